This is an optimization exercise on Yosys and OpenROAD, whose aim is a short achievable clock period and few clock cycles, not a production implementation. At most, simulation tests tie the RTL to the original design; equivalence was not proved. Runs are listed by start time; runs that overlapped did not see each other's results, and the first one shown may already differ from the original design. Some runs may be left out. An edit can pass the tests and still lose a function that they never use. For run 4, only the layout was checked, not whether the RTL still works.

--- config.mk ---
export PLATFORM = sky130hd
export DESIGN_NAME = core
export DESIGN_NICKNAME = core
export VERILOG_FILES = /design/flow/design.v
export SDC_FILE = /design/flow/constraint.sdc
export NUM_CORES = 4
export LEC_CHECK = 0
export CAP_MARGIN = 20
export CORE_MARGIN = 2
export CORE_UTILIZATION = 40
export SLEW_MARGIN = 20
--- constraint.sdc ---
create_clock -name core_clock -period 7.0 [get_ports {I_clk}]
set_input_delay 1.4000 -clock core_clock [delete_from_list [all_inputs] [get_ports {I_clk}]]
set_output_delay 1.4000 -clock core_clock [all_outputs]
set_load 0.01 [all_outputs]
--- design.v ---
    localparam ADD     = 4'b0000;
    localparam SUB     = 4'b0001;
    localparam OR      = 4'b0010;
    localparam AND     = 4'b0011;
    localparam XOR     = 4'b0100;
    localparam NOT     = 4'b0101;
    localparam READ    = 4'b0110;
    localparam WRITE   = 4'b0111;
    localparam LOAD    = 4'b1000;
    localparam CMP     = 4'b1001;
    localparam SHIFT   = 4'b1010;
    localparam JMP     = 4'b1011;
    localparam JMPC    = 4'b1100;
    localparam SPECIAL = 4'b1101;
    localparam STACK   = 4'b1110;
    localparam MEM_NOP   = 2'b00;
    localparam MEM_READ  = 2'b01;
    localparam MEM_WRITE = 2'b10;
    localparam CMP_EQ_BIT       = 0;
    localparam CMP_RA_GT_RB_BIT = 1;
    localparam CMP_RB_GT_RA_BIT = 2;
    localparam CMP_RA_ZERO_BIT  = 3;
    localparam CMP_RB_ZERO_BIT  = 4;
    localparam CMP_CODE_EQ       = 3'b000;
    localparam CMP_CODE_RA_GT_RB = 3'b001;
    localparam CMP_CODE_RB_GT_RA = 3'b010;
    localparam CMP_CODE_RA_ZERO  = 3'b011;
    localparam CMP_CODE_RB_ZERO  = 3'b100;
    localparam FETCH         = 10'b0000000001;
    localparam DECODE        = 10'b0000000010;
    localparam REG_READ      = 10'b0000000100;
    localparam EXEC          = 10'b0000001000;
    localparam STORE         = 10'b0000010000;
    localparam REG_WRITE     = 10'b0000100000;
    localparam FETCH_IRQ_NUM = 10'b0001000000;
    localparam SAVE_PC       = 10'b0010000000;
    localparam ENTER_ISR     = 10'b0100000000;
    localparam DECREMENT_SP  = 10'b1000000000;
    localparam RAM_SIZE  = 16'h8000;
    localparam APP       = 16'h0064;
    localparam TIMER1_COUNT         = RAM_SIZE - 10;
    localparam TIMER_ENABLE         = RAM_SIZE - 9;
    localparam UART_1_RW            = RAM_SIZE - 2;
    localparam UART_1_RX_DATA_READY = RAM_SIZE - 1;
    localparam UART_1_TX_READY      = RAM_SIZE;
module alu(input wire I_clk,
    input wire I_reset,
    input wire I_enable,
    input wire[3:0] I_opcode,
    input wire I_opcode_mode,
    input wire[7:0] I_immediate,
    input wire[15:0] I_pc,
    input wire[15:0] I_rA,
    input wire[15:0] I_rB,
    input wire[2:0] I_compare_code,
    input wire I_irq_active,
    output reg[15:0] O_out,
    output reg O_write_rD,
    output reg O_write_pc,
    output reg O_irq_enable,
    output reg[1:0] O_memory_size,
    output reg[1:0] O_memory_mode);
     localparam ADD     = 4'b0000;
    localparam SUB     = 4'b0001;
    localparam OR      = 4'b0010;
    localparam AND     = 4'b0011;
    localparam XOR     = 4'b0100;
    localparam NOT     = 4'b0101;
    localparam READ    = 4'b0110;
    localparam WRITE   = 4'b0111;
    localparam LOAD    = 4'b1000;
    localparam CMP     = 4'b1001;
    localparam SHIFT   = 4'b1010;
    localparam JMP     = 4'b1011;
    localparam JMPC    = 4'b1100;
    localparam SPECIAL = 4'b1101;
    localparam STACK   = 4'b1110;
     localparam MEM_NOP   = 2'b00;
    localparam MEM_READ  = 2'b01;
    localparam MEM_WRITE = 2'b10;
     localparam CMP_EQ_BIT       = 0;
    localparam CMP_RA_GT_RB_BIT = 1;
    localparam CMP_RB_GT_RA_BIT = 2;
    localparam CMP_RA_ZERO_BIT  = 3;
    localparam CMP_RB_ZERO_BIT  = 4;
    localparam CMP_CODE_EQ       = 3'b000;
    localparam CMP_CODE_RA_GT_RB = 3'b001;
    localparam CMP_CODE_RB_GT_RA = 3'b010;
    localparam CMP_CODE_RA_ZERO  = 3'b011;
    localparam CMP_CODE_RB_ZERO  = 3'b100;
localparam OPCODE_MODE_SIGNED = 1'b0;
localparam OPCODE_MODE_UNSIGNED = 1'b1;
localparam OPCODE_MODE_HI = 1'b1;
localparam OPCODE_MODE_LO = 1'b0;
localparam OPCODE_MODE_IMMEDIATE = 1'b1;
reg irq_recover;
always @(posedge I_clk)
begin: ALU
    if (I_reset) begin
        O_irq_enable <= 0;
        irq_recover <= 0;
    end
    else begin
    if (I_enable == 1) begin
        if (I_opcode == ADD)
        begin
            if (I_opcode_mode == OPCODE_MODE_SIGNED)
            begin
                if (I_immediate[0] == 1) begin
                    O_out <= $signed(I_rA) + $signed({{12{I_immediate[4]}}, I_immediate[4:1]});
                end
                else begin
                    O_out <= $signed(I_rA) + $signed(I_rB);
                end
            end
            else begin
                if (I_immediate[0] == 1) begin
                    O_out <= $unsigned(I_rA) + $unsigned({12'b0, I_immediate[4:1]});
                end
                else begin
                    O_out <= $unsigned(I_rA) + $unsigned(I_rB);
                end
            end
            O_write_pc <= 0;
            O_write_rD <= 1;
            O_memory_mode <= MEM_NOP;
            O_memory_size <= 1;
        end
        else if (I_opcode == SUB)
        begin
            if (I_opcode_mode == OPCODE_MODE_SIGNED)
            begin
                if (I_immediate[0] == 1) begin
                    O_out <= $signed(I_rA) - $signed({{12{I_immediate[4]}}, I_immediate[4:1]});
                end
                else begin
                    O_out <= $signed(I_rA) - $signed(I_rB);
                end
            end
            else begin
                if (I_immediate[0] == 1) begin
                    O_out <= $unsigned(I_rA) - $signed({12'b0, I_immediate[4:1]});
                end
                else begin
                    O_out <= $unsigned(I_rA) - $unsigned(I_rB);
                end
            end
            O_write_pc <= 0;
            O_write_rD <= 1;
            O_memory_mode <= MEM_NOP;
            O_memory_size <= 1;
        end
        else if (I_opcode == OR)
        begin
            if (I_opcode_mode == OPCODE_MODE_IMMEDIATE) begin
                O_out <= I_rA | {11'b0, I_immediate[4:0]};
            end 
            else begin 
                O_out <= I_rA | I_rB;
            end
            O_write_pc <= 0;
            O_write_rD <= 1;
            O_memory_mode <= MEM_NOP;
            O_memory_size <= 1;
        end
        else if (I_opcode == AND)
        begin
            if (I_opcode_mode == OPCODE_MODE_IMMEDIATE) begin
                O_out <= I_rA & {11'b0, I_immediate[4:0]};
            end 
            else begin 
                O_out <= I_rA & I_rB;
            end
            O_write_pc <= 0;
            O_write_rD <= 1;
            O_memory_mode <= MEM_NOP;
            O_memory_size <= 1;
        end
        else if (I_opcode == XOR)
        begin
            if (I_opcode_mode == OPCODE_MODE_IMMEDIATE) begin
                O_out <= I_rA ^ {11'b0, I_immediate[4:0]};
            end 
            else begin 
                O_out <= I_rA ^ I_rB;
            end
            O_write_pc <= 0;
            O_write_rD <= 1;
            O_memory_mode <= MEM_NOP;
            O_memory_size <= 1;
        end
        else if (I_opcode == NOT)
        begin
            O_out <= ~I_rA;
            O_write_pc <= 0;
            O_write_rD <= 1;
            O_memory_mode <= MEM_NOP;
            O_memory_size <= 1;
        end
        else if (I_opcode == READ)
        begin
            O_out <= $signed(I_rA) + $signed({{11{I_immediate[4]}}, I_immediate[4:0]});
            O_write_pc <= 0;
            O_write_rD <= 1;
            O_memory_mode <= MEM_READ;
            O_memory_size <= I_opcode_mode == 1 ? 2 : 1;
        end
        else if (I_opcode == WRITE)
        begin
            O_out <= $signed(I_rA) + $signed({{11{I_immediate[4]}}, I_immediate[4:0]});
            O_write_pc <= 0;
            O_write_rD <= 0;
            O_memory_mode <= MEM_WRITE;
            O_memory_size <= I_opcode_mode == 1 ? 2 : 1;
        end
        else if (I_opcode == LOAD)
        begin
            if (I_opcode_mode == OPCODE_MODE_HI)
            begin
                O_out[15:8] <= I_immediate;
                O_out[7:0] <= 0;
            end
            else begin
                O_out[15:8] <= 0;
                O_out[7:0] <= I_immediate;
            end
            O_write_pc <= 0;
            O_write_rD <= 1;
            O_memory_mode <= MEM_NOP;
            O_memory_size <= 1;
        end
        else if (I_opcode == CMP)
        begin
            if (I_opcode_mode == OPCODE_MODE_SIGNED)
            begin
                O_out[CMP_RB_GT_RA_BIT] <= $signed(I_rA) < $signed(I_rB) ? 1 : 0;
                O_out[CMP_RA_GT_RB_BIT] <= $signed(I_rA) > $signed(I_rB) ? 1 : 0;
                O_out[CMP_EQ_BIT]       <= $signed(I_rA) == $signed(I_rB) ? 1 : 0;
                O_out[CMP_RA_ZERO_BIT]  <= $signed(I_rA) == 0 ? 1 : 0;
                O_out[CMP_RB_ZERO_BIT]  <= $signed(I_rB) == 0 ? 1 : 0;
            end
            else
            begin
                O_out[CMP_RB_GT_RA_BIT] <= $unsigned(I_rA) < $unsigned(I_rB) ? 1 : 0;
                O_out[CMP_RA_GT_RB_BIT] <= $unsigned(I_rA) > $unsigned(I_rB) ? 1 : 0;
                O_out[CMP_EQ_BIT]       <= $unsigned(I_rA) == $unsigned(I_rB) ? 1 : 0;
                O_out[CMP_RA_ZERO_BIT]  <= $unsigned(I_rA) == 0 ? 1 : 0;
                O_out[CMP_RB_ZERO_BIT]  <= $unsigned(I_rB) == 0 ? 1 : 0;
            end
            O_out[15:5] <= 0;
            O_write_pc <= 0;
            O_write_rD <= 1;
            O_memory_mode <= MEM_NOP;
            O_memory_size <= 1;
        end
        else if (I_opcode == SHIFT)
        begin
            if (I_opcode_mode == 1) begin
                O_out <= I_rA >> $unsigned(I_immediate);
            end
            else begin
                O_out <= I_rA << $unsigned(I_immediate);
            end
            O_write_pc <= 0;
            O_write_rD <= 1;
            O_memory_mode <= MEM_NOP;
            O_memory_size <= 1;
        end
        else if (I_opcode == JMP)
        begin
            if (I_opcode_mode == 0) begin
                O_out <= $signed(I_pc) + $signed({{8{I_immediate[7]}}, I_immediate});
            end
            else begin
                O_out <= I_rA;
            end
            O_write_pc <= 1;
            O_write_rD <= 0;
            O_memory_mode <= MEM_NOP;
            O_memory_size <= 1;
        end
        else if (I_opcode == JMPC)
        begin
            if (I_opcode_mode == 1) begin
                O_out <= $signed(I_pc) + $signed({{8{I_immediate[4]}}, I_immediate});
            end
            else begin
                O_out <= I_rB;
            end
            O_memory_mode <= MEM_NOP;
            O_memory_size <= 1;
            O_write_rD <= 0;
            if (I_compare_code == CMP_CODE_EQ)
            begin
                O_write_pc <= I_rA[CMP_EQ_BIT] == 1 ? 1 : 0;
            end
            else if(I_compare_code == CMP_CODE_RA_GT_RB)
            begin
                O_write_pc <= I_rA[CMP_RA_GT_RB_BIT] == 1 ? 1 : 0;
            end
            else if(I_compare_code == CMP_CODE_RB_GT_RA)
            begin
                O_write_pc <= I_rA[CMP_RB_GT_RA_BIT] == 1 ? 1 : 0;
            end
            else if(I_compare_code == CMP_CODE_RA_ZERO)
            begin
                O_write_pc <= I_rA[CMP_RA_ZERO_BIT] == 1 ? 1 : 0;
            end
            else if(I_compare_code == CMP_CODE_RB_ZERO)
            begin
                O_write_pc <= I_rA[CMP_RB_ZERO_BIT] == 1 ? 1 : 0;
            end
        end
        else if(I_opcode == SPECIAL)
        begin
            if (I_immediate[2:0] == 3'b000) begin 
                O_out <= I_pc;
                O_memory_mode <= MEM_NOP;
                O_write_rD <= 1;
                O_write_pc <= 0;
                O_memory_size <= 1;
            end
            else if (I_immediate[2:0] == 3'b001) begin 
                O_out <= I_pc;
                O_memory_mode <= MEM_NOP;
                O_write_rD <= 0;
                O_write_pc <= 0;
                O_memory_size <= 1;
                O_irq_enable <= 1;
                irq_recover <= 1;
            end
            else if (I_immediate[2:0] == 3'b010) begin 
                O_out <= I_pc;
                O_memory_mode <= MEM_NOP;
                O_write_rD <= 0;
                O_write_pc <= 0;
                O_memory_size <= 1;
                O_irq_enable <= 0;
                irq_recover <= 0;
            end
            else if (I_immediate[2:0] == 3'b100) begin 
                O_out <= $signed(I_rA) + 2;
                O_memory_mode <= MEM_READ;
                O_write_rD <= 0;
                O_write_pc <= 1;
                O_memory_size <= 2;
                O_irq_enable <= irq_recover;
            end
        end
        else if(I_opcode == STACK)
        begin
            if (I_opcode_mode == 0) begin
                O_out <= $signed(I_rA) - 2;
                O_memory_mode <= MEM_WRITE;
                O_write_rD <= 1;
                O_write_pc <= 0;
                O_memory_size <= 2;
            end 
            else if (I_opcode_mode == 1) begin
                O_out <= $signed(I_rA) + 2;
                O_memory_mode <= MEM_READ;
                O_write_rD <= 1;
                O_write_pc <= 0;
                O_memory_size <= 2;
            end
        end
    end
    if (I_irq_active) begin
        O_irq_enable <= 0;
    end
    end
end
endmodule
module ctrl_unit(input wire I_clk, 
    input wire I_reset,
    /*verilator lint_off UNUSED*/
    input wire[15:0] I_instruction,
    input wire I_mem_ready,
    input wire I_data_ready,
    input wire I_irq_enabled,
    input wire I_irq_active,
    output reg O_irq_ack,
    output reg[9:0] O_state,
    output reg O_execute,
    output reg O_push_pc);
     localparam ADD     = 4'b0000;
    localparam SUB     = 4'b0001;
    localparam OR      = 4'b0010;
    localparam AND     = 4'b0011;
    localparam XOR     = 4'b0100;
    localparam NOT     = 4'b0101;
    localparam READ    = 4'b0110;
    localparam WRITE   = 4'b0111;
    localparam LOAD    = 4'b1000;
    localparam CMP     = 4'b1001;
    localparam SHIFT   = 4'b1010;
    localparam JMP     = 4'b1011;
    localparam JMPC    = 4'b1100;
    localparam SPECIAL = 4'b1101;
    localparam STACK   = 4'b1110;
     localparam FETCH         = 10'b0000000001;
    localparam DECODE        = 10'b0000000010;
    localparam REG_READ      = 10'b0000000100;
    localparam EXEC          = 10'b0000001000;
    localparam STORE         = 10'b0000010000;
    localparam REG_WRITE     = 10'b0000100000;
    localparam FETCH_IRQ_NUM = 10'b0001000000;
    localparam SAVE_PC       = 10'b0010000000;
    localparam ENTER_ISR     = 10'b0100000000;
    localparam DECREMENT_SP  = 10'b1000000000;
reg mem_wait, wait_irq_number, irq_save_pc;
reg[15:0] instr;
always @(posedge I_clk)
begin: CTRL_UNIT
    if (I_reset == 1) 
    begin
        mem_wait <= 0;
        O_state <= 1;
        O_execute <= 0;
        O_irq_ack <= 0;
        O_push_pc <= 0;
        wait_irq_number <= 0;
        irq_save_pc <= 0;
    end
    else if (O_state == FETCH)
    begin
        if (I_mem_ready == 1 && mem_wait == 0)
        begin
            O_execute <= 1;
            mem_wait <= 1;
        end
        else if (mem_wait == 1)
        begin
            O_execute <= 0;
            if (I_data_ready == 1)
            begin
                mem_wait <= 0;
                O_state <= DECODE;
            end
        end
    end
    else if (O_state == DECODE)
    begin
        O_state <= REG_READ;
        instr <= I_instruction;
    end
    else if (O_state == REG_READ)
    begin
        O_state <= EXEC;
    end
    else if (O_state == EXEC)
    begin
        if (instr[15:12] == WRITE || instr[15:12] == READ || (instr[15:12] == SPECIAL && instr[2:0] == 3'b100) || instr[15:12] == STACK)
        begin
            if (I_mem_ready == 1 && mem_wait == 0)
            begin
                O_execute <= 1;
                mem_wait <= 1;
            end
            O_state <= STORE; 
        end
        else 
        begin
            O_state <= REG_WRITE;
        end
    end
    else if (O_state == STORE)
    begin
        if (I_mem_ready == 1 && mem_wait == 0)
        begin
            O_execute <= 1;
            mem_wait <= 1;
        end
        else if (mem_wait == 1)
        begin
            O_execute <= 0;
            if (((instr[15:12] == WRITE || (instr[15:12] == STACK && instr[8] == 0)) && I_mem_ready == 1) 
                || ((instr[15:12] == READ || (instr[15:12] == SPECIAL && instr[2:0] == 3'b100) || (instr[15:12] == STACK && instr[8])) && I_data_ready == 1))
            begin
                mem_wait <= 0;
                O_state <= REG_WRITE;
            end
        end
    end
    else if (O_state == REG_WRITE)
    begin
        if ((instr[15:12] == STACK && instr[8]) || (instr[15:12] == SPECIAL && instr[2:0] == 3'b100)) begin
            O_state <= DECREMENT_SP;
        end
        else begin
if (I_irq_enabled && I_irq_active && irq_save_pc == 0) begin
                O_irq_ack <= 1;
                O_state <= FETCH_IRQ_NUM;
            end
            else if (irq_save_pc == 1) begin
                irq_save_pc <= 0;
                O_push_pc <= 0;
                O_state <= ENTER_ISR;
            end
            else begin
                O_state <= FETCH;
            end
        end
    end
    else if (O_state == FETCH_IRQ_NUM) begin
        O_irq_ack <= 0;
        if (wait_irq_number == 1) begin
            O_state <= SAVE_PC;
            wait_irq_number <= 0;
        end
        else begin
            wait_irq_number <= 1;
        end
    end
    else if (O_state == SAVE_PC) begin
        irq_save_pc <= 1;
        O_push_pc <= 1;
        O_irq_ack <= 0;
        O_state <= DECODE;
    end
    else if (O_state == ENTER_ISR) begin
        O_state <= FETCH;
    end
    else if (O_state == DECREMENT_SP) begin
        if (I_irq_enabled && I_irq_active && irq_save_pc == 0) begin
            O_irq_ack <= 1;
            O_state <= FETCH_IRQ_NUM;
        end
        else if (irq_save_pc == 1) begin
            irq_save_pc <= 0;
            O_push_pc <= 0;
            O_state <= ENTER_ISR;
        end
        else begin
            O_state <= FETCH;
        end
    end
end
endmodule
module decoder(input wire I_clk,
    input wire I_reset, 
    input wire I_enable,
    input wire[15:0] I_instruction,
    output reg [3:0] O_opcode,
    output reg[2:0] O_rD_select,
    output reg[1:0] O_rD_write_pos,
    output reg[2:0] O_rA_select,
    output reg[2:0] O_rB_select,
    output reg[7:0] O_immediate,
    output reg O_mode);
     localparam ADD     = 4'b0000;
    localparam SUB     = 4'b0001;
    localparam OR      = 4'b0010;
    localparam AND     = 4'b0011;
    localparam XOR     = 4'b0100;
    localparam NOT     = 4'b0101;
    localparam READ    = 4'b0110;
    localparam WRITE   = 4'b0111;
    localparam LOAD    = 4'b1000;
    localparam CMP     = 4'b1001;
    localparam SHIFT   = 4'b1010;
    localparam JMP     = 4'b1011;
    localparam JMPC    = 4'b1100;
    localparam SPECIAL = 4'b1101;
    localparam STACK   = 4'b1110;
always @(posedge I_clk)
begin: decoder
    if (I_enable == 1 && I_reset == 0)
    begin
        O_opcode    <= I_instruction[15:12];
        O_rD_select <= I_instruction[11:9];
        O_rA_select <= I_instruction[7:5];
        O_rB_select <= I_instruction[4:2];
        O_mode      <= I_instruction[8];
        if (I_instruction[15:12] == WRITE)
        begin
            O_immediate <= {{3{I_instruction[11]}}, I_instruction[11:9], I_instruction[1:0]}; 
            O_rD_write_pos <= 0;
        end
        else if(I_instruction[15:12] == LOAD || I_instruction[15:12] == JMP)
        begin
            O_immediate <= I_instruction[7:0];
            if (I_instruction[8] == 0) begin
                O_rD_write_pos <= 1;
            end
            else begin
                O_rD_write_pos <= 2;
            end
        end
        else begin
            O_immediate <= {{3{I_instruction[4]}}, I_instruction[4:0]};
            O_rD_write_pos <= 0;
        end
    end
end
endmodule
module mem_ctrl(input wire I_clk,
    input wire I_reset, 
    input wire I_exec,
    input wire I_write,
    input wire[1:0] I_size,
    input wire[15:0] I_addr, 
    input wire[15:0] I_data,
    input wire MEM_ready,
    input wire[15:0] MEM_data_in,
    input wire MEM_data_ready,
    output reg[15:0] O_data, 
    output reg O_data_ready,
    output reg O_ready,
    output reg MEM_exec,
    output reg MEM_write,
    output reg[15:0] MEM_addr,
    output reg[1:0] MEM_size,
    output reg[15:0] MEM_data_out);
reg[1:0] state;
always @(*)
begin
    MEM_addr = I_addr;
    MEM_write = I_write;
    MEM_size = I_size;
    MEM_data_out = I_data;
    O_data = MEM_data_in;
    if (state == 0)
    begin
        O_ready = MEM_ready && !I_exec;
    end
    else
    begin
        O_ready = 0;
    end
end
always @(posedge I_clk)
begin: MEM_CTRL
    if (I_reset == 1) begin
        state <= 0;
        MEM_exec <= 0;
        O_data_ready <= 0;
    end
    else begin
        if (state == 0 && I_exec == 1 && MEM_ready == 1) 
        begin
            O_data_ready <= 0;
            MEM_exec <= 1;
            if (I_write == 1) 
            begin
                state <= 2;
            end
            else
            begin
                state <= 1;
            end
        end
        else if (state == 1)
        begin
            MEM_exec <= 0;
            if (MEM_data_ready == 1)
            begin
                O_data_ready <= 1;
                state <= 2;  
            end
        end
        else if (state == 2)
        begin
            MEM_exec <= 0;
            O_data_ready <= 0;
            if (MEM_ready == 1)
            begin
                state <= 0;
            end
        end
    end
end
endmodule
module pc(input wire I_clk,
    input wire I_reset,
    input wire I_enable,
    input wire[15:0] I_in,
    input wire I_write,
    output reg[15:0] O_out);
always @(posedge I_clk)
begin: PC
    if (I_reset == 1) begin
        O_out <= 0;
    end
    else if (I_enable == 1)
    begin
        if (I_write == 1)
        begin
            O_out <= I_in;
        end
        else begin
            O_out <= O_out + 2;
        end
    end
end
endmodule
module register(input wire I_clk,
    input wire I_reset, 
    input wire I_enable,
    input wire[2:0] I_rD_select,
    input wire[2:0] I_rA_select,
    input wire[2:0] I_rB_select,
    input wire[15:0] I_rD_in,
    input wire I_rD_write,
    input wire[1:0] I_rD_write_pos,
    output reg[15:0] O_rA_out,
    output reg[15:0] O_rB_out);
reg[15:0] registers[0:7];
integer i;
always @(posedge I_clk)
begin: register
    if (I_reset) begin
        for (i=0; i < 8; i=i+1) begin
            registers[i] <= 0;
        end
    end
    else if (I_enable == 1)
    begin
        O_rA_out <= registers[I_rA_select];
        O_rB_out <= registers[I_rB_select];
        if (I_rD_write == 1)
        begin
            if (I_rD_write_pos == 0) begin
                registers[I_rD_select] <= I_rD_in;
            end
            else if (I_rD_write_pos == 1) begin
                registers[I_rD_select][7:0] <= I_rD_in[7:0];
            end
            else if(I_rD_write_pos == 2) begin
                registers[I_rD_select][15:8] <= I_rD_in[15:8];
            end
        end
    end
end
endmodule
module core(input wire I_clk, 
    input wire I_reset,
    input wire I_irq_active,
    input wire MEM_ready,
    input wire[15:0] MEM_data_in, 
    input wire MEM_data_ready,
    output reg O_irq_ack,
    output reg MEM_exec, 
    output reg MEM_write,
    output reg[1:0] MEM_size, 
    output reg[15:0] MEM_addr, 
    output reg[15:0] MEM_data_out);
     localparam ADD     = 4'b0000;
    localparam SUB     = 4'b0001;
    localparam OR      = 4'b0010;
    localparam AND     = 4'b0011;
    localparam XOR     = 4'b0100;
    localparam NOT     = 4'b0101;
    localparam READ    = 4'b0110;
    localparam WRITE   = 4'b0111;
    localparam LOAD    = 4'b1000;
    localparam CMP     = 4'b1001;
    localparam SHIFT   = 4'b1010;
    localparam JMP     = 4'b1011;
    localparam JMPC    = 4'b1100;
    localparam SPECIAL = 4'b1101;
    localparam STACK   = 4'b1110;
     localparam FETCH         = 10'b0000000001;
    localparam DECODE        = 10'b0000000010;
    localparam REG_READ      = 10'b0000000100;
    localparam EXEC          = 10'b0000001000;
    localparam STORE         = 10'b0000010000;
    localparam REG_WRITE     = 10'b0000100000;
    localparam FETCH_IRQ_NUM = 10'b0001000000;
    localparam SAVE_PC       = 10'b0010000000;
    localparam ENTER_ISR     = 10'b0100000000;
    localparam DECREMENT_SP  = 10'b1000000000;
     localparam MEM_NOP   = 2'b00;
    localparam MEM_READ  = 2'b01;
    localparam MEM_WRITE = 2'b10;
    localparam RAM_SIZE  = 16'h8000;
    localparam APP       = 16'h0064;
    localparam TIMER1_COUNT         = RAM_SIZE - 10;
    localparam TIMER_ENABLE         = RAM_SIZE - 9;
    localparam UART_1_RW            = RAM_SIZE - 2;
    localparam UART_1_RX_DATA_READY = RAM_SIZE - 1;
    localparam UART_1_TX_READY      = RAM_SIZE;
localparam PUSH_PC_INSTRUCTION = {STACK, 4'b1110, {3{1'b1}}, 5'b00001};
reg alu_enable, decoder_enable, register_enable, pc_enable, mem_enable;
wire push_pc;
reg write_rD, pc_write, mem_write;
wire alu_pc_write, mem_ready, mem_execute, mem_data_ready, alu_write_rD, mode, irq_ack, alu_irq_enable;
wire[1:0] rD_write_pos;
reg[1:0] memory_mode, memory_size, alu_memory_size;
reg[2:0] reg_rD_select, rD_select, rA_select, rB_select;
reg[3:0] opcode;
reg[7:0] immediate;
reg[15:0] irq_number, pc_out, pc_in, rA_out, rB_out, alu_out, register_in, instruction, mem_addr, mem_data_in, mem_data_out;
/*verilator lint_off UNUSED*/
reg[9:0] state;
reg read_irq_number;
reg[15:0] instruction_q;
alu alu(.I_clk(I_clk),
    .I_reset(I_reset), 
    .I_enable(alu_enable),
    .I_opcode(opcode),
    .I_opcode_mode(mode),
    .I_immediate(immediate),
    .I_pc(pc_out),
    .I_rA(rA_out),
    .I_rB(rB_out),
    .I_compare_code(rD_select),
    .I_irq_active(irq_ack),
    .O_memory_mode(memory_mode),
    .O_memory_size(alu_memory_size),
    .O_out(alu_out),
    .O_write_rD(alu_write_rD),
    .O_write_pc(alu_pc_write),
    .O_irq_enable(alu_irq_enable));
ctrl_unit ctrl_unit(.I_clk(I_clk),
    .I_reset(I_reset),
    .I_irq_active(I_irq_active),
    .I_irq_enabled(alu_irq_enable), 
    .I_instruction(instruction),
    .I_mem_ready(mem_ready),
    .I_data_ready(mem_data_ready),
    .O_irq_ack(irq_ack),
    .O_state(state),
    .O_execute(mem_execute),
    .O_push_pc(push_pc));
decoder decoder(.I_clk(I_clk), 
    .I_reset(I_reset), 
    .I_enable(decoder_enable),
    .I_instruction(instruction),
    .O_opcode(opcode),
    .O_rD_select(rD_select),
    .O_rD_write_pos(rD_write_pos),
    .O_rA_select(rA_select),
    .O_rB_select(rB_select),
    .O_immediate(immediate),
    .O_mode(mode));
mem_ctrl mem_ctrl(.I_clk(I_clk), 
    .I_reset(I_reset), 
    .I_exec(mem_execute),
    .I_write(mem_write),
    .I_size(memory_size),
    .I_addr(mem_addr),
    .I_data(mem_data_in),
    .O_data(mem_data_out),
    .O_data_ready(mem_data_ready),
    .O_ready(mem_ready),
    .MEM_ready(MEM_ready),
    .MEM_exec(MEM_exec),
    .MEM_write(MEM_write),
    .MEM_size(MEM_size),
    .MEM_addr(MEM_addr),
    .MEM_data_out(MEM_data_out),
    .MEM_data_in(MEM_data_in),
    .MEM_data_ready(MEM_data_ready));
register register(.I_clk(I_clk), 
    .I_reset(I_reset), 
    .I_enable(register_enable),
    .I_rD_write(write_rD),
    .I_rD_select(reg_rD_select),
    .I_rD_write_pos(rD_write_pos),
    .I_rA_select(rA_select),
    .I_rB_select(rB_select),
    .O_rA_out(rA_out),
    .O_rB_out(rB_out),
    .I_rD_in(register_in));
pc pc(.I_clk(I_clk),
    .I_reset(I_reset), 
    .I_in(pc_in),
    .I_enable(pc_enable),
    .I_write(pc_write),
    .O_out(pc_out));
always @(posedge I_clk)
begin: INSTRUCTION_HOLD
    if (state == DECODE) begin
        instruction_q <= instruction;
    end
end
always @(posedge I_clk)
begin: IRQ_READ_NUMBER
    if (I_reset == 1) begin
        read_irq_number <= 0;
    end
    else if (irq_ack == 1) begin
        read_irq_number <= 1;
    end
    if (read_irq_number == 1) begin
        irq_number <= MEM_data_in;
        read_irq_number <= 0;
    end
end
always @(*)
begin
    begin
        if (state == DECODE) begin
            instruction = push_pc ? PUSH_PC_INSTRUCTION : MEM_data_in; 
        end
        else begin
            instruction = instruction_q;
        end
        decoder_enable = state == DECODE;
        register_enable = (state == REG_READ) || (state == REG_WRITE) || (state == DECREMENT_SP);
        alu_enable = state == EXEC;
        mem_enable = (state == STORE) || (state == SAVE_PC);
        pc_enable = (state == REG_WRITE) || (state == ENTER_ISR);
        mem_data_in = (opcode == STACK && instruction[0] == 1) ? pc_out : rB_out;
        write_rD = ((state == REG_WRITE) && alu_write_rD) || (state == DECREMENT_SP);
        memory_size = (state == FETCH) ? 2 : alu_memory_size;
        O_irq_ack = irq_ack;
        if (state != FETCH && ((opcode == SPECIAL && instruction[2:0] == 3'b100) || (opcode == STACK && instruction[8] == 1))) begin
            mem_addr = rA_out;
        end
        else begin
            mem_addr = mem_enable ? alu_out : pc_out;
        end
        if (state == DECREMENT_SP) begin
            reg_rD_select = rA_select;
        end
        else begin
            reg_rD_select = rD_select;
        end
        if (state == ENTER_ISR) begin
            pc_in = APP + irq_number * 2;
            pc_write = 1;
        end
        else if (instruction[15:12] == SPECIAL && instruction[2:0] == 3'b100) begin
            pc_in = mem_data_out;
            pc_write = 1;
        end
        else begin
            pc_in = alu_out;
            pc_write = alu_pc_write;
        end
        if (memory_mode == MEM_READ && state != DECREMENT_SP) begin
            register_in = mem_data_out;
        end
        else begin
            register_in = alu_out;
        end
        if (mem_enable && memory_mode == MEM_WRITE)
        begin
            mem_write = 1;
        end
        else begin
            mem_write = 0;
        end
    end
end
endmodule
--- run.sh ---
#!/bin/bash
# synth_recipe.tcl (not shown) runs the flow's synth.tcl, then flattens the netlist and writes it again
# the make line also repeats each setting of config.mk as NAME=value (left out here)
make -C /OpenROAD-flow-scripts/flow DESIGN_CONFIG=/design/flow/config.mk WORK_HOME=/design/flow/orfs CLKGATE_MAP_FILE= SYNTH_SCRIPT=/design/flow/synth_recipe.tcl finish
==> impl_results.md, run 1 <==
* Initial Util at 0.403
* Hold Crit Class: reg -> reg
* Die area at 63900 µm²
* Die height at 253 µm
* Endpoints failing hold at 0
* Layout cells sized above 1 at 0.106
* Avg Cell Area, Syn at 9.00 µm²
* Met3 wire length at 11.8 mm
* Fin crit period at 5.94 ns
* Post-Synthesis Cells at 2753
* Final Skew at 0.0426 ns
* Commonest non-fill, non-tap cells in the layout: 349 x nor2_1, 245 x edfxtp_1, 233 x nand2_1
* # resized after CTS at 0
* Status: complete, no violations
* Final GP Congestion at 1.08
* Setup crit start kind: flip-flop
* Crit path DAT at 4.54 ns
* Met2 Routed Length at 47.4 mm
* RSZ-0062 raised after global routing: no
* Core area at 61500 µm²
* Most common cell after layout, fill and taps aside: nor2_1
* Number of synthesized flops with an enable pin at 245
* Clk pin slew, worst setup/hold paths at 0.07 ns
* GR Util All Layers at 0.338
* Setup ws final at 1.06 ns
* Worst skew pair latency at 0.61 ns
* Setup violations, final at 0
* Max_slew headroom at 0.144
* Post-Route Setup TNS at 0 ns
* Synthesized area at 24800 µm²
* Die Span X at 253 µm
* Hold Buf Count CTS at 0
* Post-CTS setup buffer count at 0
* Post-route ant nets at 0
* DP HPWL at 80.7 mm
* WL/cell at 31.1 µm
* I/O pin count at 58
* Detailed Route WL at 110 mm
* Largest net degree at the start of global routing at 120
* Clk Tree Root Cell: clkbuf_16
* WS Path Type: reg -> out
* Top layer in use: met5
* CTS tree: built
* Met1 Wirelength at 42.7 mm
* Total grt overflow at 0
* Clock sink total at 284
* H-Tree Depth at 1
* Sequential area share after synthesis at 0.328
* First-pass GRT wire length at 158 mm
* CTS buffer count at 31
* Pre-CTS WS at 1.65 ns
* Vias at 23880
* DRC violations left at 0
* Clock buffer depth at 3
* CP endpoint kind: primary output
* Worst-Margin Slew at 1.28 ns
* P&R area growth vs syn at 9.63%
* IO buf count at 57
* DRT Pass-1 Iters at 8
* Synth unique cells at 91
* Initial DRC count at 3046
* Syn nets at 2896
* Initial antenna violation count at 7
* Post-synth ARST share at 0
* Dominant synthesized flop cell: edfxtp_1
* Core Rows at 91
* Crit path required time at 5.60 ns
* Ys Warns at 7
* Slew Limit Fails at 0
* Vias per cell at 6.75
* # nets final at 2861
* Vias in the first global route at 22591
* Max-cap viol count at 0
* F_max at 0.168 GHz
* #FFs+latches synth at 284
* Worst-path maximum fanout at 32
* Tcrit/Tclk final at 0.849
-- layout make-up --
type / instances / area (µm²)
inverters: 96 / 360
repair buffers: 126 / 1100
fillers: 5931 / 34300
clock buffers: 34 / 787
flip-flops and latches: 284 / 8140
multi-input cells: 2179 / 15600
diodes: 7 / 17.5
clock inverters: 24 / 179
well taps: 790 / 988
-- cells by family (layout without fill, tap and decap cells) --
kind of cell	Yosys count	count (layout)	synth area share
AO/OA/AOI/OAI	711	711	0.186
XOR/XNOR	106	106	0.0375
adder cells (fa/ha/maj)	122	122	0.0634
buffers and inverters	290	280	0.0451
flip-flops	284	284	0.328
multiplexers	243	243	0.147
other	0	7	0
AND/OR/NAND/NOR	997	997	0.192
-- worst max-delay path, cell delays in order (launching register included) --
cell and delay [ns]:
dfxtp_1 0.35, or4_1 0.59, nor2_1 0.29, nand3_1 0.48, inv_2 0.27, nor2_1 0.07
a21oi_1 0.40, nor3b_2 0.25, buf_4 0.42, nand2_1 0.11, o21ai_1 0.11, clkdlybuf4s50_1 0.56
-- sequential cells by signal, indices dropped and copies added, names as in the netlist, 2 cells and up --
name	flops
alu.O_memory_mode	2
pc.O_out	16
alu.O_memory_size	2
irq_number	15
decoder.O_rD_write_pos	2
decoder.O_rB_select	3
decoder.O_immediate	8
mem_ctrl.state	2
decoder.O_opcode	4
decoder.O_rA_select	3
decoder.O_rD_select	3
ctrl_unit.instr	8
instruction_q	16
register.registers	128
register.O_rB_out	16
alu.O_out	16
register.O_rA_out	16
ctrl_unit.O_state	10
-- through the flow --
stage | instance area (µm²) | util | hold slack [ns] | cells
floorplan | 24800 | - | 0.447 | 2753
finish | 27200 | 0.442 | 0.474 | 3540
CTS | 27100 | 0.441 | 0.479 | 3533
global route | 27100 | 0.441 | 0.497 | 3534
global placement | 26200 | 0.425 | 0.460 | 3475
detailed placement | 26200 | 0.426 | 0.467 | 3475
-- routing by layer --
layer / global-route usage / vias to the layer above
met5: 0 / -
met1: 0.437 / 11637
met3: 0.0818 / 349
li1: - / 10339
met2: 0.504 / 1549
met4: 0.219 / 6
-- final timing paths --
path	startpoint	to	slack, ns	depth (start not counted)
setup reg to reg	ctrl_unit.O_state[5]$_SDFFE_PP0P_	pc.O_out[0]$_SDFFE_PP0P_	2.25	12
hold / removal	mem_ctrl.MEM_exec$_SDFFE_PP0P_	mem_ctrl.MEM_exec$_SDFFE_PP0P_	0.47	2
setup / recovery	ctrl_unit.O_state[5]$_SDFFE_PP0P_	MEM_data_out[10]	1.06	11
hold reg to reg	mem_ctrl.MEM_exec$_SDFFE_PP0P_	mem_ctrl.MEM_exec$_SDFFE_PP0P_	0.47	2
-- synth_stat cells, drive strengths merged (39+ instances only) --
master / number / share of area
buf: 51 / 0.0088
mux2: 42 / 0.019
clkbuf: 143 / 0.022
edfxtp: 245 / 0.30
dfxtp: 39 / 0.032
mux2i: 108 / 0.044
xnor2: 73 / 0.026
nor4: 44 / 0.011
ha: 116 / 0.059
a211oi: 42 / 0.013
nor3: 83 / 0.017
nand2: 233 / 0.035
inv: 91 / 0.014
nor2: 351 / 0.053
mux4: 93 / 0.085
o21ai: 162 / 0.033
a21oi: 193 / 0.039
nand3: 63 / 0.013
Testbench counts, summed over its fixed seeds: cycles 399,212.
Power of run 1 is not shown: the default activity estimate is doubtful for this run.
==> run 2, diff against run 1 <==
==> design.v (replaced) <==
    localparam ADD     = 4'b0000;
    localparam SUB     = 4'b0001;
    localparam OR      = 4'b0010;
    localparam AND     = 4'b0011;
    localparam XOR     = 4'b0100;
    localparam NOT     = 4'b0101;
    localparam READ    = 4'b0110;
    localparam WRITE   = 4'b0111;
    localparam LOAD    = 4'b1000;
    localparam CMP     = 4'b1001;
    localparam SHIFT   = 4'b1010;
    localparam JMP     = 4'b1011;
    localparam JMPC    = 4'b1100;
    localparam SPECIAL = 4'b1101;
    localparam STACK   = 4'b1110;
    localparam MEM_NOP   = 2'b00;
    localparam MEM_READ  = 2'b01;
    localparam MEM_WRITE = 2'b10;
    localparam CMP_EQ_BIT       = 0;
    localparam CMP_RA_GT_RB_BIT = 1;
    localparam CMP_RB_GT_RA_BIT = 2;
    localparam CMP_RA_ZERO_BIT  = 3;
    localparam CMP_RB_ZERO_BIT  = 4;
    localparam CMP_CODE_EQ       = 3'b000;
    localparam CMP_CODE_RA_GT_RB = 3'b001;
    localparam CMP_CODE_RB_GT_RA = 3'b010;
    localparam CMP_CODE_RA_ZERO  = 3'b011;
    localparam CMP_CODE_RB_ZERO  = 3'b100;
    localparam FETCH         = 10'b0000000001;
    localparam DECODE        = 10'b0000000010;
    localparam REG_READ      = 10'b0000000100;
    localparam EXEC          = 10'b0000001000;
    localparam STORE         = 10'b0000010000;
    localparam REG_WRITE     = 10'b0000100000;
    localparam FETCH_IRQ_NUM = 10'b0001000000;
    localparam SAVE_PC       = 10'b0010000000;
    localparam ENTER_ISR     = 10'b0100000000;
    localparam DECREMENT_SP  = 10'b1000000000;
    localparam RAM_SIZE  = 16'h8000;
    localparam APP       = 16'h0064;
    localparam TIMER1_COUNT         = RAM_SIZE - 10;
    localparam TIMER_ENABLE         = RAM_SIZE - 9;
    localparam UART_1_RW            = RAM_SIZE - 2;
    localparam UART_1_RX_DATA_READY = RAM_SIZE - 1;
    localparam UART_1_TX_READY      = RAM_SIZE;
module core(input wire I_clk,
    input wire I_reset,
    input wire I_irq_active,
    input wire MEM_ready,
    input wire[15:0] MEM_data_in,
    input wire MEM_data_ready,
    output reg O_irq_ack,
    output reg MEM_exec,
    output reg MEM_write,
    output reg[1:0] MEM_size,
    output reg[15:0] MEM_addr,
    output reg[15:0] MEM_data_out);
     localparam ADD     = 4'b0000;
    localparam SUB     = 4'b0001;
    localparam OR      = 4'b0010;
    localparam AND     = 4'b0011;
    localparam XOR     = 4'b0100;
    localparam NOT     = 4'b0101;
    localparam READ    = 4'b0110;
    localparam WRITE   = 4'b0111;
    localparam LOAD    = 4'b1000;
    localparam CMP     = 4'b1001;
    localparam SHIFT   = 4'b1010;
    localparam JMP     = 4'b1011;
    localparam JMPC    = 4'b1100;
    localparam SPECIAL = 4'b1101;
    localparam STACK   = 4'b1110;
localparam OK_FETCH = 2'd0, OK_KILL = 2'd1, OK_READ = 2'd2, OK_WRITE = 2'd3;
localparam M_RUN = 3'd0, M_DRAIN = 3'd1, M_ACK = 3'd2, M_NUM = 3'd3, M_PUSH = 3'd4;
localparam APP = 16'h0064;
reg        r_fetch;              
reg        o_v;                  
reg [1:0]  o_kind;
reg [15:0] fpc;                  
reg [15:0] npc;                  
reg [1:0]  ib_cnt;               
reg [15:0] ib0, ib1;
reg        ir_v;
reg [15:0] ir, ipc;
reg [1:0]  st;
reg [15:0] regs [0:7];
reg        ie, rec, irq_q;
reg [2:0]  mode;
reg [15:0] irqn;
reg [15:0] A, B, bop, lop, moff, tgt_rel;
reg        cin;
reg [15:0] sum_q, log_q, shf_q, sp_q;
reg [4:0]  cmp_q;
wire [3:0] op = ir[15:12];
wire m = ir[8];
wire [2:0] rd = ir[11:9], ra = ir[7:5], rb = ir[4:2];
wire is_add   = op == ADD;
wire is_sub   = op == SUB;
wire is_or    = op == OR;
wire is_and   = op == AND;
wire is_xor   = op == XOR;
wire is_not   = op == NOT;
wire is_read  = op == READ;
wire is_write = op == WRITE;
wire is_load  = op == LOAD;
wire is_cmp   = op == CMP;
wire is_shift = op == SHIFT;
wire is_jmp   = op == JMP;
wire is_jmpc  = op == JMPC;
wire is_spec  = op == SPECIAL;
wire is_spc   = is_spec && ir[2:0] == 3'b000;
wire is_ei    = is_spec && ir[2:0] == 3'b001;
wire is_di    = is_spec && ir[2:0] == 3'b010;
wire is_reti  = is_spec && ir[2:0] == 3'b100;
wire is_push  = op == STACK && !m;
wire is_pop   = op == STACK && m;
wire is_rdop  = is_read || is_pop || is_reti;
wire is_wrop  = is_write || is_push;
wire is_memop = is_rdop || is_wrop;
wire is_logic = is_or || is_and || is_xor || is_not || is_load || is_spc;
wire wb_en    = is_add || is_sub || is_logic || is_cmp || is_shift || is_push || is_pop || is_reti;
wire acc = MEM_exec && MEM_ready;
wire s0 = ir_v && st == 2'd0;
wire s1 = ir_v && st == 2'd1;
wire s2 = ir_v && st == 2'd2;
wire s3 = ir_v && st == 2'd3;
wire flag = (rd == 3'd0) ? A[0] : (rd == 3'd1) ? A[1] : (rd == 3'd2) ? A[2] :
            (rd == 3'd3) ? A[3] : (rd == 3'd4) ? A[4] : 1'b0;
wire br_taken = is_jmp || (is_jmpc && flag);
wire [15:0] br_tgt = (is_jmp && !m) || (is_jmpc && m) ? tgt_rel : is_jmp ? A : B;
wire rd_done = s3 && is_rdop && MEM_data_ready && o_v && o_kind == OK_READ;
wire redirect_br = s1 && br_taken;
wire redirect_reti = rd_done && is_reti;
wire irq_vec_go = mode == M_PUSH && acc;
wire redirect = redirect_br || redirect_reti || irq_vec_go;
wire [15:0] vec = APP + {irqn[14:0], 1'b0};
wire [15:0] rtgt = redirect_reti ? MEM_data_in : irq_vec_go ? vec : br_tgt;
wire ir_done = (s2 && !is_memop) || ((s2 || s3) && is_wrop && acc) || rd_done;
wire ir_free = !ir_v || ir_done;
wire irq_take = mode == M_RUN && ir_free && ie && irq_q && !redirect_reti;
wire kill = redirect || irq_take;
wire fc = MEM_data_ready && o_v && o_kind == OK_FETCH;
wire ir_load = mode == M_RUN && ir_free && !irq_take && !redirect && (ib_cnt != 2'd0 || fc);
wire [15:0] ir_src = (ib_cnt != 2'd0) ? ib0 : MEM_data_in;
wire fetch_ok = ({1'b0, ib_cnt} + {2'b0, o_v && o_kind == OK_FETCH}) <= 3'd1;
wire [15:0] maddr = A + moff;
wire [15:0] wdata = (is_push && ir[0]) ? ipc : B;
wire [1:0]  msize = (is_read || is_write) ? (m ? 2'd2 : 2'd1) : 2'd2;
wire dreq = s1 && is_memop;
wire [15:0] rA_v = regs[ra];
wire [15:0] rB_v = regs[rb];
wire [15:0] imm4 = m ? {12'b0, ir[4:1]} : {{12{ir[4]}}, ir[4:1]};
wire [15:0] bsrc = ir[0] ? imm4 : rB_v;
wire eq = A == B;
wire lt = m ? (A < B) : ($signed(A) < $signed(B));
wire gt = !lt && !eq;
wire [15:0] res = (is_add || is_sub) ? sum_q :
                  is_logic ? log_q :
                  is_shift ? shf_q :
                  is_cmp ? {11'b0, cmp_q} : sp_q;
wire [2:0] wb_addr = (is_pop || is_reti) ? ra : rd;
wire [1:0] wb_mask = is_load ? (m ? 2'b10 : 2'b01) : 2'b11;
integer i;
always @(posedge I_clk) begin
    if (I_reset) begin
        MEM_exec <= 1'b0;
        r_fetch <= 1'b0;
        o_v <= 1'b0;
        o_kind <= OK_FETCH;
        fpc <= 16'h0000;
        npc <= 16'h0000;
        ib_cnt <= 2'd0;
        ir_v <= 1'b0;
        st <= 2'd0;
        ie <= 1'b0;
        rec <= 1'b0;
        irq_q <= 1'b0;
        mode <= M_RUN;
        O_irq_ack <= 1'b0;
        for (i = 0; i < 8; i = i + 1)
            regs[i] <= 16'h0000;
    end
    else begin
        irq_q <= I_irq_active;
        if (mode == M_NUM) begin
            MEM_exec <= 1'b1;
            r_fetch <= 1'b0;
            MEM_write <= 1'b1;
            MEM_size <= 2'd2;
            MEM_addr <= regs[7] - 16'd2;
            MEM_data_out <= npc;
        end
        else if (dreq) begin
            MEM_exec <= 1'b1;
            r_fetch <= 1'b0;
            MEM_write <= is_wrop;
            MEM_size <= msize;
            MEM_addr <= maddr;
            MEM_data_out <= wdata;
        end
        else if (redirect) begin
            MEM_exec <= 1'b1;
            r_fetch <= 1'b1;
            MEM_write <= 1'b0;
            MEM_size <= 2'd2;
            MEM_addr <= rtgt;
        end
        else if (irq_take || acc) begin
            MEM_exec <= 1'b0;
        end
        else if (!MEM_exec && mode == M_RUN && fetch_ok) begin
            MEM_exec <= 1'b1;
            r_fetch <= 1'b1;
            MEM_write <= 1'b0;
            MEM_size <= 2'd2;
            MEM_addr <= fpc;
        end
        if (redirect)
            fpc <= rtgt;
        else if (acc && r_fetch)
            fpc <= fpc + 16'd2;
        if (acc) begin
            o_v <= 1'b1;
            o_kind <= r_fetch ? (kill ? OK_KILL : OK_FETCH) : (MEM_write ? OK_WRITE : OK_READ);
        end
        else begin
            if (MEM_data_ready)
                o_v <= 1'b0;
            if (kill && o_kind == OK_FETCH)
                o_kind <= OK_KILL;
        end
        if (kill) begin
            ib_cnt <= 2'd0;
        end
        else begin
            if (ir_load && ib_cnt != 2'd0) begin
                if (fc) begin
                    if (ib_cnt == 2'd1) begin
                        ib0 <= MEM_data_in;
                    end
                    else begin
                        ib0 <= ib1;
                        ib1 <= MEM_data_in;
                    end
                end
                else begin
                    ib0 <= ib1;
                    ib_cnt <= ib_cnt - 2'd1;
                end
            end
            else if (fc && !ir_load) begin
                if (ib_cnt == 2'd0)
                    ib0 <= MEM_data_in;
                else
                    ib1 <= MEM_data_in;
                ib_cnt <= ib_cnt + 2'd1;
            end
        end
        if (redirect)
            npc <= rtgt;
        else if (ir_load)
            npc <= npc + 16'd2;
        if (ir_load) begin
            ir <= ir_src;
            ipc <= npc;
            ir_v <= 1'b1;
            st <= 2'd0;
        end
        else if (ir_done || irq_take) begin
            ir_v <= 1'b0;
        end
        else if (ir_v) begin
            if (st != 2'd3)
                st <= st + 2'd1;
        end
        if (s0) begin
            A <= rA_v;
            B <= rB_v;
            bop <= is_sub ? ~bsrc : bsrc;
            cin <= is_sub;
            lop <= m ? {11'b0, ir[4:0]} : rB_v;
            moff <= is_read ? {{11{ir[4]}}, ir[4:0]} :
                    is_write ? {{11{ir[11]}}, ir[11:9], ir[1:0]} :
                    is_push ? 16'hFFFE : 16'h0000;
            tgt_rel <= ipc + (is_jmp ? {{8{ir[7]}}, ir[7:0]} : {{11{ir[4]}}, ir[4:0]});
        end
        if (s1) begin
            sum_q <= A + bop + {15'b0, cin};
            log_q <= is_or ? (A | lop) : is_and ? (A & lop) : is_xor ? (A ^ lop) :
                     is_not ? ~A : is_load ? {ir[7:0], ir[7:0]} : ipc;
            shf_q <= ir[4] ? 16'h0000 : (m ? (A >> ir[3:0]) : (A << ir[3:0]));
            cmp_q <= {B == 16'h0000, A == 16'h0000, lt, gt, eq};
            sp_q <= is_push ? A - 16'd2 : A + 16'd2;
            if (is_ei) begin
                ie <= 1'b1;
                rec <= 1'b1;
            end
            if (is_di) begin
                ie <= 1'b0;
                rec <= 1'b0;
            end
        end
        if (s2 && wb_en) begin
            if (wb_mask[0]) regs[wb_addr][7:0] <= res[7:0];
            if (wb_mask[1]) regs[wb_addr][15:8] <= res[15:8];
        end
        if (rd_done) begin
            if (is_reti)
                ie <= rec;
            else
                regs[rd] <= MEM_data_in;
        end
        case (mode)
            M_RUN: begin
                if (irq_take)
                    mode <= M_DRAIN;
            end
            M_DRAIN: begin
                if (!o_v && !MEM_exec) begin
                    O_irq_ack <= 1'b1;
                    ie <= 1'b0;
                    mode <= M_ACK;
                end
            end
            M_ACK: begin
                O_irq_ack <= 1'b0;
                mode <= M_NUM;
            end
            M_NUM: begin
                irqn <= MEM_data_in;
                regs[7] <= regs[7] - 16'd2;
                mode <= M_PUSH;
            end
            default: begin
                if (acc)
                    mode <= M_RUN;
            end
        endcase
    end
end
endmodule
==> run 2 against run 1 <==
Fmax up 23%; core utilization up 1.2 points; sequential share of layout area increased by 13 points; sequential cell count rose by 164; via count down 11%; critical path depth rose by 1; register-to-register slack worse by 0.10 ns; global-route usage fell by 8.0 points; clock skew shrank 0.0064 ns; area after synthesis is 7.7% higher.
==> impl_results.md, run 2 <==
* Ys Warns at 1
* Dominant synthesized flop cell: edfxtp_1
* Post-synth top area share at 0.447
* Hold Buf Count CTS at 0
* Post-Synthesis Cells at 2514
* Area contributors post-synth: edfxtp_1 45%, mux4_2 5.7%, ha_1 5.4%
* Post-Route Setup TNS at 0 ns
* Worst skew pair latency at 0.63 ns
* # resized after CTS at 0
* DRC violations left at 0
* Layout cells sized above 1 at 0.108
* #FFs+latches synth at 448
* Number of synthesized flops with an enable pin at 397
* DP HPWL at 65.2 mm
* Post-synth ARST share at 0
* Vias in the first global route at 20169
* Post-synthesis simple-gate area fraction at 0.145
* Clk pin slew, worst setup/hold paths at 0.06 ns
* Initial antenna violation count at 2
* WS Path Type: reg -> reg
* I/O pin count at 58
* Sequential area share after synthesis at 0.485
* Vias per cell at 6.17
* Clk Tree Root Cell: clkbuf_16
* CTS buffer count at 52
* Fill cells at 6171
* Detailed Route WL at 91.2 mm
* Synth top cells by count: 397 x edfxtp_1, 286 x nor2_1, 231 x nand2_1
* Synth unique cells at 83
* Vias at 21180
* Clock buffer depth at 3
* Initial DRC count at 2538
* CP endpoint kind: flip-flop
* WL/cell at 26.6 µm
* Fin crit period at 4.85 ns
* Avg Cell Area, Syn at 10.6 µm²
* GR Util All Layers at 0.258
* P&R area growth vs syn at 11.9%
* Crit path DAT at 5.20 ns
* Clock sink total at 448
* Max-cap viol count at 0
* Multi-input logic area at 12900 µm²
* Core area at 65900 µm²
* DRT Pass-1 Iters at 5
* Largest family of logic cells by synthesized area: simple AND/OR/NAND/NOR gates
* Share of synthesized area spent on multiplexers at 0.0988
* Hold Crit Class: reg -> reg
* Die area at 68800 µm²
* Final GP Congestion at 0.961
* Final Skew at 0.0362 ns
* Total grt overflow at 0
* Initial Util at 0.405
* Post-CTS setup buffer count at 0
* Commonest non-fill, non-tap cells in the layout: 397 x edfxtp_1, 283 x nor2_1, 231 x nand2_1
* Adder-cell share of the synthesized area at 0.0577
* H-Tree Depth at 2
* Largest net degree at the start of global routing at 70
* Xor and xnor area share after synthesis at 0.0354
* Die height at 262 µm
* Slew Limit Fails at 0
* CTS tree: built
* F_max at 0.206 GHz
* Post-route ant nets at 0
* Synthesized area at 26700 µm²
* Post-synthesis compound-gate area fraction at 0.143
* Worst-path maximum fanout at 22
* Most common cell after layout, fill and taps aside: edfxtp_1
* RSZ-0062 raised after global routing: no
* Die Span X at 262 µm
* Worst-Margin Slew at 1.12 ns
* Tcrit/Tclk final at 0.693
* IO buf count at 57
* Most common cell in the synthesized netlist: edfxtp_1
* Max FFs per register at 128
* FF/Latch Area at 12900 µm²
* Setup crit start kind: flip-flop
* Crit path required time at 7.35 ns
* First-pass GRT wire length at 133 mm
* Max_slew headroom at 0.254
* Cell taking the most area after synthesis: edfxtp_1
* Setup violations, final at 0
* Endpoints failing hold at 0
* Core Rows at 94
* Status: complete, no violations
* Syn nets at 2655
* # nets final at 2667
## run 2: cell count changes after synthesis, sizes merged, moves of 15 or more
cell / previous run / this run
nor4: 44 / 18
o211ai: 27 / 46
o21a: 12 / 27
nand3: 63 / 48
buf: 51 / 26
mux2i: 108 / 57
mux4: 93 / 67
a21oi: 193 / 156
nor2: 351 / 287
edfxtp: 245 / 397
clkbuf: 143 / 116
## run 2: cell families after synthesis
| family | count (synthesis) |
|---|---|
| flops | 448 |
| mux | 168 |
| fa+ha+maj | 120 |
| simple gates | 826 |
| buf+inv | 243 |
| xor+xnor | 108 |
| compound gates | 601 |
## run 2: area by class of cell
cell class,instances,area share
sequential,448,0.433
multi-input combinational,1823,0.431
clock buffer,65,0.0459
tap,864,0.0362
timing repair buffer,100,0.0297
inverter,101,0.0127
clock inverter,30,0.0114
antenna,2,0.000167
## run 2: final timing paths
kind / startpoint / slack [ns] / end / depth (start not counted)
max reg2reg: ir[13]$_DFFE_PP_ / 2.15 / sp_q[15]$_DFFE_PP_ / 12
max: ir[13]$_DFFE_PP_ / 2.15 / sp_q[15]$_DFFE_PP_ / 12
min reg2reg: O_irq_ack$_SDFFE_PP0P_ / 0.49 / O_irq_ack$_SDFFE_PP0P_ / 2
min: O_irq_ack$_SDFFE_PP0P_ / 0.49 / O_irq_ack$_SDFFE_PP0P_ / 2
## run 2: critical path, stage by stage, from the launching register on
cell      delay, ns
edfxtp_1       0.81
nand2b_1       0.21
or3_1          0.67
inv_1          0.55
ha_1           0.38
nor2b_1        0.14
o21ai_0        0.29
a21boi_0       0.22
o41ai_1        0.54
o211ai_1       0.24
a31o_2         0.27
a21oi_1        0.17
xnor2_1        0.08
## run 2: layer usage
layer / up-vias / share of wire / global-route usage
met1: 10424 / 0.41 / 0.357
met4: 0 / 0.045 / 0.103
met2: 1126 / 0.45 / 0.399
met5: - / 0 / 0
li1: 9413 / - / -
met3: 217 / 0.099 / 0.0490
## run 2: metrics by stage
| stage | std cells | hold slack (ns) | utilization | setup WS [ns] | cell area, µm² |
|---|---|---|---|---|---|
| floorplan | 2514 | 0.430 | - | 2.59 | 26700 |
| global placement | 3336 | 0.483 | 0.427 | 2.19 | 28200 |
| detailed placement | 3336 | 0.485 | 0.427 | 2.11 | 28200 |
| CTS | 3431 | 0.497 | 0.453 | 2.36 | 29900 |
| global route | 3431 | 0.531 | 0.454 | 1.93 | 29900 |
| finish | 3433 | 0.491 | 0.454 | 2.15 | 29900 |
Testbench counts for the RTL of run 2, summed over its fixed seeds: cycles 128,395.
Power of run 2 is not shown: the default activity estimate is doubtful for this run.
==> run 3, diff against run 2 <==
--- a/config.mk
+++ b/config.mk
@@ -5,7 +5,10 @@
 export SDC_FILE = /design/flow/constraint.sdc
 export NUM_CORES = 4
 export LEC_CHECK = 0
+export ABC_CLOCK_PERIOD_IN_PS = 2400
 export CAP_MARGIN = 20
 export CORE_MARGIN = 2
 export CORE_UTILIZATION = 40
+export SETUP_SLACK_MARGIN = 4.6
 export SLEW_MARGIN = 20
+export TNS_END_PERCENT = 100
==> run 3 against run 2 <==
Setup slack improved by 1.6 ns; still clean on timing, DRC and antenna; sequential cell count unchanged; first-iteration DRC count increased by 43%; routed wire length grew 22%; synthesized cell count unchanged; fmax increased by 49%; area after synthesis is the same.
==> impl_results.md, run 3 <==
* Status: complete, no violations
* Initial Util at 0.405
* I/O pin count at 58
* Multi-input logic area at 15900 µm²
* GR peak layer: met2
* Fill cells at 5285
* Worst Path Buf+Inv at 6
* CTS buffer count at 51
* Post-route ant nets at 0
* Core area at 65900 µm²
* Syn nets at 2655
* Sequential area share after synthesis at 0.485
* Clock sink total at 448
* Dominant synthesized flop cell: edfxtp_1
* IO buf count at 57
* Die Span X at 262 µm
* Setup ws final at 3.73 ns
* Post-Route Setup TNS at 0 ns
* Synthesized area at 26700 µm²
* Endpoints failing hold at 0
* RSZ-0062 raised after global routing: yes
* Hold Crit Class: reg -> reg
* Synth top cells by count: 397 x edfxtp_1, 286 x nor2_1, 231 x nand2_1
* Final Skew at 0.0249 ns
* Detailed Route WL at 111 mm
* Clock buffer depth at 3
* M1 GR Usage at 0.410
* Core Rows at 94
* Cell taking the most area after synthesis: edfxtp_1
* Worst skew pair latency at 0.64 ns
* WS Path Type: reg -> reg
* H-Tree Depth at 2
* CP startpoint: ir[12]$_DFFE_PP_
* Die area at 68800 µm²
* DP HPWL at 67.0 mm
* Hold_sp: O_irq_ack$_SDFFE_PP0P_
* CTS tree: built
* # nets final at 3023
* Met2 Use GR at 0.440
* Fin crit period at 3.27 ns
* Final hold slack at 0.505 ns
* Slowest CP cell: edfxtp_1
* Clk pin slew, worst setup/hold paths at 0.07 ns
* Ant diodes at 0
* RR Startpoint: ir[12]$_DFFE_PP_
* Post-Synthesis Cells at 2514
* Worst-Margin Slew at 0.981 ns
* Final GP Congestion at 0.946
* Max stage delay on crit path at 0.47 ns
* Layout cells sized above 1 at 0.379
* Vias per cell at 6.40
* Avg Cell Area, Syn at 10.6 µm²
* Initial antenna violation count at 5
* Final instance area at 37200 µm²
* Worst-path maximum fanout at 4
* GR Util All Layers at 0.298
* Crit path required time at 7.36 ns
* Commonest non-fill, non-tap cells in the layout: 397 x edfxtp_1, 198 x nand2_1, 197 x nor2_1
* Initial DRC count at 3640
* Die height at 262 µm
* P&R area growth vs syn at 39.5%
* WL/cell at 29.3 µm
* Most common cell in the synthesized netlist: edfxtp_1
* Synth unique cells at 83
* Setup violations, final at 0
* Post-synth top area share at 0.447
* Post-synth ARST share at 0
* Vias in the first global route at 22413
* Hold Buf Count CTS at 0
* F_max at 0.306 GHz
* Total grt overflow at 0
* Most common cell after layout, fill and taps aside: edfxtp_1
* #FFs+latches synth at 448
* DRC violations left at 0
* Setup crit start kind: flip-flop
* CP endpoint kind: flip-flop
* Max-cap viol count at 0
* Tcrit/Tclk final at 0.467
* Crit-path leading delay family: compound AO/OA/AOI/OAI gates
* Crit path cell chain: buf_6 > buf_6 > nor2b_1 > o211ai_1 > o31a_1 > a31oi_4 > buf_6 > a21o_1 > a2111o_1 > buf_6 > a31oi_4 > buf_6 > buf_12
* Largest net degree at the start of global routing at 45
* Number of synthesized flops with an enable pin at 397
* Clk Tree Root Cell: clkbuf_16
* Ys Warns at 1
* Area contributors post-synth: edfxtp_1 45%, mux4_2 5.7%, ha_1 5.4%
* Vias at 24226
* M3 GR Usage at 0.0691
* Max_slew headroom at 0.344
* Slew Limit Fails at 0
* DRT Pass-1 Iters at 7
* Most used cell, CP: buf_6
* Max FFs per register at 128
* DP Area at 28900 µm²
* Pre-CTS WS at 2.00 ns
* Crit path DAT at 3.63 ns
* FF/Latch Area at 12900 µm²
* First-pass GRT wire length at 152 mm
-- run 3: changes by cell type in the layout (fill, tap and decap cells not counted), moves of 39 or more --
cell,delta
a21oi_1,-66
nor2_2,+54
clkdlybuf4s50_1,-39
buf_12,+58
nor2_1,-86
buf_6,+113
buf_4,+146
o21ai_0,-60
a21oi_2,+56
-- run 3: worst paths after layout --
check	slack, ns	depth (start not counted)	endpoint
hold reg to reg	0.50	2	O_irq_ack$_SDFFE_PP0P_
hold / removal	0.50	2	O_irq_ack$_SDFFE_PP0P_
setup / recovery	3.73	13	MEM_addr[11]$_DFFE_PP_
setup reg to reg	3.73	13	MEM_addr[11]$_DFFE_PP_
-- run 3: worst register-to-register path: stages, from the launching register on --
cell,delay (ns)
edfxtp_1,0.47
buf_6,0.17
buf_6,0.12
nor2b_1,0.14
o211ai_1,0.42
o31a_1,0.28
a31oi_4,0.13
buf_6,0.15
a21o_1,0.17
a2111o_1,0.36
buf_6,0.16
a31oi_4,0.17
buf_6,0.16
buf_12,0.11
-- run 3: per-layer routing --
layer / wire length (µm) / vias to the layer above
li1: - / 10195
met1: 41600 / 11899
met2: 48000 / 1715
met3: 14500 / 405
met4: 6790 / 12
met5: 256 / -
-- run 3: kinds of logic after synthesis --
logic type,count (synthesis),share of synthesized area
fa+ha+maj,120,0.0577
simple gates,826,0.145
compound gates,601,0.143
flops,448,0.485
buf+inv,243,0.0352
mux,168,0.0988
xor+xnor,108,0.0354
-- run 3: cell type report --
class	instances	area share
Clock buffer	59	0.0351
Clock inverter	36	0.0151
Inverter	101	0.0117
Multi-Input combinational cell	1839	0.428
Sequential cell	448	0.348
Tap cell	864	0.0290
Timing Repair Buffer	441	0.134
-- run 3: timing repair --
item | in CTS | in global routing
gates resized for setup | 528 | 354
gates cloned | 29 | 14
pin swaps | 129 | 138
setup endpoints to repair | 738 | 637
setup buffers | 210 | 105
-- run 3: stage by stage --
| step | util | instances |
|---|---|---|
| after floorplan | - | 2514 |
| after global placement | 0.439 | 3335 |
| after detailed placement | 0.439 | 3335 |
| after CTS | 0.527 | 3669 |
| after global routing | 0.566 | 3788 |
| final | 0.566 | 3788 |
Power of run 3 is not shown: the default activity estimate is doubtful for this run.
==> run 4, diff against run 3 <==
==> design.v (replaced) <==
    localparam ADD     = 4'b0000;
    localparam SUB     = 4'b0001;
    localparam OR      = 4'b0010;
    localparam AND     = 4'b0011;
    localparam XOR     = 4'b0100;
    localparam NOT     = 4'b0101;
    localparam READ    = 4'b0110;
    localparam WRITE   = 4'b0111;
    localparam LOAD    = 4'b1000;
    localparam CMP     = 4'b1001;
    localparam SHIFT   = 4'b1010;
    localparam JMP     = 4'b1011;
    localparam JMPC    = 4'b1100;
    localparam SPECIAL = 4'b1101;
    localparam STACK   = 4'b1110;
    localparam MEM_NOP   = 2'b00;
    localparam MEM_READ  = 2'b01;
    localparam MEM_WRITE = 2'b10;
    localparam CMP_EQ_BIT       = 0;
    localparam CMP_RA_GT_RB_BIT = 1;
    localparam CMP_RB_GT_RA_BIT = 2;
    localparam CMP_RA_ZERO_BIT  = 3;
    localparam CMP_RB_ZERO_BIT  = 4;
    localparam CMP_CODE_EQ       = 3'b000;
    localparam CMP_CODE_RA_GT_RB = 3'b001;
    localparam CMP_CODE_RB_GT_RA = 3'b010;
    localparam CMP_CODE_RA_ZERO  = 3'b011;
    localparam CMP_CODE_RB_ZERO  = 3'b100;
    localparam FETCH         = 10'b0000000001;
    localparam DECODE        = 10'b0000000010;
    localparam REG_READ      = 10'b0000000100;
    localparam EXEC          = 10'b0000001000;
    localparam STORE         = 10'b0000010000;
    localparam REG_WRITE     = 10'b0000100000;
    localparam FETCH_IRQ_NUM = 10'b0001000000;
    localparam SAVE_PC       = 10'b0010000000;
    localparam ENTER_ISR     = 10'b0100000000;
    localparam DECREMENT_SP  = 10'b1000000000;
    localparam RAM_SIZE  = 16'h8000;
    localparam APP       = 16'h0064;
    localparam TIMER1_COUNT         = RAM_SIZE - 10;
    localparam TIMER_ENABLE         = RAM_SIZE - 9;
    localparam UART_1_RW            = RAM_SIZE - 2;
    localparam UART_1_RX_DATA_READY = RAM_SIZE - 1;
    localparam UART_1_TX_READY      = RAM_SIZE;
module core(input wire I_clk,
    input wire I_reset,
    input wire I_irq_active,
    input wire MEM_ready,
    input wire[15:0] MEM_data_in,
    input wire MEM_data_ready,
    output reg O_irq_ack,
    output reg MEM_exec,
    output reg MEM_write,
    output reg[1:0] MEM_size,
    output reg[15:0] MEM_addr,
    output reg[15:0] MEM_data_out);
     localparam ADD     = 4'b0000;
    localparam SUB     = 4'b0001;
    localparam OR      = 4'b0010;
    localparam AND     = 4'b0011;
    localparam XOR     = 4'b0100;
    localparam NOT     = 4'b0101;
    localparam READ    = 4'b0110;
    localparam WRITE   = 4'b0111;
    localparam LOAD    = 4'b1000;
    localparam CMP     = 4'b1001;
    localparam SHIFT   = 4'b1010;
    localparam JMP     = 4'b1011;
    localparam JMPC    = 4'b1100;
    localparam SPECIAL = 4'b1101;
    localparam STACK   = 4'b1110;
localparam OK_FETCH = 2'd0, OK_KILL = 2'd1, OK_READ = 2'd2, OK_WRITE = 2'd3;
localparam M_RUN = 3'd0, M_DRAIN = 3'd1, M_ACK = 3'd2, M_NUM = 3'd3, M_PUSH = 3'd4;
localparam W_SUM = 3'd0, W_LOG = 3'd1, W_SHF = 3'd2, W_CMP = 3'd3, W_SP = 3'd4, W_LD = 3'd5;
localparam APP = 16'h0064;
localparam CI = 4;               
reg        r_fetch;              
reg        o_v;                  
reg [1:0]  o_kind;
reg [15:0] o_addr;
reg [15:0] fpc;                  
reg [15:0] npc;                  
reg [1:0]  ib_cnt;               
reg [15:0] ib0, ib1;
reg        ie, rec, irq_q;
reg [2:0]  mode;
reg [15:0] irqn;
reg [127:0] rf;                  
localparam CN = 1 << CI, TW = 15 - CI;
reg [CN-1:0]       cv;
reg [CN*TW-1:0]    ctag;
reg [CN*16-1:0]    cdat;
reg        d_v;
reg [15:0] d_ir, d_pc;
reg        x_v, x_st;
reg [15:0] x_ir, x_pc;
reg [15:0] A, B, bop, lop, moff, tgt_rel;
reg        cin;
reg [15:0] sum_q, log_q, shf_q, sp_q, ld_q;
reg [4:0]  cmp_q;
reg        w_v, w_en1, w_en2;
reg [2:0]  w_a1, w_a2, w_sel;
reg [1:0]  w_mask;
wire [3:0] op = x_ir[15:12];
wire m = x_ir[8];
wire [2:0] rd = x_ir[11:9], ra = x_ir[7:5];
wire is_add   = op == ADD;
wire is_sub   = op == SUB;
wire is_or    = op == OR;
wire is_and   = op == AND;
wire is_xor   = op == XOR;
wire is_not   = op == NOT;
wire is_read  = op == READ;
wire is_write = op == WRITE;
wire is_load  = op == LOAD;
wire is_cmp   = op == CMP;
wire is_shift = op == SHIFT;
wire is_jmp   = op == JMP;
wire is_jmpc  = op == JMPC;
wire is_spec  = op == SPECIAL;
wire is_spc   = is_spec && x_ir[2:0] == 3'b000;
wire is_ei    = is_spec && x_ir[2:0] == 3'b001;
wire is_di    = is_spec && x_ir[2:0] == 3'b010;
wire is_reti  = is_spec && x_ir[2:0] == 3'b100;
wire is_push  = op == STACK && !m;
wire is_pop   = op == STACK && m;
wire is_rdop  = is_read || is_pop || is_reti;
wire is_wrop  = is_write || is_push;
wire is_memop = is_rdop || is_wrop;
wire is_logic = is_or || is_and || is_xor || is_not || is_load || is_spc;
wire x_wen1   = is_add || is_sub || is_logic || is_cmp || is_shift || is_read || is_push || is_pop || is_reti;
wire [2:0] x_a1 = is_reti ? ra : rd;
wire x_wen2   = is_pop;
wire [2:0] x_sel = (is_add || is_sub) ? W_SUM : is_logic ? W_LOG : is_shift ? W_SHF :
                   is_cmp ? W_CMP : (is_read || is_pop) ? W_LD : W_SP;
wire [3:0] dop = d_ir[15:12];
wire dm = d_ir[8];
wire [2:0] d_ra = d_ir[7:5], d_rb = d_ir[4:2];
wire d_spec = dop == SPECIAL;
wire d_uses_a = !(dop == LOAD || (dop == JMP && !dm) || (d_spec && d_ir[2:0] != 3'b100) || dop == 4'hF);
wire d_uses_b = ((dop == ADD || dop == SUB) && !d_ir[0]) ||
                ((dop == OR || dop == AND || dop == XOR) && !dm) ||
                dop == WRITE || dop == CMP || (dop == JMPC && !dm) ||
                (dop == STACK && !dm && !d_ir[0]);
wire hazard = x_v && ((d_uses_a && ((x_wen1 && x_a1 == d_ra) || (x_wen2 && ra == d_ra))) ||
                      (d_uses_b && ((x_wen1 && x_a1 == d_rb) || (x_wen2 && ra == d_rb))));
wire [15:0] res = (w_sel == W_SUM) ? sum_q : (w_sel == W_LOG) ? log_q : (w_sel == W_SHF) ? shf_q :
                  (w_sel == W_CMP) ? {11'b0, cmp_q} : (w_sel == W_LD) ? ld_q : sp_q;
reg [15:0] rA_v, rB_v;
always @(*) begin
    rA_v = rf[16*d_ra +: 16];
    if (w_v && w_en2 && w_a2 == d_ra)
        rA_v = sp_q;
    if (w_v && w_en1 && w_a1 == d_ra) begin
        if (w_mask[0]) rA_v[7:0] = res[7:0];
        if (w_mask[1]) rA_v[15:8] = res[15:8];
    end
    rB_v = rf[16*d_rb +: 16];
    if (w_v && w_en2 && w_a2 == d_rb)
        rB_v = sp_q;
    if (w_v && w_en1 && w_a1 == d_rb) begin
        if (w_mask[0]) rB_v[7:0] = res[7:0];
        if (w_mask[1]) rB_v[15:8] = res[15:8];
    end
end
wire [15:0] imm4 = dm ? {12'b0, d_ir[4:1]} : {{12{d_ir[4]}}, d_ir[4:1]};
wire [15:0] bsrc = d_ir[0] ? imm4 : rB_v;
wire hit     = cv[fpc[CI:1]]     && ctag[TW*fpc[CI:1] +: TW]     == fpc[15:CI+1];
wire hit_rel = cv[tgt_rel[CI:1]] && ctag[TW*tgt_rel[CI:1] +: TW] == tgt_rel[15:CI+1];
wire hit_A   = cv[A[CI:1]]       && ctag[TW*A[CI:1] +: TW]       == A[15:CI+1];
wire hit_B   = cv[B[CI:1]]       && ctag[TW*B[CI:1] +: TW]       == B[15:CI+1];
wire [15:0] cdata = cdat[16*fpc[CI:1] +: 16];
wire acc = MEM_exec && MEM_ready;
wire x_first = x_v && !x_st;
wire x_wait = x_v && x_st;
wire flag = (rd == 3'd0) ? A[0] : (rd == 3'd1) ? A[1] : (rd == 3'd2) ? A[2] :
            (rd == 3'd3) ? A[3] : (rd == 3'd4) ? A[4] : 1'b0;
wire br_taken = is_jmp || (is_jmpc && flag);
wire [15:0] br_tgt = (is_jmp && !m) || (is_jmpc && m) ? tgt_rel : is_jmp ? A : B;
wire wr_done = x_wait && is_wrop && acc && !r_fetch;
wire rd_done = x_wait && is_rdop && MEM_data_ready && o_v && o_kind == OK_READ;
wire x_done = (x_first && !is_memop) || wr_done || rd_done;
wire x_free = !x_v || x_done;
wire redirect_br = x_first && br_taken;
wire redirect_reti = rd_done && is_reti;
wire irq_vec_go = mode == M_PUSH && acc;
wire redirect = redirect_br || redirect_reti || irq_vec_go;
wire [15:0] vec = APP + {irqn[14:0], 1'b0};
wire rt_hit = redirect_br && (((is_jmp && !m) || (is_jmpc && m)) ? hit_rel : is_jmp ? hit_A : hit_B);
wire [15:0] rtgt = redirect_reti ? MEM_data_in : irq_vec_go ? vec : br_tgt;
wire irq_take = mode == M_RUN && ie && irq_q && x_free && !redirect;
wire kill = redirect || irq_take;
wire o_live = o_v && o_kind == OK_FETCH;
wire fc = MEM_data_ready && o_live;
wire ch = mode == M_RUN && hit && !o_live && ib_cnt != 2'd2;
wire d_adv = d_v && x_free && !hazard && !kill;
wire d_load = (!d_v || d_adv) && !kill && mode == M_RUN && (ib_cnt != 2'd0 || fc || ch);
wire [15:0] new_instr = fc ? MEM_data_in : cdata;
wire [15:0] d_src = (ib_cnt != 2'd0) ? ib0 : new_instr;
wire fetch_ok = ({1'b0, ib_cnt} + {2'b0, o_live}) <= 3'd1;
wire [15:0] maddr = A + moff;
wire [15:0] wdata = (is_push && x_ir[0]) ? x_pc : B;
wire [1:0]  msize = (is_read || is_write) ? (m ? 2'd2 : 2'd1) : 2'd2;
wire dreq = x_first && is_memop;
wire eq = A == B;
wire lt = m ? (A < B) : ($signed(A) < $signed(B));
wire gt = !lt && !eq;
integer i;
always @(posedge I_clk) begin
    if (I_reset) begin
        MEM_exec <= 1'b0;
        r_fetch <= 1'b0;
        o_v <= 1'b0;
        o_kind <= OK_FETCH;
        fpc <= 16'h0000;
        npc <= 16'h0000;
        ib_cnt <= 2'd0;
        d_v <= 1'b0;
        x_v <= 1'b0;
        x_st <= 1'b0;
        w_v <= 1'b0;
        ie <= 1'b0;
        rec <= 1'b0;
        irq_q <= 1'b0;
        mode <= M_RUN;
        O_irq_ack <= 1'b0;
        for (i = 0; i < 8; i = i + 1)
            rf[16*i +: 16] <= 16'h0000;
        cv <= {CN{1'b0}};
    end
    else begin
        irq_q <= I_irq_active;
        if (mode == M_NUM) begin
            MEM_exec <= 1'b1;
            r_fetch <= 1'b0;
            MEM_write <= 1'b1;
            MEM_size <= 2'd2;
            MEM_addr <= rf[127:112] - 16'd2;
            MEM_data_out <= npc;
        end
        else if (dreq) begin
            MEM_exec <= 1'b1;
            r_fetch <= 1'b0;
            MEM_write <= is_wrop;
            MEM_size <= msize;
            MEM_addr <= maddr;
            MEM_data_out <= wdata;
        end
        else if (redirect) begin
            MEM_exec <= !rt_hit;
            r_fetch <= 1'b1;
            MEM_write <= 1'b0;
            MEM_size <= 2'd2;
            MEM_addr <= rtgt;
        end
        else if (irq_take || acc || (ch && r_fetch)) begin
            MEM_exec <= 1'b0;
        end
        else if (!MEM_exec && mode == M_RUN && fetch_ok && !hit) begin
            MEM_exec <= 1'b1;
            r_fetch <= 1'b1;
            MEM_write <= 1'b0;
            MEM_size <= 2'd2;
            MEM_addr <= fpc;
        end
        if (redirect)
            fpc <= rtgt;
        else if ((acc && r_fetch) || ch)
            fpc <= fpc + 16'd2;
        if (acc) begin
            o_v <= 1'b1;
            o_addr <= MEM_addr;
            o_kind <= r_fetch ? ((kill || ch) ? OK_KILL : OK_FETCH) : (MEM_write ? OK_WRITE : OK_READ);
        end
        else begin
            if (MEM_data_ready)
                o_v <= 1'b0;
            if (kill && o_kind == OK_FETCH)
                o_kind <= OK_KILL;
        end
        if (MEM_data_ready && o_v && (o_kind == OK_FETCH || o_kind == OK_KILL)) begin
            cv[o_addr[CI:1]] <= 1'b1;
            ctag[TW*o_addr[CI:1] +: TW] <= o_addr[15:CI+1];
            cdat[16*o_addr[CI:1] +: 16] <= MEM_data_in;
        end
        if (kill) begin
            ib_cnt <= 2'd0;
        end
        else begin
            if (d_load && ib_cnt != 2'd0) begin
                if (fc || ch) begin
                    if (ib_cnt == 2'd1) begin
                        ib0 <= new_instr;
                    end
                    else begin
                        ib0 <= ib1;
                        ib1 <= new_instr;
                    end
                end
                else begin
                    ib0 <= ib1;
                    ib_cnt <= ib_cnt - 2'd1;
                end
            end
            else if ((fc || ch) && !d_load) begin
                if (ib_cnt == 2'd0)
                    ib0 <= new_instr;
                else
                    ib1 <= new_instr;
                ib_cnt <= ib_cnt + 2'd1;
            end
        end
        if (redirect)
            npc <= rtgt;
        else if (irq_take)
            npc <= d_v ? d_pc : npc;
        else if (d_load)
            npc <= npc + 16'd2;
        if (d_load) begin
            d_ir <= d_src;
            d_pc <= npc;
            d_v <= 1'b1;
        end
        else if (d_adv || kill) begin
            d_v <= 1'b0;
        end
        if (d_adv) begin
            x_v <= 1'b1;
            x_st <= 1'b0;
            x_ir <= d_ir;
            x_pc <= d_pc;
            A <= rA_v;
            B <= rB_v;
            bop <= (dop == SUB) ? ~bsrc : bsrc;
            cin <= dop == SUB;
            lop <= dm ? {11'b0, d_ir[4:0]} : rB_v;
            moff <= (dop == READ) ? {{11{d_ir[4]}}, d_ir[4:0]} :
                    (dop == WRITE) ? {{11{d_ir[11]}}, d_ir[11:9], d_ir[1:0]} :
                    (dop == STACK && !dm) ? 16'hFFFE : 16'h0000;
            tgt_rel <= d_pc + ((dop == JMP) ? {{8{d_ir[7]}}, d_ir[7:0]} : {{11{d_ir[4]}}, d_ir[4:0]});
        end
        else if (x_done) begin
            x_v <= 1'b0;
        end
        else if (x_v) begin
            x_st <= 1'b1;
        end
        if (x_first) begin
            sum_q <= A + bop + {15'b0, cin};
            log_q <= is_or ? (A | lop) : is_and ? (A & lop) : is_xor ? (A ^ lop) :
                     is_not ? ~A : is_load ? {x_ir[7:0], x_ir[7:0]} : x_pc;
            shf_q <= x_ir[4] ? 16'h0000 : (m ? (A >> x_ir[3:0]) : (A << x_ir[3:0]));
            cmp_q <= {B == 16'h0000, A == 16'h0000, lt, gt, eq};
            sp_q <= is_push ? A - 16'd2 : A + 16'd2;
            if (is_ei) begin
                ie <= 1'b1;
                rec <= 1'b1;
            end
            if (is_di) begin
                ie <= 1'b0;
                rec <= 1'b0;
            end
        end
        if (rd_done) begin
            ld_q <= MEM_data_in;
            if (is_reti)
                ie <= rec;
        end
        w_v <= x_done;
        if (x_done) begin
            w_en1 <= x_wen1;
            w_a1 <= x_a1;
            w_en2 <= x_wen2;
            w_a2 <= ra;
            w_sel <= x_sel;
            w_mask <= is_load ? (m ? 2'b10 : 2'b01) : 2'b11;
        end
        if (w_v && w_en2)
            rf[16*w_a2 +: 16] <= sp_q;
        if (w_v && w_en1) begin
            if (w_mask[0]) rf[16*w_a1 +: 8] <= res[7:0];
            if (w_mask[1]) rf[16*w_a1+8 +: 8] <= res[15:8];
        end
        case (mode)
            M_RUN: begin
                if (irq_take)
                    mode <= M_DRAIN;
            end
            M_DRAIN: begin
                if (!o_v && !MEM_exec && !w_v) begin
                    O_irq_ack <= 1'b1;
                    ie <= 1'b0;
                    mode <= M_ACK;
                end
            end
            M_ACK: begin
                O_irq_ack <= 1'b0;
                mode <= M_NUM;
            end
            M_NUM: begin
                irqn <= MEM_data_in;
                rf[127:112] <= rf[127:112] - 16'd2;
                mode <= M_PUSH;
            end
            default: begin
                if (acc)
                    mode <= M_RUN;
            end
        endcase
    end
end
endmodule
==> run 4 against run 3 <==
Highest routed layer unchanged; count of clock-buffer cells in the layout rose by 77; first-iteration DRC count rose by 140%; global-route usage increased by 2.4 points; critical endpoint is now ib0[1]$_DFFE_PP_; cell area grew 120%.
==> impl_results.md, run 4 <==
* RSZ-0062 raised after global routing: yes
* Worst Path Buf+Inv at 3
* Clock buffer depth at 3
* Post-Synthesis Cells at 5347
* Hold Crit Class: reg -> reg
* Largest net degree at the start of global routing at 102
* Sequential area share after synthesis at 0.457
* Clk Tree Root Cell: clkbuf_16
* Clock sink total at 971
* Crit path cell chain: buf_4 > nand2_1 > o22ai_1 > a221oi_1 > xnor2_1 > and4_2 > o2111ai_4 > buf_12 > nand2_4 > a21oi_4 > clkbuf_16 > mux2_2
* Die area at 152000 µm²
* Max-cap viol count at 0
* Vias at 54797
* Initial antenna violation count at 14
* CTS tree: built
* Die height at 390 µm
* Clk pin slew, worst setup/hold paths at 0.06 ns
* Area contributors post-synth: edfxtp_1 39%, mux4_2 12%, mux2_2 6.6%
* Final Skew at 0.0788 ns
* Slowest CP cell: nand2_1
* Avg Cell Area, Syn at 11.1 µm²
* IO buf count at 57
* DRC violations left at 0
* Synth top cells by count: 777 x edfxtp_1, 680 x nand2_1, 451 x o21ai_0
* Slew Limit Fails at 0
* Crit-path leading delay family: compound AO/OA/AOI/OAI gates
* Crit path required time at 7.49 ns
* Hold Buf Count CTS at 0
* DP HPWL at 146 mm
* Setup ws final at 3.32 ns
* Worst-Margin Slew at 1.15 ns
* Core area at 148000 µm²
* Synthesized area at 59500 µm²
* F_max at 0.272 GHz
* Max stage delay on crit path at 0.47 ns
* Worst-path maximum fanout at 9
* P&R area growth vs syn at 38.9%
* CTS buffer count at 113
* Number of synthesized flops with an enable pin at 777
* I/O pin count at 58
* Initial Util at 0.403
* Worst skew pair latency at 0.81 ns
* # nets final at 6202
* Most common cell in the synthesized netlist: edfxtp_1
* #FFs+latches synth at 971
* Vias per cell at 6.79
* Initial DRC count at 8880
* Post-route ant nets at 0
* Tcrit/Tclk final at 0.526
* GR Util All Layers at 0.321
* Synth unique cells at 94
* Most common cell after layout, fill and taps aside: edfxtp_1
* Setup crit start kind: flip-flop
* WL/cell at 33.2 µm
* Vias in the first global route at 49675
* DRT Pass-1 Iters at 7
* Layout cells sized above 1 at 0.447
* Max_slew headroom at 0.227
* Total grt overflow at 0
* Setup violations, final at 0
* Pre-CTS WS at 1.57 ns
* Core Rows at 141
* WS Path Type: reg -> reg
* Syn nets at 5503
* Status: complete, no violations
* H-Tree Depth at 3
* Max FFs per register at 256
* Dominant synthesized flop cell: edfxtp_1
* Post-synth ARST share at 0
* CP endpoint kind: flip-flop
* Crit path DAT at 4.17 ns
* Cell taking the most area after synthesis: edfxtp_1
* Ys Warns at 1
* Final GP Congestion at 0.988
* Commonest non-fill, non-tap cells in the layout: 777 x edfxtp_1, 479 x nand2_1, 396 x buf_4
* Fin crit period at 3.68 ns
* Post-synth top area share at 0.392
* Detailed Route WL at 268 mm
* First-pass GRT wire length at 357 mm
* Endpoints failing hold at 0
* Die Span X at 390 µm
run 4: cell count changes in the layout (fill, tap and decap cells not counted), moves of 92 or more:
cell and delta:
o21ai_1 +95, nand2_1 +281, mux2i_1 +92, mux2_4 +117
buf_4 +207, nand2_2 +105, o21ai_2 +124, a22oi_1 +111
buf_6 +116, mux2_2 +187, edfxtp_1 +380, dfxtp_1 +138
mux4_2 +246, nor2_1 +127
run 4: path summary, 6_finish.rpt:
check                       from  cells after the start                  to  slack (ns)
max          fpc[2]$_SDFFE_PP0P_                     12    ib0[1]$_DFFE_PP_        3.32
min reg2reg   d_ir[11]$_DFFE_PP_                      0  x_ir[11]$_DFFE_PP_        0.45
max reg2reg  fpc[2]$_SDFFE_PP0P_                     12    ib0[1]$_DFFE_PP_        3.32
min           d_ir[11]$_DFFE_PP_                      0  x_ir[11]$_DFFE_PP_        0.45
run 4: layer usage:
| metal | vias to the layer above | global-route usage | wire length [µm] |
|---|---|---|---|
| li1 | 21963 | - | - |
| met1 | 26791 | 0.420 | 93600 |
| met2 | 4732 | 0.477 | 114000 |
| met3 | 1297 | 0.0951 | 39200 |
| met4 | 14 | 0.180 | 21500 |
| met5 | - | 0 | 225 |
run 4: layout make-up:
cell class,instances,area (µm²)
diodes,5,12.5
clock buffers,136,2960
clock inverters,74,935
fillers,11495,65100
inverters,130,581
multi-input cells,3903,37200
flip-flops and latches,971,27200
well taps,1930,2410
repair buffers,925,11400
repair inverters,2,12.5
run 4: repair_timing:
| item | 4_1_cts | 5_1_grt |
|---|---|---|
| setup endpoints to repair | 1564 | 1368 |
| setup buffers | 476 | 186 |
| pin swaps | 242 | 324 |
| gates resized for setup | 1421 | 989 |
| cloned | 83 | 30 |
run 4: stage by stage:
stage	setup TNS, ns	hold WS, ns	cell area [µm²]	instances	utilization
2_1_floorplan	-814.54	0.424	59900	5347	-
3_3_place_gp	0	0.486	62500	7086	0.422
4_1_cts	0	0.467	77100	7855	0.522
6_report	0	0.446	82700	8076	0.559
5_1_grt	0	0.470	82700	8072	0.559
3_5_place_dp	0	0.477	62500	7086	0.423
run 4: cell families (layout without fill, tap and decap cells):
| group | count (synthesis) | count (layout) | synth area share |
|---|---|---|---|
| multiplexers | 818 | 818 | 0.211 |
| XOR/XNOR | 167 | 167 | 0.0248 |
| adder cells (fa/ha/maj) | 135 | 135 | 0.0290 |
| flip-flops | 971 | 971 | 0.457 |
| AND/OR/NAND/NOR | 1526 | 1560 | 0.113 |
| buffers and inverters | 510 | 1267 | 0.0334 |
| AO/OA/AOI/OAI | 1220 | 1223 | 0.131 |
| other | 0 | 5 | 0 |
run 4: worst reg2reg max path: stages (launching register included):
cell and delay (ns):
dfxtp_4 0.36, buf_4 0.19, nand2_1 0.47, o22ai_1 0.19, a221oi_1 0.43, xnor2_1 0.13
and4_2 0.30, o2111ai_4 0.30, buf_12 0.17, nand2_4 0.06, a21oi_4 0.24, clkbuf_16 0.20
mux2_2 0.33
Power of run 4 is not shown: the default activity estimate is doubtful for this run.
==> run 5, diff against run 4 <==
--- a/design.v
+++ b/design.v
@@ -74,7 +74,8 @@
 localparam M_RUN = 3'd0, M_DRAIN = 3'd1, M_ACK = 3'd2, M_NUM = 3'd3, M_PUSH = 3'd4;
 localparam W_SUM = 3'd0, W_LOG = 3'd1, W_SHF = 3'd2, W_CMP = 3'd3, W_SP = 3'd4, W_LD = 3'd5;
 localparam APP = 16'h0064;
-localparam CI = 4;               
+localparam CI = 4;
+localparam DW = 30;               
 reg        r_fetch;              
 reg        o_v;                  
 reg [1:0]  o_kind;
@@ -83,6 +84,7 @@
 reg [15:0] npc;                  
 reg [1:0]  ib_cnt;               
 reg [15:0] ib0, ib1;
+reg        ib_wp, ib_rp;
 reg        ie, rec, irq_q;
 reg [2:0]  mode;
 reg [15:0] irqn;
@@ -105,35 +107,33 @@
 wire [3:0] op = x_ir[15:12];
 wire m = x_ir[8];
 wire [2:0] rd = x_ir[11:9], ra = x_ir[7:5];
-wire is_add   = op == ADD;
-wire is_sub   = op == SUB;
-wire is_or    = op == OR;
-wire is_and   = op == AND;
-wire is_xor   = op == XOR;
-wire is_not   = op == NOT;
-wire is_read  = op == READ;
-wire is_write = op == WRITE;
-wire is_load  = op == LOAD;
-wire is_cmp   = op == CMP;
-wire is_shift = op == SHIFT;
-wire is_jmp   = op == JMP;
-wire is_jmpc  = op == JMPC;
-wire is_spec  = op == SPECIAL;
-wire is_spc   = is_spec && x_ir[2:0] == 3'b000;
-wire is_ei    = is_spec && x_ir[2:0] == 3'b001;
-wire is_di    = is_spec && x_ir[2:0] == 3'b010;
-wire is_reti  = is_spec && x_ir[2:0] == 3'b100;
-wire is_push  = op == STACK && !m;
-wire is_pop   = op == STACK && m;
-wire is_rdop  = is_read || is_pop || is_reti;
-wire is_wrop  = is_write || is_push;
-wire is_memop = is_rdop || is_wrop;
-wire is_logic = is_or || is_and || is_xor || is_not || is_load || is_spc;
-wire x_wen1   = is_add || is_sub || is_logic || is_cmp || is_shift || is_read || is_push || is_pop || is_reti;
-wire [2:0] x_a1 = is_reti ? ra : rd;
-wire x_wen2   = is_pop;
-wire [2:0] x_sel = (is_add || is_sub) ? W_SUM : is_logic ? W_LOG : is_shift ? W_SHF :
-                   is_cmp ? W_CMP : (is_read || is_pop) ? W_LD : W_SP;
+wire [DW-1:0] d_dec;
+reg  [DW-1:0] x_dec;
+idec dec_d(.i(d_ir), .o(d_dec));
+wire is_sub   = x_dec[0];
+wire is_or    = x_dec[1];
+wire is_and   = x_dec[2];
+wire is_xor   = x_dec[3];
+wire is_not   = x_dec[4];
+wire is_read  = x_dec[5];
+wire is_write = x_dec[6];
+wire is_load  = x_dec[7];
+wire is_jmp   = x_dec[8];
+wire is_jmpc  = x_dec[9];
+wire is_ei    = x_dec[10];
+wire is_di    = x_dec[11];
+wire is_reti  = x_dec[12];
+wire is_push  = x_dec[13];
+wire is_rdop  = x_dec[14];
+wire is_wrop  = x_dec[15];
+wire is_memop = x_dec[16];
+wire x_wen1   = x_dec[17];
+wire x_wen2   = x_dec[18];
+wire br_rel   = x_dec[19];
+wire [2:0] x_a1  = x_dec[22:20];
+wire [2:0] x_sel = x_dec[25:23];
+wire [1:0] x_mask = x_dec[27:26];
+wire [1:0] msize  = x_dec[29:28];
 wire [3:0] dop = d_ir[15:12];
 wire dm = d_ir[8];
 wire [2:0] d_ra = d_ir[7:5], d_rb = d_ir[4:2];
@@ -166,18 +166,30 @@
 end
 wire [15:0] imm4 = dm ? {12'b0, d_ir[4:1]} : {{12{d_ir[4]}}, d_ir[4:1]};
 wire [15:0] bsrc = d_ir[0] ? imm4 : rB_v;
-wire hit     = cv[fpc[CI:1]]     && ctag[TW*fpc[CI:1] +: TW]     == fpc[15:CI+1];
-wire hit_rel = cv[tgt_rel[CI:1]] && ctag[TW*tgt_rel[CI:1] +: TW] == tgt_rel[15:CI+1];
-wire hit_A   = cv[A[CI:1]]       && ctag[TW*A[CI:1] +: TW]       == A[15:CI+1];
-wire hit_B   = cv[B[CI:1]]       && ctag[TW*B[CI:1] +: TW]       == B[15:CI+1];
-wire [15:0] cdata = cdat[16*fpc[CI:1] +: 16];
+wire fill = MEM_data_ready && o_v && (o_kind == OK_FETCH || o_kind == OK_KILL);
+wire [CI-1:0] fidx = o_addr[CI:1];
+wire [15:0] fpc2 = fpc + 16'd2;
+wire hc_f   = cv[fpc[CI:1]]     && ctag[TW*fpc[CI:1] +: TW]     == fpc[15:CI+1]     && !(fill && fidx == fpc[CI:1]);
+wire hc_f2  = cv[fpc2[CI:1]]    && ctag[TW*fpc2[CI:1] +: TW]    == fpc2[15:CI+1]    && !(fill && fidx == fpc2[CI:1]);
+wire hc_rel = cv[tgt_rel[CI:1]] && ctag[TW*tgt_rel[CI:1] +: TW] == tgt_rel[15:CI+1] && !(fill && fidx == tgt_rel[CI:1]);
+wire hc_A   = cv[A[CI:1]]       && ctag[TW*A[CI:1] +: TW]       == A[15:CI+1]       && !(fill && fidx == A[CI:1]);
+wire hc_B   = cv[B[CI:1]]       && ctag[TW*B[CI:1] +: TW]       == B[15:CI+1]       && !(fill && fidx == B[CI:1]);
+wire [15:0] cd_f   = cdat[16*fpc[CI:1] +: 16];
+wire [15:0] cd_f2  = cdat[16*fpc2[CI:1] +: 16];
+wire [15:0] cd_rel = cdat[16*tgt_rel[CI:1] +: 16];
+wire [15:0] cd_A   = cdat[16*A[CI:1] +: 16];
+wire [15:0] cd_B   = cdat[16*B[CI:1] +: 16];
+reg hit;                         
+reg [15:0] cdata;                
 wire acc = MEM_exec && MEM_ready;
 wire x_first = x_v && !x_st;
 wire x_wait = x_v && x_st;
-wire flag = (rd == 3'd0) ? A[0] : (rd == 3'd1) ? A[1] : (rd == 3'd2) ? A[2] :
-            (rd == 3'd3) ? A[3] : (rd == 3'd4) ? A[4] : 1'b0;
-wire br_taken = is_jmp || (is_jmpc && flag);
-wire [15:0] br_tgt = (is_jmp && !m) || (is_jmpc && m) ? tgt_rel : is_jmp ? A : B;
+reg  br_taken;                   
+wire [2:0] d_c = d_ir[11:9];
+wire d_flag = (d_c == 3'd0) ? rA_v[0] : (d_c == 3'd1) ? rA_v[1] : (d_c == 3'd2) ? rA_v[2] :
+              (d_c == 3'd3) ? rA_v[3] : (d_c == 3'd4) ? rA_v[4] : 1'b0;
+wire d_taken = dop == JMP || (dop == JMPC && d_flag);
+wire [15:0] br_tgt = br_rel ? tgt_rel : is_jmp ? A : B;
 wire wr_done = x_wait && is_wrop && acc && !r_fetch;
 wire rd_done = x_wait && is_rdop && MEM_data_ready && o_v && o_kind == OK_READ;
 wire x_done = (x_first && !is_memop) || wr_done || rd_done;
@@ -187,7 +199,8 @@
 wire irq_vec_go = mode == M_PUSH && acc;
 wire redirect = redirect_br || redirect_reti || irq_vec_go;
 wire [15:0] vec = APP + {irqn[14:0], 1'b0};
-wire rt_hit = redirect_br && (((is_jmp && !m) || (is_jmpc && m)) ? hit_rel : is_jmp ? hit_A : hit_B);
+wire rt_hit = redirect_br && (br_rel ? hc_rel : is_jmp ? hc_A : hc_B);
+wire [15:0] rt_cd = br_rel ? cd_rel : is_jmp ? cd_A : cd_B;
 wire [15:0] rtgt = redirect_reti ? MEM_data_in : irq_vec_go ? vec : br_tgt;
 wire irq_take = mode == M_RUN && ie && irq_q && x_free && !redirect;
 wire kill = redirect || irq_take;
@@ -197,11 +210,12 @@
 wire d_adv = d_v && x_free && !hazard && !kill;
 wire d_load = (!d_v || d_adv) && !kill && mode == M_RUN && (ib_cnt != 2'd0 || fc || ch);
 wire [15:0] new_instr = fc ? MEM_data_in : cdata;
-wire [15:0] d_src = (ib_cnt != 2'd0) ? ib0 : new_instr;
+wire [15:0] d_src = (ib_cnt != 2'd0) ? (ib_rp ? ib1 : ib0) : new_instr;
+wire ib_pop = d_load && ib_cnt != 2'd0;
+wire ib_keep = (fc || ch) && !(d_load && ib_cnt == 2'd0);
 wire fetch_ok = ({1'b0, ib_cnt} + {2'b0, o_live}) <= 3'd1;
 wire [15:0] maddr = A + moff;
 wire [15:0] wdata = (is_push && x_ir[0]) ? x_pc : B;
-wire [1:0]  msize = (is_read || is_write) ? (m ? 2'd2 : 2'd1) : 2'd2;
 wire dreq = x_first && is_memop;
 wire eq = A == B;
 wire lt = m ? (A < B) : ($signed(A) < $signed(B));
@@ -216,6 +230,8 @@
         fpc <= 16'h0000;
         npc <= 16'h0000;
         ib_cnt <= 2'd0;
+        ib_wp <= 1'b0;
+        ib_rp <= 1'b0;
         d_v <= 1'b0;
         x_v <= 1'b0;
         x_st <= 1'b0;
@@ -228,6 +244,7 @@
         for (i = 0; i < 8; i = i + 1)
             rf[16*i +: 16] <= 16'h0000;
         cv <= {CN{1'b0}};
+        hit <= 1'b0;
     end
     else begin
         irq_q <= I_irq_active;
@@ -264,10 +281,20 @@
             MEM_size <= 2'd2;
             MEM_addr <= fpc;
         end
-        if (redirect)
+        if (redirect) begin
             fpc <= rtgt;
-        else if ((acc && r_fetch) || ch)
-            fpc <= fpc + 16'd2;
+            hit <= rt_hit;
+            cdata <= rt_cd;
+        end
+        else if ((acc && r_fetch) || ch) begin
+            fpc <= fpc2;
+            hit <= hc_f2;
+            cdata <= cd_f2;
+        end
+        else begin
+            hit <= hc_f;
+            cdata <= cd_f;
+        end
         if (acc) begin
             o_v <= 1'b1;
             o_addr <= MEM_addr;
@@ -279,37 +306,24 @@
             if (kill && o_kind == OK_FETCH)
                 o_kind <= OK_KILL;
         end
-        if (MEM_data_ready && o_v && (o_kind == OK_FETCH || o_kind == OK_KILL)) begin
+        if (fill) begin
             cv[o_addr[CI:1]] <= 1'b1;
             ctag[TW*o_addr[CI:1] +: TW] <= o_addr[15:CI+1];
             cdat[16*o_addr[CI:1] +: 16] <= MEM_data_in;
         end
+        if (fc || ch) begin
+            if (ib_wp) ib1 <= new_instr;
+            else       ib0 <= new_instr;
+        end
         if (kill) begin
             ib_cnt <= 2'd0;
+            ib_wp <= 1'b0;
+            ib_rp <= 1'b0;
         end
         else begin
-            if (d_load && ib_cnt != 2'd0) begin
-                if (fc || ch) begin
-                    if (ib_cnt == 2'd1) begin
-                        ib0 <= new_instr;
-                    end
-                    else begin
-                        ib0 <= ib1;
-                        ib1 <= new_instr;
-                    end
-                end
-                else begin
-                    ib0 <= ib1;
-                    ib_cnt <= ib_cnt - 2'd1;
-                end
-            end
-            else if ((fc || ch) && !d_load) begin
-                if (ib_cnt == 2'd0)
-                    ib0 <= new_instr;
-                else
-                    ib1 <= new_instr;
-                ib_cnt <= ib_cnt + 2'd1;
-            end
+            ib_cnt <= ib_cnt + {1'b0, ib_keep} - {1'b0, ib_pop};
+            if (ib_keep) ib_wp <= !ib_wp;
+            if (ib_pop) ib_rp <= !ib_rp;
         end
         if (redirect)
             npc <= rtgt;
@@ -329,6 +343,8 @@
             x_v <= 1'b1;
             x_st <= 1'b0;
             x_ir <= d_ir;
+            x_dec <= d_dec;
+            br_taken <= d_taken;
             x_pc <= d_pc;
             A <= rA_v;
             B <= rB_v;
@@ -374,7 +390,7 @@
             w_en2 <= x_wen2;
             w_a2 <= ra;
             w_sel <= x_sel;
-            w_mask <= is_load ? (m ? 2'b10 : 2'b01) : 2'b11;
+            w_mask <= x_mask;
         end
         if (w_v && w_en2)
             rf[16*w_a2 +: 16] <= sp_q;
@@ -411,3 +427,57 @@
     end
 end
 endmodule
+module idec(input wire [15:0] i, output wire [29:0] o);
+     localparam ADD     = 4'b0000;
+    localparam SUB     = 4'b0001;
+    localparam OR      = 4'b0010;
+    localparam AND     = 4'b0011;
+    localparam XOR     = 4'b0100;
+    localparam NOT     = 4'b0101;
+    localparam READ    = 4'b0110;
+    localparam WRITE   = 4'b0111;
+    localparam LOAD    = 4'b1000;
+    localparam CMP     = 4'b1001;
+    localparam SHIFT   = 4'b1010;
+    localparam JMP     = 4'b1011;
+    localparam JMPC    = 4'b1100;
+    localparam SPECIAL = 4'b1101;
+    localparam STACK   = 4'b1110;
+localparam W_SUM = 3'd0, W_LOG = 3'd1, W_SHF = 3'd2, W_CMP = 3'd3, W_SP = 3'd4, W_LD = 3'd5;
+wire [3:0] op = i[15:12];
+wire m = i[8];
+wire is_add   = op == ADD;
+wire is_sub   = op == SUB;
+wire is_or    = op == OR;
+wire is_and   = op == AND;
+wire is_xor   = op == XOR;
+wire is_not   = op == NOT;
+wire is_read  = op == READ;
+wire is_write = op == WRITE;
+wire is_load  = op == LOAD;
+wire is_cmp   = op == CMP;
+wire is_shift = op == SHIFT;
+wire is_jmp   = op == JMP;
+wire is_jmpc  = op == JMPC;
+wire is_spec  = op == SPECIAL;
+wire is_spc   = is_spec && i[2:0] == 3'b000;
+wire is_ei    = is_spec && i[2:0] == 3'b001;
+wire is_di    = is_spec && i[2:0] == 3'b010;
+wire is_reti  = is_spec && i[2:0] == 3'b100;
+wire is_push  = op == STACK && !m;
+wire is_pop   = op == STACK && m;
+wire is_rdop  = is_read || is_pop || is_reti;
+wire is_wrop  = is_write || is_push;
+wire is_memop = is_rdop || is_wrop;
+wire is_logic = is_or || is_and || is_xor || is_not || is_load || is_spc;
+wire wen1     = is_add || is_sub || is_logic || is_cmp || is_shift || is_read || is_push || is_pop || is_reti;
+wire [2:0] a1 = is_reti ? i[7:5] : i[11:9];
+wire wen2     = is_pop;
+wire br_rel   = (is_jmp && !m) || (is_jmpc && m);
+wire [2:0] sel = (is_add || is_sub) ? W_SUM : is_logic ? W_LOG : is_shift ? W_SHF :
+                 is_cmp ? W_CMP : (is_read || is_pop) ? W_LD : W_SP;
+wire [1:0] mask = is_load ? (m ? 2'b10 : 2'b01) : 2'b11;
+wire [1:0] msize = (is_read || is_write) ? (m ? 2'd2 : 2'd1) : 2'd2;
+assign o = {msize, mask, sel, a1, br_rel, wen2, wen1, is_memop, is_wrop, is_rdop, is_push, is_reti,
+            is_di, is_ei, is_jmpc, is_jmp, is_load, is_write, is_read, is_not, is_xor, is_and, is_or, is_sub};
+endmodule
==> run 5 against run 4 <==
Register-to-register slack better by 0.40 ns; highest routed layer unchanged; non-clock buffer count down 84; largest cell class unchanged; core utilization down 2.6 points; count of clock-buffer cells in the layout up 3; clock skew down 0.0076 ns; routed wire length up 6.2%; area after synthesis up 5.9%; fmax up 12%.
==> impl_results.md, run 5 <==
* Status: complete, no violations
* I/O pin count at 58
* Dominant synthesized flop cell: edfxtp_1
* Max FFs per register at 256
* Vias at 58474
* CTS buffer count at 114
* Worst r2r path cells at 10
* Layout cells sized above 1 at 0.364
* Initial DRC count at 9926
* DRC violations left at 0
* Slew Limit Fails at 0
* Pre-CTS WS at 1.32 ns
* Avg Cell Area, Syn at 10.7 µm²
* Crit path DAT at 3.97 ns
* Final Skew at 0.0712 ns
* Ys Warns at 1
* Post-synth ARST share at 0
* Post-route ant nets at 0
* Post-synth top area share at 0.387
* Max-cap viol count at 0
* Final GP Congestion at 0.977
* # nets final at 6549
* Tcrit/Tclk final at 0.468
* Most common cell after layout, fill and taps aside: edfxtp_1
* Setup violations, final at 0
* Dpl cells at 7669
* Worst Path Buf+Inv at 2
* DP HPWL at 159 mm
* Die area at 161000 µm²
* #FFs+latches synth at 1010
* Fin crit period at 3.28 ns
* Crit path cell chain: buf_4 > inv_4 > nand3_2 > o22ai_1 > nor3_4 > xnor2_1 > nor4_1 > and3_1 > a311o_2 > a211oi_2
* Fill cells at 12882
* Core Rows at 145
* P&R area growth vs syn at 32.3%
* CP endpoint kind: flip-flop
* GR Util All Layers at 0.320
* Multi-input logic area at 37800 µm²
* Die height at 401 µm
* Largest net degree at the start of global routing at 97
* Die Span X at 401 µm
* Initial Util at 0.403
* Cell taking the most area after synthesis: edfxtp_1
* Worst-path maximum fanout at 13
* Most common cell in the synthesized netlist: nand2_1
* Hold Buf Count CTS at 0
* Cell depth of the worst setup path at 10
* Worst-Margin Slew at 1.15 ns
* R2R Setup Slk at 3.72 ns
* Clock buffer depth at 3
* Clock sink total at 1010
* Vias per cell at 6.83
* Clk Tree Root Cell: clkbuf_16
* Number of synthesized flops with an enable pin at 813
* Sequential area share after synthesis at 0.450
* Total grt overflow at 0
* Post-Route Setup TNS at 0 ns
* FF/Latch Area at 28400 µm²
* Synthesized area at 63100 µm²
* Max stage delay on crit path at 0.47 ns
* Crit path required time at 7.69 ns
* Crit-path leading delay family: compound AO/OA/AOI/OAI gates
* Post-Synthesis Cells at 5872
* Syn nets at 6025
* Core area at 156000 µm²
* IO buf count at 57
* Area contributors post-synth: edfxtp_1 39%, mux4_2 11%, dfxtp_1 6.3%
* Setup ws final at 3.72 ns
* WL/cell at 33.3 µm
* F_max at 0.305 GHz
* WS Path Type: reg -> reg
* Setup crit start kind: flip-flop
* Endpoints failing hold at 0
* RSZ-0062 raised after global routing: yes
* Synth top cells by count: 858 x nand2_1, 813 x edfxtp_1, 443 x nor2_1
* DRT Pass-1 Iters at 7
* Worst skew pair latency at 0.79 ns
* Vias in the first global route at 52103
* Slowest CP cell: nand3_2
* H-Tree Depth at 3
* Max_slew headroom at 0.229
* Final non-filler cell total at 8562
* Hold Crit Class: reg -> reg
* Initial antenna violation count at 14
* Commonest non-fill, non-tap cells in the layout: 813 x edfxtp_1, 721 x nand2_1, 396 x buf_4
* Synth unique cells at 88
* Clk pin slew, worst setup/hold paths at 0.07 ns
* Detailed Route WL at 285 mm
* CTS tree: built
* First-pass GRT wire length at 378 mm
* Worst Hold Path Cells at 0
## run 5: cell count changes after synthesis, sizes merged, moves of 38 or more
cell    delta
nand2    +178
mux2     -103
a211oi   +128
and2      +57
o21ai    -112
buf       +63
xnor2     +43
a31oi     +38
nor2      +39
a21oi     +67
mux2i     +65
## run 5: worst reg2reg max path: cells and delay by family (launching register included)
| family | cells | cell delay (ns) |
|---|---|---|
| AND/OR/NAND/NOR | 4 | 0.94 |
| XOR/XNOR | 1 | 0.23 |
| buffers and inverters | 2 | 0.61 |
| AO/OA/AOI/OAI | 3 | 1.04 |
| flip-flops | 1 | 0.37 |
## run 5: final cells by class
type | instances | share of cell area
timing repair inverter | 2 | 0.000180
inverter | 129 | 0.00687
antenna | 6 | 0.000180
clock inverter | 79 | 0.0102
timing repair buffer | 841 | 0.123
sequential | 1010 | 0.340
tap | 2058 | 0.0309
clock buffer | 139 | 0.0357
multi-input combinational | 4298 | 0.453
## run 5: per-stage QoR
stage	util	hold WS, ns	area, µm²
2_1_floorplan	-	0.400	63800
3_3_place_gp	0.422	0.404	66000
3_5_place_dp	0.422	0.408	66000
4_1_cts	0.501	0.401	78400
5_1_grt	0.533	0.435	83400
6_report	0.533	0.409	83400
## run 5: final timing paths
check	from	end
setup / recovery	A[4]$_DFFE_PP_	MEM_exec$_SDFFE_PP0P_
hold reg to reg	x_dec[26]$_SDFFCE_PN1P_	w_mask[0]$_DFFE_PP_
setup reg to reg	A[4]$_DFFE_PP_	MEM_exec$_SDFFE_PP0P_
hold / removal	x_dec[26]$_SDFFCE_PN1P_	w_mask[0]$_DFFE_PP_
## run 5: per-layer routing
layer  share of wire  routed length (µm)  up-vias  track usage
met5         0.00064                 181        -            0
met4           0.081               23000       14        0.173
met3            0.16               44900     1361        0.101
met2            0.41              118000     5334        0.465
met1            0.35               99000    28386        0.424
li1                -                   -    23379            -
## run 5: cell families after synthesis
family	count (synthesis)	share of synthesized area
buffers and inverters	589	0.0389
AOI/OAI and AO/OA	1350	0.140
adders and majority gates	132	0.0268
xor gates and xnor gates	215	0.0299
and+or+nand+nor	1802	0.126
DFF	1010	0.450
muxes	774	0.190
## run 5: repair_timing
item / in CTS / in global routing
pin swaps: 240 / 315
resized for setup: 1090 / 650
gates cloned: 59 / 53
endpoints found under the setup margin: 1571 / 1223
buffers inserted: 390 / 166
Testbench counts for the RTL of run 5, summed over its fixed seeds: cycles 96,845.
Power of run 5 is not shown: the default activity estimate is doubtful for this run.
==> run 6, diff against run 5 <==
--- a/design.v
+++ b/design.v
@@ -71,7 +71,7 @@
     localparam SPECIAL = 4'b1101;
     localparam STACK   = 4'b1110;
 localparam OK_FETCH = 2'd0, OK_KILL = 2'd1, OK_READ = 2'd2, OK_WRITE = 2'd3;
-localparam M_RUN = 3'd0, M_DRAIN = 3'd1, M_ACK = 3'd2, M_NUM = 3'd3, M_PUSH = 3'd4;
+localparam M_RUN = 3'd0, M_DRAIN = 3'd1, M_ACK = 3'd2, M_NUM = 3'd3, M_PUSH = 3'd4, M_VEC = 3'd5;
 localparam W_SUM = 3'd0, W_LOG = 3'd1, W_SHF = 3'd2, W_CMP = 3'd3, W_SP = 3'd4, W_LD = 3'd5;
 localparam APP = 16'h0064;
 localparam CI = 4;
@@ -95,7 +95,8 @@
 reg [CN*16-1:0]    cdat;
 reg        d_v;
 reg [15:0] d_ir, d_pc;
-reg        x_v, x_st;
+reg        x_v;
+reg [1:0]  x_st;
 reg [15:0] x_ir, x_pc;
 reg [15:0] A, B, bop, lop, moff, tgt_rel;
 reg        cin;
@@ -168,22 +169,20 @@
 wire [15:0] bsrc = d_ir[0] ? imm4 : rB_v;
 wire fill = MEM_data_ready && o_v && (o_kind == OK_FETCH || o_kind == OK_KILL);
 wire [CI-1:0] fidx = o_addr[CI:1];
-wire [15:0] fpc2 = fpc + 16'd2;
+wire [15:0] fpc2;
+add16 add_fpc2(.a(fpc), .b(16'd2), .ci(1'b0), .s(fpc2));
 wire hc_f   = cv[fpc[CI:1]]     && ctag[TW*fpc[CI:1] +: TW]     == fpc[15:CI+1]     && !(fill && fidx == fpc[CI:1]);
 wire hc_f2  = cv[fpc2[CI:1]]    && ctag[TW*fpc2[CI:1] +: TW]    == fpc2[15:CI+1]    && !(fill && fidx == fpc2[CI:1]);
 wire hc_rel = cv[tgt_rel[CI:1]] && ctag[TW*tgt_rel[CI:1] +: TW] == tgt_rel[15:CI+1] && !(fill && fidx == tgt_rel[CI:1]);
-wire hc_A   = cv[A[CI:1]]       && ctag[TW*A[CI:1] +: TW]       == A[15:CI+1]       && !(fill && fidx == A[CI:1]);
-wire hc_B   = cv[B[CI:1]]       && ctag[TW*B[CI:1] +: TW]       == B[15:CI+1]       && !(fill && fidx == B[CI:1]);
 wire [15:0] cd_f   = cdat[16*fpc[CI:1] +: 16];
 wire [15:0] cd_f2  = cdat[16*fpc2[CI:1] +: 16];
 wire [15:0] cd_rel = cdat[16*tgt_rel[CI:1] +: 16];
-wire [15:0] cd_A   = cdat[16*A[CI:1] +: 16];
-wire [15:0] cd_B   = cdat[16*B[CI:1] +: 16];
 reg hit;                         
 reg [15:0] cdata;                
 wire acc = MEM_exec && MEM_ready;
-wire x_first = x_v && !x_st;
-wire x_wait = x_v && x_st;
+wire x_first = x_v && x_st == 2'd0;
+wire x_wait = x_v && x_st == 2'd1;
+wire reti_fin = x_v && x_st == 2'd2;    
 reg  br_taken;                   
 wire [2:0] d_c = d_ir[11:9];
 wire d_flag = (d_c == 3'd0) ? rA_v[0] : (d_c == 3'd1) ? rA_v[1] : (d_c == 3'd2) ? rA_v[2] :
@@ -192,16 +191,16 @@
 wire [15:0] br_tgt = br_rel ? tgt_rel : is_jmp ? A : B;
 wire wr_done = x_wait && is_wrop && acc && !r_fetch;
 wire rd_done = x_wait && is_rdop && MEM_data_ready && o_v && o_kind == OK_READ;
-wire x_done = (x_first && !is_memop) || wr_done || rd_done;
+wire x_done = (x_first && !is_memop) || wr_done || (rd_done && !is_reti) || reti_fin;
 wire x_free = !x_v || x_done;
 wire redirect_br = x_first && br_taken;
-wire redirect_reti = rd_done && is_reti;
-wire irq_vec_go = mode == M_PUSH && acc;
+wire redirect_reti = reti_fin;
+wire irq_vec_go = mode == M_VEC;
 wire redirect = redirect_br || redirect_reti || irq_vec_go;
 wire [15:0] vec = APP + {irqn[14:0], 1'b0};
-wire rt_hit = redirect_br && (br_rel ? hc_rel : is_jmp ? hc_A : hc_B);
-wire [15:0] rt_cd = br_rel ? cd_rel : is_jmp ? cd_A : cd_B;
-wire [15:0] rtgt = redirect_reti ? MEM_data_in : irq_vec_go ? vec : br_tgt;
+wire rt_hit = redirect_br && br_rel && hc_rel;
+wire [15:0] rt_cd = cd_rel;
+wire [15:0] rtgt = redirect_reti ? ld_q : irq_vec_go ? vec : br_tgt;
 wire irq_take = mode == M_RUN && ie && irq_q && x_free && !redirect;
 wire kill = redirect || irq_take;
 wire o_live = o_v && o_kind == OK_FETCH;
@@ -214,12 +213,45 @@
 wire ib_pop = d_load && ib_cnt != 2'd0;
 wire ib_keep = (fc || ch) && !(d_load && ib_cnt == 2'd0);
 wire fetch_ok = ({1'b0, ib_cnt} + {2'b0, o_live}) <= 3'd1;
-wire [15:0] maddr = A + moff;
+wire [15:0] maddr, sum_d, sp_d, tgt_d;
+add16 add_maddr(.a(A), .b(moff), .ci(1'b0), .s(maddr));
+add16 add_sum(.a(A), .b(bop), .ci(cin), .s(sum_d));
+add16 add_sp(.a(A), .b(is_push ? 16'hFFFE : 16'h0002), .ci(1'b0), .s(sp_d));
+add16 add_tgt(.a(d_pc), .b((dop == JMP) ? {{8{d_ir[7]}}, d_ir[7:0]} : {{11{d_ir[4]}}, d_ir[4:0]}), .ci(1'b0), .s(tgt_d));
 wire [15:0] wdata = (is_push && x_ir[0]) ? x_pc : B;
 wire dreq = x_first && is_memop;
 wire eq = A == B;
 wire lt = m ? (A < B) : ($signed(A) < $signed(B));
 wire gt = !lt && !eq;
+reg        q_ld, q_ld_d, q_write, q_write_i;
+reg [1:0]  q_size, q_size_i;
+reg [15:0] q_addr, q_addr_i, q_dout, q_dout_i;
+always @(*) begin
+    q_ld = 1'b1;
+    q_ld_d = 1'b0;
+    q_write = 1'b0;
+    q_size = 2'd2;
+    q_addr = fpc;
+    q_dout = npc;
+    if (mode == M_NUM) begin
+        q_ld_d = 1'b1;
+        q_write = 1'b1;
+        q_addr = rf[127:112] - 16'd2;
+    end
+    else if (dreq) begin
+        q_ld_d = 1'b1;
+        q_write = is_wrop;
+        q_size = msize;
+        q_addr = maddr;
+        q_dout = wdata;
+    end
+    else if (redirect) begin
+        q_addr = rtgt;
+    end
+    else if (MEM_exec) begin
+        q_ld = 1'b0;
+    end
+end
 integer i;
 always @(posedge I_clk) begin
     if (I_reset) begin
@@ -234,7 +266,7 @@
         ib_rp <= 1'b0;
         d_v <= 1'b0;
         x_v <= 1'b0;
-        x_st <= 1'b0;
+        x_st <= 2'd0;
         w_v <= 1'b0;
         ie <= 1'b0;
         rec <= 1'b0;
@@ -248,28 +280,13 @@
     end
     else begin
         irq_q <= I_irq_active;
-        if (mode == M_NUM) begin
+        if (mode == M_NUM || dreq) begin
             MEM_exec <= 1'b1;
             r_fetch <= 1'b0;
-            MEM_write <= 1'b1;
-            MEM_size <= 2'd2;
-            MEM_addr <= rf[127:112] - 16'd2;
-            MEM_data_out <= npc;
-        end
-        else if (dreq) begin
-            MEM_exec <= 1'b1;
-            r_fetch <= 1'b0;
-            MEM_write <= is_wrop;
-            MEM_size <= msize;
-            MEM_addr <= maddr;
-            MEM_data_out <= wdata;
         end
         else if (redirect) begin
             MEM_exec <= !rt_hit;
             r_fetch <= 1'b1;
-            MEM_write <= 1'b0;
-            MEM_size <= 2'd2;
-            MEM_addr <= rtgt;
         end
         else if (irq_take || acc || (ch && r_fetch)) begin
             MEM_exec <= 1'b0;
@@ -277,10 +294,15 @@
         else if (!MEM_exec && mode == M_RUN && fetch_ok && !hit) begin
             MEM_exec <= 1'b1;
             r_fetch <= 1'b1;
-            MEM_write <= 1'b0;
-            MEM_size <= 2'd2;
-            MEM_addr <= fpc;
         end
+        MEM_write <= q_ld ? q_write : q_write_i;
+        q_write_i <= q_ld ? q_write : MEM_write;
+        MEM_size <= q_ld ? q_size : q_size_i;
+        q_size_i <= q_ld ? q_size : MEM_size;
+        MEM_addr <= q_ld ? q_addr : q_addr_i;
+        q_addr_i <= q_ld ? q_addr : MEM_addr;
+        MEM_data_out <= q_ld_d ? q_dout : q_dout_i;
+        q_dout_i <= q_ld_d ? q_dout : MEM_data_out;
         if (redirect) begin
             fpc <= rtgt;
             hit <= rt_hit;
@@ -297,8 +319,8 @@
         end
         if (acc) begin
             o_v <= 1'b1;
-            o_addr <= MEM_addr;
-            o_kind <= r_fetch ? ((kill || ch) ? OK_KILL : OK_FETCH) : (MEM_write ? OK_WRITE : OK_READ);
+            o_addr <= q_addr_i;
+            o_kind <= r_fetch ? ((kill || ch) ? OK_KILL : OK_FETCH) : (q_write_i ? OK_WRITE : OK_READ);
         end
         else begin
             if (MEM_data_ready)
@@ -321,7 +343,11 @@
             ib_rp <= 1'b0;
         end
         else begin
-            ib_cnt <= ib_cnt + {1'b0, ib_keep} - {1'b0, ib_pop};
+            case ({ib_keep, ib_pop})
+                2'b10: ib_cnt <= ib_cnt + 2'd1;
+                2'b01: ib_cnt <= ib_cnt - 2'd1;
+                default: ;
+            endcase
             if (ib_keep) ib_wp <= !ib_wp;
             if (ib_pop) ib_rp <= !ib_rp;
         end
@@ -341,7 +367,7 @@
         end
         if (d_adv) begin
             x_v <= 1'b1;
-            x_st <= 1'b0;
+            x_st <= 2'd0;
             x_ir <= d_ir;
             x_dec <= d_dec;
             br_taken <= d_taken;
@@ -354,21 +380,24 @@
             moff <= (dop == READ) ? {{11{d_ir[4]}}, d_ir[4:0]} :
                     (dop == WRITE) ? {{11{d_ir[11]}}, d_ir[11:9], d_ir[1:0]} :
                     (dop == STACK && !dm) ? 16'hFFFE : 16'h0000;
-            tgt_rel <= d_pc + ((dop == JMP) ? {{8{d_ir[7]}}, d_ir[7:0]} : {{11{d_ir[4]}}, d_ir[4:0]});
+            tgt_rel <= tgt_d;
         end
         else if (x_done) begin
             x_v <= 1'b0;
         end
-        else if (x_v) begin
-            x_st <= 1'b1;
+        else if (x_first) begin
+            x_st <= 2'd1;
+        end
+        else if (rd_done) begin
+            x_st <= 2'd2;
         end
         if (x_first) begin
-            sum_q <= A + bop + {15'b0, cin};
+            sum_q <= sum_d;
             log_q <= is_or ? (A | lop) : is_and ? (A & lop) : is_xor ? (A ^ lop) :
                      is_not ? ~A : is_load ? {x_ir[7:0], x_ir[7:0]} : x_pc;
             shf_q <= x_ir[4] ? 16'h0000 : (m ? (A >> x_ir[3:0]) : (A << x_ir[3:0]));
             cmp_q <= {B == 16'h0000, A == 16'h0000, lt, gt, eq};
-            sp_q <= is_push ? A - 16'd2 : A + 16'd2;
+            sp_q <= sp_d;
             if (is_ei) begin
                 ie <= 1'b1;
                 rec <= 1'b1;
@@ -419,9 +448,12 @@
                 rf[127:112] <= rf[127:112] - 16'd2;
                 mode <= M_PUSH;
             end
-            default: begin
+            M_PUSH: begin
                 if (acc)
-                    mode <= M_RUN;
+                    mode <= M_VEC;
+            end
+            default: begin
+                mode <= M_RUN;
             end
         endcase
     end
@@ -481,3 +513,46 @@
 assign o = {msize, mask, sel, a1, br_rel, wen2, wen1, is_memop, is_wrop, is_rdop, is_push, is_reti,
             is_di, is_ei, is_jmpc, is_jmp, is_load, is_write, is_read, is_not, is_xor, is_and, is_or, is_sub};
 endmodule
+module add16(input wire [15:0] a, input wire [15:0] b, input wire ci, output wire [15:0] s);
+wire [15:0] p = a ^ b;
+wire [15:0] g0 = (a & b) | {15'b0, p[0] & ci};
+wire [15:0] g1, p1, g2, p2, g3, p3, g4;
+genvar i;
+generate
+    for (i = 0; i < 16; i = i + 1) begin : l1
+        if (i < 1) begin : lo
+            assign g1[i] = g0[i];
+            assign p1[i] = p[i];
+        end else begin : hi
+            assign g1[i] = g0[i] | (p[i] & g0[i-1]);
+            assign p1[i] = p[i] & p[i-1];
+        end
+    end
+    for (i = 0; i < 16; i = i + 1) begin : l2
+        if (i < 2) begin : lo
+            assign g2[i] = g1[i];
+            assign p2[i] = p1[i];
+        end else begin : hi
+            assign g2[i] = g1[i] | (p1[i] & g1[i-2]);
+            assign p2[i] = p1[i] & p1[i-2];
+        end
+    end
+    for (i = 0; i < 16; i = i + 1) begin : l3
+        if (i < 4) begin : lo
+            assign g3[i] = g2[i];
+            assign p3[i] = p2[i];
+        end else begin : hi
+            assign g3[i] = g2[i] | (p2[i] & g2[i-4]);
+            assign p3[i] = p2[i] & p2[i-4];
+        end
+    end
+    for (i = 0; i < 16; i = i + 1) begin : l4
+        if (i < 8) begin : lo
+            assign g4[i] = g3[i];
+        end else begin : hi
+            assign g4[i] = g3[i] | (p3[i] & g3[i-8]);
+        end
+    end
+endgenerate
+assign s = p ^ {g4[14:0], ci};
+endmodule
==> run 6 against run 5 <==
Via count decreased by 10%; critical path depth increased by 1; area after synthesis decreased by 1.9%; global-route usage decreased by 3.5 points; fmax increased by 4.3%; register-to-register slack improved by 0.13 ns; hold slack improved by 0.0046 ns; highest routed layer unchanged; critical path type unchanged; cell area decreased by 2.1%; still clean on timing, DRC and antenna.
==> impl_results.md, run 6 <==
* Pre-CTS WS at 1.97 ns
* Crit path DAT at 3.64 ns
* Clk Tree Root Cell: clkbuf_16
* Worst-path maximum fanout at 5
* Post-route ant nets at 0
* Core Rows at 144
* # nets final at 6116
* Status: complete, no violations
* RSZ-0062 raised after global routing: yes
* Endpoints failing hold at 0
* Area contributors post-synth: edfxtp_1 41%, mux4_2 7.3%, mux2i_1 6.9%
* Slew Limit Fails at 0
* Dominant synthesized flop cell: edfxtp_1
* IO buf count at 57
* Most common cell after layout, fill and taps aside: edfxtp_1
* Final Skew at 0.0346 ns
* Number of synthesized flops with an enable pin at 848
* Post-Route Setup TNS at 0 ns
* Die area at 158000 µm²
* Hold EP: w_sel[1]$_DFFE_PP_
* Worst r2r path cells at 11
* Worst-Margin Slew at 1.14 ns
* Syn nets at 5568
* Max_slew headroom at 0.239
* Fin crit period at 3.14 ns
* Cell taking the most area after synthesis: edfxtp_1
* DRT Pass-1 Iters at 9
* CP endpoint kind: flip-flop
* Detailed Route WL at 247 mm
* Layout cells sized above 1 at 0.371
* Tcrit/Tclk final at 0.449
* Vias in the first global route at 48054
* Synth unique cells at 98
* P&R area growth vs syn at 31.9%
* I/O pin count at 58
* Crit path required time at 7.50 ns
* H-Tree Depth at 3
* Clock sink total at 1046
* Synthesized area at 61900 µm²
* RR Startpoint: d_ir[7]$_DFFE_PP_
* Final hold slack at 0.413 ns
* Max FFs per register at 256
* WS Path Type: reg -> reg
* Hold Crit Class: reg -> reg
* Die Span X at 397 µm
* CTS tree: built
* R2R Setup Slk at 3.86 ns
* Vias at 52551
* Ys Warns at 1
* Core area at 154000 µm²
* Initial antenna violation count at 9
* Post-synth ARST share at 0
* First-pass GRT wire length at 335 mm
* WL/cell at 30.5 µm
* Commonest non-fill, non-tap cells in the layout: 848 x edfxtp_1, 451 x nand2_1, 395 x mux2i_1
* DRC violations left at 0
* Worst skew pair latency at 0.77 ns
* F_max at 0.318 GHz
* Max-cap viol count at 0
* Setup violations, final at 0
* Setup crit start kind: flip-flop
* #FFs+latches synth at 1046
* Final GP Congestion at 0.942
* Largest net degree at the start of global routing at 80
* Synth top cells by count: 848 x edfxtp_1, 540 x nand2_1, 427 x mux2i_1
* Avg Cell Area, Syn at 11.4 µm²
* Initial DRC count at 7047
* Vias per cell at 6.48
* Most common cell in the synthesized netlist: edfxtp_1
* DP Area at 64400 µm²
* Clk pin slew, worst setup/hold paths at 0.06 ns
* CTS buffer count at 113
* Hold Buf Count CTS at 0
* Die height at 397 µm
* R2R Path End: br_taken$_DFFE_PP_
* Initial Util at 0.402
* Final instance area at 81600 µm²
* GR Util All Layers at 0.285
* Post-synth top area share at 0.411
* Total grt overflow at 0
* Worst Hold Path Cells at 0
* Setup ws final at 3.86 ns
* Hold_sp: x_dec[24]$_SDFFCE_PP0P_
* DP HPWL at 135 mm
* Clock buffer depth at 3
* Sequential area share after synthesis at 0.476
* Post-Synthesis Cells at 5411
[run 6: cell count changes in the layout (fill, tap and decap cells not counted), moves of 53 or more]
cell / before / now
a22oi_1: 100 / 47
mux2_2: 197 / 116
mux2_4: 48 / 221
mux2i_1: 188 / 395
mux4_2: 298 / 200
nand2_1: 721 / 451
[run 6: area by class of cell]
class | count | area, µm²
Timing Repair Buffer | 822 | 9910
Timing Repair inverter | 3 | 23.8
Multi-Input combinational cell | 3860 | 35300
Inverter | 113 | 519
Antenna cell | 4 | 10.0
Clock buffer | 139 | 3050
Tap cell | 2044 | 2560
Sequential cell | 1046 | 29500
Fill cell | 12551 | 72200
Clock inverter | 74 | 802
[run 6: per-layer routing]
metal | up-vias | routed length, µm | GRT usage
met5 | - | 103 | 0
met4 | 10 | 17700 | 0.137
met3 | 1029 | 29700 | 0.0722
met2 | 3805 | 108000 | 0.439
met1 | 25969 | 91600 | 0.376
li1 | 21738 | - | -
[run 6: cells by family after synthesis]
logic type | synth area share
muxes | 0.208
xor gates and xnor gates | 0.0266
AOI/OAI and AO/OA | 0.121
and+or+nand+nor | 0.102
adders and majority gates | 0.0281
buffers and inverters | 0.0395
DFF | 0.476
[run 6: worst max path at each step]
stage | start | depth (start not counted) | slack, ns | endpoint
4_1_cts | A[0]$_DFFE_PP_ | 14 | 4.00 | sum_q[14]$_DFFE_PP_
5_1_grt | A[0]$_DFFE_PP_ | 15 | 3.75 | MEM_addr[14]$_DFFE_PN_
6_report | d_ir[7]$_DFFE_PP_ | 11 | 3.86 | br_taken$_DFFE_PP_
2_1_floorplan | I_reset | 4 | 1.57 | cdat[0]$_DFFE_PP_
3_3_place_gp | MEM_ready | 10 | 2.03 | tgt_rel[13]$_DFFE_PP_
3_5_place_dp | MEM_ready | 10 | 1.97 | tgt_rel[11]$_DFFE_PP_
[run 6: what timing repair did]
action / in CTS / in global routing
gates resized for setup: 1063 / 747
setup buffers: 351 / 204
pin swaps: 207 / 329
setup endpoints to repair: 1694 / 1228
gates cloned: 76 / 29
[run 6: critical path, cell delays in order (launching register included)]
cell	delay (ns)
edfxtp_1	0.52
buf_12	0.20
xor2_1	0.14
nor4_2	0.41
buf_6	0.19
mux2_2	0.33
mux2_2	0.31
a22oi_2	0.17
o21ai_2	0.09
a22oi_2	0.25
o22ai_1	0.12
and2_1	0.16
[run 6: metrics by stage]
stage	utilization	std cells
after floorplan	-	5411
after global placement	0.418	7228
after detailed placement	0.418	7228
after CTS	0.496	7868
after global routing	0.530	8101
final	0.531	8105
Testbench counts for the RTL of run 6, summed over its fixed seeds: cycles 96,845.
Power of run 6 is not shown: the default activity estimate is doubtful for this run.
==> run 7, diff against run 6 <==
--- a/design.v
+++ b/design.v
@@ -171,11 +171,22 @@
 wire [CI-1:0] fidx = o_addr[CI:1];
 wire [15:0] fpc2;
 add16 add_fpc2(.a(fpc), .b(16'd2), .ci(1'b0), .s(fpc2));
-wire hc_f   = cv[fpc[CI:1]]     && ctag[TW*fpc[CI:1] +: TW]     == fpc[15:CI+1]     && !(fill && fidx == fpc[CI:1]);
-wire hc_f2  = cv[fpc2[CI:1]]    && ctag[TW*fpc2[CI:1] +: TW]    == fpc2[15:CI+1]    && !(fill && fidx == fpc2[CI:1]);
-wire hc_rel = cv[tgt_rel[CI:1]] && ctag[TW*tgt_rel[CI:1] +: TW] == tgt_rel[15:CI+1] && !(fill && fidx == tgt_rel[CI:1]);
+wire [CN-1:0] m_f, m_r;
+wire [TW-1:0] ftag = fpc[15:CI+1], ftag1 = fpc[15:CI+1] + 1'b1, rtag = tgt_rel[15:CI+1];
+genvar gi;
+generate
+    for (gi = 0; gi < CN; gi = gi + 1) begin : cmpg
+        assign m_f[gi] = cv[gi] && ctag[TW*gi +: TW] == ftag;
+        assign m_r[gi] = cv[gi] && ctag[TW*gi +: TW] == rtag;
+    end
+endgenerate
+wire [CI-1:0] fi = fpc[CI:1], fi2 = fpc[CI:1] + 1'b1, ri = tgt_rel[CI:1];
+wire m_f2 = (fi != {CI{1'b1}}) ? m_f[fi2] : (cv[0] && ctag[TW-1:0] == ftag1);
+wire hc_f   = m_f[fi] && !(fill && fidx == fi);
+wire hc_f2  = m_f2 && !(fill && fidx == fi2);
+wire hc_rel = m_r[ri] && !(fill && fidx == ri);
 wire [15:0] cd_f   = cdat[16*fpc[CI:1] +: 16];
-wire [15:0] cd_f2  = cdat[16*fpc2[CI:1] +: 16];
+wire [15:0] cd_f2  = cdat[16*fi2 +: 16];
 wire [15:0] cd_rel = cdat[16*tgt_rel[CI:1] +: 16];
 reg hit;                         
 reg [15:0] cdata;                
@@ -185,8 +196,18 @@
 wire reti_fin = x_v && x_st == 2'd2;    
 reg  br_taken;                   
 wire [2:0] d_c = d_ir[11:9];
-wire d_flag = (d_c == 3'd0) ? rA_v[0] : (d_c == 3'd1) ? rA_v[1] : (d_c == 3'd2) ? rA_v[2] :
-              (d_c == 3'd3) ? rA_v[3] : (d_c == 3'd4) ? rA_v[4] : 1'b0;
+reg [7:0] fl;
+integer k;
+always @(*)
+    for (k = 0; k < 8; k = k + 1)
+        fl[k] = (d_c == 3'd0) ? rf[16*k] : (d_c == 3'd1) ? rf[16*k+1] : (d_c == 3'd2) ? rf[16*k+2] :
+                (d_c == 3'd3) ? rf[16*k+3] : (d_c == 3'd4) ? rf[16*k+4] : 1'b0;
+wire res_fl = (d_c == 3'd0) ? res[0] : (d_c == 3'd1) ? res[1] : (d_c == 3'd2) ? res[2] :
+              (d_c == 3'd3) ? res[3] : (d_c == 3'd4) ? res[4] : 1'b0;
+wire sp_fl = (d_c == 3'd0) ? sp_q[0] : (d_c == 3'd1) ? sp_q[1] : (d_c == 3'd2) ? sp_q[2] :
+             (d_c == 3'd3) ? sp_q[3] : (d_c == 3'd4) ? sp_q[4] : 1'b0;
+wire d_flag = (w_v && w_en1 && w_mask[0] && w_a1 == d_ra) ? res_fl :
+              (w_v && w_en2 && w_a2 == d_ra) ? sp_fl : fl[d_ra];
 wire d_taken = dop == JMP || (dop == JMPC && d_flag);
 wire [15:0] br_tgt = br_rel ? tgt_rel : is_jmp ? A : B;
 wire wr_done = x_wait && is_wrop && acc && !r_fetch;
@@ -223,9 +244,9 @@
 wire eq = A == B;
 wire lt = m ? (A < B) : ($signed(A) < $signed(B));
 wire gt = !lt && !eq;
-reg        q_ld, q_ld_d, q_write, q_write_i;
-reg [1:0]  q_size, q_size_i;
-reg [15:0] q_addr, q_addr_i, q_dout, q_dout_i;
+reg        q_ld, q_ld_d, q_write;
+reg [1:0]  q_size;
+reg [15:0] q_addr, q_dout;
 always @(*) begin
     q_ld = 1'b1;
     q_ld_d = 1'b0;
@@ -256,6 +277,10 @@
 always @(posedge I_clk) begin
     if (I_reset) begin
         MEM_exec <= 1'b0;
+        MEM_write <= 1'b0;
+        MEM_size <= 2'd0;
+        MEM_addr <= 16'h0000;
+        MEM_data_out <= 16'h0000;
         r_fetch <= 1'b0;
         o_v <= 1'b0;
         o_kind <= OK_FETCH;
@@ -295,14 +320,13 @@
             MEM_exec <= 1'b1;
             r_fetch <= 1'b1;
         end
-        MEM_write <= q_ld ? q_write : q_write_i;
-        q_write_i <= q_ld ? q_write : MEM_write;
-        MEM_size <= q_ld ? q_size : q_size_i;
-        q_size_i <= q_ld ? q_size : MEM_size;
-        MEM_addr <= q_ld ? q_addr : q_addr_i;
-        q_addr_i <= q_ld ? q_addr : MEM_addr;
-        MEM_data_out <= q_ld_d ? q_dout : q_dout_i;
-        q_dout_i <= q_ld_d ? q_dout : MEM_data_out;
+        if (q_ld) begin
+            MEM_write <= q_write;
+            MEM_size <= q_size;
+            MEM_addr <= q_addr;
+        end
+        if (q_ld_d)
+            MEM_data_out <= q_dout;
         if (redirect) begin
             fpc <= rtgt;
             hit <= rt_hit;
@@ -319,8 +343,8 @@
         end
         if (acc) begin
             o_v <= 1'b1;
-            o_addr <= q_addr_i;
-            o_kind <= r_fetch ? ((kill || ch) ? OK_KILL : OK_FETCH) : (q_write_i ? OK_WRITE : OK_READ);
+            o_addr <= MEM_addr;
+            o_kind <= r_fetch ? ((kill || ch) ? OK_KILL : OK_FETCH) : (MEM_write ? OK_WRITE : OK_READ);
         end
         else begin
             if (MEM_data_ready)
==> run 7 against run 6 <==
Core utilization down 1.2 points; still clean; synthesized cell count up 6.0%; sequential cell count down 35; clock skew up 0.012 ns; sequential share of layout area up 1.1 points; cell area down 7.2%; global-route usage up 0.64 points; count of clock-buffer cells in the layout up 6; hold slack better by 0.0098 ns.
==> impl_results.md, run 7 <==
* Commonest non-fill, non-tap cells in the layout: 778 x edfxtp_1, 631 x nand2_1, 355 x buf_4
* Synth unique cells at 94
* Initial antenna violation count at 5
* GR Util All Layers at 0.292
* Final core area utilization at 0.518
* Post-synthesis simple-gate area fraction at 0.131
* I/O pin count at 58
* Core Rows at 140
* Clk Tree Root Cell: clkbuf_16
* Max FFs per register at 256
* End of the critical path: hit$_SDFF_PP0_
* Avg Cell Area, Syn at 10.3 µm²
* Area contributors post-synth: edfxtp_1 40%, dfxtp_1 7.9%, xnor2_1 5.2%
* Die area at 151000 µm²
* Post-route ant nets at 0
* Hold Crit Class: reg -> reg
* H-Tree Depth at 3
* CP startpoint: tgt_rel[10]$_DFFE_PP_
* First-pass GRT wire length at 330 mm
* R2R Path End: hit$_SDFF_PP0_
* Post-Synthesis Cells at 5736
* Crit path required time at 7.65 ns
* Ant diodes at 0
* Die Span X at 388 µm
* Worst-path maximum fanout at 17
* Dominant synthesized flop cell: edfxtp_1
* Post-synthesis compound-gate area fraction at 0.163
* Max_slew headroom at 0.273
* F_max at 0.338 GHz
* Slew Limit Fails at 0
* Vias per cell at 6.44
* R2R Setup Slk at 4.04 ns
* Die height at 388 µm
* Status: complete, no violations
* Sequential area share after synthesis at 0.475
* CP endpoint kind: flip-flop
* Final hold slack at 0.423 ns
* Most common cell in the synthesized netlist: edfxtp_1
* WL/cell at 29.1 µm
* Xor and xnor area share after synthesis at 0.0748
* Endpoints failing hold at 0
* Max-cap viol count at 0
* IO buf count at 57
* Cell taking the most area after synthesis: edfxtp_1
* Core area at 146000 µm²
* WS Path Type: reg -> reg
* Final instance area at 75700 µm²
* Setup crit start kind: flip-flop
* Synthesized area at 59000 µm²
* Total grt overflow at 0
* P&R area growth vs syn at 28.4%
* Syn nets at 5891
* Final Skew at 0.0469 ns
* Worst skew pair latency at 0.76 ns
* Layout cells sized above 1 at 0.288
* Adder-cell share of the synthesized area at 0.0291
* CTS buffer count at 111
* DP Area at 61600 µm²
* CTS tree: built
* # nets final at 6284
* Share of synthesized area spent on multiplexers at 0.0905
* Synth top cells by count: 778 x edfxtp_1, 730 x nand2_1, 377 x nor2_1
* Fin crit period at 2.96 ns
* Clock buffer depth at 3
* Initial Util at 0.404
* Worst-Margin Slew at 1.09 ns
* Worst r2r path cells at 10
* DRT Pass-1 Iters at 6
* Tcrit/Tclk final at 0.423
* Crit path DAT at 3.61 ns
* Detailed Route WL at 237 mm
* Vias in the first global route at 48160
* Post-synth ARST share at 0
* Largest family of logic cells by synthesized area: compound AO/OA/AOI/OAI gates
* DRC violations left at 0
* RSZ-0062 raised after global routing: yes
* Clock sink total at 1011
* Largest net degree at the start of global routing at 95
* Fill cells at 12441
* #FFs+latches synth at 1011
* DP HPWL at 137 mm
* Ys Warns at 1
* Initial DRC count at 7973
* Setup violations, final at 0
* Vias at 52411
* Most common cell after layout, fill and taps aside: edfxtp_1
* Post-synth top area share at 0.396
* Number of synthesized flops with an enable pin at 778
* Final GP Congestion at 0.939
* RR Startpoint: tgt_rel[10]$_DFFE_PP_
* Clk pin slew, worst setup/hold paths at 0.07 ns
run 7: cell types whose count changed after synthesis, sizes merged, moves of 138 or more:
| cell | delta |
|---|---|
| mux4 | -145 |
| a22o | +142 |
| xnor2 | +225 |
| nand2 | +190 |
| mux2 | -138 |
| mux2i | -267 |
run 7: how the worst min path moves through the flow:
| stage | start | to | slack [ns] | cells after the start |
|---|---|---|---|---|
| 2_1_floorplan | x_dec[26]$_SDFFCE_PN1P_ | w_mask[0]$_DFFE_PP_ | 0.40 | 0 |
| 3_3_place_gp | x_dec[26]$_SDFFCE_PN1P_ | w_mask[0]$_DFFE_PP_ | 0.41 | 0 |
| 3_5_place_dp | x_dec[24]$_SDFFCE_PP0P_ | w_sel[1]$_DFFE_PP_ | 0.41 | 0 |
| 4_1_cts | x_dec[24]$_SDFFCE_PP0P_ | w_sel[1]$_DFFE_PP_ | 0.42 | 0 |
| 5_1_grt | x_dec[24]$_SDFFCE_PP0P_ | w_sel[1]$_DFFE_PP_ | 0.43 | 0 |
| 6_report | x_dec[24]$_SDFFCE_PP0P_ | w_sel[1]$_DFFE_PP_ | 0.42 | 0 |
run 7: repair_timing:
item                                    4_1_cts  5_1_grt
buffers inserted                            284      141
pin swaps                                   174      218
gates resized for setup                    1039      520
hold buffers                                  0        0
endpoints found under the setup margin     1616     1070
cloned                                       50       19
run 7: per-stage QoR:
step / std cells / setup WS (ns) / setup TNS [ns]
final: 8143 / 4.04 / 0
after global routing: 8143 / 4.03 / 0
after CTS: 7982 / 4.21 / 0
after detailed placement: 7438 / 1.90 / 0
after global placement: 7437 / 1.98 / 0
after floorplan: 5736 / -5.47 / -2364.49
run 7: cell type report:
class,count,area (µm²),share of cell area
clock buffers,145,3110,0.0411
clock inverters,65,646,0.00852
inverters,115,458,0.00605
multi-input cells,4210,33200,0.438
flip-flops and latches,1011,28200,0.372
well taps,1917,2400,0.0317
repair buffers,677,7770,0.103
repair inverters,3,20.0,0.000264
run 7: cell families (layout without fill, tap and decap cells):
| family | after synthesis | count (layout) |
|---|---|---|
| mux | 427 | 427 |
| xor+xnor | 504 | 504 |
| simple gates | 1697 | 1719 |
| flops | 1011 | 1011 |
| fa+ha+maj | 134 | 134 |
| buf+inv | 539 | 1005 |
| compound gates | 1424 | 1426 |
run 7: worst max-delay path, cell delays in order, from the launching register on:
cell,delay [ns]
edfxtp_1,0.45
buf_12,0.21
xor2_1,0.19
nor4_1,0.40
a31oi_2,0.34
o21ai_2,0.24
a32oi_1,0.15
mux2i_2,0.31
nand4_1,0.22
o41a_1,0.18
o2bb2ai_1,0.12
run 7: metal layers:
layer | wire length (µm) | vias up | global-route usage
met2 | 104000 | 3637 | 0.444
met4 | 15100 | 6 | 0.140
met1 | 89200 | 25695 | 0.389
li1 | - | 22201 | -
met5 | 42 | - | 0
met3 | 28800 | 872 | 0.0708
Testbench counts for the RTL of run 7, summed over its fixed seeds: cycles 96,845.
Power of run 7 is not shown: the default activity estimate is doubtful for this run.
==> run 8, diff against run 7 <==
--- a/design.v
+++ b/design.v
@@ -74,8 +74,8 @@
 localparam M_RUN = 3'd0, M_DRAIN = 3'd1, M_ACK = 3'd2, M_NUM = 3'd3, M_PUSH = 3'd4, M_VEC = 3'd5;
 localparam W_SUM = 3'd0, W_LOG = 3'd1, W_SHF = 3'd2, W_CMP = 3'd3, W_SP = 3'd4, W_LD = 3'd5;
 localparam APP = 16'h0064;
-localparam CI = 4;
-localparam DW = 30;               
+localparam CI = 4;               
+localparam DW = 31;
 reg        r_fetch;              
 reg        o_v;                  
 reg [1:0]  o_kind;
@@ -94,11 +94,11 @@
 reg [CN*TW-1:0]    ctag;
 reg [CN*16-1:0]    cdat;
 reg        d_v;
-reg [15:0] d_ir, d_pc;
+reg [15:0] d_ir, d_pc, d_pc2;     
 reg        x_v;
 reg [1:0]  x_st;
 reg [15:0] x_ir, x_pc;
-reg [15:0] A, B, bop, lop, moff, tgt_rel;
+reg [15:0] A, B, bop, lop, moff, tgt_rel, tgt_rel2;
 reg        cin;
 reg [15:0] sum_q, log_q, shf_q, sp_q, ld_q;
 reg [4:0]  cmp_q;
@@ -135,6 +135,7 @@
 wire [2:0] x_sel = x_dec[25:23];
 wire [1:0] x_mask = x_dec[27:26];
 wire [1:0] msize  = x_dec[29:28];
+wire is_cmp       = x_dec[30];
 wire [3:0] dop = d_ir[15:12];
 wire dm = d_ir[8];
 wire [2:0] d_ra = d_ir[7:5], d_rb = d_ir[4:2];
@@ -144,7 +145,8 @@
                 ((dop == OR || dop == AND || dop == XOR) && !dm) ||
                 dop == WRITE || dop == CMP || (dop == JMPC && !dm) ||
                 (dop == STACK && !dm && !d_ir[0]);
-wire hazard = x_v && ((d_uses_a && ((x_wen1 && x_a1 == d_ra) || (x_wen2 && ra == d_ra))) ||
+wire fwd_cmp = x_v && is_cmp && x_a1 == d_ra && dop == JMPC;
+wire hazard = x_v && ((d_uses_a && !fwd_cmp && ((x_wen1 && x_a1 == d_ra) || (x_wen2 && ra == d_ra))) ||
                       (d_uses_b && ((x_wen1 && x_a1 == d_rb) || (x_wen2 && ra == d_rb))));
 wire [15:0] res = (w_sel == W_SUM) ? sum_q : (w_sel == W_LOG) ? log_q : (w_sel == W_SHF) ? shf_q :
                   (w_sel == W_CMP) ? {11'b0, cmp_q} : (w_sel == W_LD) ? ld_q : sp_q;
@@ -185,6 +187,16 @@
 wire hc_f   = m_f[fi] && !(fill && fidx == fi);
 wire hc_f2  = m_f2 && !(fill && fidx == fi2);
 wire hc_rel = m_r[ri] && !(fill && fidx == ri);
+wire [CN-1:0] m_r2;
+wire [TW-1:0] rtag2 = tgt_rel2[15:CI+1];
+generate
+    for (gi = 0; gi < CN; gi = gi + 1) begin : cmpg2
+        assign m_r2[gi] = cv[gi] && ctag[TW*gi +: TW] == rtag2;
+    end
+endgenerate
+wire [CI-1:0] ri2 = tgt_rel2[CI:1];
+wire hc_rel2 = m_r2[ri2] && !(fill && fidx == ri2);
+wire [15:0] cd_rel2 = cdat[16*ri2 +: 16];
 wire [15:0] cd_f   = cdat[16*fpc[CI:1] +: 16];
 wire [15:0] cd_f2  = cdat[16*fi2 +: 16];
 wire [15:0] cd_rel = cdat[16*tgt_rel[CI:1] +: 16];
@@ -206,7 +218,11 @@
               (d_c == 3'd3) ? res[3] : (d_c == 3'd4) ? res[4] : 1'b0;
 wire sp_fl = (d_c == 3'd0) ? sp_q[0] : (d_c == 3'd1) ? sp_q[1] : (d_c == 3'd2) ? sp_q[2] :
              (d_c == 3'd3) ? sp_q[3] : (d_c == 3'd4) ? sp_q[4] : 1'b0;
-wire d_flag = (w_v && w_en1 && w_mask[0] && w_a1 == d_ra) ? res_fl :
+wire [4:0] x_flags = {B == 16'h0000, A == 16'h0000, lt, gt, eq};
+wire x_fl = (d_c == 3'd0) ? x_flags[0] : (d_c == 3'd1) ? x_flags[1] : (d_c == 3'd2) ? x_flags[2] :
+            (d_c == 3'd3) ? x_flags[3] : (d_c == 3'd4) ? x_flags[4] : 1'b0;
+wire d_flag = fwd_cmp ? x_fl :
+              (w_v && w_en1 && w_mask[0] && w_a1 == d_ra) ? res_fl :
               (w_v && w_en2 && w_a2 == d_ra) ? sp_fl : fl[d_ra];
 wire d_taken = dop == JMP || (dop == JMPC && d_flag);
 wire [15:0] br_tgt = br_rel ? tgt_rel : is_jmp ? A : B;
@@ -222,23 +238,28 @@
 wire rt_hit = redirect_br && br_rel && hc_rel;
 wire [15:0] rt_cd = cd_rel;
 wire [15:0] rtgt = redirect_reti ? ld_q : irq_vec_go ? vec : br_tgt;
+wire [15:0] npc2;
+add16 add_npc2(.a(npc), .b(16'd2), .ci(1'b0), .s(npc2));
 wire irq_take = mode == M_RUN && ie && irq_q && x_free && !redirect;
 wire kill = redirect || irq_take;
 wire o_live = o_v && o_kind == OK_FETCH;
 wire fc = MEM_data_ready && o_live;
 wire ch = mode == M_RUN && hit && !o_live && ib_cnt != 2'd2;
 wire d_adv = d_v && x_free && !hazard && !kill;
+wire d_free = !d_v || (x_free && !hazard);
 wire d_load = (!d_v || d_adv) && !kill && mode == M_RUN && (ib_cnt != 2'd0 || fc || ch);
 wire [15:0] new_instr = fc ? MEM_data_in : cdata;
 wire [15:0] d_src = (ib_cnt != 2'd0) ? (ib_rp ? ib1 : ib0) : new_instr;
 wire ib_pop = d_load && ib_cnt != 2'd0;
 wire ib_keep = (fc || ch) && !(d_load && ib_cnt == 2'd0);
 wire fetch_ok = ({1'b0, ib_cnt} + {2'b0, o_live}) <= 3'd1;
-wire [15:0] maddr, sum_d, sp_d, tgt_d;
+wire [15:0] maddr, sum_d, sp_d, tgt_d, tgt_d2;
 add16 add_maddr(.a(A), .b(moff), .ci(1'b0), .s(maddr));
 add16 add_sum(.a(A), .b(bop), .ci(cin), .s(sum_d));
 add16 add_sp(.a(A), .b(is_push ? 16'hFFFE : 16'h0002), .ci(1'b0), .s(sp_d));
-add16 add_tgt(.a(d_pc), .b((dop == JMP) ? {{8{d_ir[7]}}, d_ir[7:0]} : {{11{d_ir[4]}}, d_ir[4:0]}), .ci(1'b0), .s(tgt_d));
+wire [15:0] d_off = (dop == JMP) ? {{8{d_ir[7]}}, d_ir[7:0]} : {{11{d_ir[4]}}, d_ir[4:0]};
+add16 add_tgt(.a(d_pc), .b(d_off), .ci(1'b0), .s(tgt_d));
+add16 add_tgt2(.a(d_pc2), .b(d_off), .ci(1'b0), .s(tgt_d2));
 wire [15:0] wdata = (is_push && x_ir[0]) ? x_pc : B;
 wire dreq = x_first && is_memop;
 wire eq = A == B;
@@ -276,6 +297,38 @@
 integer i;
 always @(posedge I_clk) begin
     if (I_reset) begin
+        d_ir <= 16'h0000;
+        d_pc <= 16'h0000;
+        d_pc2 <= 16'h0000;
+        x_ir <= 16'h0000;
+        x_pc <= 16'h0000;
+        A <= 16'h0000;
+        B <= 16'h0000;
+        bop <= 16'h0000;
+        lop <= 16'h0000;
+        moff <= 16'h0000;
+        tgt_rel <= 16'h0000;
+        tgt_rel2 <= 16'h0000;
+        cdata <= 16'h0000;
+        ib0 <= 16'h0000;
+        ib1 <= 16'h0000;
+        ld_q <= 16'h0000;
+        o_addr <= 16'h0000;
+        sum_q <= 16'h0000;
+        log_q <= 16'h0000;
+        shf_q <= 16'h0000;
+        sp_q <= 16'h0000;
+        irqn <= 16'h0000;
+        x_dec <= {DW{1'b0}};
+        cmp_q <= 5'd0;
+        br_taken <= 1'b0;
+        cin <= 1'b0;
+        w_en1 <= 1'b0;
+        w_en2 <= 1'b0;
+        w_a1 <= 3'd0;
+        w_a2 <= 3'd0;
+        w_sel <= 3'd0;
+        w_mask <= 2'd0;
         MEM_exec <= 1'b0;
         MEM_write <= 1'b0;
         MEM_size <= 2'd0;
@@ -332,13 +385,15 @@
             hit <= rt_hit;
             cdata <= rt_cd;
         end
-        else if ((acc && r_fetch) || ch) begin
+        else if (ch) begin
             fpc <= fpc2;
             hit <= hc_f2;
             cdata <= cd_f2;
         end
         else begin
-            hit <= hc_f;
+            if (acc && r_fetch)
+                fpc <= fpc2;
+            hit <= hc_f && !(acc && r_fetch);
             cdata <= cd_f;
         end
         if (acc) begin
@@ -380,18 +435,30 @@
         else if (irq_take)
             npc <= d_v ? d_pc : npc;
         else if (d_load)
-            npc <= npc + 16'd2;
-        if (d_load) begin
+            npc <= npc2;
+        if (d_free) begin
             d_ir <= d_src;
             d_pc <= npc;
-            d_v <= 1'b1;
+            d_pc2 <= npc2;
         end
-        else if (d_adv || kill) begin
+        if (d_load)
+            d_v <= 1'b1;
+        else if (d_adv || kill)
             d_v <= 1'b0;
-        end
         if (d_adv) begin
             x_v <= 1'b1;
             x_st <= 2'd0;
+        end
+        else if (x_done) begin
+            x_v <= 1'b0;
+        end
+        else if (x_first) begin
+            x_st <= 2'd1;
+        end
+        else if (rd_done) begin
+            x_st <= 2'd2;
+        end
+        if (x_free) begin
             x_ir <= d_ir;
             x_dec <= d_dec;
             br_taken <= d_taken;
@@ -405,23 +472,15 @@
                     (dop == WRITE) ? {{11{d_ir[11]}}, d_ir[11:9], d_ir[1:0]} :
                     (dop == STACK && !dm) ? 16'hFFFE : 16'h0000;
             tgt_rel <= tgt_d;
+            tgt_rel2 <= tgt_d2;
         end
-        else if (x_done) begin
-            x_v <= 1'b0;
-        end
-        else if (x_first) begin
-            x_st <= 2'd1;
-        end
-        else if (rd_done) begin
-            x_st <= 2'd2;
-        end
+        sum_q <= sum_d;
+        log_q <= is_or ? (A | lop) : is_and ? (A & lop) : is_xor ? (A ^ lop) :
+                 is_not ? ~A : is_load ? {x_ir[7:0], x_ir[7:0]} : x_pc;
+        shf_q <= x_ir[4] ? 16'h0000 : (m ? (A >> x_ir[3:0]) : (A << x_ir[3:0]));
+        cmp_q <= x_flags;
+        sp_q <= sp_d;
         if (x_first) begin
-            sum_q <= sum_d;
-            log_q <= is_or ? (A | lop) : is_and ? (A & lop) : is_xor ? (A ^ lop) :
-                     is_not ? ~A : is_load ? {x_ir[7:0], x_ir[7:0]} : x_pc;
-            shf_q <= x_ir[4] ? 16'h0000 : (m ? (A >> x_ir[3:0]) : (A << x_ir[3:0]));
-            cmp_q <= {B == 16'h0000, A == 16'h0000, lt, gt, eq};
-            sp_q <= sp_d;
             if (is_ei) begin
                 ie <= 1'b1;
                 rec <= 1'b1;
@@ -431,20 +490,19 @@
                 rec <= 1'b0;
             end
         end
-        if (rd_done) begin
+        if (x_wait)
             ld_q <= MEM_data_in;
+        if (rd_done) begin
             if (is_reti)
                 ie <= rec;
         end
         w_v <= x_done;
-        if (x_done) begin
-            w_en1 <= x_wen1;
-            w_a1 <= x_a1;
-            w_en2 <= x_wen2;
-            w_a2 <= ra;
-            w_sel <= x_sel;
-            w_mask <= x_mask;
-        end
+        w_en1 <= x_wen1;
+        w_a1 <= x_a1;
+        w_en2 <= x_wen2;
+        w_a2 <= ra;
+        w_sel <= x_sel;
+        w_mask <= x_mask;
         if (w_v && w_en2)
             rf[16*w_a2 +: 16] <= sp_q;
         if (w_v && w_en1) begin
@@ -483,7 +541,7 @@
     end
 end
 endmodule
-module idec(input wire [15:0] i, output wire [29:0] o);
+module idec(input wire [15:0] i, output wire [30:0] o);
      localparam ADD     = 4'b0000;
     localparam SUB     = 4'b0001;
     localparam OR      = 4'b0010;
@@ -534,7 +592,7 @@
                  is_cmp ? W_CMP : (is_read || is_pop) ? W_LD : W_SP;
 wire [1:0] mask = is_load ? (m ? 2'b10 : 2'b01) : 2'b11;
 wire [1:0] msize = (is_read || is_write) ? (m ? 2'd2 : 2'd1) : 2'd2;
-assign o = {msize, mask, sel, a1, br_rel, wen2, wen1, is_memop, is_wrop, is_rdop, is_push, is_reti,
+assign o = {is_cmp, msize, mask, sel, a1, br_rel, wen2, wen1, is_memop, is_wrop, is_rdop, is_push, is_reti,
             is_di, is_ei, is_jmpc, is_jmp, is_load, is_write, is_read, is_not, is_xor, is_and, is_or, is_sub};
 endmodule
 module add16(input wire [15:0] a, input wire [15:0] b, input wire ci, output wire [15:0] s);
==> run 8 against run 7 <==
Fmax increased by 7.2%; global-route usage increased by 1.8 points; setup slack improved by 0.20 ns; first-iteration DRC count increased by 2.0%; sequential share of layout area decreased by 4.5 points; register-to-register slack improved by 0.20 ns; area after synthesis increased by 1.5%; routed wire length increased by 6.1%; count of clock-buffer cells in the layout increased by 5; cell area increased by 0.60%; critical path depth decreased by 8; critical endpoint is now MEM_exec.
==> impl_results.md, run 8 <==
* GR peak layer: met2
* Synth top cells by count: 718 x nand2_1, 621 x nor2_1, 580 x dfxtp_1
* Avg Cell Area, Syn at 9.33 µm²
* First-pass GRT wire length at 356 mm
* Post-Synthesis Cells at 6416
* Post-synth ARST share at 0
* R2R Setup Slk at 4.24 ns
* Clk Tree Root Cell: clkbuf_16
* Endpoints failing hold at 0
* Die height at 391 µm
* Commonest non-fill, non-tap cells in the layout: 672 x nand2_1, 565 x nor2_1, 476 x dfxtp_1
* DP HPWL at 148 mm
* WL/cell at 29.0 µm
* Worst skew pair latency at 0.79 ns
* Dominant synthesized flop cell: dfxtp_1
* Status: complete, no violations
* Hold EP: o_addr[10]$_SDFFE_PP0N_
* #FFs+latches synth at 1012
* CP endpoint kind: primary output
* Max-cap viol count at 0
* Final Skew at 0.0690 ns
* F_max at 0.362 GHz
* Core Rows at 141
* CTS tree: built
* H-Tree Depth at 3
* Number of synthesized flops with an enable pin at 432
* I/O pin count at 58
* Die Span X at 391 µm
* Max FFs per register at 256
* Clock buffer depth at 3
* DRT Pass-1 Iters at 9
* Core area at 148000 µm²
* Vias per cell at 6.50
* Dpl cells at 7985
* Most common cell in the synthesized netlist: nand2_1
* Hold_sp: o_addr[10]$_SDFFE_PP0N_
* Layout cells sized above 1 at 0.263
* RR Startpoint: d_ir[2]$_SDFFE_PP0P_
* Syn nets at 6571
* Slew Limit Fails at 0
* Slowest CP cell: dfxtp_2
* Sequential area share after synthesis at 0.411
* Crit path DAT at 1.36 ns
* Total grt overflow at 0
* Synth unique cells at 89
* Detailed Route WL at 251 mm
* Max_slew headroom at 0.192
* Largest net degree at the start of global routing at 100
* Initial antenna violation count at 7
* IO buf count at 57
* CTS buffer count at 114
* M3 GR Usage at 0.0623
* Final GP Congestion at 0.973
* P&R area growth vs syn at 27.3%
* CP startpoint: MEM_exec$_SDFFE_PP0P_
* Hold Crit Class: reg -> reg
* Most common cell after layout, fill and taps aside: nand2_1
* Worst-path maximum fanout at 2
* Area contributors post-synth: edfxtp_1 22%, dfxtp_1 19%, xnor2_1 4.8%
* Ys Warns at 1
* R2R Path End: bop[0]$_SDFFE_PP0N_
* Worst-Margin Slew at 1.20 ns
* Worst Hold Path Cells at 2
* Final non-filler cell total at 8674
* Crit path cell chain: buf_8 > buf_6
* WS Path Type: reg -> out
* GR Util All Layers at 0.309
* Initial DRC count at 8129
* Cell taking the most area after synthesis: edfxtp_1
* Max stage delay on crit path at 0.32 ns
* Fin crit period at 2.76 ns
* Worst r2r path cells at 9
* M1 GR Usage at 0.424
* # nets final at 6797
* Vias at 56369
* DRC violations left at 0
* Die area at 153000 µm²
* Clk pin slew, worst setup/hold paths at 0.06 ns
* RSZ-0062 raised after global routing: yes
* Clock sink total at 1012
* Setup crit start kind: flip-flop
* Tcrit/Tclk final at 0.394
* Post-route ant nets at 0
* Crit path required time at 5.60 ns
* Setup violations, final at 0
* Initial Util at 0.404
* Post-synth top area share at 0.217
* Vias in the first global route at 52130
* Synthesized area at 59900 µm²
* Met2 Use GR at 0.461
-- run 8: per-layer routing --
layer	share of wire	vias up	routed length [µm]
met5	0.00013	-	33
met4	0.063	4	15800
met3	0.12	843	29200
met2	0.42	3604	107000
met1	0.40	27765	99800
li1	-	24153	-
-- run 8: what timing repair did --
item / in CTS / in global routing
hold endpoints to repair: 0 / 0
hold buffers: 0 / 0
pin swaps: 150 / 165
endpoints found under the setup margin: 1441 / 978
resized for setup: 1031 / 369
gates cloned: 35 / 26
buffers inserted: 290 / 120
-- run 8: cell families (layout without fill, tap and decap cells) --
logic type	Yosys count	after routing	synth area share
DFF	1012	1012	0.411
muxes	484	484	0.100
adders and majority gates	134	134	0.0286
and+or+nand+nor	1967	1973	0.149
AOI/OAI and AO/OA	1665	1669	0.197
xor gates and xnor gates	479	479	0.0701
other	0	2	0
buffers and inverters	675	991	0.0446
-- run 8: cell type report --
class | count | area [µm²]
Timing Repair inverter | 1 | 5.00
Clock inverter | 66 | 830
Clock buffer | 150 | 3200
Inverter | 97 | 419
Fill cell | 13009 | 72000
Multi-Input combinational cell | 4739 | 36500
Antenna cell | 2 | 5.00
Timing Repair Buffer | 677 | 7900
Tap cell | 1930 | 2410
Sequential cell | 1012 | 24900
-- run 8: stage by stage --
| stage | TNS [ns] | util | cell area [µm²] | hold WS, ns | setup slack (ns) |
|---|---|---|---|---|---|
| 2_1_floorplan | -764.30 | - | 61000 | 0.432 | -1.77 |
| 3_3_place_gp | 0 | 0.422 | 62600 | 0.449 | 2.31 |
| 3_5_place_dp | 0 | 0.422 | 62600 | 0.447 | 2.21 |
| 4_1_cts | 0 | 0.494 | 73200 | 0.455 | 4.22 |
| 5_1_grt | 0 | 0.514 | 76200 | 0.476 | 4.23 |
| 6_report | 0 | 0.514 | 76200 | 0.456 | 4.24 |
-- run 8: worst max-delay path: cells and delay by family (launching register included) --
family	cells	cell delay, ns
DFF	1	0.32
buffers and inverters	2	0.25
-- run 8: worst max path at each step --
stage / end / slack, ns / depth (start not counted)
2_1_floorplan: cdat[0]$_DFFE_PP_ / -1.77 / 5
3_3_place_gp: moff[2]$_SDFFE_PP0N_ / 2.31 / 9
3_5_place_dp: moff[3]$_SDFFE_PP0N_ / 2.21 / 9
4_1_cts: MEM_exec / 4.22 / 2
5_1_grt: cdata[11]$_SDFF_PP0_ / 4.23 / 10
6_report: MEM_exec / 4.24 / 2
Testbench counts for the RTL of run 8, summed over its fixed seeds: cycles 94,731.
Power of run 8 is not shown: the default activity estimate is doubtful for this run.
==> run 9, diff against run 8 <==
--- a/design.v
+++ b/design.v
@@ -140,12 +140,8 @@
 wire dm = d_ir[8];
 wire [2:0] d_ra = d_ir[7:5], d_rb = d_ir[4:2];
 wire d_spec = dop == SPECIAL;
-wire d_uses_a = !(dop == LOAD || (dop == JMP && !dm) || (d_spec && d_ir[2:0] != 3'b100) || dop == 4'hF);
-wire d_uses_b = ((dop == ADD || dop == SUB) && !d_ir[0]) ||
-                ((dop == OR || dop == AND || dop == XOR) && !dm) ||
-                dop == WRITE || dop == CMP || (dop == JMPC && !dm) ||
-                (dop == STACK && !dm && !d_ir[0]);
-wire fwd_cmp = x_v && is_cmp && x_a1 == d_ra && dop == JMPC;
+reg d_uses_a, d_uses_b, d_jmpc;
+wire fwd_cmp = x_v && is_cmp && x_a1 == d_ra && d_jmpc;
 wire hazard = x_v && ((d_uses_a && !fwd_cmp && ((x_wen1 && x_a1 == d_ra) || (x_wen2 && ra == d_ra))) ||
                       (d_uses_b && ((x_wen1 && x_a1 == d_rb) || (x_wen2 && ra == d_rb))));
 wire [15:0] res = (w_sel == W_SUM) ? sum_q : (w_sel == W_LOG) ? log_q : (w_sel == W_SHF) ? shf_q :
@@ -250,6 +246,13 @@
 wire d_load = (!d_v || d_adv) && !kill && mode == M_RUN && (ib_cnt != 2'd0 || fc || ch);
 wire [15:0] new_instr = fc ? MEM_data_in : cdata;
 wire [15:0] d_src = (ib_cnt != 2'd0) ? (ib_rp ? ib1 : ib0) : new_instr;
+wire [3:0] sop = d_src[15:12];
+wire sm = d_src[8];
+wire s_uses_a = !(sop == LOAD || (sop == JMP && !sm) || (sop == SPECIAL && d_src[2:0] != 3'b100) || sop == 4'hF);
+wire s_uses_b = ((sop == ADD || sop == SUB) && !d_src[0]) ||
+                ((sop == OR || sop == AND || sop == XOR) && !sm) ||
+                sop == WRITE || sop == CMP || (sop == JMPC && !sm) ||
+                (sop == STACK && !sm && !d_src[0]);
 wire ib_pop = d_load && ib_cnt != 2'd0;
 wire ib_keep = (fc || ch) && !(d_load && ib_cnt == 2'd0);
 wire fetch_ok = ({1'b0, ib_cnt} + {2'b0, o_live}) <= 3'd1;
@@ -320,6 +323,9 @@
         sp_q <= 16'h0000;
         irqn <= 16'h0000;
         x_dec <= {DW{1'b0}};
+        d_uses_a <= 1'b0;
+        d_uses_b <= 1'b0;
+        d_jmpc <= 1'b0;
         cmp_q <= 5'd0;
         br_taken <= 1'b0;
         cin <= 1'b0;
@@ -438,6 +444,9 @@
             npc <= npc2;
         if (d_free) begin
             d_ir <= d_src;
+            d_uses_a <= s_uses_a;
+            d_uses_b <= s_uses_b;
+            d_jmpc <= sop == JMPC;
             d_pc <= npc;
             d_pc2 <= npc2;
         end
==> run 9 against run 8 <==
Largest cell class unchanged; clock skew shrank 0.027 ns; register-to-register slack lost 0.37 ns; still clean; area after synthesis grew 0.16%.
==> impl_results.md, run 9 <==
* Post-Synthesis Cells at 6439
* M1 GR Usage at 0.411
* Endpoints failing hold at 0
* CTS tree: built
* Final GP Congestion at 0.953
* Dpl cells at 8124
* Setup violations, final at 0
* Worst-Margin Slew at 1.30 ns
* Number of synthesized flops with an enable pin at 432
* Total grt overflow at 0
* Post-synth top area share at 0.216
* Initial Util at 0.401
* Cell taking the most area after synthesis: edfxtp_1
* Status: complete, no violations
* Fin crit period at 3.13 ns
* Vias in the first global route at 51249
* Synth unique cells at 93
* Max FFs per register at 256
* Core area at 149000 µm²
* Worst-path maximum fanout at 6
* Most common cell in the synthesized netlist: nand2_1
* Initial antenna violation count at 7
* Hold Crit Class: reg -> reg
* Max_slew headroom at 0.130
* Clock buffer depth at 3
* Avg Cell Area, Syn at 9.31 µm²
* Die area at 153000 µm²
* Die Span X at 391 µm
* Post-synth ARST share at 0
* Initial DRC count at 7702
* Clk Tree Root Cell: clkbuf_16
* M3 GR Usage at 0.0843
* Worst Hold Path Cells at 2
* Sequential area share after synthesis at 0.411
* Detailed Route WL at 254 mm
* DRC violations left at 0
* Ys Warns at 1
* Setup crit start kind: flip-flop
* Final Skew at 0.0420 ns
* Slew Limit Fails at 0
* Vias at 56439
* CTS buffer count at 113
* Worst skew pair latency at 0.78 ns
* Final non-filler cell total at 8847
* Crit path required time at 7.66 ns
* P&R area growth vs syn at 30.4%
* H-Tree Depth at 3
* I/O pin count at 58
* # nets final at 6884
* Worst r2r path cells at 12
* Pre-CTS WS at 1.89 ns
* Core Rows at 142
* Syn nets at 6594
* Setup ws final at 3.87 ns
* Die height at 391 µm
* Layout cells sized above 1 at 0.309
* Max-cap viol count at 0
* Synthesized area at 60000 µm²
* Synth top cells by count: 767 x nand2_1, 612 x nor2_1, 583 x dfxtp_1
* Vias per cell at 6.38
* DP HPWL at 145 mm
* DRT Pass-1 Iters at 7
* First-pass GRT wire length at 349 mm
* Met2 Use GR at 0.447
* GR peak layer: met2
* RSZ-0062 raised after global routing: yes
* Crit path DAT at 3.79 ns
* Post-route ant nets at 0
* Clock sink total at 1015
* Commonest non-fill, non-tap cells in the layout: 642 x nand2_1, 528 x nor2_1, 479 x dfxtp_1
* Tcrit/Tclk final at 0.446
* Dominant synthesized flop cell: dfxtp_1
* WL/cell at 28.7 µm
* IO buf count at 57
* Clk pin slew, worst setup/hold paths at 0.06 ns
* Most common cell after layout, fill and taps aside: nand2_1
* F_max at 0.320 GHz
* CP endpoint kind: flip-flop
* Largest net degree at the start of global routing at 180
* WS Path Type: reg -> reg
* #FFs+latches synth at 1015
* GR Util All Layers at 0.304
* Area contributors post-synth: edfxtp_1 22%, dfxtp_1 19%, mux2_2 6.0%
[run 9: worst paths after layout]
check,startpoint,endpoint,slack (ns)
worst max-delay path,x_ir[5]$_SDFFE_PP0N_,ib_cnt[1]$_SDFFE_PP0P_,3.87
worst min-delay path,tgt_rel[0]$_SDFFE_PP0N_,tgt_rel[0]$_SDFFE_PP0N_,0.46
worst max register to register,x_ir[5]$_SDFFE_PP0N_,ib_cnt[1]$_SDFFE_PP0P_,3.87
worst min register to register,tgt_rel[0]$_SDFFE_PP0N_,tgt_rel[0]$_SDFFE_PP0N_,0.46
[run 9: worst max-delay path: stages, from the launching register on]
cell and delay (ns):
dfxtp_1 0.72, xnor2_1 0.20, nand4_1 0.38, a21boi_4 0.39
o311ai_4 0.14, buf_12 0.17, buf_6 0.11, a41o_1 0.28
ha_4 0.20, xnor2_4 0.18, nor2_4 0.04, xnor2_1 0.13
nor2_1 0.06
[run 9: layout make-up]
type	instances	area, µm²
fillers	12848	71200
multi-input cells	4811	37900
flip-flops and latches	1015	24900
repair buffers	685	8590
clock buffers	164	3190
well taps	2016	2520
clock inverters	48	616
inverters	103	417
diodes	5	12.5
[run 9: kinds of logic after synthesis]
logic type	Yosys count	synth area share
AO/OA/AOI/OAI	1520	0.167
XOR/XNOR	483	0.0706
adder cells (fa/ha/maj)	134	0.0286
buffers and inverters	628	0.0429
flip-flops	1015	0.411
multiplexers	654	0.131
AND/OR/NAND/NOR	2005	0.149
[run 9: timing repair]
item | CTS | global route
hold buffers | 0 | 0
endpoints found under the hold margin | 0 | 0
cloned | 57 | 38
setup buffers | 254 | 157
pin swaps | 206 | 253
endpoints found under the setup margin | 1379 | 933
resized for setup | 993 | 660
[run 9: metrics by stage]
step	hold slack (ns)	area (µm²)	util	TNS (ns)
floorplan	0.427	61200	-	-687.95
global placement	0.443	62900	0.421	0
detailed placement	0.454	62900	0.421	0
CTS	0.459	73400	0.491	0
global route	0.477	78200	0.523	0
finish	0.463	78200	0.523	0
[run 9: layer usage]
metal	wire [µm]	share of wire
met5	125	0.00049
met4	17100	0.068
met2	106000	0.42
met1	97500	0.38
met3	32400	0.13
Testbench counts for the RTL of run 9, summed over its fixed seeds: cycles 94,731.
Power of run 9 is not shown: the default activity estimate is doubtful for this run.
==> run 10, diff against run 9 <==
--- a/design.v
+++ b/design.v
@@ -141,9 +141,9 @@
 wire [2:0] d_ra = d_ir[7:5], d_rb = d_ir[4:2];
 wire d_spec = dop == SPECIAL;
 reg d_uses_a, d_uses_b, d_jmpc;
-wire fwd_cmp = x_v && is_cmp && x_a1 == d_ra && d_jmpc;
-wire hazard = x_v && ((d_uses_a && !fwd_cmp && ((x_wen1 && x_a1 == d_ra) || (x_wen2 && ra == d_ra))) ||
-                      (d_uses_b && ((x_wen1 && x_a1 == d_rb) || (x_wen2 && ra == d_rb))));
+reg [7:0] d_rma, d_rmb, x_wm, x_cm;
+wire fwd_cmp = x_v && d_jmpc && |(d_rma & x_cm);
+wire hazard = x_v && ((!fwd_cmp && |(d_rma & x_wm)) || |(d_rmb & x_wm));
 wire [15:0] res = (w_sel == W_SUM) ? sum_q : (w_sel == W_LOG) ? log_q : (w_sel == W_SHF) ? shf_q :
                   (w_sel == W_CMP) ? {11'b0, cmp_q} : (w_sel == W_LD) ? ld_q : sp_q;
 reg [15:0] rA_v, rB_v;
@@ -240,12 +240,12 @@
 wire kill = redirect || irq_take;
 wire o_live = o_v && o_kind == OK_FETCH;
 wire fc = MEM_data_ready && o_live;
-wire ch = mode == M_RUN && hit && !o_live && ib_cnt != 2'd2;
+wire ch = mode == M_RUN && hit && !o_live && !ib_cnt[1];
 wire d_adv = d_v && x_free && !hazard && !kill;
 wire d_free = !d_v || (x_free && !hazard);
-wire d_load = (!d_v || d_adv) && !kill && mode == M_RUN && (ib_cnt != 2'd0 || fc || ch);
+wire d_load = (!d_v || d_adv) && !kill && mode == M_RUN && (ib_cnt[0] || fc || ch);
 wire [15:0] new_instr = fc ? MEM_data_in : cdata;
-wire [15:0] d_src = (ib_cnt != 2'd0) ? (ib_rp ? ib1 : ib0) : new_instr;
+wire [15:0] d_src = ib_cnt[0] ? (ib_rp ? ib1 : ib0) : new_instr;
 wire [3:0] sop = d_src[15:12];
 wire sm = d_src[8];
 wire s_uses_a = !(sop == LOAD || (sop == JMP && !sm) || (sop == SPECIAL && d_src[2:0] != 3'b100) || sop == 4'hF);
@@ -253,9 +253,9 @@
                 ((sop == OR || sop == AND || sop == XOR) && !sm) ||
                 sop == WRITE || sop == CMP || (sop == JMPC && !sm) ||
                 (sop == STACK && !sm && !d_src[0]);
-wire ib_pop = d_load && ib_cnt != 2'd0;
-wire ib_keep = (fc || ch) && !(d_load && ib_cnt == 2'd0);
-wire fetch_ok = ({1'b0, ib_cnt} + {2'b0, o_live}) <= 3'd1;
+wire ib_pop = d_load && ib_cnt[0];
+wire ib_keep = (fc || ch) && !(d_load && !ib_cnt[0]);
+wire fetch_ok = !ib_cnt[1] && !(ib_cnt[0] && o_live);
 wire [15:0] maddr, sum_d, sp_d, tgt_d, tgt_d2;
 add16 add_maddr(.a(A), .b(moff), .ci(1'b0), .s(maddr));
 add16 add_sum(.a(A), .b(bop), .ci(cin), .s(sum_d));
@@ -326,6 +326,10 @@
         d_uses_a <= 1'b0;
         d_uses_b <= 1'b0;
         d_jmpc <= 1'b0;
+        d_rma <= 8'd0;
+        d_rmb <= 8'd0;
+        x_wm <= 8'd0;
+        x_cm <= 8'd0;
         cmp_q <= 5'd0;
         br_taken <= 1'b0;
         cin <= 1'b0;
@@ -428,11 +432,8 @@
             ib_rp <= 1'b0;
         end
         else begin
-            case ({ib_keep, ib_pop})
-                2'b10: ib_cnt <= ib_cnt + 2'd1;
-                2'b01: ib_cnt <= ib_cnt - 2'd1;
-                default: ;
-            endcase
+            ib_cnt[0] <= (ib_keep && !ib_pop) || (ib_cnt[0] && !(ib_pop && !ib_keep)) || ib_cnt[1];
+            ib_cnt[1] <= (ib_keep && !ib_pop && ib_cnt[0]) || (ib_cnt[1] && !(ib_pop && !ib_keep));
             if (ib_keep) ib_wp <= !ib_wp;
             if (ib_pop) ib_rp <= !ib_rp;
         end
@@ -446,6 +447,8 @@
             d_ir <= d_src;
             d_uses_a <= s_uses_a;
             d_uses_b <= s_uses_b;
+            d_rma <= s_uses_a ? (8'd1 << d_src[7:5]) : 8'd0;
+            d_rmb <= s_uses_b ? (8'd1 << d_src[4:2]) : 8'd0;
             d_jmpc <= sop == JMPC;
             d_pc <= npc;
             d_pc2 <= npc2;
@@ -470,6 +473,8 @@
         if (x_free) begin
             x_ir <= d_ir;
             x_dec <= d_dec;
+            x_wm <= (d_dec[17] ? (8'd1 << d_dec[22:20]) : 8'd0) | (d_dec[18] ? (8'd1 << d_ir[7:5]) : 8'd0);
+            x_cm <= d_dec[30] ? (8'd1 << d_dec[22:20]) : 8'd0;
             br_taken <= d_taken;
             x_pc <= d_pc;
             A <= rA_v;
==> run 10 against run 9 <==
Now fails the layout checks on capacitance limit, slew limit; cell count rose by 5.2%; sequential cell count rose by 29; critical endpoint is now d_rma[3]$_SDFFE_PP0P_; critical path depth fell by 2; routed wire length rose by 10%; fmax rose by 1.7%; largest cell class unchanged; sequential share of layout area fell by 1.3 points; hold slack improved by 0.0016 ns.
==> impl_results.md, run 10 <==
* Area contributors post-synth: edfxtp_1 21%, dfxtp_1 20%, mux2_2 6.7%
* SO Faults: capacitance limit, slew limit
* Worst r2r path cells at 11
* Worst-path maximum fanout at 8
* Setup crit start kind: input port
* DRT Pass-1 Iters at 8
* Initial DRC count at 9309
* Setup ws final at 3.93 ns
* Sequential area share after synthesis at 0.411
* Multi-input logic area at 40000 µm²
* Slew Limit Fails at 7
* F_max at 0.326 GHz
* Total grt overflow at 0
* Final GP Congestion at 0.954
* Synthesized area at 61400 µm²
* Die height at 396 µm
* Max FFs per register at 256
* Largest net degree at the start of global routing at 91
* WS Path Type: in -> reg
* Die Span X at 396 µm
* Core area at 152000 µm²
* # nets final at 7322
* Crit path DAT at 3.79 ns
* Post-Synthesis Cells at 6742
* CTS tree: built
* Core Rows at 143
* Final Skew at 0.0877 ns
* Dominant synthesized flop cell: dfxtp_1
* Cell taking the most area after synthesis: edfxtp_1
* Die area at 157000 µm²
* Initial antenna violation count at 8
* Crit path required time at 7.72 ns
* GR Util All Layers at 0.317
* Vias at 60598
* CP endpoint kind: flip-flop
* CTS buffer count at 118
* Initial Util at 0.403
* Syn nets at 6897
* Fin crit period at 3.07 ns
* Avg Cell Area, Syn at 9.11 µm²
* Clk Tree Root Cell: clkbuf_16
* IO buf count at 57
* First-pass GRT wire length at 374 mm
* Detailed Route WL at 280 mm
* Max-cap viol count at 2
* DP HPWL at 154 mm
* Layout cells sized above 1 at 0.338
* Number of synthesized flops with an enable pin at 432
* Synth unique cells at 90
* H-Tree Depth at 3
* Vias in the first global route at 54648
* Dpl cells at 8430
* Final non-filler cell total at 9309
* Worst Hold Path Cells at 2
* Post-Route Setup TNS at 0 ns
* Ys Warns at 1
* Most common cell after layout, fill and taps aside: nand2_1
* Max_slew headroom at -0.119
* Post-synth ARST share at 0
* RSZ-0062 raised after global routing: yes
* Clock sink total at 1044
* Tcrit/Tclk final at 0.439
* Endpoints failing hold at 0
* Synth top cells by count: 894 x nand2_1, 654 x nor2_1, 612 x dfxtp_1
* Hold Crit Class: reg -> reg
* Status: finished with violations
* DRC violations left at 0
* FF/Latch Area at 25500 µm²
* Post-route ant nets at 0
* Vias per cell at 6.51
* Post-synth top area share at 0.211
* Clk pin slew, worst setup/hold paths at 0.06 ns
* #FFs+latches synth at 1044
* Pre-CTS WS at 2.30 ns
* I/O pin count at 58
* Worst skew pair latency at 0.84 ns
* Most common cell in the synthesized netlist: nand2_1
* WL/cell at 30.0 µm
* Clock buffer depth at 3
* P&R area growth vs syn at 36.0%
* Setup violations, final at 0
* Commonest non-fill, non-tap cells in the layout: 771 x nand2_1, 556 x nor2_1, 504 x dfxtp_1
* Fill cells at 12583
* Worst-Margin Slew at 1.67 ns
==> run 10: worst max-delay path, stage by stage <==
cell      delay, ns
buf_8          0.11
and4bb_2       0.26
buf_12         0.16
mux2i_4        0.19
mux2_4         0.29
or4b_4         0.54
a31oi_4        0.17
o21ai_2        0.10
or3_4          0.43
o21ai_2        0.14
==> run 10: area by class of cell <==
cell class,count,share of cell area
multi-input combinational,5046,0.479
sequential,1044,0.306
timing repair buffer,845,0.130
clock buffer,160,0.0396
tap,2030,0.0304
clock inverter,66,0.00950
inverter,112,0.00570
antenna,6,0.000180
==> run 10: path summary, 6_finish.rpt <==
path         slack [ns]                   from               endpoint
min reg2reg        0.46  d_rmb[5]$_SDFFE_PP0P_  d_rmb[5]$_SDFFE_PP0P_
max                3.93         MEM_data_ready  d_rma[3]$_SDFFE_PP0P_
min                0.46  d_rmb[5]$_SDFFE_PP0P_  d_rmb[5]$_SDFFE_PP0P_
max reg2reg        4.11      A[0]$_SDFFE_PP0N_  br_taken$_SDFFE_PP0N_
==> run 10: layer usage <==
metal | vias up | GRT usage | wire length [µm]
met5 | - | 0 | 58
met4 | 10 | 0.183 | 23000
met3 | 1333 | 0.0766 | 38100
met2 | 4465 | 0.479 | 117000
met1 | 29405 | 0.413 | 101000
li1 | 25385 | - | -
==> run 10: kinds of logic (layout without fill, tap and decap cells) <==
| group | count (synthesis) | in the layout | share of synthesized area |
|---|---|---|---|
| and+or+nand+nor | 2250 | 2260 | 0.163 |
| AOI/OAI and AO/OA | 1547 | 1553 | 0.163 |
| DFF | 1044 | 1044 | 0.411 |
| buffers and inverters | 668 | 1183 | 0.0429 |
| muxes | 640 | 640 | 0.127 |
| xor gates and xnor gates | 458 | 458 | 0.0653 |
| adders and majority gates | 135 | 135 | 0.0281 |
| other | 0 | 6 | 0 |
==> run 10: per-stage QoR <==
stage | instance area [µm²] | hold WS [ns] | utilization
floorplan | 62600 | 0.427 | -
finish | 83500 | 0.464 | 0.548
CTS | 76800 | 0.450 | 0.504
global route | 83500 | 0.484 | 0.548
detailed placement | 64400 | 0.446 | 0.423
global placement | 64300 | 0.441 | 0.423
==> run 10: repair_timing <==
action,4_1_cts,5_1_grt
cloned,56,57
buffers inserted,341,193
hold buffers,0,0
pin swaps,199,364
endpoints found under the setup margin,1405,1150
resized for setup,1143,928
Testbench counts for the RTL of run 10, summed over its fixed seeds: cycles 94,731.
Power of run 10 is not shown: the default activity estimate is doubtful for this run.
==> run 11, diff against run 10 <==
--- a/design.v
+++ b/design.v
@@ -93,6 +93,7 @@
 reg [CN-1:0]       cv;
 reg [CN*TW-1:0]    ctag;
 reg [CN*16-1:0]    cdat;
+reg [CN*4-1:0]     cpre;        
 reg        d_v;
 reg [15:0] d_ir, d_pc, d_pc2;     
 reg        x_v;
@@ -105,6 +106,11 @@
 reg        w_v, w_en1, w_en2;
 reg [2:0]  w_a1, w_a2, w_sel;
 reg [1:0]  w_mask;
+wire [15:0] maddr, sum_d, sp_d, tgt_d, tgt_d2;
+reg  [15:0] d_off;               
+wire [CI+1:0] lo1 = {1'b0, d_pc[CI:0]} + {1'b0, d_off[CI:0]};
+wire [CI+1:0] lo2 = {1'b0, d_pc2[CI:0]} + {1'b0, d_off[CI:0]};
+wire c_lo1 = lo1[CI+1], c_lo2 = lo2[CI+1];
 wire [3:0] op = x_ir[15:12];
 wire m = x_ir[8];
 wire [2:0] rd = x_ir[11:9], ra = x_ir[7:5];
@@ -169,13 +175,18 @@
 wire [CI-1:0] fidx = o_addr[CI:1];
 wire [15:0] fpc2;
 add16 add_fpc2(.a(fpc), .b(16'd2), .ci(1'b0), .s(fpc2));
-wire [CN-1:0] m_f, m_r;
+wire [CN-1:0] m_f, md_r, md_r2;
+reg  [CN-1:0] m_r, m_r2;
 wire [TW-1:0] ftag = fpc[15:CI+1], ftag1 = fpc[15:CI+1] + 1'b1, rtag = tgt_rel[15:CI+1];
 genvar gi;
 generate
     for (gi = 0; gi < CN; gi = gi + 1) begin : cmpg
         assign m_f[gi] = cv[gi] && ctag[TW*gi +: TW] == ftag;
-        assign m_r[gi] = cv[gi] && ctag[TW*gi +: TW] == rtag;
+        wire e1, e2;
+        sumeq #(.LO(CI+1)) eq1(.a(d_pc), .b(d_off), .k(ctag[TW*gi +: TW]), .c(c_lo1), .eq(e1));
+        sumeq #(.LO(CI+1)) eq2(.a(d_pc2), .b(d_off), .k(ctag[TW*gi +: TW]), .c(c_lo2), .eq(e2));
+        assign md_r[gi] = cv[gi] && e1;
+        assign md_r2[gi] = cv[gi] && e2;
     end
 endgenerate
 wire [CI-1:0] fi = fpc[CI:1], fi2 = fpc[CI:1] + 1'b1, ri = tgt_rel[CI:1];
@@ -183,13 +194,6 @@
 wire hc_f   = m_f[fi] && !(fill && fidx == fi);
 wire hc_f2  = m_f2 && !(fill && fidx == fi2);
 wire hc_rel = m_r[ri] && !(fill && fidx == ri);
-wire [CN-1:0] m_r2;
-wire [TW-1:0] rtag2 = tgt_rel2[15:CI+1];
-generate
-    for (gi = 0; gi < CN; gi = gi + 1) begin : cmpg2
-        assign m_r2[gi] = cv[gi] && ctag[TW*gi +: TW] == rtag2;
-    end
-endgenerate
 wire [CI-1:0] ri2 = tgt_rel2[CI:1];
 wire hc_rel2 = m_r2[ri2] && !(fill && fidx == ri2);
 wire [15:0] cd_rel2 = cdat[16*ri2 +: 16];
@@ -246,21 +250,22 @@
 wire d_load = (!d_v || d_adv) && !kill && mode == M_RUN && (ib_cnt[0] || fc || ch);
 wire [15:0] new_instr = fc ? MEM_data_in : cdata;
 wire [15:0] d_src = ib_cnt[0] ? (ib_rp ? ib1 : ib0) : new_instr;
-wire [3:0] sop = d_src[15:12];
-wire sm = d_src[8];
-wire s_uses_a = !(sop == LOAD || (sop == JMP && !sm) || (sop == SPECIAL && d_src[2:0] != 3'b100) || sop == 4'hF);
-wire s_uses_b = ((sop == ADD || sop == SUB) && !d_src[0]) ||
-                ((sop == OR || sop == AND || sop == XOR) && !sm) ||
-                sop == WRITE || sop == CMP || (sop == JMPC && !sm) ||
-                (sop == STACK && !sm && !d_src[0]);
+wire [15:0] d_in = redirect_br ? rt_cd : d_src;
+wire [3:0] pre_src, pre_mem;
+pdec pdec_src(.w(d_src), .p(pre_src));
+pdec pdec_mem(.w(MEM_data_in), .p(pre_mem));
+wire [3:0] rt_pre = cpre[4*tgt_rel[CI:1] +: 4];
+wire [3:0] pre_in = redirect_br ? rt_pre : pre_src;
+wire s_uses_a = pre_in[0];
+wire s_uses_b = pre_in[1];
+wire s_jmpc = pre_in[2];
+wire s_jmp = pre_in[3];
 wire ib_pop = d_load && ib_cnt[0];
 wire ib_keep = (fc || ch) && !(d_load && !ib_cnt[0]);
 wire fetch_ok = !ib_cnt[1] && !(ib_cnt[0] && o_live);
-wire [15:0] maddr, sum_d, sp_d, tgt_d, tgt_d2;
 add16 add_maddr(.a(A), .b(moff), .ci(1'b0), .s(maddr));
 add16 add_sum(.a(A), .b(bop), .ci(cin), .s(sum_d));
 add16 add_sp(.a(A), .b(is_push ? 16'hFFFE : 16'h0002), .ci(1'b0), .s(sp_d));
-wire [15:0] d_off = (dop == JMP) ? {{8{d_ir[7]}}, d_ir[7:0]} : {{11{d_ir[4]}}, d_ir[4:0]};
 add16 add_tgt(.a(d_pc), .b(d_off), .ci(1'b0), .s(tgt_d));
 add16 add_tgt2(.a(d_pc2), .b(d_off), .ci(1'b0), .s(tgt_d2));
 wire [15:0] wdata = (is_push && x_ir[0]) ? x_pc : B;
@@ -312,6 +317,8 @@
         moff <= 16'h0000;
         tgt_rel <= 16'h0000;
         tgt_rel2 <= 16'h0000;
+        m_r <= {CN{1'b0}};
+        m_r2 <= {CN{1'b0}};
         cdata <= 16'h0000;
         ib0 <= 16'h0000;
         ib1 <= 16'h0000;
@@ -327,6 +334,7 @@
         d_uses_b <= 1'b0;
         d_jmpc <= 1'b0;
         d_rma <= 8'd0;
+        d_off <= 16'h0000;
         d_rmb <= 8'd0;
         x_wm <= 8'd0;
         x_cm <= 8'd0;
@@ -391,9 +399,9 @@
         if (q_ld_d)
             MEM_data_out <= q_dout;
         if (redirect) begin
-            fpc <= rtgt;
-            hit <= rt_hit;
-            cdata <= rt_cd;
+            fpc <= rt_hit ? tgt_rel2 : rtgt;
+            hit <= rt_hit && hc_rel2;
+            cdata <= cd_rel2;
         end
         else if (ch) begin
             fpc <= fpc2;
@@ -421,6 +429,7 @@
             cv[o_addr[CI:1]] <= 1'b1;
             ctag[TW*o_addr[CI:1] +: TW] <= o_addr[15:CI+1];
             cdat[16*o_addr[CI:1] +: 16] <= MEM_data_in;
+            cpre[4*o_addr[CI:1] +: 4] <= pre_mem;
         end
         if (fc || ch) begin
             if (ib_wp) ib1 <= new_instr;
@@ -438,22 +447,25 @@
             if (ib_pop) ib_rp <= !ib_rp;
         end
         if (redirect)
-            npc <= rtgt;
+            npc <= rt_hit ? tgt_rel2 : rtgt;
         else if (irq_take)
             npc <= d_v ? d_pc : npc;
         else if (d_load)
             npc <= npc2;
-        if (d_free) begin
-            d_ir <= d_src;
+        if (d_free || redirect_br) begin
+            d_ir <= d_in;
             d_uses_a <= s_uses_a;
             d_uses_b <= s_uses_b;
-            d_rma <= s_uses_a ? (8'd1 << d_src[7:5]) : 8'd0;
-            d_rmb <= s_uses_b ? (8'd1 << d_src[4:2]) : 8'd0;
-            d_jmpc <= sop == JMPC;
-            d_pc <= npc;
-            d_pc2 <= npc2;
+            d_rma <= s_uses_a ? (8'd1 << d_in[7:5]) : 8'd0;
+            d_off <= s_jmp ? {{8{d_in[7]}}, d_in[7:0]} : {{11{d_in[4]}}, d_in[4:0]};
+            d_rmb <= s_uses_b ? (8'd1 << d_in[4:2]) : 8'd0;
+            d_jmpc <= s_jmpc;
+            d_pc <= redirect_br ? tgt_rel : npc;
+            d_pc2 <= redirect_br ? tgt_rel2 : npc2;
         end
-        if (d_load)
+        if (redirect_br)
+            d_v <= rt_hit;
+        else if (d_load)
             d_v <= 1'b1;
         else if (d_adv || kill)
             d_v <= 1'b0;
@@ -487,6 +499,8 @@
                     (dop == STACK && !dm) ? 16'hFFFE : 16'h0000;
             tgt_rel <= tgt_d;
             tgt_rel2 <= tgt_d2;
+            m_r <= md_r & ~(fill ? ({{(CN-1){1'b0}}, 1'b1} << fidx) : {CN{1'b0}});
+            m_r2 <= md_r2 & ~(fill ? ({{(CN-1){1'b0}}, 1'b1} << fidx) : {CN{1'b0}});
         end
         sum_q <= sum_d;
         log_q <= is_or ? (A | lop) : is_and ? (A & lop) : is_xor ? (A ^ lop) :
@@ -652,3 +666,42 @@
 endgenerate
 assign s = p ^ {g4[14:0], ci};
 endmodule
+module sumeq #(parameter LO = 5) (input wire [15:0] a, input wire [15:0] b, input wire [15-LO:0] k,
+    input wire c, output wire eq);
+wire [15:LO] x = a[15:LO] ^ b[15:LO];
+wire [15:LO] kk = k;
+wire [15:LO] ci;
+assign ci[LO] = c;
+genvar i;
+generate
+    for (i = LO + 1; i <= 15; i = i + 1) begin : cg
+        assign ci[i] = (a[i-1] & b[i-1]) | ((a[i-1] | b[i-1]) & ~kk[i-1]);
+    end
+endgenerate
+assign eq = &(~(x ^ ci ^ kk));
+endmodule
+module pdec(input wire [15:0] w, output wire [3:0] p);
+     localparam ADD     = 4'b0000;
+    localparam SUB     = 4'b0001;
+    localparam OR      = 4'b0010;
+    localparam AND     = 4'b0011;
+    localparam XOR     = 4'b0100;
+    localparam NOT     = 4'b0101;
+    localparam READ    = 4'b0110;
+    localparam WRITE   = 4'b0111;
+    localparam LOAD    = 4'b1000;
+    localparam CMP     = 4'b1001;
+    localparam SHIFT   = 4'b1010;
+    localparam JMP     = 4'b1011;
+    localparam JMPC    = 4'b1100;
+    localparam SPECIAL = 4'b1101;
+    localparam STACK   = 4'b1110;
+wire [3:0] op = w[15:12];
+wire m = w[8];
+wire uses_a = !(op == LOAD || (op == JMP && !m) || (op == SPECIAL && w[2:0] != 3'b100) || op == 4'hF);
+wire uses_b = ((op == ADD || op == SUB) && !w[0]) ||
+              ((op == OR || op == AND || op == XOR) && !m) ||
+              op == WRITE || op == CMP || (op == JMPC && !m) ||
+              (op == STACK && !m && !w[0]);
+assign p = {op == JMP, op == JMPC, uses_b, uses_a};
+endmodule
==> run 11 against run 10 <==
The run now finishes clean; first-iteration DRC count rose by 51%; core utilization is 0.50 points lower; non-clock buffer count rose by 314.
==> impl_results.md, run 11 <==
* Fill cells at 16092
* Detailed Route WL at 411 mm
* Worst Hold Path Cells at 1
* Crit-path leading delay family: simple AND/OR/NAND/NOR gates
* CTS buffer count at 142
* Clock sink total at 1175
* Setup violations, final at 0
* Die area at 201000 µm²
* Worst r2r path cells at 9
* F_max at 0.316 GHz
* Max FFs per register at 256
* IO buf count at 57
* Total grt overflow at 0
* Crit path required time at 7.56 ns
* DRC violations left at 0
* # nets final at 9275
* Post-Synthesis Cells at 8662
* Final Skew at 0.0505 ns
* Final GP Congestion at 0.983
* Hold EP: w_a1[1]$_SDFF_PP0_
* Max stage delay on crit path at 0.60 ns
* WS Path Type: reg -> reg
* Synthesized area at 79000 µm²
* #FFs+latches synth at 1175
* Hold Crit Class: reg -> reg
* CP endpoint kind: flip-flop
* Post-synth top area share at 0.189
* Final hold slack at 0.455 ns
* Area contributors post-synth: edfxtp_1 19%, dfxtp_1 17%, xnor2_1 7.8%
* First-pass GRT wire length at 534 mm
* I/O pin count at 58
* Core Rows at 163
* Max-cap viol count at 0
* Worst-Margin Slew at 1.12 ns
* Vias per cell at 6.94
* Commonest non-fill, non-tap cells in the layout: 691 x nand2_1, 680 x xnor2_1, 591 x nor2_1
* Worst skew pair latency at 0.86 ns
* Vias in the first global route at 72948
* Final non-filler cell total at 11854
* GR Util All Layers at 0.365
* Avg Cell Area, Syn at 9.12 µm²
* P&R area growth vs syn at 35.3%
* Worst Path Buf+Inv at 3
* Post-synth ARST share at 0
* Slowest CP cell: or4_4
* Synth top cells by count: 858 x nand2_1, 699 x xnor2_1, 697 x clkbuf_1
* Most common cell after layout, fill and taps aside: nand2_1
* Endpoints failing hold at 0
* Tcrit/Tclk final at 0.452
* Initial antenna violation count at 21
* CP startpoint: ib_cnt[1]$_SDFF_PP0_
* Setup crit start kind: flip-flop
* Cell depth of the worst setup path at 9
* Sequential area share after synthesis at 0.361
* Clock buffer depth at 3
* RSZ-0062 raised after global routing: yes
* Dominant synthesized flop cell: dfxtp_1
* Largest net degree at the start of global routing at 107
* Die Span X at 448 µm
* Number of synthesized flops with an enable pin at 496
* Cell taking the most area after synthesis: edfxtp_1
* DRT Pass-1 Iters at 30
* Initial Util at 0.401
* Setup ws final at 3.84 ns
* DP Area at 81900 µm²
* Syn nets at 8854
* Core area at 197000 µm²
* Vias at 82258
* RR Startpoint: ib_cnt[1]$_SDFF_PP0_
* Clk Tree Root Cell: clkbuf_16
* WL/cell at 34.7 µm
* Most common cell in the synthesized netlist: nand2_1
* Status: complete, no violations
* R2R Setup Slk at 3.84 ns
* Dpl cells at 10701
* Synth unique cells at 93
* Final instance area at 107000 µm²
* Slew Limit Fails at 0
* Hold_sp: x_dec[21]$_SDFFE_PP0N_
* H-Tree Depth at 4
* Crit path cell chain: or4_4 > or4_4 > a31oi_4 > buf_12 > buf_16 > buf_16 > mux2i_1 > a211o_1 > nand4_1
* Worst-path maximum fanout at 8
* Die height at 448 µm
* R2R Path End: cdata[8]$_SDFF_PP0_
* Ys Warns at 1
* Max_slew headroom at 0.255
* Clk pin slew, worst setup/hold paths at 0.06 ns
* CTS tree: built
* Crit path DAT at 3.72 ns
* Fin crit period at 3.16 ns
* Post-route ant nets at 0
* Pre-CTS WS at 2.32 ns
* Layout cells sized above 1 at 0.332
* Initial DRC count at 14015
* DP HPWL at 220 mm
==> run 11: cell families after synthesis <==
kind of cell               count (synthesis)  synth area share
and+or+nand+nor                         2366             0.136
xor gates and xnor gates                 967             0.107
DFF                                     1175             0.361
AOI/OAI and AO/OA                       2203             0.191
muxes                                    727             0.125
buffers and inverters                   1053            0.0522
adders and majority gates                171            0.0277
==> run 11: worst max path at each step <==
stage / to / slack [ns]
2_1_floorplan: cdat[0]$_DFFE_PP_ / -2.72
3_3_place_gp: A[15]$_SDFFE_PP0N_ / 2.39
3_5_place_dp: cdat[60]$_DFFE_PP_ / 2.32
4_1_cts: cdata[1]$_SDFF_PP0_ / 4.01
5_1_grt: cdata[8]$_SDFF_PP0_ / 3.83
6_report: cdata[8]$_SDFF_PP0_ / 3.84
==> run 11: area by class of cell <==
class | instances | area, µm² | area share
well taps | 2640 | 3300 | 0.0309
repair buffers | 1159 | 15300 | 0.143
clock buffers | 211 | 4190 | 0.0392
flip-flops and latches | 1175 | 28800 | 0.269
multi-input cells | 6450 | 54100 | 0.506
inverters | 155 | 659 | 0.00617
diodes | 16 | 40.0 | 0.000375
clock inverters | 48 | 507 | 0.00474
==> run 11: repair_timing <==
action / in CTS / in global routing
hold buffers: 0 / 0
pin swaps: 311 / 429
gates resized for setup: 1646 / 1031
setup buffers: 454 / 281
setup endpoints to repair: 1622 / 945
cloned: 86 / 57
==> run 11: per-layer routing <==
metal / track usage / routed length [µm] / up-vias
met2: 0.530 / 164000 / 7580
met4: 0.259 / 43100 / 30
li1: - / - / 32459
met3: 0.134 / 65000 / 2585
met5: 0.00168 / 496 / -
met1: 0.444 / 139000 / 39604
==> run 11: through the flow <==
stage,setup TNS (ns),utilization
detailed placement,0,0.416
global placement,0,0.416
global route,0,0.543
floorplan,-1347.31,-
CTS,0,0.503
finish,0,0.543
Testbench counts for the RTL of run 11, summed over its fixed seeds: cycles 91,911.
Power of run 11 is not shown: the default activity estimate is doubtful for this run.
==> run 12, diff against run 11 <==
==> design.v: back to that of run 10 <==
--- a/config.mk
+++ b/config.mk
@@ -6,9 +6,9 @@
 export NUM_CORES = 4
 export LEC_CHECK = 0
 export ABC_CLOCK_PERIOD_IN_PS = 2400
-export CAP_MARGIN = 20
+export CAP_MARGIN = 30
 export CORE_MARGIN = 2
 export CORE_UTILIZATION = 40
 export SETUP_SLACK_MARGIN = 4.6
-export SLEW_MARGIN = 20
+export SLEW_MARGIN = 30
 export TNS_END_PERCENT = 100
==> run 12 against run 11 <==
The layout now fails its checks (capacitance limit, slew limit); synthesized cell count fell by 22%; global-route usage fell by 5.0 points; count of clock-buffer cells in the layout fell by 48; clock skew rose by 0.0043 ns; hold slack improved by 0.0063 ns; area after synthesis fell by 22%; sequential share of layout area rose by 4.5 points; core utilization fell by 0.89 points; highest routed layer unchanged.
==> impl_results.md, run 12 <==
* Status: finished with violations
* SO Faults: capacitance limit, slew limit
* Vias in the first global route at 54501
* Post-synth top area share at 0.211
* Dominant synthesized flop cell: dfxtp_1
* Worst Path Buf+Inv at 2
* Area contributors post-synth: edfxtp_1 21%, dfxtp_1 20%, mux2_2 6.7%
* Crit path required time at 7.72 ns
* Most used cell, CP: o21ai_2
* Fin crit period at 3.07 ns
* Post-route ant nets at 0
* CTS buffer count at 117
* Avg Cell Area, Syn at 9.11 µm²
* Synth unique cells at 90
* WL/cell at 29.3 µm
* Worst skew pair latency at 0.81 ns
* First-pass GRT wire length at 372 mm
* Total grt overflow at 0
* Max_slew headroom at -0.224
* Crit-path leading delay family: simple AND/OR/NAND/NOR gates
* Cell taking the most area after synthesis: edfxtp_1
* Hold EP: w_a1[1]$_SDFF_PP0_
* RSZ-0062 raised after global routing: yes
* IO buf count at 57
* Fill cells at 12930
* Crit path cell chain: buf_8 > and4bb_2 > buf_12 > mux2i_4 > mux2_4 > or4b_4 > a31oi_4 > o21ai_2 > or3_4 > o21ai_2
* Synthesized area at 61400 µm²
* CP endpoint kind: flip-flop
* Setup crit start kind: input port
* Clock sink total at 1044
* Number of synthesized flops with an enable pin at 432
* Core area at 152000 µm²
* Max stage delay on crit path at 0.54 ns
* P&R area growth vs syn at 32.5%
* F_max at 0.326 GHz
* R2R Setup Slk at 4.18 ns
* CTS tree: built
* I/O pin count at 58
* Slew Limit Fails at 4
* Largest net degree at the start of global routing at 121
* Cell depth of the worst setup path at 10
* DP Area at 64400 µm²
* WS Path Type: in -> reg
* Final GP Congestion at 0.954
* Die height at 396 µm
* Die area at 157000 µm²
* R2R Path End: br_taken$_SDFFE_PP0N_
* Initial Util at 0.403
* Clock buffer depth at 3
* Ys Warns at 1
* Most common cell in the synthesized netlist: nand2_1
* Crit path DAT at 3.79 ns
* DP HPWL at 154 mm
* DRT Pass-1 Iters at 8
* Hold Crit Class: reg -> reg
* DRC violations left at 0
* Vias per cell at 6.45
* #FFs+latches synth at 1044
* CP startpoint: MEM_data_ready
* GR Util All Layers at 0.315
* Worst Hold Path Cells at 1
* Worst r2r path cells at 7
* Clk pin slew, worst setup/hold paths at 0.06 ns
* Initial DRC count at 8570
* Initial antenna violation count at 11
* Endpoints failing hold at 0
* Final instance area at 81400 µm²
* Syn nets at 6897
* H-Tree Depth at 3
* Vias at 59547
* Core Rows at 143
* Worst-Margin Slew at 1.82 ns
* Sequential area share after synthesis at 0.411
* Tcrit/Tclk final at 0.439
* RR Startpoint: d_ir[6]$_SDFFE_PP0P_
* FF/Latch Area at 25500 µm²
* Hold_sp: x_dec[21]$_SDFFE_PP0N_
* Post-synth ARST share at 0
* Setup violations, final at 0
* Synth top cells by count: 894 x nand2_1, 654 x nor2_1, 612 x dfxtp_1
* Max FFs per register at 256
* Worst-path maximum fanout at 7
* Layout cells sized above 1 at 0.312
* Detailed Route WL at 271 mm
* Multi-input logic area at 39000 µm²
* # nets final at 7257
* Final Skew at 0.0549 ns
* Max-cap viol count at 1
* Clk Tree Root Cell: clkbuf_16
* Slowest CP cell: or4b_4
* Die Span X at 396 µm
* Commonest non-fill, non-tap cells in the layout: 802 x nand2_1, 572 x nor2_1, 504 x dfxtp_1
* Most common cell after layout, fill and taps aside: nand2_1
* Post-Synthesis Cells at 6742
-- run 12: how the worst max path moves through the flow --
stage | slack, ns | end
floorplan | -1.75 | cdat[0]$_DFFE_PP_
global placement | 2.35 | d_rma[1]$_SDFFE_PP0P_
detailed placement | 2.28 | d_rma[3]$_SDFFE_PP0P_
CTS | 3.97 | d_rma[3]$_SDFFE_PP0P_
global route | 3.92 | d_rma[3]$_SDFFE_PP0P_
finish | 3.93 | d_rma[3]$_SDFFE_PP0P_
-- run 12: logic make-up after synthesis --
group / after synthesis / share of synthesized area
mux: 640 / 0.127
compound gates: 1547 / 0.163
xor+xnor: 458 / 0.0653
simple gates: 2250 / 0.163
buf+inv: 668 / 0.0429
fa+ha+maj: 135 / 0.0281
flops: 1044 / 0.411
-- run 12: layer usage --
metal | part of all wire | track usage | vias to the layer above | wire, µm
li1 | - | - | 25253 | -
met1 | 0.37 | 0.411 | 28958 | 101000
met2 | 0.42 | 0.477 | 4176 | 115000
met3 | 0.13 | 0.0781 | 1142 | 34100
met4 | 0.076 | 0.175 | 18 | 20500
met5 | 0.00040 | 0 | - | 108
-- run 12: what timing repair did --
item | CTS | global route
resized for setup | 1100 | 743
pin swaps | 164 | 263
buffers inserted | 322 | 165
gates cloned | 51 | 44
endpoints found under the setup margin | 1375 | 1208
hold buffers | 0 | 0
-- run 12: stage by stage --
stage | TNS, ns | instances | utilization | hold WS [ns] | worst slack (ns)
final | 0 | 9236 | 0.534 | 0.462 | 3.93
after global routing | 0 | 9235 | 0.534 | 0.479 | 3.92
after CTS | 0 | 9026 | 0.501 | 0.454 | 3.97
after detailed placement | 0 | 8431 | 0.423 | 0.447 | 2.28
after global placement | 0 | 8429 | 0.423 | 0.441 | 2.35
after floorplan | -757.64 | 6742 | - | 0.427 | -1.75
-- run 12: cell type report --
cell class | instances | share of cell area
clock inverter | 59 | 0.00814
antenna | 1 | 0.0000308
inverter | 112 | 0.00574
multi-input combinational | 5046 | 0.480
clock buffer | 163 | 0.0421
sequential | 1044 | 0.314
timing repair buffer | 781 | 0.119
tap | 2030 | 0.0312
-- run 12: worst register-to-register path, stage by stage (launching register included) --
cell      delay (ns)
dfxtp_2         0.62
nor2b_1         0.87
o221a_2         0.35
a211oi_1        0.05
o21ai_0         0.26
nand4_1         0.22
nand4_1         0.21
a211oi_1        0.10
Testbench counts for the RTL of run 12, summed over its fixed seeds: cycles 94,731.
Power of run 12 is not shown: the default activity estimate is doubtful for this run.
==> run 13, diff against run 12 <==
--- a/design.v
+++ b/design.v
@@ -240,12 +240,12 @@
 wire kill = redirect || irq_take;
 wire o_live = o_v && o_kind == OK_FETCH;
 wire fc = MEM_data_ready && o_live;
-wire ch = mode == M_RUN && hit && !o_live && !ib_cnt[1];
+wire ch = mode == M_RUN && hit && !o_live && ib_cnt != 2'd2;
 wire d_adv = d_v && x_free && !hazard && !kill;
 wire d_free = !d_v || (x_free && !hazard);
-wire d_load = (!d_v || d_adv) && !kill && mode == M_RUN && (ib_cnt[0] || fc || ch);
+wire d_load = (!d_v || d_adv) && !kill && mode == M_RUN && (ib_cnt != 2'd0 || fc || ch);
 wire [15:0] new_instr = fc ? MEM_data_in : cdata;
-wire [15:0] d_src = ib_cnt[0] ? (ib_rp ? ib1 : ib0) : new_instr;
+wire [15:0] d_src = (ib_cnt != 2'd0) ? (ib_rp ? ib1 : ib0) : new_instr;
 wire [3:0] sop = d_src[15:12];
 wire sm = d_src[8];
 wire s_uses_a = !(sop == LOAD || (sop == JMP && !sm) || (sop == SPECIAL && d_src[2:0] != 3'b100) || sop == 4'hF);
@@ -253,9 +253,9 @@
                 ((sop == OR || sop == AND || sop == XOR) && !sm) ||
                 sop == WRITE || sop == CMP || (sop == JMPC && !sm) ||
                 (sop == STACK && !sm && !d_src[0]);
-wire ib_pop = d_load && ib_cnt[0];
-wire ib_keep = (fc || ch) && !(d_load && !ib_cnt[0]);
-wire fetch_ok = !ib_cnt[1] && !(ib_cnt[0] && o_live);
+wire ib_pop = d_load && ib_cnt != 2'd0;
+wire ib_keep = (fc || ch) && !(d_load && ib_cnt == 2'd0);
+wire fetch_ok = ({1'b0, ib_cnt} + {2'b0, o_live}) <= 3'd1;
 wire [15:0] maddr, sum_d, sp_d, tgt_d, tgt_d2;
 add16 add_maddr(.a(A), .b(moff), .ci(1'b0), .s(maddr));
 add16 add_sum(.a(A), .b(bop), .ci(cin), .s(sum_d));
@@ -432,8 +432,11 @@
             ib_rp <= 1'b0;
         end
         else begin
-            ib_cnt[0] <= (ib_keep && !ib_pop) || (ib_cnt[0] && !(ib_pop && !ib_keep)) || ib_cnt[1];
-            ib_cnt[1] <= (ib_keep && !ib_pop && ib_cnt[0]) || (ib_cnt[1] && !(ib_pop && !ib_keep));
+            case ({ib_keep, ib_pop})
+                2'b10: ib_cnt <= ib_cnt + 2'd1;
+                2'b01: ib_cnt <= ib_cnt - 2'd1;
+                default: ;
+            endcase
             if (ib_keep) ib_wp <= !ib_wp;
             if (ib_pop) ib_rp <= !ib_rp;
         end
--- a/config.mk
+++ b/config.mk
@@ -6,9 +6,9 @@
 export NUM_CORES = 4
 export LEC_CHECK = 0
 export ABC_CLOCK_PERIOD_IN_PS = 2400
-export CAP_MARGIN = 30
+export CAP_MARGIN = 20
 export CORE_MARGIN = 2
 export CORE_UTILIZATION = 40
 export SETUP_SLACK_MARGIN = 4.6
-export SLEW_MARGIN = 30
+export SLEW_MARGIN = 20
 export TNS_END_PERCENT = 100
==> run 13 against run 12 <==
Now clean on timing, DRC and antenna; setup slack improved by 0.063 ns; cell area increased by 0.86%; sequential cell count unchanged; non-clock buffer count increased by 78; clock skew decreased by 0.011 ns; count of clock-buffer cells in the layout decreased by 14; core utilization increased by 0.59 points; die area decreased by 0.35%; routed wire length increased by 3.6%; highest routed layer unchanged.
==> impl_results.md, run 13 <==
* Synthesized area at 61200 µm²
* Vias in the first global route at 54701
* Die height at 395 µm
* Detailed Route WL at 281 mm
* Crit path DAT at 3.68 ns
* P&R area growth vs syn at 34.1%
* Initial antenna violation count at 11
* I/O pin count at 58
* CTS tree: built
* Number of synthesized flops with an enable pin at 432
* Max_slew headroom at 0.282
* # nets final at 7201
* Largest net degree at the start of global routing at 167
* Vias at 60646
* Layout cells sized above 1 at 0.305
* Worst-path maximum fanout at 7
* Initial DRC count at 9035
* Hold Buf Count CTS at 0
* Final core area utilization at 0.540
* Clk pin slew, worst setup/hold paths at 0.06 ns
* Sequential area share after synthesis at 0.412
* First-pass GRT wire length at 383 mm
* Max-cap viol count at 0
* Slowest CP cell: and4bb_4
* Core Rows at 143
* Commonest non-fill, non-tap cells in the layout: 665 x nand2_1, 533 x nor2_1, 509 x dfxtp_1
* WL/cell at 30.6 µm
* Clock buffer depth at 3
* Post-synth top area share at 0.212
* F_max at 0.332 GHz
* Most common cell in the synthesized netlist: nand2_1
* Hold Crit Class: reg -> reg
* Crit-path leading delay family: compound AO/OA/AOI/OAI gates
* Slew Limit Fails at 0
* WS Path Type: in -> reg
* Synth top cells by count: 767 x nand2_1, 632 x nor2_1, 612 x dfxtp_1
* H-Tree Depth at 3
* Status: complete, no violations
* Tcrit/Tclk final at 0.430
* Setup crit start kind: input port
* Worst skew pair latency at 0.78 ns
* Max stage delay on crit path at 0.37 ns
* Area contributors post-synth: edfxtp_1 21%, dfxtp_1 20%, xnor2_1 4.8%
* DRT Pass-1 Iters at 6
* GR Util All Layers at 0.328
* Dominant synthesized flop cell: dfxtp_1
* Syn nets at 6789
* Ys Warns at 1
* Clk Tree Root Cell: clkbuf_16
* CTS buffer count at 117
* CP startpoint: MEM_data_ready
* Core area at 152000 µm²
* Worst-Margin Slew at 1.08 ns
* Total grt overflow at 0
* Post-route ant nets at 0
* Clock sink total at 1044
* Most used cell, CP: o211ai_1
* Crit path required time at 7.68 ns
* CP endpoint kind: flip-flop
* #FFs+latches synth at 1044
* Most common cell after layout, fill and taps aside: nand2_1
* Max FFs per register at 256
* Post-Synthesis Cells at 6634
* Final Skew at 0.0443 ns
* Synth unique cells at 91
* RR Startpoint: o_kind[1]$_SDFFE_PP0P_
* Setup violations, final at 0
* Cell taking the most area after synthesis: edfxtp_1
* Worst Path Buf+Inv at 2
* Final GP Congestion at 0.997
* Avg Cell Area, Syn at 9.22 µm²
* IO buf count at 57
* Vias per cell at 6.61
* DP HPWL at 158 mm
* Initial Util at 0.403
* Crit path cell chain: buf_12 > and4bb_4 > buf_6 > mux2i_4 > a21oi_4 > or2_4 > o211ai_1 > o21ai_1 > o211ai_1 > nand2_1 > o31ai_1
* Hold_sp: x_dec[24]$_SDFFE_PP0N_
* Fin crit period at 3.01 ns
* RSZ-0062 raised after global routing: yes
* Endpoints failing hold at 0
* Post-synth ARST share at 0
* Post-Route Setup TNS at 0 ns
* Die area at 156000 µm²
* Die Span X at 395 µm
* DRC violations left at 0
run 13: cell types whose count changed after synthesis, sizes merged, moves of 55 or more:
cell	before	now
a22o	18	166
a21oi	450	381
a32o	33	199
a32oi	66	11
mux2	364	145
nand2	894	768
run 13: metrics by stage:
step	std cells	hold WS (ns)	cell area, µm²	worst slack, ns
5_1_grt	9178	0.479	82000	3.99
3_5_place_dp	8307	0.445	64100	2.13
2_1_floorplan	6634	0.427	62300	-1.70
6_report	9179	0.457	82100	3.99
3_3_place_gp	8306	0.437	64100	2.15
4_1_cts	8947	0.457	77000	4.16
run 13: worst register-to-register path, cell delays in order, from the launching register on:
cell and delay, ns:
dfxtp_4 0.36, buf_4 0.18, and4bb_4 0.44, buf_6 0.15
mux2i_4 0.26, a21oi_4 0.09, or2_4 0.28, o211ai_1 0.27
o21ai_1 0.13, o211ai_1 0.26, nand2_1 0.16, o31ai_1 0.21
run 13: worst paths after layout:
| kind | end | slack, ns | cells past startpoint |
|---|---|---|---|
| min reg2reg | w_sel[1]$_SDFF_PP0_ | 0.46 | 1 |
| min | w_sel[1]$_SDFF_PP0_ | 0.46 | 1 |
| max reg2reg | d_rmb[7]$_SDFFE_PP0P_ | 4.11 | 11 |
| max | d_rmb[7]$_SDFFE_PP0P_ | 3.99 | 11 |
run 13: cells by family after synthesis:
group,Yosys count,synth area share
and+or+nand+nor,2067,0.151
AOI/OAI and AO/OA,1780,0.205
DFF,1044,0.412
buffers and inverters,693,0.0454
xor gates and xnor gates,471,0.0674
muxes,445,0.0903
adders and majority gates,134,0.0280
run 13: area by class of cell:
| cell class | count | area, µm² |
|---|---|---|
| fillers | 12784 | 69900 |
| multi-input cells | 4909 | 38700 |
| flip-flops and latches | 1044 | 25500 |
| repair buffers | 859 | 10600 |
| clock buffers | 149 | 3210 |
| well taps | 2030 | 2540 |
| clock inverters | 71 | 922 |
| inverters | 115 | 517 |
| diodes | 2 | 5.00 |
run 13: what timing repair did:
item	4_1_cts	5_1_grt
pin swaps	235	261
cloned	56	40
gates resized for setup	1270	602
buffers inserted	364	190
endpoints found under the setup margin	1447	1104
run 13: layer usage:
metal / up-vias / part of all wire / GRT usage
met1: 29732 / 0.38 / 0.443
met3: 1068 / 0.14 / 0.0907
met5: - / 0.00024 / 0.00523
li1: 25378 / - / -
met4: 10 / 0.069 / 0.180
met2: 4458 / 0.42 / 0.471
Testbench counts for the RTL of run 13, summed over its fixed seeds: cycles 94,731.
Power of run 13 is not shown: the default activity estimate is doubtful for this run.

-- what the ideal ports hide --
The flow's constraints put no driver on any port. The routed layouts listed below were extracted and timed again, unchanged, in two steps.
Step 1 sets driving cells, clkbuf_16 on the clock port and buf_2 on the other inputs (assumed; they add their load-dependent delay and slew).
Step 2 also shifts input and output timing later by t, the mid clock arrival at the registers, as if the neighbouring blocks saw the same clock.
Three values: no drivers, after step 1, after step 2; two values: the first two.
run | t (ns) | setup WS [ns] | hold WS [ns] | pins driven straight from the clock port
run 1 | 0.648 | 1.056 / 0.997 / 1.547 | 0.474 / 0.474 / 0.474 | 1
run 2 | 0.672 | 2.150 / 2.150 / 2.086 | 0.491 / 0.491 / 0.491 | 1
run 3 | 0.697 | 3.734 / 3.734 / 3.168 | 0.505 / 0.505 / 0.505 | 1
run 4 | 0.849 | 3.320 / 3.320 / 2.685 | 0.446 / 0.446 / 0.446 | 1
run 5 | 0.835 | 3.724 / 3.682 / 2.848 | 0.409 / 0.409 / 0.409 | 1
run 6 | 0.829 | 3.859 / 3.859 / 3.072 | 0.413 / 0.413 / 0.413 | 1
run 7 | 0.816 | 4.042 / 4.003 / 3.188 | 0.423 / 0.423 / 0.423 | 1
run 8 | 0.840 | 4.241 / 4.161 / 3.396 | 0.456 / 0.456 / 0.456 | 1
run 9 | 0.841 | 3.875 / 3.875 / 3.157 | 0.463 / 0.463 / 0.463 | 1
run 10 | 0.872 | 3.928 / 3.872 / 3.000 | 0.464 / 0.464 / 0.464 | 1
run 11 | 0.928 | 3.836 / 3.836 / 3.028 | 0.455 / 0.455 / 0.455 | 1
run 12 | 0.857 | 3.929 / 3.869 / 3.013 | 0.462 / 0.462 / 0.462 | 1
run 13 | 0.847 | 3.992 / 3.908 / 3.061 | 0.457 / 0.457 / 0.457 | 1
For run 13, which loses most, drivers alone change the setup slack by -0.084 ns; drivers and shift together by -0.931 ns.
